This design comes from an exercise in tuning for small area on the open sky130 flow, not from production work.
RTL that was checked went through simulation tests only; none was proved equivalent to the original.
Runs are listed by start time; runs that overlapped did not see each other's results, and the first one shown may already differ from the original design.
Some runs may be left out. An edit can pass the tests and still lose a function that they never use.
Function not checked in runs 3 and 4: the RTL went through the layout flow alone.
No activity file was given, so power comes from the tool's default toggle rates. The clock port is modelled as an ideal driver; clocking choices that lean on that would not hold on a real chip.

<file path="flow/run.sh">
#!/bin/bash
# synth_recipe.tcl (not shown) runs the flow's synth.tcl, then flattens the netlist and writes it again
# the make line also repeats each setting of config.mk as NAME=value (left out here)
make -C /OpenROAD-flow-scripts/flow DESIGN_CONFIG=/design/flow/config.mk WORK_HOME=/design/flow/orfs CLKGATE_MAP_FILE= SYNTH_SCRIPT=/design/flow/synth_recipe.tcl finish
</file>
<file path="flow/config.mk">
export PLATFORM = sky130hd
export DESIGN_NAME = TopModule
export DESIGN_NICKNAME = TopModule
export VERILOG_FILES = /design/flow/design.v
export SDC_FILE = /design/flow/constraint.sdc
export NUM_CORES = 4
export LEC_CHECK = 0
export CAP_MARGIN = 20
export CORE_MARGIN = 2
export CORE_UTILIZATION = 45
export PLACE_DENSITY = 0.6
export SLEW_MARGIN = 20
</file>
<file path="flow/constraint.sdc">
create_clock -name core_clock -period 10.0 [get_ports {axis_clk}]
set_input_delay 2.0000 -clock core_clock [delete_from_list [all_inputs] [get_ports {axis_clk}]]
set_output_delay 2.0000 -clock core_clock [all_outputs]
set_load 0.01 [all_outputs]
</file>
<file path="flow/design.v">
`timescale 1ns / 1ps
module LineBuffer
               #(parameter LINE_W = 64)  
               (input clk,
               input reset,  
               input [7:0] input_data,  
               input is_valid_data,  
               input read_data,  
               output [23:0] output_data);   
localparam AW = $clog2(LINE_W);
reg [7:0] mem [LINE_W-1:0];  
reg [AW-1:0] wraddr;  
reg [AW-1:0] rdaddr;  
wire [AW-1:0] rdaddr1 = rdaddr + 1'b1;
wire [AW-1:0] rdaddr2 = rdaddr + 2'd2;
always@(posedge clk) begin
if(is_valid_data)
mem[wraddr]<=input_data;
end
always@(posedge clk) begin
if(reset)
wraddr<=0;
else if(is_valid_data)
wraddr<=wraddr+1'b1;
end
assign output_data={mem[rdaddr],mem[rdaddr1],mem[rdaddr2]};
always@(posedge clk)begin
if(reset)
rdaddr<=0;
else if(read_data)
rdaddr<=rdaddr+1'b1;
end
endmodule
`timescale 1ns / 1ps
module MulAcc
               (input clk,
               input [71:0] pixel_data,  
               input is_valid_pdata,  
               output reg is_valid_odata,  
               output reg [7:0] pixel_odata );  
integer i;
localparam [71:0] KERNEL = {8'd0, 8'hFF, 8'd0, 8'hFF, 8'd5, 8'hFF, 8'd0, 8'hFF, 8'd0};
reg [15:0] o_data_mult [8:0];  
reg [15:0] o_data_sum;  
reg [15:0] o_data_sumf;  
reg multdatavalid;
reg sumdatavalid;
always@(posedge clk)
begin
for(i=0;i<9;i=i+1)
begin
o_data_mult[i]<=$signed(KERNEL[i*8+:8])*$signed({1'b0,pixel_data[i*8+:8]});
end
multdatavalid<=is_valid_pdata;
end
always@(*) begin
o_data_sum=0;
for(i=0;i<9;i=i+1)
begin
o_data_sum=$signed(o_data_sum)+$signed(o_data_mult[i]);
end
end
always @(posedge clk)
begin
    if(o_data_sum[15])
    begin
        o_data_sumf<=-o_data_sum;
    end
    else begin
        o_data_sumf<=o_data_sum;
    end
    sumdatavalid<=multdatavalid;
end
always@(posedge clk) begin
pixel_odata<= o_data_sumf[7:0];
is_valid_odata<=sumdatavalid;
end
endmodule
`timescale 1ns / 1ps
module CntrLogic
                #(parameter LINE_W = 64)  
                ( input clk,   
                input reset,  
                input [7:0] input_data,  
                input is_valid_input,  
                output is_valid_output ,  
                output reg [71:0] output_data, 
                output reg intr_signal 
);
localparam AW = $clog2(LINE_W);
reg [AW-1:0]counter_pixel;  
reg [AW-1:0]counter_read;   
reg [1:0] current_buffer_write; 
reg [1:0]current_buffer_read;   
reg [3:0] linebuffer_read;  
reg [3:0] linebuffer_valid; 
reg read_buffer;  
reg [11:0] total_pixel_counter;
reg read_state;
wire [23:0] datalb0;  
wire [23:0] datalb1;  
wire [23:0] datalb2;  
wire [23:0] datalb3;  
localparam IDLE='b0,
            reading_state='b1;
assign is_valid_output=read_buffer;
always@(posedge clk) begin
if(reset)
total_pixel_counter<=0;
else begin
if(is_valid_input & !read_buffer)  
total_pixel_counter<=total_pixel_counter+1;  
else if(!is_valid_input & read_buffer)  
total_pixel_counter<=total_pixel_counter-1;  
end
end
always@(posedge clk) begin
if(reset) begin
read_state<=IDLE;   
read_buffer<=0;
intr_signal<='b0;
end
else 
begin
case(read_state)  
IDLE: begin
       intr_signal<='b0; 
      if(total_pixel_counter>=3*LINE_W)  
      begin
      read_buffer<=1;  
      read_state<=reading_state;  
      intr_signal<='b0;
      end
      end
reading_state: begin
             if(counter_read==LINE_W-1)  
             begin
             read_state<=IDLE;
             read_buffer<=0;
             intr_signal<='b1;
             end
             end
endcase
end
end
always@(posedge clk) begin
if(reset)
counter_pixel<=0;
else if(is_valid_input)
counter_pixel<=counter_pixel+'b1;
end
always@(posedge clk) begin
if(reset)
current_buffer_write<=0;
else if(counter_pixel==LINE_W-1 & is_valid_input)  
current_buffer_write<=current_buffer_write+'b1;
end
always@(*) begin
linebuffer_valid=0;
linebuffer_valid[current_buffer_write]=is_valid_input;
end
always@(posedge clk) begin
if(reset)
counter_read<=0;
else if(read_buffer)
counter_read<=counter_read+'b1;
end
always@(posedge clk) begin
if(reset)
current_buffer_read<=0;
else if(counter_read==LINE_W-1 & read_buffer )  
current_buffer_read<=current_buffer_read+1;
end
always@(*) begin
case(current_buffer_read)
0: begin
   output_data={datalb2,datalb1,datalb0};  
   end
1: begin
    output_data={datalb3,datalb2,datalb1}; 
    end
2: begin
    output_data={datalb0,datalb3,datalb2}; 
    end
default: begin  
   output_data={datalb1,datalb0,datalb3}; 
    end
endcase
end
always@(*) begin
if(current_buffer_read==2'b00) begin
linebuffer_read[0]=read_buffer;
linebuffer_read[1]=read_buffer;
linebuffer_read[2]=read_buffer;
linebuffer_read[3]=0;
end
else if(current_buffer_read==2'b01) begin
linebuffer_read[0]=0;
linebuffer_read[1]=read_buffer;
linebuffer_read[2]=read_buffer;
linebuffer_read[3]=read_buffer;
end 
else if(current_buffer_read==2'b10) begin
linebuffer_read[0]=read_buffer;
linebuffer_read[1]=0;
linebuffer_read[2]=read_buffer;
linebuffer_read[3]=read_buffer;
end
else begin  
linebuffer_read[0]=read_buffer;
linebuffer_read[1]=read_buffer;
linebuffer_read[2]=0;
linebuffer_read[3]=read_buffer;
end
end
LineBuffer #(.LINE_W(LINE_W)) line_buffer0( .clk(clk), 
              .reset(reset), 
              .input_data(input_data), 
              .is_valid_data(linebuffer_valid[0]),    
              .read_data(linebuffer_read[0]), 
              . output_data(datalb0));  
LineBuffer #(.LINE_W(LINE_W)) line_buffer1( .clk(clk), 
              .reset(reset), 
              .input_data(input_data), 
              .is_valid_data(linebuffer_valid[1]),  
              .read_data(linebuffer_read[1]), 
              . output_data(datalb1));  
LineBuffer #(.LINE_W(LINE_W)) line_buffer2( .clk(clk), 
              .reset(reset), 
              .input_data(input_data), 
              .is_valid_data(linebuffer_valid[2]),  
              .read_data(linebuffer_read[2]), 
              . output_data(datalb2));  
LineBuffer #(.LINE_W(LINE_W)) line_buffer3( .clk(clk), 
              .reset(reset), 
              .input_data(input_data), 
              .is_valid_data(linebuffer_valid[3]),  
              .read_data(linebuffer_read[3]), 
              . output_data(datalb3));  
endmodule
`timescale 1ns / 1ps
module TopModule(
input axis_clk,   
input axis_resetn,  
input i_datavalid,  
input [7:0] idata,  
output s_axis_ready, 
output o_datavalid,  
output [7:0] odata, 
input m_axis_ready, 
output intr
    );
localparam LINE_W = 64;  
wire [7:0] conv_data;
wire conv_data_valid;
wire [71:0] pixeldata;
wire pixeldata_valid;
assign s_axis_ready=1'b1;
assign o_datavalid=conv_data_valid;
assign odata=conv_data;
 CntrLogic #(.LINE_W(LINE_W)) UUT1 (  .clk(axis_clk),
            .reset(!axis_resetn),
          .input_data(idata),
           .is_valid_input(i_datavalid),
           .is_valid_output(pixeldata_valid) ,
          .output_data (pixeldata),
          .intr_signal(intr)
);
MulAcc UUT2 (. clk(axis_clk),
        .pixel_data(pixeldata),
        .is_valid_pdata(pixeldata_valid),
        . is_valid_odata(conv_data_valid),
        . pixel_odata(conv_data) );
endmodule
</file>
==> results of run 1 <==
## per-layer routing
metal / vias to the layer above / share of wire
met1: 39300 / 0.37
met3: 787 / 0.11
met2: 4484 / 0.48
met4: 24 / 0.045
li1: 28000 / -
met5: - / 0.00041
## logic make-up (layout without fill, tap and decap cells)
kind of cell               count (synthesis)  after routing  synth area share
AOI/OAI and AO/OA                        332            332            0.0197
xor gates and xnor gates                 130            130           0.00939
adders and majority gates                113            113            0.0142
buffers and inverters                    663            826            0.0263
DFF                                     2241           2241             0.535
muxes                                   2003           2003             0.356
other                                      1              3         0.0000307
and+or+nand+nor                         1033           1033            0.0392
## stage by stage
stage	total power, W	utilization	cell area (um^2)
after floorplan	0.0199	-	122000
after global placement	0.0236	0.467	126000
after detailed placement	0.0237	0.467	126000
after CTS	0.0333	0.499	135000
after global routing	0.0344	0.499	135000
final	0.0332	0.499	135000
## synthesized netlist by cell type (11+ instances only)
master | instances | area share
xor2_1 | 41 | 0.0029
a211oi_1 | 17 | 0.0010
nand3_1 | 97 | 0.0040
o2111ai_1 | 11 | 0.00079
mux2_2 | 14 | 0.0013
o21ai_0 | 29 | 0.0012
buf_6 | 47 | 0.0043
buf_2 | 159 | 0.0065
a31oi_1 | 23 | 0.0012
mux4_2 | 1866 | 0.34
nor2_1 | 346 | 0.011
fa_1 | 42 | 0.0069
dfxtp_1 | 193 | 0.032
a22oi_1 | 18 | 0.0011
nor2b_1 | 32 | 0.0016
edfxtp_1 | 2048 | 0.50
and3_1 | 33 | 0.0017
buf_4 | 44 | 0.0027
nand2_1 | 314 | 0.0097
nand3b_1 | 14 | 0.00086
mux2i_1 | 120 | 0.0098
xnor2_1 | 88 | 0.0063
clkbuf_1 | 204 | 0.0063
ha_1 | 71 | 0.0073
and2_1 | 68 | 0.0035
o22ai_1 | 23 | 0.0012
or3_1 | 19 | 0.00097
buf_1 | 90 | 0.0028
a21oi_1 | 67 | 0.0027
a21boi_0 | 12 | 0.00074
nor3_1 | 15 | 0.00061
inv_1 | 114 | 0.0035
nand4_1 | 34 | 0.0017
## path summary, 6_finish.rpt
path,cells after the start,to,startpoint
worst max-delay path,17,UUT2.o_data_mult[4][9]$_DFF_P_,UUT1.line_buffer2.rdaddr[1]$_SDFFE_PN0P_
worst min-delay path,0,UUT2.is_valid_odata$_DFF_P_,UUT2.sumdatavalid$_DFF_P_
worst max register to register,17,UUT2.o_data_mult[4][9]$_DFF_P_,UUT1.line_buffer2.rdaddr[1]$_SDFFE_PN0P_
worst min register to register,0,UUT2.is_valid_odata$_DFF_P_,UUT2.sumdatavalid$_DFF_P_
## cell usage in the layout (no fill, tap or decap), types with 18 or more instances in the layout
| cell type | instances |
|---|---|
| clkbuf_1 | 52 |
| inv_1 | 113 |
| nand4_1 | 34 |
| nor2b_1 | 32 |
| buf_4 | 196 |
| nor2_2 | 44 |
| a21oi_1 | 67 |
| clkbuf_16 | 278 |
| nand3_1 | 97 |
| clkinv_1 | 43 |
| nor2_1 | 302 |
| and3_1 | 33 |
| mux2i_1 | 120 |
| o22ai_1 | 23 |
| nand2_1 | 314 |
| edfxtp_1 | 2048 |
| clkbuf_8 | 19 |
| bufinv_16 | 20 |
| xor2_1 | 30 |
| ha_1 | 62 |
| a31oi_1 | 23 |
| xnor2_1 | 81 |
| and2_1 | 68 |
| or3_1 | 19 |
| dfxtp_1 | 169 |
| o21ai_0 | 29 |
| clkinv_2 | 45 |
| fa_1 | 42 |
| mux4_2 | 1866 |
| a22oi_1 | 18 |
## power groups by stage
stage	Sequential [W]	Combinational [W]	Clock [W]
after floorplan	0.0107	0.00918	0
after global placement	0.0111	0.0125	0
after detailed placement	0.0111	0.0126	0
after CTS	0.0109	0.0126	0.00975
after global routing	0.0109	0.0134	0.0101
final	0.0109	0.0127	0.00966
## sequential cells by signal, summed over array words and instances, names as in the netlist, 8 cells and up, named ones only
| name | cells |
|---|---|
| UUT2.o_data_sumf | 8 |
| UUT1.line_buffer0.mem | 512 |
| UUT1.line_buffer1.mem | 512 |
| UUT1.total_pixel_counter | 12 |
| UUT2.pixel_odata | 8 |
| UUT1.line_buffer2.mem | 512 |
| UUT1.line_buffer3.mem | 512 |
| UUT2.o_data_mult | 71 |
## area by class of cell
class                           count  area (um^2)  share of cell area
Sequential cell                  2241        65400               0.485
Inverter                          116          435             0.00323
Clock buffer                      341         7300              0.0541
Antenna cell                        2         5.00           0.0000371
Timing Repair Buffer              236         2070              0.0153
Clock inverter                    133         1260             0.00934
Multi-Input combinational cell   3612        54000               0.400
Tap cell                         3570         4470              0.0331
==> out/qor.yml, run 1 <==
slowest_stage: "o31ai_1"
antenna_found_initial: 23
viasPerCell: 7.08
dieArea_um2: 276000
tightestPinTransition_ns: 1.30
die_w_um: 525
p_seq_frac: 0.328
numCtsBuffers: 267
hold_slack_ns: 0.312
hold_path.class: "reg -> reg"
hold_buffers: 0
p_int_w: 0.0220
routed_wl_um: 389000
dp_slack_ns: 3.47
finalClockSkew_ns: 0.0532
timing.final.crit_share: 0.661
reg2reg_slack_ns: 3.39
clock_path_buffers: 4
synth_cell_types: 98
cts_tree: "yes"
routedWlPerCell_um: 37.9
num_rows: 191
drc: 0
combPwrFrac: 0.381
fillers: 21600
cts_resized: 0
worstSetupPathType: "reg -> reg"
switching_power_w: 0.0112
grt_util_met2: 0.440
use_met1: 0.383
finalSetupTns_ns: 0
clkSinkCount: 2241
synth.cell_area_um2: 122000
switching_share: 0.337
fmax_mhz: 151
synthToLayoutAreaGrowth_pct: 10.5
use_met3: 0.0583
critPathCaptureType: "flop"
synth_cells: 6516
htree_levels: 5
grt_pass1_wl_um: 547000
cts_setup_buffers: 0
synth_area_per_cell_um2: 18.7
relSlewSlack: 0.126
crit_family: "compound AO/OA/AOI/OAI gates"
vias: 72500
startpoint_type: "flop"
hold_violations: 0
total_leakage_power_nw: 40.1
clk_latency_ns: 0.88
gp_congestion: 0.893
cp_num_buf_inv: 1
fin_crit_ns: 6.61
power_density_nw_per_um2: 246
status: "timing/DRC/antenna clean"
coreArea_um2: 270000
rsz0062_at_grt: "no"
synth_edf_count: 2048
max_cap_violations: 0
max_stage_delay_ns: 0.93
clock-root-buffer: "clkbuf_16"
die_h_um: 525
drt-initial-drc-count: 10100
p_clk_frac: 0.291
worst_ep_arrival_time_ns: 7.42
cp_cell_sequence: "ha_4 -> buf_4 -> mux4_2 -> mux2i_1 -> a21oi_1 -> o31ai_1 -> o22ai_1 -> a211oi_1 -> a21oi_1 -> ha_1 -> ha_1 -> fa_1 -> a21o_1 -> a21oi_1 -> o21bai_1 -> a21oi_1 -> xnor2_1"
drive_gt1_frac: 0.393
grt_pass1_vias: 71600
critPathRequiredTime_ns: 10.81
cp_max_fo: 39
grt_overflow: 0
hpwl_um: 253000
track_usage: 0.279
nets: 6599
ys.flop_type: "edfxtp_1"
setup_slack_ns: 3.39
placed_cells: 9764
finalNonFillerCells: 10300
syn_nets: 6641
synth_seq_cells: 2241
busiest_layer: "met2"
drv_slew: 0
ys_warn_count: 4
io_pins: 23
clk_pin_slew_ns: 0.06
ant_nets: 0
grt_max_degree: 129
crit_top_cell: "a21oi_1"
setup_violations: 0
peakVddDrop_uv: 584
portBuffers: 20
async_flop_share: 0
drt-pass1-iter-count: 8
start_util: 0.452
yosysSeqAreaShare: 0.535
==> run 2: changes to the inputs <==
==> flow/design.v (replaced) <==
`timescale 1ns / 1ps
module LineBuffer
               #(parameter LINE_W = 64)  
               (input clk,
               input [7:0] input_data,
               input shift,
               output [7:0] tap1,           
               output [7:0] tap_r,          
               output [7:0] tap_c,          
               output [7:0] tap_l,          
               output [7:0] tap_w,          
               output [7:0] tap_t);         
localparam N = 2*LINE_W;
reg [8*N-1:0] chain;
always @(posedge clk)
  if (shift)
    chain <= {chain[8*N-9:0], input_data};
assign tap1  = chain[8*1-1 -: 8];
assign tap_r = chain[8*(LINE_W-1)-1 -: 8];
assign tap_c = chain[8*LINE_W-1 -: 8];
assign tap_l = chain[8*(LINE_W+1)-1 -: 8];
assign tap_w = chain[8*(N-1)-1 -: 8];
assign tap_t = chain[8*N-1 -: 8];
endmodule
`timescale 1ns / 1ps
module MulAcc
               (input [7:0] c,  
               input [7:0] l,   
               input [7:0] r,   
               input [7:0] t,   
               input [7:0] b,   
               output [7:0] pixel_odata);
wire [10:0] pos = {1'b0, c, 2'b00} + {3'b000, c};
wire [9:0]  neg = ({2'b00, l} + {2'b00, r}) + ({2'b00, t} + {2'b00, b});
wire [11:0] s   = {1'b0, pos} - {2'b00, neg};
assign pixel_odata = s[11] ? -s[7:0] : s[7:0];
endmodule
`timescale 1ns / 1ps
module CntrLogic
                #(parameter LINE_W = 64)
                ( input clk,
                input reset,  
                input is_valid_input,
                output col_first,  
                output col_last,   
                output rows_ok     
);
localparam AW = $clog2(LINE_W);
reg [AW-1:0] col;
reg [1:0] rows;
assign col_first = (col == 0);
assign col_last  = (col == LINE_W-1);
assign rows_ok   = rows[1];
always @(posedge clk) begin
  if (reset) begin
    col <= 0;
    rows <= 0;
  end else if (is_valid_input) begin
    col <= col + 1'b1;
    if (col_last && !rows[1])
      rows <= rows + 1'b1;
  end
end
endmodule
`timescale 1ns / 1ps
module TopModule(
input axis_clk,
input axis_resetn,
input i_datavalid,
input [7:0] idata,
output s_axis_ready,
output o_datavalid,
output [7:0] odata,
input m_axis_ready,  
output intr
    );
localparam LINE_W = 64;
wire reset = !axis_resetn;
wire col_first, col_last, rows_ok;
wire [7:0] tap1, tap_r, tap_c, tap_l, tap_w, tap_t;
wire [7:0] result;
reg [7:0] odata_r;
reg       ovalid_r;
reg [7:0] last_px;   
reg       last_due;  
assign s_axis_ready = 1'b1;
assign o_datavalid = ovalid_r;
assign odata = odata_r;
assign intr = last_due;
CntrLogic #(.LINE_W(LINE_W)) ctrl (
  .clk(axis_clk), .reset(reset), .is_valid_input(i_datavalid),
  .col_first(col_first), .col_last(col_last), .rows_ok(rows_ok));
LineBuffer #(.LINE_W(LINE_W)) lines (
  .clk(axis_clk), .input_data(idata), .shift(i_datavalid),
  .tap1(tap1), .tap_r(tap_r), .tap_c(tap_c), .tap_l(tap_l),
  .tap_w(tap_w), .tap_t(tap_t));
MulAcc mac (
  .c(tap_c),
  .l(col_first ? tap1 : tap_l),
  .r(col_last ? tap_w : tap_r),
  .t(tap_t),
  .b(idata),
  .pixel_odata(result));
wire take = i_datavalid & rows_ok;
always @(posedge axis_clk) begin
  if (reset) begin
    ovalid_r <= 1'b0;
    last_due <= 1'b0;
  end else begin
    ovalid_r <= last_due | (take & !col_first);
    last_due <= take & col_last;
  end
end
always @(posedge axis_clk) begin
  if (take & col_first)
    last_px <= result;
  if (last_due)
    odata_r <= last_px;
  else
    odata_r <= result;
end
endmodule
==> out/qor.yml, run 2 <==
min_path_cells: 0
timing.final.crit_share: 0.672
p_clk_frac: 0.356
worst_ep_arrival_time_ns: 7.25
cts_tree: "yes"
clock_path_buffers: 3
fmax_mhz: 149
synth.cell_area_um2: 33500
clk_latency_ns: 0.64
fin_crit_ns: 6.72
portBuffers: 20
htree_levels: 3
synth_cell_types: 50
synth.top_cell.area_share: 0.924
synth_area_per_cell_um2: 25.0
p_seq_frac: 0.528
drv_slew: 0
use_met1: 0.179
yosysMostFrequentCell: "edfxtp_1"
cts_resized: 0
peakVddDrop_uv: 198
finalClockSkew_ns: 0.0293
worstReg2RegStart: "ctrl.col[0]$_SDFFE_PN0P_"
numCtsBuffers: 96
viasPerCell: 4.75
hold_end: "lines.chain[426]$_DFFE_PP_"
switching_share: 0.223
drive_gt1_frac: 0.110
hold_buffers: 0
cts_setup_buffers: 0
hold_path.class: "reg -> reg"
reg2reg_slack_ns: 3.28
hold_violations: 0
critPathRequiredTime_ns: 10.52
final_common_cell: "edfxtp_1"
io_pins: 23
use_met3: 0.0273
track_usage: 0.106
clock-root-buffer: "clkbuf_16"
routed_wl_um: 40400
grt_pass1_wl_um: 64000
routedWlPerCell_um: 16.1
antenna_found_initial: 2
die_h_um: 277
rsz0062_at_grt: "no"
yosys.area.top_type: "edfxtp_1"
finalSetupTns_ns: 0
setup_violations: 0
combPwrFrac: 0.116
final_util: 0.515
synthTopCellsByArea: "edfxtp_1, ha_1, dfxtp_1"
ys_warn_count: 3
drt-initial-drc-count: 1060
grt_util_met2: 0.128
relSlewSlack: 0.296
worstSetupPathType: "reg -> reg"
ys.flop_type: "edfxtp_1"
p_int_w: 0.00773
drc: 0
status: "timing/DRC/antenna clean"
clkSinkCount: 1050
grt_overflow: 0
yosysSeqAreaShare: 0.935
num_rows: 100
start_util: 0.453
switching_power_w: 0.00222
async_flop_share: 0
total_leakage_power_nw: 12.9
gp_congestion: 0.752
busiest_layer: "met1"
insertedDiodeCount: 0
synth_cells: 1342
grt_max_degree: 205
max_cap_violations: 0
final_cell_mix: "edfxtp_1, clkbuf_16, ha_1"
nets: 1524
r2r_end: "odata_r[7]$_DFF_P_"
power_density_nw_per_um2: 261
netlist_top_cells_count: "edfxtp_1, ha_1, nand2_1, inv_1, xnor2_1"
grt_pass1_vias: 11600
synthToLayoutAreaGrowth_pct: 13.8
coreArea_um2: 74100
synth_seq_cells: 1050
hpwl_um: 19400
drt-pass1-iter-count: 4
min_from: "lines.chain[418]$_DFFE_PP_"
largest-register: "lines.chain"
die_w_um: 277
cp_max_fo: 11
largest_reg_flops: 1024
critPathCaptureType: "flop"
syn_nets: 1405
synth_edf_count: 1032
dieArea_um2: 76700
ant_nets: 0
largestRegisters: "lines.chain: 1024 flops, last_px: 8 flops, odata_r: 8 flops"
clk_pin_slew_ns: 0.06
vias: 11900
tightestPinTransition_ns: 1.06
r2r_cells: 26
fillers: 5735
startpoint_type: "flop"
==> run 2: changes by cell type after synthesis, sizes merged, moves of 92 or more <==
cell and change:
edfxtp -1016, clkbuf -203, nand3 -92, nand2 -275, buf -339, dfxtp -175, nor2 -327, mux4 -1869
mux2i -119
==> run 2: layer usage <==
metal | wire [um] | vias to the layer above
li1 | - | 5539
met1 | 21900 | 6080
met2 | 15700 | 211
met3 | 1860 | 81
met4 | 938 | 0
met5 | 0 | -
==> run 2: through the flow <==
step	total power, W	instances	hold WS, ns	instance area [um^2]	setup WS (ns)
2_1_floorplan	0.00612	1342	0.400	33500	4.01
3_3_place_gp	0.00646	2332	0.404	35000	2.90
3_5_place_dp	0.00649	2332	0.405	35000	2.82
4_1_cts	0.0101	2507	0.410	38100	3.19
5_1_grt	0.0104	2507	0.412	38100	2.65
6_report	0.00995	2507	0.410	38100	3.28
==> run 2: kinds of logic (layout without fill, tap and decap cells) <==
group | after synthesis | count (layout) | share of synthesized area
other | 1 | 1 | 0.000112
buffers and inverters | 40 | 236 | 0.00459
AOI/OAI and AO/OA | 54 | 54 | 0.0115
and+or+nand+nor | 98 | 98 | 0.0137
muxes | 16 | 16 | 0.00534
xor gates and xnor gates | 32 | 32 | 0.00836
DFF | 1050 | 1050 | 0.935
adders and majority gates | 51 | 51 | 0.0215
==> run 2: worst max-delay path, cell delays in order (launching register included) <==
cell and delay, ns:
dfxtp_1 0.35, ha_1 0.25, and3_1 0.20, nand3_1 0.46, clkinv_1 0.57, nand2_1 0.19, nand2_1 0.07, ha_1 0.23
fa_1 0.41, a21o_1 0.18, a21oi_1 0.21, o21bai_1 0.10, a21oi_1 0.21, xnor2_1 0.16, ha_1 0.26, nor4_1 0.08
nor3_1 0.31, xor2_1 0.24, fa_1 0.45, inv_1 0.07, ha_1 0.14, a21oi_1 0.06, o31ai_1 0.65, inv_1 0.19
o311ai_2 0.12, xnor2_1 0.16, mux2_2 0.28
==> run 2: how the worst max path moves through the flow <==
stage | startpoint | endpoint | cells after the start
5_1_grt | ctrl.col[0]$_SDFFE_PN0P_ | odata_r[7]$_DFF_P_ | 25
2_1_floorplan | idata[0] | odata_r[7]$_DFF_P_ | 19
3_5_place_dp | idata[0] | odata_r[7]$_DFF_P_ | 20
4_1_cts | ctrl.col[0]$_SDFFE_PN0P_ | odata_r[7]$_DFF_P_ | 26
6_report | ctrl.col[0]$_SDFFE_PN0P_ | odata_r[7]$_DFF_P_ | 26
3_3_place_gp | idata[0] | odata_r[7]$_DFF_P_ | 20
==> run 2: layout make-up <==
cell class                 count  area (um^2)  area share
clock buffer                 122         2570      0.0675
clock inverter                53          541      0.0142
inverter                      35          131     0.00344
multi-input combinational    252         2030      0.0532
sequential                  1050        31400       0.822
tap                          969         1210      0.0318
timing repair buffer          26          313     0.00820
==> run 2: power groups by stage <==
| stage | clock network [W] | logic, W | registers, W |
|---|---|---|---|
| 2_1_floorplan | 0 | 0.000812 | 0.00531 |
| 3_3_place_gp | 0 | 0.00112 | 0.00534 |
| 3_5_place_dp | 0 | 0.00115 | 0.00534 |
| 4_1_cts | 0.00367 | 0.00116 | 0.00526 |
| 5_1_grt | 0.00383 | 0.00129 | 0.00528 |
| 6_report | 0.00354 | 0.00115 | 0.00525 |
==> run 3: changes to the inputs <==
--- a/flow/design.v
+++ b/flow/design.v
@@ -34,4 +34,5 @@
 wire [9:0]  neg = ({2'b00, l} + {2'b00, r}) + ({2'b00, t} + {2'b00, b});
-wire [11:0] s   = {1'b0, pos} - {2'b00, neg};
-assign pixel_odata = s[11] ? -s[7:0] : s[7:0];
+wire        sgn = pos < {1'b0, neg};
+wire [7:0]  low = pos[7:0] + ~neg[7:0] + {7'd0, ~sgn};
+assign pixel_odata = low ^ {8{sgn}};
 endmodule
==> flow/flow/run.sh (new file) <==
#!/bin/bash
# Standard ORFS layout; only the clock tree options differ (no dummy loads,
# larger sink clusters driven by clkbuf_16).
set -euo pipefail
export CTS_ARGS="-sink_clustering_enable -repair_clock_nets -sink_clustering_size 30 -sink_clustering_max_diameter 100 -dont_use_dummy_load -buf_list sky130_fd_sc_hd__clkbuf_16"
bash standard.sh > standard.log 2>&1
==> flow/standard.sh (new file) <==
#!/bin/bash
# synth_recipe.tcl (not shown) runs the flow's synth.tcl, then flattens the netlist and writes it again
# the make line also repeats each setting of config.mk as NAME=value (left out here)
make -C /OpenROAD-flow-scripts/flow DESIGN_CONFIG=/design/flow/config.mk WORK_HOME=/design/flow/orfs CLKGATE_MAP_FILE= SYNTH_SCRIPT=/design/flow/synth_recipe.tcl "${@:-finish}"
removed: flow/run.sh
==> out/qor.yml, run 3 <==
status: "timing/DRC/antenna clean"
final_cell_mix: "edfxtp_1, ha_1, clkbuf_16"
portBuffers: 20
grt_overflow: 0
antenna_found_initial: 1
peakVddDrop_uv: 129
ant_nets: 0
start_util: 0.452
cp_max_fo: 10
yosys.area.top_type: "edfxtp_1"
routedWlPerCell_um: 16.4
synth_area_per_cell_um2: 25.0
synth_seq_cells: 1050
ys_warn_count: 3
setup_violations: 0
async_flop_share: 0
clock-root-buffer: "clkbuf_16"
yosysMostFrequentCell: "edfxtp_1"
worst_ep_arrival_time_ns: 7.48
largest-register: "lines.chain"
reg2reg_slack_ns: 3.07
nets: 1471
power_density_nw_per_um2: 219
cts_setup_buffers: 0
drt-initial-drc-count: 1394
relSlewSlack: 0.249
numCtsBuffers: 40
yosysSeqAreaShare: 0.936
track_usage: 0.101
hold_buffers: 0
syn_nets: 1402
dieArea_um2: 76600
min_from: "lines.chain[869]$_DFFE_PP_"
drc: 0
largestRegisters: "lines.chain: 1024 flops, last_px: 8 flops, odata_r: 8 flops"
clock_path_buffers: 3
r2r_end: "odata_r[6]$_DFF_P_"
startpoint_type: "input pin"
rsz0062_at_grt: "no"
finalClockSkew_ns: 0.0165
netlist_top_cells_count: "edfxtp_1, ha_1, nand2_1, xnor2_1, inv_1"
final_common_cell: "edfxtp_1"
cts_tree: "yes"
clkSinkCount: 1050
coreArea_um2: 74100
worstReg2RegStart: "ctrl.col[0]$_SDFFE_PN0P_"
drive_gt1_frac: 0.0504
synthToLayoutAreaGrowth_pct: 7.51
routed_wl_um: 39000
synth.top_cell.area_share: 0.926
synth_edf_count: 1032
vias: 11500
timing.final.crit_share: 0.700
fin_crit_ns: 7.00
die_w_um: 277
synth.cell_area_um2: 33500
io_pins: 23
grt_pass1_vias: 11100
synth_cell_types: 39
total_leakage_power_nw: 11.9
cts_resized: 0
hold_violations: 0
largest_reg_flops: 1024
clk_latency_ns: 0.59
max_cap_violations: 0
gp_congestion: 0.749
hold_end: "lines.chain[877]$_DFFE_PP_"
r2r_cells: 35
critPathRequiredTime_ns: 10.49
grt_max_degree: 215
die_h_um: 277
drv_slew: 0
hold_slack_ns: 0.414
finalSetupTns_ns: 0
num_rows: 100
viasPerCell: 4.83
worstSetupPathType: "in -> reg"
critPathCaptureType: "flop"
drt-pass1-iter-count: 4
fmax_mhz: 143
grt_pass1_wl_um: 62100
hpwl_um: 19700
hold_path.class: "reg -> reg"
clk_pin_slew_ns: 0.11
tightestPinTransition_ns: 1.13
synthTopCellsByArea: "edfxtp_1, ha_1, dfxtp_1"
ys.flop_type: "edfxtp_1"
insertedDiodeCount: 0
htree_levels: 2
synth_cells: 1341
min_path_cells: 0
[run 3: cell count changes in the layout (fill, tap and decap cells not counted), moves of 9 or more]
cell       before  now
clkbuf_1       22    0
clkbuf_16      99   40
inv_1          33   23
clkinv_2       21    0
clkinv_1       16    1
bufinv_16       9    0
[run 3: layout make-up]
type	count	area (um^2)
Clock buffer	40	1000
Fill cell	5899	38100
Inverter	24	90.1
Multi-Input combinational cell	262	2010
Sequential cell	1050	31400
Tap cell	969	1210
Timing Repair Buffer	32	333
[run 3: how the worst max path moves through the flow]
stage	to	slack [ns]	cells past startpoint	startpoint
floorplan	odata_r[6]$_DFF_P_	3.48	27	idata[0]
global route	odata_r[6]$_DFF_P_	2.51	35	ctrl.col[0]$_SDFFE_PN0P_
finish	odata_r[6]$_DFF_P_	3.00	28	idata[0]
CTS	odata_r[6]$_DFF_P_	3.06	35	ctrl.col[0]$_SDFFE_PN0P_
global placement	odata_r[6]$_DFF_P_	2.48	28	idata[0]
detailed placement	odata_r[6]$_DFF_P_	2.49	28	idata[0]
[run 3: logic make-up after synthesis]
family,share of synthesized area
compound gates,0.0135
xor+xnor,0.00968
fa+ha+maj,0.0194
buf+inv,0.00359
flops,0.936
mux,0.00564
other cells,0.000112
simple gates,0.0117
[run 3: critical path: stages]
cell             delay [ns]
clkdlybuf4s50_1        0.45
ha_1                   0.26
fa_1                   0.41
a21o_1                 0.18
a21oi_1                0.23
o21bai_1               0.10
a21oi_1                0.23
xnor2_1                0.16
ha_1                   0.30
a21oi_1                0.16
o21ai_0                0.16
a21o_1                 0.21
a21oi_1                0.19
ha_1                   0.28
nand3_1                0.11
nor2_1                 0.06
a22oi_1                0.17
o2111ai_1              0.14
buf_4                  0.20
a21oi_1                0.18
fa_1                   0.23
nor2b_1                0.06
o21a_1                 0.18
o21a_1                 0.20
nand3_1                0.08
o211ai_1               0.10
xnor2_1                0.18
mux2_2                 0.27
[run 3: per-layer routing]
metal  up-vias  GRT usage  share of wire
met1      5920      0.176           0.55
li1       5364          -              -
met3        55     0.0218          0.047
met4         2     0.0319          0.022
met2       147      0.124           0.38
met5         -          0        0.00033
[run 3: metrics by stage]
step	cell area, um^2	utilization	worst slack, ns	cells	total power [W]
after floorplan	33500	-	3.48	1341	0.00584
after global placement	35000	0.472	2.48	2336	0.00609
after detailed placement	35000	0.472	2.49	2336	0.00612
after CTS	36000	0.486	3.06	2376	0.00800
after global routing	36000	0.486	2.51	2377	0.00827
final	36000	0.486	3.00	2377	0.00789
[run 3: power by group]
group	internal, W	switching, W	leakage [nW]
Combinational	0.000348	0.000440	1.17
Clock	0.000726	0.00114	0.493
Sequential	0.00515	0.0000767	10.2
==> run 4: changes to the inputs <==
--- a/flow/config.mk
+++ b/flow/config.mk
@@ -9,4 +9,4 @@
 export CORE_MARGIN = 2
-export CORE_UTILIZATION = 45
-export PLACE_DENSITY = 0.6
+export CORE_UTILIZATION = 60
+export PLACE_DENSITY = 0.75
 export SLEW_MARGIN = 20
==> out/qor.yml, run 4 <==
finalNonFillerCells: 2154
max_cap_violations: 0
synthToLayoutAreaGrowth_pct: 6.76
ys_warn_count: 3
setup_violations: 0
cts_setup_buffers: 0
cp_max_fo: 10
grt_pass1_wl_um: 60400
final_common_cell: "edfxtp_1"
synth_area_per_cell_um2: 25.0
insertedDiodeCount: 0
num_rows: 86
crit_top_cell: "ha_1"
gp_congestion: 0.744
viasPerCell: 5.38
worstSetupPathType: "reg -> reg"
vias: 11600
grt_pass1_vias: 11000
clk_latency_ns: 0.60
critPathCaptureType: "flop"
rsz0062_at_grt: "no"
post_dp_cell_area_um2: 34700
hpwl_um: 19400
drt-pass1-iter-count: 5
clk_pin_slew_ns: 0.11
slowest_stage: "o2111ai_1"
max_stage_delay_ns: 0.84
hold_buffers: 0
antenna_found_initial: 1
hold_violations: 0
hold_path.class: "reg -> reg"
worst_ep_arrival_time_ns: 7.94
drive_gt1_frac: 0.0491
die_w_um: 240
final_cell_mix: "edfxtp_1, ha_1, clkbuf_16"
largest-register: "lines.chain"
synth.top_cell.area_share: 0.926
coreArea_um2: 55100
clkSinkCount: 1050
start_util: 0.608
placed_cells: 2112
routed_wl_um: 39600
htree_levels: 2
synth_seq_cells: 1050
total_leakage_power_nw: 11.9
relSlewSlack: 0.327
setup_slack_ns: 2.53
largest_reg_flops: 1024
drv_slew: 0
startpoint_type: "flop"
yosysSeqAreaShare: 0.936
portBuffers: 20
synth_cell_types: 39
cts_resized: 0
routedWlPerCell_um: 18.4
track_usage: 0.137
clock_path_buffers: 3
yosys.area.top_type: "edfxtp_1"
peakVddDrop_uv: 187
synth_cells: 1341
finalSetupTns_ns: 0
async_flop_share: 0
timing.final.crit_share: 0.747
dp_slack_ns: 1.98
nets: 1469
ys.flop_type: "edfxtp_1"
status: "timing/DRC/antenna clean"
reg2reg_slack_ns: 2.53
yosysMostFrequentCell: "edfxtp_1"
netlist_top_cells_count: "edfxtp_1, ha_1, nand2_1, xnor2_1, inv_1"
fmax_mhz: 134
finalClockSkew_ns: 0.0235
fin_crit_ns: 7.47
io_pins: 23
postLayoutCellArea_um2: 35700
critPathRequiredTime_ns: 10.48
drc: 0
syn_nets: 1402
power_density_nw_per_um2: 220
grt_max_degree: 233
drt-initial-drc-count: 974
hold_slack_ns: 0.409
die_h_um: 240
synthTopCellsByArea: "edfxtp_1, ha_1, dfxtp_1"
synth.cell_area_um2: 33500
numCtsBuffers: 40
clock-root-buffer: "clkbuf_16"
synth_edf_count: 1032
largestRegisters: "lines.chain: 1024 flops, last_px: 8 flops, odata_r: 8 flops"
ant_nets: 0
dieArea_um2: 57700
cts_tree: "yes"
tightestPinTransition_ns: 1.01
grt_overflow: 0
## run 4: cell count changes in the layout (fill, tap and decap cells not counted)
cell and delta:
buf_4 -4, buf_16 +2
## run 4: cells by family (layout without fill, tap and decap cells)
kind of cell / after synthesis / after routing / synth area share
mux: 17 / 17 / 0.00564
fa+ha+maj: 49 / 49 / 0.0194
flops: 1050 / 1050 / 0.936
buf+inv: 29 / 94 / 0.00359
other cells: 1 / 1 / 0.000112
simple gates: 85 / 85 / 0.0117
compound gates: 73 / 73 / 0.0135
xor+xnor: 37 / 37 / 0.00968
## run 4: final cells by class
| type | count | area [um^2] |
|---|---|---|
| timing repair buffer | 30 | 358 |
| sequential | 1050 | 31400 |
| clock buffer | 40 | 1000 |
| multi-input combinational | 262 | 2010 |
| tap | 748 | 936 |
| inverter | 24 | 90.1 |
| fill | 3501 | 19300 |
## run 4: report_power, final
| part | switching [W] | internal [W] | leakage (nW) |
|---|---|---|---|
| Clock | 0.00113 | 0.000725 | 0.493 |
| Combinational | 0.000435 | 0.000344 | 1.18 |
| Sequential | 0.0000799 | 0.00515 | 10.2 |
| Total | 0.00164 | 0.00622 | 11.9 |
## run 4: stage by stage
stage                      util  power [W]
after floorplan               -    0.00584
after global placement    0.630    0.00607
after detailed placement  0.630    0.00610
after CTS                 0.648    0.00796
after global routing      0.649    0.00819
final                     0.649    0.00787
## run 4: per-layer routing
| layer | vias up | GRT usage | share of wire |
|---|---|---|---|
| met3 | 53 | 0.0207 | 0.039 |
| met4 | 0 | 0.0414 | 0.022 |
| met5 | - | 0 | 0 |
| li1 | 5347 | - | - |
| met1 | 6014 | 0.231 | 0.52 |
| met2 | 170 | 0.189 | 0.42 |
## run 4: path summary, 6_finish.rpt
check                                  start                         end  cells after the start
hold reg to reg   lines.chain[484]$_DFFE_PP_  lines.chain[492]$_DFFE_PP_                      0
setup / recovery    ctrl.col[0]$_SDFFE_PN0P_          odata_r[6]$_DFF_P_                     32
hold / removal    lines.chain[484]$_DFFE_PP_  lines.chain[492]$_DFFE_PP_                      0
setup reg to reg    ctrl.col[0]$_SDFFE_PN0P_          odata_r[6]$_DFF_P_                     32
## run 4: worst max-delay path: cells and delay by family, from the launching register on
family                   cells  cell delay [ns]
XOR/XNOR                     2             0.24
multiplexers                 1             0.31
AND/OR/NAND/NOR              9             1.31
flip-flops                   1             0.41
buffers and inverters        2             0.53
adder cells (fa/ha/maj)      6             1.76
AO/OA/AOI/OAI               12             2.79
==> run 5: changes to the inputs <==
--- a/flow/design.v
+++ b/flow/design.v
@@ -32,7 +32,113 @@
                output [7:0] pixel_odata);
-wire [10:0] pos = {1'b0, c, 2'b00} + {3'b000, c};
-wire [9:0]  neg = ({2'b00, l} + {2'b00, r}) + ({2'b00, t} + {2'b00, b});
-wire        sgn = pos < {1'b0, neg};
-wire [7:0]  low = pos[7:0] + ~neg[7:0] + {7'd0, ~sgn};
-assign pixel_odata = low ^ {8{sgn}};
+wire w1 = c[0] ^ c[2];
+wire w2 = c[0] & c[2];
+wire w3 = c[1] ^ c[3];
+wire w4 = c[1] & c[3];
+wire w5 = c[2] ^ c[4];
+wire w6 = c[2] & c[4];
+wire w7 = c[3] ^ c[5];
+wire w8 = c[3] & c[5];
+wire w9 = c[4] ^ c[6];
+wire w10 = c[4] & c[6];
+wire w11 = c[5] ^ c[7];
+wire w12 = c[5] & c[7];
+wire w13 = c[0] ^ ~l[0];
+wire w14 = c[0] & ~l[0];
+wire w15 = c[1] ^ ~l[1] ^ ~r[1];
+wire w16 = (c[1] & ~l[1]) | (~r[1] & (c[1] ^ ~l[1]));
+wire w17 = ~l[2] ^ ~r[2] ^ ~t[2];
+wire w18 = (~l[2] & ~r[2]) | (~t[2] & (~l[2] ^ ~r[2]));
+wire w19 = ~b[2] ^ 1'b1;
+wire w20 = ~b[2] & 1'b1;
+wire w21 = ~l[3] ^ ~r[3] ^ ~t[3];
+wire w22 = (~l[3] & ~r[3]) | (~t[3] & (~l[3] ^ ~r[3]));
+wire w23 = ~b[3] ^ w2 ^ w3;
+wire w24 = (~b[3] & w2) | (w3 & (~b[3] ^ w2));
+wire w25 = ~l[4] ^ ~r[4] ^ ~t[4];
+wire w26 = (~l[4] & ~r[4]) | (~t[4] & (~l[4] ^ ~r[4]));
+wire w27 = ~b[4] ^ w4 ^ w5;
+wire w28 = (~b[4] & w4) | (w5 & (~b[4] ^ w4));
+wire w29 = ~l[5] ^ ~r[5] ^ ~t[5];
+wire w30 = (~l[5] & ~r[5]) | (~t[5] & (~l[5] ^ ~r[5]));
+wire w31 = ~b[5] ^ w6 ^ w7;
+wire w32 = (~b[5] & w6) | (w7 & (~b[5] ^ w6));
+wire w33 = ~l[6] ^ ~r[6] ^ ~t[6];
+wire w34 = (~l[6] & ~r[6]) | (~t[6] & (~l[6] ^ ~r[6]));
+wire w35 = ~b[6] ^ w8 ^ w9;
+wire w36 = (~b[6] & w8) | (w9 & (~b[6] ^ w8));
+wire w37 = ~l[7] ^ ~r[7] ^ ~t[7];
+wire w38 = (~l[7] & ~r[7]) | (~t[7] & (~l[7] ^ ~r[7]));
+wire w39 = ~b[7] ^ w10 ^ w11;
+wire w40 = (~b[7] & w10) | (w11 & (~b[7] ^ w10));
+wire w41 = ~r[0] ^ ~t[0];
+wire w42 = ~r[0] & ~t[0];
+wire w43 = ~t[1] ^ ~b[1] ^ w14;
+wire w44 = (~t[1] & ~b[1]) | (w14 & (~t[1] ^ ~b[1]));
+wire w45 = w1 ^ w16 ^ w17;
+wire w46 = (w1 & w16) | (w17 & (w1 ^ w16));
+wire w47 = w18 ^ w20 ^ w21;
+wire w48 = (w18 & w20) | (w21 & (w18 ^ w20));
+wire w49 = w22 ^ w24 ^ w25;
+wire w50 = (w22 & w24) | (w25 & (w22 ^ w24));
+wire w51 = w26 ^ w28 ^ w29;
+wire w52 = (w26 & w28) | (w29 & (w26 ^ w28));
+wire w53 = w30 ^ w32 ^ w33;
+wire w54 = (w30 & w32) | (w33 & (w30 ^ w32));
+wire w55 = w34 ^ w36 ^ w37;
+wire w56 = (w34 & w36) | (w37 & (w34 ^ w36));
+wire w57 = c[6] ^ w12 ^ w38;
+wire w58 = (c[6] & w12) | (w38 & (c[6] ^ w12));
+wire w59 = ~b[0] ^ w13;
+wire w60 = ~b[0] & w13;
+wire w61 = w15 ^ w42 ^ w43;
+wire w62 = (w15 & w42) | (w43 & (w15 ^ w42));
+wire w63 = w19 ^ w44 ^ w45;
+wire w64 = (w19 & w44) | (w45 & (w19 ^ w44));
+wire w65 = w23 ^ w46 ^ w47;
+wire w66 = (w23 & w46) | (w47 & (w23 ^ w46));
+wire w67 = w27 ^ w48 ^ w49;
+wire w68 = (w27 & w48) | (w49 & (w27 ^ w48));
+wire w69 = w31 ^ w50 ^ w51;
+wire w70 = (w31 & w50) | (w51 & (w31 ^ w50));
+wire w71 = w35 ^ w52 ^ w53;
+wire w72 = (w35 & w52) | (w53 & (w35 ^ w52));
+wire w73 = w39 ^ w54 ^ w55;
+wire w74 = (w39 & w54) | (w55 & (w39 ^ w54));
+wire w75 = w40 ^ w56 ^ w57;
+wire w76 = (w40 & w56) | (w57 & (w40 ^ w56));
+wire w77 = c[7] ^ w58;
+wire w78 = c[7] & w58;
+wire w79 = w41 ^ w59;
+wire w80 = w41 & w59;
+wire w81 = w60 ^ w61 ^ w80;
+wire w82 = (w60 & w61) | (w80 & (w60 ^ w61));
+wire w83 = w62 ^ w63 ^ w82;
+wire w84 = (w62 & w63) | (w82 & (w62 ^ w63));
+wire w85 = w64 ^ w65 ^ w84;
+wire w86 = (w64 & w65) | (w84 & (w64 ^ w65));
+wire w87 = w66 ^ w67 ^ w86;
+wire w88 = (w66 & w67) | (w86 & (w66 ^ w67));
+wire w89 = w68 ^ w69 ^ w88;
+wire w90 = (w68 & w69) | (w88 & (w68 ^ w69));
+wire w91 = w70 ^ w71 ^ w90;
+wire w92 = (w70 & w71) | (w90 & (w70 ^ w71));
+wire w93 = w72 ^ w73 ^ w92;
+wire w94 = (w72 & w73) | (w92 & (w72 ^ w73));
+wire w95 = w74 ^ w75 ^ w94;
+wire w96 = (w74 & w75) | (w94 & (w74 ^ w75));
+wire w97 = w76 ^ w77 ^ w96;
+wire w98 = (w76 & w77) | (w96 & (w76 ^ w77));
+wire w99 = 1'b1 ^ w78 ^ w98;
+wire w100 = (1'b1 & w78) | (w98 & (1'b1 ^ w78));
+wire w101 = 1'b1 ^ w100;
+wire w102 = 1'b1 & w100;
+wire [7:0] s = {w93, w91, w89, w87, w85, w83, w81, w79};
+wire neg = w101;
+wire [7:0] below;
+assign below[0] = 1'b0;
+genvar i;
+generate for (i = 1; i < 8; i = i + 1) begin : g_neg
+  assign below[i] = below[i-1] | s[i-1];
+end endgenerate
+assign pixel_odata = s ^ ({8{neg}} & below);
 endmodule
--- a/flow/config.mk
+++ b/flow/config.mk
@@ -9,4 +9,4 @@
 export CORE_MARGIN = 2
-export CORE_UTILIZATION = 60
-export PLACE_DENSITY = 0.75
+export CORE_UTILIZATION = 45
+export PLACE_DENSITY = 0.6
 export SLEW_MARGIN = 20
==> out/qor.yml, run 5 <==
status: "timing/DRC/antenna clean"
antenna_found_initial: 0
hold_violations: 0
synth_edf_count: 1032
tightestPinTransition_ns: 1.08
crit_top_cell: "fa_1"
grt_pass1_vias: 10400
cp_num_buf_inv: 5
min_from: "lines.chain[689]$_DFFE_PP_"
critPathRequiredTime_ns: 10.47
final_cell_mix: "edfxtp_1, inv_1, clkbuf_16"
synth.cell_area_um2: 33100
clock-root-buffer: "clkbuf_16"
yosys.area.top_type: "edfxtp_1"
cp_cell_sequence: "clkdlybuf4s50_1 -> inv_1 -> fa_1 -> fa_1 -> inv_1 -> fa_1 -> fa_1 -> fa_1 -> fa_1 -> inv_1 -> fa_1 -> fa_1 -> inv_1 -> fa_1 -> nand3b_1 -> and2_1 -> and3_1 -> a221o_1"
cp_max_fo: 7
largestRegisters: "lines.chain: 1024 flops, last_px: 8 flops, odata_r: 8 flops"
netlist_top_cells_count: "edfxtp_1, inv_1, fa_1, dfxtp_1"
multi_input_area_um2: 1590
drt-initial-drc-count: 1112
startpoint: "idata[1]"
drive_gt1_frac: 0.0504
syn_nets: 1306
postLayoutCellArea_um2: 35600
largest_reg_flops: 1024
total_leakage_power_nw: 11.8
max_cap_violations: 0
post_dp_cell_area_um2: 34600
finalClockSkew_ns: 0.0394
max_stage_delay_ns: 0.49
clk_pin_slew_ns: 0.11
cts_setup_buffers: 0
synthToLayoutAreaGrowth_pct: 7.50
grt_overflow: 0
critPathCaptureType: "flop"
async_flop_share: 0
power.total_w: 0.00773
largest-register: "lines.chain"
hold_slack_ns: 0.405
hpwl_um: 19400
htree_levels: 2
ys_warn_count: 3
portBuffers: 20
yosysSeqAreaShare: 0.946
grt_max_degree: 214
final_util: 0.488
cts_tree: "yes"
yosysMostFrequentCell: "edfxtp_1"
nets: 1374
power_density_nw_per_um2: 217
rsz0062_at_grt: "no"
relSlewSlack: 0.279
fillers: 5668
numCtsBuffers: 40
finalSetupTns_ns: 0
fmax_mhz: 155
hold_buffers: 0
synth_cell_types: 40
clock_path_buffers: 3
drt-pass1-iter-count: 4
crit_family: "adder cells"
worstReg2RegStart: "ctrl.col[2]$_SDFFE_PN0P_"
peakVddDrop_uv: 116
ys.flop_type: "edfxtp_1"
final_common_cell: "edfxtp_1"
drc: 0
drv_slew: 0
start_util: 0.454
dieArea_um2: 75800
track_usage: 0.101
slowest_stage: "fa_1"
clk_latency_ns: 0.60
viasPerCell: 4.78
die_w_um: 275
hold_path.class: "reg -> reg"
setup_violations: 0
timing.final.crit_share: 0.646
vias: 10800
synth_area_per_cell_um2: 26.6
regArea_um2: 31400
ant_nets: 0
gp_congestion: 0.731
synthTopCellsByArea: "edfxtp_1, fa_1, dfxtp_1"
clkSinkCount: 1050
worst_ep_arrival_time_ns: 6.93
routed_wl_um: 38500
cts_resized: 0
num_rows: 99
io_pins: 23
synth_seq_cells: 1050
fin_crit_ns: 6.46
die_h_um: 275
startpoint_type: "input pin"
synth_cells: 1244
grt_pass1_wl_um: 59900
coreArea_um2: 73000
worstSetupPathType: "in -> reg"
synth.top_cell.area_share: 0.935
routedWlPerCell_um: 17.0
## run 5: cell count changes after synthesis, sizes merged, moves of 5 or more
cell,delta
mux2i,+13
o21ai,-19
mux2,-9
a21o,-8
inv,+23
ha,-29
a21oi,-22
fa,+30
o21a,-5
nor2,-7
nand2,-29
xnor2,-22
## run 5: per-stage QoR
| step | setup WS (ns) | instances |
|---|---|---|
| after floorplan | 3.65 | 1244 |
| after global placement | 2.91 | 2229 |
| after detailed placement | 2.91 | 2229 |
| after CTS | 3.55 | 2269 |
| after global routing | 3.33 | 2269 |
| final | 3.54 | 2270 |
## run 5: logic make-up after synthesis
logic type / share of synthesized area
flops: 0.946
buf+inv: 0.00612
fa+ha+maj: 0.0268
simple gates: 0.00831
mux: 0.00657
compound gates: 0.00317
xor+xnor: 0.00291
other cells: 0.000113
## run 5: layout make-up
| class | instances | share of cell area |
|---|---|---|
| inverters | 46 | 0.00485 |
| multi-input cells | 143 | 0.0445 |
| well taps | 959 | 0.0337 |
| diodes | 1 | 0.0000702 |
| flip-flops and latches | 1050 | 0.880 |
| clock buffers | 40 | 0.0281 |
| repair buffers | 31 | 0.00878 |
## run 5: worst paths after layout
path / to / slack (ns) / depth (start not counted)
max: odata_r[5]$_DFF_P_ / 3.54 / 18
min: lines.chain[697]$_DFFE_PP_ / 0.41 / 0
max reg2reg: odata_r[5]$_DFF_P_ / 3.73 / 20
min reg2reg: lines.chain[697]$_DFFE_PP_ / 0.41 / 0
## run 5: per-layer routing
metal	up-vias	global-route usage	share of wire
li1	4957	-	-
met1	5708	0.181	0.56
met2	133	0.122	0.39
met3	48	0.0181	0.036
met4	0	0.0303	0.020
met5	-	0	0
## run 5: report_power, final
group	total, W	switching (W)	internal, W
Combinational	0.000646	0.000366	0.000280
Clock	0.00186	0.00114	0.000725
Sequential	0.00522	0.0000763	0.00515
Total	0.00773	0.00158	0.00615
==> run 6: changes to the inputs <==
--- a/flow/flow/run.sh
+++ b/flow/flow/run.sh
@@ -5,2 +5,3 @@
 export CTS_ARGS="-sink_clustering_enable -repair_clock_nets -sink_clustering_size 30 -sink_clustering_max_diameter 100 -dont_use_dummy_load -buf_list sky130_fd_sc_hd__clkbuf_16"
+export BUFFER_PORTS_ARGS="-buffer_cell sky130_fd_sc_hd__buf_1"
 bash standard.sh > standard.log 2>&1
==> out/qor.yml, run 6 <==
status: "timing/DRC/antenna clean"
yosysMostFrequentCell: "edfxtp_1"
slowest_stage: "and2_1"
peakVddDrop_uv: 157
num_rows: 99
power_density_nw_per_um2: 218
cp_max_fo: 10
synth_area_per_cell_um2: 26.6
grt_overflow: 0
async_flop_share: 0
r2r_cells: 20
viasPerCell: 4.78
ys_warn_count: 3
cp_cell_sequence: "nor4_1 -> and2_1 -> mux2_2 -> fa_1 -> inv_1 -> fa_1 -> fa_1 -> inv_1 -> fa_1 -> fa_1 -> fa_1 -> inv_1 -> fa_1 -> fa_1 -> inv_1 -> fa_1 -> nand3b_1 -> and2_1 -> and3_1 -> a221o_1"
yosysSeqAreaShare: 0.946
nets: 1374
max_cap_violations: 0
critPathRequiredTime_ns: 10.47
largest-register: "lines.chain"
hold_end: "lines.chain[42]$_DFFE_PP_"
cts_setup_buffers: 0
die_h_um: 275
hold_buffers: 0
clk_latency_ns: 0.59
drc: 0
routed_wl_um: 37900
clkSinkCount: 1050
routedWlPerCell_um: 16.7
die_w_um: 275
total_leakage_power_nw: 11.7
worstSetupPathType: "reg -> reg"
synthTopCellsByArea: "edfxtp_1, fa_1, dfxtp_1"
synthToLayoutAreaGrowth_pct: 7.29
clock-root-buffer: "clkbuf_16"
cts_tree: "yes"
critPathCaptureType: "flop"
tightestPinTransition_ns: 0.959
rsz0062_at_grt: "no"
final_cell_mix: "edfxtp_1, inv_1, clkbuf_16"
timing.final.crit_share: 0.638
worstReg2RegStart: "ctrl.col[2]$_SDFFE_PN0P_"
min_path_cells: 0
track_usage: 0.0992
numCtsBuffers: 41
start_util: 0.454
clock_path_buffers: 3
startpoint_type: "flop"
synth_edf_count: 1032
finalClockSkew_ns: 0.0532
drt-pass1-iter-count: 4
setup_violations: 0
hold_violations: 0
crit_cells: 20
max_stage_delay_ns: 0.58
fillers: 5676
worst_ep_arrival_time_ns: 6.85
drv_slew: 0
antenna_found_initial: 0
clk_pin_slew_ns: 0.11
dieArea_um2: 75800
coreArea_um2: 73000
startpoint: "ctrl.col[2]$_SDFFE_PN0P_"
min_from: "lines.chain[34]$_DFFE_PP_"
crit_family: "adder cells"
synth.cell_area_um2: 33100
yosys.area.top_type: "edfxtp_1"
syn_nets: 1306
regArea_um2: 31400
relSlewSlack: 0.360
drt-initial-drc-count: 1258
netlist_top_cells_count: "edfxtp_1, inv_1, fa_1, dfxtp_1"
crit_top_cell: "fa_1"
io_pins: 23
finalSetupTns_ns: 0
synth.top_cell.area_share: 0.935
fin_crit_ns: 6.38
grt_max_degree: 216
largest_reg_flops: 1024
final_util: 0.487
largestRegisters: "lines.chain: 1024 flops, last_px: 8 flops, odata_r: 8 flops"
vias: 10900
hold_slack_ns: 0.357
ant_nets: 0
grt_pass1_vias: 10200
portBuffers: 20
synth_seq_cells: 1050
drive_gt1_frac: 0.0504
cp_num_buf_inv: 4
hold_path.class: "reg -> reg"
synth_cell_types: 40
htree_levels: 2
multi_input_area_um2: 1590
synth_cells: 1244
fmax_mhz: 157
grt_pass1_wl_um: 58900
reg2reg_slack_ns: 3.62
r2r_end: "odata_r[5]$_DFF_P_"
final_common_cell: "edfxtp_1"
ys.flop_type: "edfxtp_1"
hpwl_um: 19000
gp_congestion: 0.735
cts_resized: 0
==> run 6: changes by cell type in the layout (fill, tap and decap cells not counted), sizes merged <==
cell	previous run	this run
buf	12	29
clkbuf	40	42
clkdlybuf4s50	19	0
diode	1	2
==> run 6: per-layer routing <==
layer  global-route usage  share of wire  up-vias
met5                    0              0        -
met4               0.0296          0.020        0
met3               0.0182          0.039       49
met2                0.120           0.39      123
met1                0.177           0.55     5723
li1                     -              -     4961
==> run 6: where the power goes <==
part           internal [W]  switching (W)
Combinational      0.000260       0.000368
Clock              0.000742        0.00114
Sequential          0.00515      0.0000853
Total               0.00615        0.00160
==> run 6: how the worst max path moves through the flow <==
stage	end	slack (ns)
finish	odata_r[5]$_DFF_P_	3.62
global route	odata_r[5]$_DFF_P_	3.37
global placement	odata_r[5]$_DFF_P_	3.31
detailed placement	odata_r[5]$_DFF_P_	3.25
CTS	odata_r[5]$_DFF_P_	3.59
floorplan	odata_r[5]$_DFF_P_	3.65
==> run 6: layout make-up <==
type / instances / share of cell area
flip-flops and latches: 1050 / 0.882
multi-input cells: 143 / 0.0446
well taps: 959 / 0.0337
clock buffers: 41 / 0.0289
repair buffers: 30 / 0.00605
inverters: 46 / 0.00486
diodes: 2 / 0.000141
==> run 6: cell families after synthesis <==
kind of cell             Yosys count  synth area share
adder cells (fa/ha/maj)           50            0.0268
other                              1          0.000113
flip-flops                      1050             0.946
XOR/XNOR                          11           0.00291
multiplexers                      21           0.00657
AO/OA/AOI/OAI                     12           0.00317
buffers and inverters             51           0.00612
AND/OR/NAND/NOR                   48           0.00831
==> run 6: through the flow <==
stage | cells | power, W | worst slack [ns] | area (um^2)
2_1_floorplan | 1244 | 0.00571 | 3.65 | 33100
3_3_place_gp | 2227 | 0.00594 | 3.31 | 34500
3_5_place_dp | 2227 | 0.00597 | 3.25 | 34500
4_1_cts | 2268 | 0.00786 | 3.59 | 35500
5_1_grt | 2269 | 0.00808 | 3.37 | 35600
6_report | 2271 | 0.00775 | 3.62 | 35600
==> run 7: changes to the inputs <==
==> flow/flow/run.sh (replaced) <==
#!/bin/bash
# Standard ORFS layout; only the clock tree options differ (no dummy loads,
# larger sink clusters driven by clkbuf_16).
set -euo pipefail
export CTS_ARGS="-sink_clustering_enable -repair_clock_nets -sink_clustering_size 34 -sink_clustering_max_diameter 100 -dont_use_dummy_load -buf_list sky130_fd_sc_hd__clkbuf_16"
export BUFFER_PORTS_ARGS=""
bash standard.sh > standard.log 2>&1
==> out/qor.yml, run 7 <==
reg2reg_slack_ns: 3.75
die_h_um: 275
rsz0062_at_grt: "no"
io_pins: 23
critPathCaptureType: "flop"
finalClockSkew_ns: 0.0696
yosys.area.top_type: "edfxtp_1"
clk_pin_slew_ns: 0.12
min_from: "lines.chain[187]$_DFFE_PP_"
largest-register: "lines.chain"
cp_cell_sequence: "clkdlybuf4s50_1 -> inv_1 -> fa_1 -> fa_1 -> inv_1 -> fa_1 -> fa_1 -> fa_1 -> fa_1 -> inv_1 -> fa_1 -> fa_1 -> inv_1 -> fa_1 -> nand3b_1 -> and2_1 -> and3_1 -> a221o_1"
htree_levels: 2
yosysMostFrequentCell: "edfxtp_1"
routed_wl_um: 38400
synth_fa_ha_area_frac: 0.0268
synth_top_family_by_area: "adder cells"
synthSimpleGateAreaFrac: 0.00831
portBuffers: 20
p_clk_frac: 0.235
drc: 0
power_density_nw_per_um2: 216
hold_slack_ns: 0.354
drt-pass1-iter-count: 4
final_common_cell: "edfxtp_1"
peakVddDrop_uv: 157
fin_crit_ns: 6.45
worst_ep_arrival_time_ns: 6.93
hpwl_um: 19400
routedWlPerCell_um: 16.9
hold_end: "lines.chain[195]$_DFFE_PP_"
synth_compound_area_frac: 0.00317
min_path_cells: 0
synth.top_cell.area_share: 0.935
clkSinkCount: 1050
drv_slew: 0
hold_buffers: 0
cts_tree: "yes"
coreArea_um2: 73000
combPwrFrac: 0.084
max_stage_delay_ns: 0.49
drt-initial-drc-count: 1270
p_int_w: 0.00610
p_seq_frac: 0.681
drive_gt1_frac: 0.0482
grt_max_degree: 214
crit_top_cell: "fa_1"
grt_overflow: 0
fmax_mhz: 155
synthMuxAreaShare: 0.00657
track_usage: 0.101
antenna_found_initial: 1
numCtsBuffers: 37
setup_violations: 0
largestRegisters: "lines.chain: 1024 flops, last_px: 8 flops, odata_r: 8 flops"
final_util: 0.487
clock_path_buffers: 3
post_dp_cell_area_um2: 34600
async_flop_share: 0
cts_setup_buffers: 0
synth_seq_cells: 1050
max_cap_violations: 0
netlist_top_cells_count: "edfxtp_1, inv_1, fa_1, dfxtp_1"
timing.final.crit_share: 0.645
ant_nets: 0
tightestPinTransition_ns: 1.08
hold_path.class: "reg -> reg"
grt_pass1_vias: 10300
finalSetupTns_ns: 0
syn_nets: 1306
hold_violations: 0
r2r_end: "odata_r[5]$_DFF_P_"
r2r_cells: 20
synthToLayoutAreaGrowth_pct: 7.27
worstReg2RegStart: "ctrl.col[2]$_SDFFE_PN0P_"
nets: 1371
clk_latency_ns: 0.62
startpoint_type: "input pin"
synth_edf_count: 1032
synth_cells: 1244
synth_xor_area_frac: 0.00291
synthTopCellsByArea: "edfxtp_1, fa_1, dfxtp_1"
ys.flop_type: "edfxtp_1"
yosysSeqAreaShare: 0.946
total_leakage_power_nw: 11.7
gp_congestion: 0.731
synth.cell_area_um2: 33100
slowest_stage: "fa_1"
final_cell_mix: "edfxtp_1, inv_1, clkbuf_16"
num_rows: 99
start_util: 0.454
status: "timing/DRC/antenna clean"
synth_area_per_cell_um2: 26.6
largest_reg_flops: 1024
cts_resized: 0
viasPerCell: 4.81
insertedDiodeCount: 0
worstSetupPathType: "in -> reg"
switching_share: 0.204
critPathRequiredTime_ns: 10.48
dieArea_um2: 75800
ys_warn_count: 3
synth_cell_types: 40
die_w_um: 275
postLayoutCellArea_um2: 35500
switching_power_w: 0.00157
vias: 10900
cp_max_fo: 7
grt_pass1_wl_um: 59700
clock-root-buffer: "clkbuf_16"
relSlewSlack: 0.277
fillers: 5676
run 7: cell types whose count changed in the layout (fill, tap and decap cells not counted), moves of 2 or more:
cell             change
diode_2              -2
buf_4                +4
clkdlybuf4s50_1     +19
buf_1               -19
clkbuf_16            -4
run 7: kinds of logic (layout without fill, tap and decap cells):
group           count (synthesis)  after routing
buf+inv                        51            114
mux                            21             21
compound gates                 12             12
flops                        1050           1050
simple gates                   48             48
xor+xnor                       11             11
other cells                     1              1
fa+ha+maj                      50             50
run 7: power by group through the flow:
| stage | Sequential (W) | Combinational [W] | Clock [W] |
|---|---|---|---|
| 6_report | 0.00522 | 0.000645 | 0.00180 |
| 5_1_grt | 0.00525 | 0.000731 | 0.00203 |
| 4_1_cts | 0.00523 | 0.000659 | 0.00191 |
| 3_5_place_dp | 0.00532 | 0.000653 | 0 |
| 3_3_place_gp | 0.00532 | 0.000638 | 0 |
| 2_1_floorplan | 0.00529 | 0.000418 | 0 |
run 7: worst max-delay path by stage:
stage / endpoint / depth (start not counted) / start
finish: odata_r[5]$_DFF_P_ / 18 / idata[1]
CTS: odata_r[5]$_DFF_P_ / 18 / idata[1]
floorplan: odata_r[5]$_DFF_P_ / 18 / idata[1]
detailed placement: odata_r[5]$_DFF_P_ / 18 / idata[1]
global placement: odata_r[5]$_DFF_P_ / 18 / idata[1]
global route: odata_r[5]$_DFF_P_ / 18 / idata[1]
run 7: worst max-delay path: cells and delay by family:
family                   cells  cell delay, ns
adder cells (fa/ha/maj)      9            3.22
AO/OA/AOI/OAI                1            0.25
AND/OR/NAND/NOR              3            0.72
buffers and inverters        5            0.73
run 7: cell type report:
type,instances,area (um^2),share of cell area
Sequential cell,1050,31400,0.882
Tap cell,959,1200,0.0338
Clock buffer,37,926,0.0260
Timing Repair Buffer,31,313,0.00880
Multi-Input combinational cell,143,1590,0.0446
Inverter,46,173,0.00486
run 7: layer usage:
layer  vias up  wire, um  track usage
li1       4943         -            -
met1      5758     21100        0.180
met2       152     15000        0.123
met3        41      1490       0.0167
met4         0       729       0.0303
met5         -         0            0
run 7: per-stage QoR:
stage,total power [W],setup WS (ns),instances
after floorplan,0.00571,3.65,1244
after global placement,0.00596,2.91,2229
after detailed placement,0.00598,2.91,2229
after CTS,0.00780,3.57,2266
after global routing,0.00801,3.34,2266
final,0.00767,3.55,2266
==> run 8: changes to the inputs <==
==> flow/design.v (replaced) <==
`timescale 1ns / 1ps
module LineBuffer
               #(parameter LINE_W = 64)  
               (input clk,
               input [7:0] input_data,
               input shift,
               output [7:0] tap1,           
               output [7:0] tap_r,          
               output [7:0] tap_c,          
               output [7:0] tap_l,          
               output [7:0] tap_w,          
               output [7:0] tap_t);         
localparam N = 2*LINE_W;
reg [8*N-1:0] chain;
always @(posedge clk)
  if (shift)
    chain <= {chain[8*N-9:0], input_data};
assign tap1  = chain[8*1-1 -: 8];
assign tap_r = chain[8*(LINE_W-1)-1 -: 8];
assign tap_c = chain[8*LINE_W-1 -: 8];
assign tap_l = chain[8*(LINE_W+1)-1 -: 8];
assign tap_w = chain[8*(N-1)-1 -: 8];
assign tap_t = chain[8*N-1 -: 8];
endmodule
`timescale 1ns / 1ps
module MulAcc
               (input [7:0] c,  
               input [7:0] l,   
               input [7:0] r,   
               input [7:0] t,   
               input [7:0] b,   
               output [7:0] pixel_odata);
wire w1 = l[0] ^ r[0];
wire w2 = l[0] & r[0];
wire w3 = l[1] ^ r[1] ^ t[1];
wire w4 = (l[1] & r[1]) | (t[1] & (l[1] ^ r[1]));
wire w5 = l[2] ^ r[2] ^ t[2];
wire w6 = (l[2] & r[2]) | (t[2] & (l[2] ^ r[2]));
wire w7 = l[3] ^ r[3] ^ t[3];
wire w8 = (l[3] & r[3]) | (t[3] & (l[3] ^ r[3]));
wire w9 = l[4] ^ r[4] ^ t[4];
wire w10 = (l[4] & r[4]) | (t[4] & (l[4] ^ r[4]));
wire w11 = l[5] ^ r[5] ^ t[5];
wire w12 = (l[5] & r[5]) | (t[5] & (l[5] ^ r[5]));
wire w13 = l[6] ^ r[6] ^ t[6];
wire w14 = (l[6] & r[6]) | (t[6] & (l[6] ^ r[6]));
wire w15 = l[7] ^ r[7] ^ t[7];
wire w16 = (l[7] & r[7]) | (t[7] & (l[7] ^ r[7]));
wire w17 = t[0] ^ b[0];
wire w18 = t[0] & b[0];
wire w19 = b[1] ^ w2 ^ w3;
wire w20 = (b[1] & w2) | (w3 & (b[1] ^ w2));
wire w21 = b[2] ^ w4 ^ w5;
wire w22 = (b[2] & w4) | (w5 & (b[2] ^ w4));
wire w23 = b[3] ^ w6 ^ w7;
wire w24 = (b[3] & w6) | (w7 & (b[3] ^ w6));
wire w25 = b[4] ^ w8 ^ w9;
wire w26 = (b[4] & w8) | (w9 & (b[4] ^ w8));
wire w27 = b[5] ^ w10 ^ w11;
wire w28 = (b[5] & w10) | (w11 & (b[5] ^ w10));
wire w29 = b[6] ^ w12 ^ w13;
wire w30 = (b[6] & w12) | (w13 & (b[6] ^ w12));
wire w31 = b[7] ^ w14 ^ w15;
wire w32 = (b[7] & w14) | (w15 & (b[7] ^ w14));
wire w33 = w1 ^ w17;
wire w34 = w1 & w17;
wire w35 = w18 ^ w19 ^ w34;
wire w36 = (w18 & w19) | (w34 & (w18 ^ w19));
wire w37 = w20 ^ w21 ^ w36;
wire w38 = (w20 & w21) | (w36 & (w20 ^ w21));
wire w39 = w22 ^ w23 ^ w38;
wire w40 = (w22 & w23) | (w38 & (w22 ^ w23));
wire w41 = w24 ^ w25 ^ w40;
wire w42 = (w24 & w25) | (w40 & (w24 ^ w25));
wire w43 = w26 ^ w27 ^ w42;
wire w44 = (w26 & w27) | (w42 & (w26 ^ w27));
wire w45 = w28 ^ w29 ^ w44;
wire w46 = (w28 & w29) | (w44 & (w28 ^ w29));
wire w47 = w30 ^ w31 ^ w46;
wire w48 = (w30 & w31) | (w46 & (w30 ^ w31));
wire w49 = w16 ^ w32 ^ w48;
wire w50 = (w16 & w32) | (w48 & (w16 ^ w32));
wire w51 = c[0] ^ ~w33;
wire w52 = c[0] & ~w33;
wire w53 = c[1] ^ ~w35;
wire w54 = c[1] & ~w35;
wire w55 = c[0] ^ c[2] ^ ~w37;
wire w56 = (c[0] & c[2]) | (~w37 & (c[0] ^ c[2]));
wire w57 = c[1] ^ c[3] ^ ~w39;
wire w58 = (c[1] & c[3]) | (~w39 & (c[1] ^ c[3]));
wire w59 = c[2] ^ c[4] ^ ~w41;
wire w60 = (c[2] & c[4]) | (~w41 & (c[2] ^ c[4]));
wire w61 = c[3] ^ c[5] ^ ~w43;
wire w62 = (c[3] & c[5]) | (~w43 & (c[3] ^ c[5]));
wire w63 = c[4] ^ c[6] ^ ~w45;
wire w64 = (c[4] & c[6]) | (~w45 & (c[4] ^ c[6]));
wire w65 = c[5] ^ c[7] ^ ~w47;
wire w66 = (c[5] & c[7]) | (~w47 & (c[5] ^ c[7]));
wire w67 = c[6] ^ ~w49;
wire w68 = c[6] & ~w49;
wire w69 = c[7] ^ ~w50;
wire w70 = c[7] & ~w50;
wire w71 = 1'b1 ^ w51;
wire w72 = 1'b1 & w51;
wire w73 = w52 ^ w53 ^ w72;
wire w74 = (w52 & w53) | (w72 & (w52 ^ w53));
wire w75 = w54 ^ w55 ^ w74;
wire w76 = (w54 & w55) | (w74 & (w54 ^ w55));
wire w77 = w56 ^ w57 ^ w76;
wire w78 = (w56 & w57) | (w76 & (w56 ^ w57));
wire w79 = w58 ^ w59 ^ w78;
wire w80 = (w58 & w59) | (w78 & (w58 ^ w59));
wire w81 = w60 ^ w61 ^ w80;
wire w82 = (w60 & w61) | (w80 & (w60 ^ w61));
wire w83 = w62 ^ w63 ^ w82;
wire w84 = (w62 & w63) | (w82 & (w62 ^ w63));
wire w85 = w64 ^ w65 ^ w84;
wire w86 = (w64 & w65) | (w84 & (w64 ^ w65));
wire w87 = w66 ^ w67 ^ w86;
wire w88 = (w66 & w67) | (w86 & (w66 ^ w67));
wire w89 = w68 ^ w69 ^ w88;
wire w90 = (w68 & w69) | (w88 & (w68 ^ w69));
wire w91 = 1'b1 ^ w70 ^ w90;
wire w92 = (1'b1 & w70) | (w90 & (1'b1 ^ w70));
wire w93 = 1'b1 ^ w92;
wire w94 = 1'b1 & w92;
wire [7:0] s = {w85, w83, w81, w79, w77, w75, w73, w71};
wire neg = w93;
wire [7:0] below;
assign below[0] = 1'b0;
genvar i;
generate for (i = 1; i < 8; i = i + 1) begin : g_neg
  assign below[i] = below[i-1] | s[i-1];
end endgenerate
assign pixel_odata = s ^ ({8{neg}} & below);
endmodule
`timescale 1ns / 1ps
module CntrLogic
                ( input clk,
                input reset,  
                input is_valid_input,
                output col_first,  
                output col_last,   
                output rows_ok     
);
reg [5:0] col;
reg [1:0] rows;
wire fb = col[5] ^ col[4] ^ (col[4:0] == 5'd0);
assign col_first = (col == 6'b000000);
assign col_last  = (col == 6'b100000);
assign rows_ok   = rows[1];
always @(posedge clk) begin
  if (reset) begin
    col <= 0;
    rows <= 0;
  end else if (is_valid_input) begin
    col <= {col[4:0], fb};
    if (col_last && !rows[1])
      rows <= rows + 1'b1;
  end
end
endmodule
`timescale 1ns / 1ps
module TopModule(
input axis_clk,
input axis_resetn,
input i_datavalid,
input [7:0] idata,
output s_axis_ready,
output o_datavalid,
output [7:0] odata,
input m_axis_ready,  
output intr
    );
localparam LINE_W = 64;
wire reset = !axis_resetn;
wire col_first, col_last, rows_ok;
wire [7:0] tap1, tap_r, tap_c, tap_l, tap_w, tap_t;
wire [7:0] result;
reg [7:0] odata_r;
reg       ovalid_r;
reg [7:0] last_px;   
reg       last_due;  
assign s_axis_ready = 1'b1;
assign o_datavalid = ovalid_r;
assign odata = odata_r;
assign intr = last_due;
CntrLogic ctrl (
  .clk(axis_clk), .reset(reset), .is_valid_input(i_datavalid),
  .col_first(col_first), .col_last(col_last), .rows_ok(rows_ok));
LineBuffer #(.LINE_W(LINE_W)) lines (
  .clk(axis_clk), .input_data(idata), .shift(i_datavalid),
  .tap1(tap1), .tap_r(tap_r), .tap_c(tap_c), .tap_l(tap_l),
  .tap_w(tap_w), .tap_t(tap_t));
MulAcc mac (
  .c(tap_c),
  .l(col_first ? tap1 : tap_l),
  .r(col_last ? tap_w : tap_r),
  .t(tap_t),
  .b(idata),
  .pixel_odata(result));
wire take = i_datavalid & rows_ok;
always @(posedge axis_clk) begin
  if (reset) begin
    ovalid_r <= 1'b0;
    last_due <= 1'b0;
  end else begin
    ovalid_r <= last_due | (take & !col_first);
    last_due <= take & col_last;
  end
end
always @(posedge axis_clk) begin
  if (take & col_first)
    last_px <= result;
  if (last_due)
    odata_r <= last_px;
  else
    odata_r <= result;
end
endmodule
==> flow/flow/run.sh (replaced) <==
#!/bin/bash
# Standard ORFS layout with two changes: the clock tree uses clkbuf_16 only,
# with sink clusters of up to 32 flip-flops and no dummy loads, and the
# port buffers are buf_1.
set -euo pipefail
export CTS_ARGS="-sink_clustering_enable -repair_clock_nets -sink_clustering_size 32 -sink_clustering_max_diameter 100 -dont_use_dummy_load -buf_list sky130_fd_sc_hd__clkbuf_16"
export BUFFER_PORTS_ARGS="-buffer_cell sky130_fd_sc_hd__buf_1"
bash standard.sh > standard.log 2>&1
==> out/qor.yml, run 8 <==
status: "timing/DRC/antenna clean"
startpoint_type: "flop"
setup_slack_ns: 3.04
hold_buffers: 0
ys_warn_count: 3
start_util: 0.454
routed_wl_um: 37300
cts_setup_buffers: 0
synthToLayoutAreaGrowth_pct: 7.20
critPathCaptureType: "flop"
grt_max_degree: 201
htree_levels: 2
yosysSeqAreaShare: 0.948
largestRegisters: "lines.chain: 1024 flops, last_px: 8 flops, odata_r: 8 flops"
peakVddDrop_uv: 167
largest-register: "lines.chain"
synthTopCellsByArea: "edfxtp_1, fa_1, dfxtp_1"
synth.top_cell.area_share: 0.937
final_cell_mix: "edfxtp_1, inv_1, clkbuf_16"
ys.flop_type: "edfxtp_1"
die_w_um: 275
yosys.area.top_type: "edfxtp_1"
ant_nets: 0
coreArea_um2: 72800
drv_slew: 0
synth.cell_area_um2: 33100
total_leakage_power_nw: 11.7
rsz0062_at_grt: "no"
relSlewSlack: 0.310
fillers: 5735
finalSetupTns_ns: 0
viasPerCell: 4.75
drt-pass1-iter-count: 5
cp_max_fo: 9
max_cap_violations: 0
synth_edf_count: 1032
clkSinkCount: 1050
final_common_cell: "edfxtp_1"
max_stage_delay_ns: 0.53
worst_ep_arrival_time_ns: 7.48
drive_gt1_frac: 0.0547
vias: 10700
dp_slack_ns: 2.77
die_h_um: 275
hold_violations: 0
syn_nets: 1291
portBuffers: 20
tightestPinTransition_ns: 1.03
track_usage: 0.0984
synth_area_per_cell_um2: 26.9
critPathRequiredTime_ns: 10.52
synth_cell_types: 34
clk_pin_slew_ns: 0.11
gp_congestion: 0.692
crit_top_cell: "fa_1"
setup_violations: 0
grt_pass1_wl_um: 58500
io_pins: 23
drt-initial-drc-count: 1143
numCtsBuffers: 39
power_density_nw_per_um2: 221
timing.final.crit_share: 0.696
hpwl_um: 18000
antenna_found_initial: 2
synth_cells: 1231
cts_resized: 0
synth_seq_cells: 1050
routedWlPerCell_um: 16.5
clk_latency_ns: 0.58
finalClockSkew_ns: 0.0404
largest_reg_flops: 1024
drc: 0
fmax_mhz: 144
grt_overflow: 0
netlist_top_cells_count: "edfxtp_1, inv_1, fa_1, dfxtp_1, mux2_2"
grt_pass1_vias: 10100
clock_path_buffers: 3
yosysMostFrequentCell: "edfxtp_1"
slowest_stage: "fa_1"
cp_cell_sequence: "nor4_4 -> nand2_2 -> mux2_2 -> fa_1 -> inv_1 -> fa_1 -> fa_1 -> inv_1 -> fa_1 -> fa_1 -> inv_1 -> fa_1 -> fa_1 -> inv_1 -> fa_1 -> fa_1 -> fa_1 -> inv_1 -> ha_1 -> ha_1 -> a211oi_4 -> nand2_4 -> or4_1 -> o211ai_1"
async_flop_share: 0
dieArea_um2: 75600
cts_tree: "yes"
hold_path.class: "reg -> reg"
nets: 1359
clock-root-buffer: "clkbuf_16"
worstSetupPathType: "reg -> reg"
fin_crit_ns: 6.96
num_rows: 99
## run 8: cell types whose count changed in the layout (fill, tap and decap cells not counted), moves of 3 or more
cell             change
nor2b_1              +3
nand2_1              -4
and2_1               -5
buf_1               +19
clkdlybuf4s50_1     -19
mux2i_1              -4
mux2_2               +9
## run 8: worst paths after layout
check             slack (ns)                          to                       start  depth (start not counted)
setup / recovery        3.04          odata_r[6]$_DFF_P_    ctrl.col[0]$_SDFFE_PN0P_                         24
hold / removal          0.38  lines.chain[219]$_DFFE_PP_  lines.chain[211]$_DFFE_PP_                          0
setup reg to reg        3.04          odata_r[6]$_DFF_P_    ctrl.col[0]$_SDFFE_PN0P_                         24
hold reg to reg         0.38  lines.chain[219]$_DFFE_PP_  lines.chain[211]$_DFFE_PP_                          0
## run 8: cell families after synthesis
| kind of cell | Yosys count | share of synthesized area |
|---|---|---|
| AOI/OAI and AO/OA | 10 | 0.00238 |
| xor gates and xnor gates | 8 | 0.00212 |
| adders and majority gates | 48 | 0.0261 |
| buffers and inverters | 52 | 0.00602 |
| DFF | 1050 | 0.948 |
| muxes | 26 | 0.00844 |
| other | 1 | 0.000113 |
| and+or+nand+nor | 36 | 0.00647 |
## run 8: per-layer routing
layer	track usage	up-vias	wire length [um]
met5	0	-	13
met4	0.0290	2	794
met3	0.0189	52	1440
met2	0.120	130	14400
met1	0.174	5627	20700
li1	-	4902	-
## run 8: worst max-delay path: cells and delay by family, from the launching register on
family	cells	cell delay, ns
simple gates	4	1.35
compound gates	2	0.50
flops	1	0.36
mux	1	0.37
fa+ha+maj	12	4.06
buf+inv	5	0.26
## run 8: final cells by class
type | count | area [um^2] | share of cell area
Antenna cell | 1 | 2.50 | 0.0000706
Clock buffer | 39 | 976 | 0.0275
Inverter | 48 | 180 | 0.00508
Multi-Input combinational cell | 129 | 1510 | 0.0426
Sequential cell | 1050 | 31400 | 0.885
Tap cell | 959 | 1200 | 0.0339
Timing Repair Buffer | 31 | 219 | 0.00618
## run 8: metrics by stage
stage           util  power, W  hold WS, ns  std cells  cell area (um^2)
2_1_floorplan      -   0.00584        0.400       1231             33100
3_3_place_gp   0.473   0.00608        0.402       2216             34400
3_5_place_dp   0.473   0.00610        0.405       2216             34400
4_1_cts        0.486   0.00796        0.376       2255             35400
5_1_grt        0.486   0.00821        0.374       2256             35400
6_report       0.487   0.00783        0.377       2257             35400
## run 8: power by group
group	switching, W	leakage [nW]	total (W)	internal (W)
Clock	0.00114	0.481	0.00185	0.000709
Sequential	0.0000810	10.2	0.00524	0.00516
Combinational	0.000420	0.946	0.000739	0.000319
==> run 9: changes to the inputs <==
--- a/flow/config.mk
+++ b/flow/config.mk
@@ -9,4 +9,4 @@
 export CORE_MARGIN = 2
-export CORE_UTILIZATION = 45
-export PLACE_DENSITY = 0.6
+export CORE_UTILIZATION = 65
+export PLACE_DENSITY = 0.8
 export SLEW_MARGIN = 20
==> out/qor.yml, run 9 <==
status: "timing/DRC/antenna clean"
grt_overflow: 0
final_util: 0.698
ys_warn_count: 3
synthTopCellsByArea: "edfxtp_1, fa_1, dfxtp_1"
track_usage: 0.149
nets: 1356
clock-root-buffer: "clkbuf_16"
cts_setup_buffers: 0
power_density_nw_per_um2: 223
synth.cell_area_um2: 33100
hold_end: "lines.chain[794]$_DFFE_PP_"
synth_compound_area_frac: 0.00238
use_met3: 0.0210
critPathRequiredTime_ns: 10.51
ys.flop_type: "edfxtp_1"
total_leakage_power_nw: 11.6
yosysMostFrequentCell: "edfxtp_1"
grt_util_met2: 0.208
startpoint_type: "flop"
synth_seq_cells: 1050
routed_wl_um: 38800
clk_latency_ns: 0.59
insertedDiodeCount: 0
worst_ep_arrival_time_ns: 7.53
num_rows: 82
coreArea_um2: 50200
dieArea_um2: 52700
grt_pass1_vias: 10400
final_cell_mix: "edfxtp_1, inv_1, clkbuf_16"
gp_congestion: 0.722
busiest_layer: "met1"
relSlewSlack: 0.324
r2r_cells: 24
synth_area_per_cell_um2: 26.9
p_int_w: 0.00618
routedWlPerCell_um: 19.7
crit_top_cell: "fa_1"
worstReg2RegStart: "ctrl.col[0]$_SDFFE_PN0P_"
min_path_cells: 0
synthToLayoutAreaGrowth_pct: 5.94
yosys.area.top_type: "edfxtp_1"
synth_xor_area_frac: 0.00212
clock_path_buffers: 3
largestRegisters: "lines.chain: 1024 flops, last_px: 8 flops, odata_r: 8 flops"
die_w_um: 230
final_common_cell: "edfxtp_1"
synthSimpleGateAreaFrac: 0.00647
hold_violations: 0
hpwl_um: 19400
fin_crit_ns: 7.02
numCtsBuffers: 38
postLayoutCellArea_um2: 35000
slowest_stage: "fa_1"
finalClockSkew_ns: 0.0237
peakVddDrop_uv: 165
synth_cells: 1231
drive_gt1_frac: 0.0526
max_cap_violations: 0
clkSinkCount: 1050
finalSetupTns_ns: 0
cts_resized: 0
io_pins: 23
drt-initial-drc-count: 1026
cp_max_fo: 9
drc: 0
p_seq_frac: 0.672
synth.top_cell.area_share: 0.937
min_from: "lines.chain[786]$_DFFE_PP_"
synth_top_family_by_area: "adder cells"
combPwrFrac: 0.097
drt-pass1-iter-count: 5
switching_power_w: 0.00163
use_met1: 0.250
htree_levels: 2
synth_edf_count: 1032
clk_pin_slew_ns: 0.11
portBuffers: 20
largest-register: "lines.chain"
fillers: 2825
reg2reg_slack_ns: 2.98
regArea_um2: 31400
switching_share: 0.209
largest_reg_flops: 1024
p_clk_frac: 0.231
fmax_mhz: 142
drv_slew: 0
synth_fa_ha_area_frac: 0.0261
r2r_end: "odata_r[6]$_DFF_P_"
rsz0062_at_grt: "no"
hold_buffers: 0
vias: 10700
syn_nets: 1291
worstSetupPathType: "reg -> reg"
multi_input_area_um2: 1510
synthMuxAreaShare: 0.00844
netlist_top_cells_count: "edfxtp_1, inv_1, fa_1, dfxtp_1, mux2_2"
tightestPinTransition_ns: 1.01
critPathCaptureType: "flop"
die_h_um: 230
max_stage_delay_ns: 0.53
antenna_found_initial: 2
cts_tree: "yes"
yosysSeqAreaShare: 0.948
synth_cell_types: 34
viasPerCell: 5.44
start_util: 0.659
async_flop_share: 0
timing.final.crit_share: 0.702
cp_cell_sequence: "nor4_4 -> nand2_2 -> mux2_2 -> fa_1 -> inv_1 -> fa_1 -> fa_1 -> inv_1 -> fa_1 -> fa_1 -> inv_1 -> fa_1 -> fa_1 -> inv_1 -> fa_1 -> fa_1 -> fa_1 -> inv_1 -> ha_1 -> ha_1 -> a211oi_4 -> nand2_4 -> or4_1 -> o211ai_1"
hold_path.class: "reg -> reg"
post_dp_cell_area_um2: 34100
setup_violations: 0
grt_max_degree: 211
ant_nets: 0
grt_pass1_wl_um: 59200
## run 9: power groups by stage
stage                     clock [W]  sequential [W]  combinational (W)
after detailed placement          0         0.00534           0.000770
after floorplan                   0         0.00531           0.000535
after global routing        0.00200         0.00527           0.000865
after global placement            0         0.00533           0.000726
after CTS                   0.00188         0.00526           0.000771
final                       0.00180         0.00525           0.000756
## run 9: area by class of cell
cell class / count / area share
Inverter: 48 / 0.00514
Clock buffer: 38 / 0.0272
Tap cell: 672 / 0.0240
Sequential cell: 1050 / 0.895
Multi-Input combinational cell: 129 / 0.0431
Timing Repair Buffer: 29 / 0.00547
## run 9: worst max-delay path, delay by kind of cell, from the launching register on
kind                       cells  cell delay, ns
buffers and inverters          5            0.26
muxes                          1            0.37
AOI/OAI and AO/OA              2            0.50
DFF                            1            0.37
and+or+nand+nor                4            1.36
adders and majority gates     12            4.09
## run 9: cell families after synthesis
logic type / Yosys count
flip-flops: 1050
buffers and inverters: 52
adder cells (fa/ha/maj): 48
AND/OR/NAND/NOR: 36
multiplexers: 26
AO/OA/AOI/OAI: 10
XOR/XNOR: 8
other: 1
## run 9: routing by layer
metal  wire length [um]  part of all wire
met5                  0                 0
met4                834             0.021
met3               1680             0.043
met2              17000              0.44
met1              19300              0.50
## run 9: worst max path at each step
stage,startpoint,end,cells past startpoint
after floorplan,idata[1],odata_r[6]$_DFF_P_,20
after global placement,idata[1],odata_r[6]$_DFF_P_,21
after detailed placement,idata[1],odata_r[6]$_DFF_P_,21
after CTS,ctrl.col[0]$_SDFFE_PN0P_,odata_r[6]$_DFF_P_,24
after global routing,ctrl.col[0]$_SDFFE_PN0P_,odata_r[6]$_DFF_P_,24
final,ctrl.col[0]$_SDFFE_PN0P_,odata_r[6]$_DFF_P_,24
## run 9: through the flow
step	std cells	power, W	hold slack [ns]	setup slack, ns
final	1966	0.00781	0.407	2.98
after global placement	1928	0.00606	0.401	2.78
after global routing	1966	0.00814	0.422	2.63
after detailed placement	1928	0.00611	0.405	2.73
after floorplan	1231	0.00584	0.400	3.25
after CTS	1966	0.00791	0.406	2.96
==> run 10: changes to the inputs <==
==> flow/flow/run.sh (replaced) <==
#!/bin/bash
# Standard ORFS layout with two changes: the clock tree uses clkbuf_16 only,
# with sink clusters of up to 32 flip-flops and no dummy loads, and the
# port buffers are buf_1.
set -euo pipefail
export CTS_ARGS="-sink_clustering_enable -repair_clock_nets -sink_clustering_size 34 -sink_clustering_max_diameter 100 -dont_use_dummy_load -buf_list sky130_fd_sc_hd__clkbuf_16"
export BUFFER_PORTS_ARGS="-buffer_cell sky130_fd_sc_hd__buf_1"
bash standard.sh > standard.log 2>&1
==> out/qor.yml, run 10 <==
clk_latency_ns: 0.59
timing.final.crit_share: 0.698
tightestPinTransition_ns: 1.01
largest_reg_flops: 1024
io_pins: 23
hold_violations: 0
largest-register: "lines.chain"
synth_top_family_by_area: "adder cells"
power_density_nw_per_um2: 222
synth_seq_cells: 1050
hpwl_um: 19400
gp_congestion: 0.722
synth_cells: 1231
final_common_cell: "edfxtp_1"
grt_pass1_wl_um: 59100
min_from: "lines.chain[582]$_DFFE_PP_"
start_util: 0.659
synth_fa_ha_area_frac: 0.0261
die_w_um: 230
htree_levels: 2
track_usage: 0.149
numCtsBuffers: 36
nets: 1354
cts_setup_buffers: 0
r2r_cells: 24
dieArea_um2: 52700
switching_share: 0.209
synth_cell_types: 34
ys.flop_type: "edfxtp_1"
total_leakage_power_nw: 11.6
worstSetupPathType: "reg -> reg"
peakVddDrop_uv: 145
synthMuxAreaShare: 0.00844
viasPerCell: 5.45
max_cap_violations: 0
yosys.area.top_type: "edfxtp_1"
drt-initial-drc-count: 1195
startpoint_type: "flop"
hold_path.class: "reg -> reg"
synthSimpleGateAreaFrac: 0.00647
regArea_um2: 31400
synthTopCellsByArea: "edfxtp_1, fa_1, dfxtp_1"
routed_wl_um: 38900
async_flop_share: 0
drc: 0
coreArea_um2: 50200
hold_end: "lines.chain[590]$_DFFE_PP_"
final_cell_mix: "edfxtp_1, inv_1, clkbuf_16"
fillers: 2827
num_rows: 82
rsz0062_at_grt: "no"
cts_tree: "yes"
syn_nets: 1291
drt-pass1-iter-count: 5
switching_power_w: 0.00162
r2r_end: "odata_r[6]$_DFF_P_"
p_int_w: 0.00614
fmax_mhz: 143
antenna_found_initial: 3
critPathRequiredTime_ns: 10.51
yosysMostFrequentCell: "edfxtp_1"
clk_pin_slew_ns: 0.12
combPwrFrac: 0.098
netlist_top_cells_count: "edfxtp_1, inv_1, fa_1, dfxtp_1, mux2_2"
finalNonFillerCells: 1965
clkSinkCount: 1050
clock-root-buffer: "clkbuf_16"
placed_cells: 1928
grt_max_degree: 211
synth_compound_area_frac: 0.00238
drive_gt1_frac: 0.0511
finalClockSkew_ns: 0.0222
min_path_cells: 0
portBuffers: 20
synth_edf_count: 1032
drv_slew: 0
yosysSeqAreaShare: 0.948
synthToLayoutAreaGrowth_pct: 5.80
routedWlPerCell_um: 19.8
reg2reg_slack_ns: 3.02
vias: 10700
synth.cell_area_um2: 33100
setup_violations: 0
ant_nets: 0
grt_pass1_vias: 10300
worstReg2RegStart: "ctrl.col[0]$_SDFFE_PN0P_"
largestRegisters: "lines.chain: 1024 flops, last_px: 8 flops, odata_r: 8 flops"
hold_slack_ns: 0.418
synth.top_cell.area_share: 0.937
die_h_um: 230
clock_path_buffers: 3
synth_area_per_cell_um2: 26.9
worst_ep_arrival_time_ns: 7.50
p_clk_frac: 0.227
multi_input_area_um2: 1510
cp_max_fo: 9
finalSetupTns_ns: 0
status: "timing/DRC/antenna clean"
hold_buffers: 0
cts_resized: 0
grt_overflow: 0
relSlewSlack: 0.323
p_seq_frac: 0.676
synth_xor_area_frac: 0.00212
critPathCaptureType: "flop"
fin_crit_ns: 6.98
ys_warn_count: 3
==> run 10: cells by family (layout without fill, tap and decap cells) <==
family / count (synthesis) / after routing
other cells: 1 / 2
buf+inv: 52 / 113
fa+ha+maj: 48 / 48
compound gates: 10 / 10
xor+xnor: 8 / 8
flops: 1050 / 1050
simple gates: 36 / 36
mux: 26 / 26
==> run 10: metrics by stage <==
step	instance area (um^2)	worst slack [ns]	power [W]	util
2_1_floorplan	33100	3.25	0.00584	-
3_3_place_gp	34100	2.78	0.00606	0.679
3_5_place_dp	34100	2.73	0.00611	0.679
4_1_cts	35000	2.97	0.00786	0.697
5_1_grt	35000	2.64	0.00810	0.697
6_report	35000	3.02	0.00777	0.697
==> run 10: layout make-up <==
type,instances,area share
Antenna cell,1,0.0000715
Sequential cell,1050,0.896
Clock buffer,36,0.0258
Tap cell,672,0.0240
Multi-Input combinational cell,129,0.0431
Timing Repair Buffer,29,0.00547
Inverter,48,0.00515
==> run 10: critical path, stage by stage, from the launching register on <==
cell and delay, ns:
dfxtp_1 0.37, nor4_4 0.48, nand2_2 0.30, mux2_2 0.37, fa_1 0.53, inv_1 0.05, fa_1 0.50, fa_1 0.18
inv_1 0.05, fa_1 0.37, fa_1 0.37, inv_1 0.07, fa_1 0.18, fa_1 0.17, inv_1 0.05, fa_1 0.38
fa_1 0.39, fa_1 0.49, inv_1 0.04, ha_1 0.19, ha_1 0.34, a211oi_4 0.37, nand2_4 0.09, or4_1 0.47
o211ai_1 0.11
==> run 10: routing by layer <==
metal	vias to the layer above	global-route usage	share of wire
li1	4895	-	-
met1	5596	0.247	0.49
met2	184	0.212	0.45
met3	42	0.0265	0.042
met4	0	0.0381	0.018
met5	-	0	0
==> run 10: power groups by stage <==
stage	clock network (W)	logic (W)	registers [W]
6_report	0.00176	0.000758	0.00525
5_1_grt	0.00196	0.000866	0.00527
4_1_cts	0.00184	0.000771	0.00526
3_5_place_dp	0	0.000770	0.00534
3_3_place_gp	0	0.000726	0.00533
2_1_floorplan	0	0.000535	0.00531
==> run 10: worst max-delay path by stage <==
stage / start / cells past startpoint / slack (ns) / to
CTS: ctrl.col[0]$_SDFFE_PN0P_ / 24 / 2.97 / odata_r[6]$_DFF_P_
global route: ctrl.col[0]$_SDFFE_PN0P_ / 24 / 2.64 / odata_r[6]$_DFF_P_
finish: ctrl.col[0]$_SDFFE_PN0P_ / 24 / 3.02 / odata_r[6]$_DFF_P_
detailed placement: idata[1] / 21 / 2.73 / odata_r[6]$_DFF_P_
global placement: idata[1] / 21 / 2.78 / odata_r[6]$_DFF_P_
floorplan: idata[1] / 20 / 3.25 / odata_r[6]$_DFF_P_
==> run 11: changes to the inputs <==
--- a/flow/design.v
+++ b/flow/design.v
@@ -35,15 +35,15 @@
 wire w3 = l[1] ^ r[1] ^ t[1];
-wire w4 = (l[1] & r[1]) | (t[1] & (l[1] ^ r[1]));
+wire w4 = (l[1] & (r[1] | t[1])) | (r[1] & t[1]);
 wire w5 = l[2] ^ r[2] ^ t[2];
-wire w6 = (l[2] & r[2]) | (t[2] & (l[2] ^ r[2]));
+wire w6 = (l[2] & (r[2] | t[2])) | (r[2] & t[2]);
 wire w7 = l[3] ^ r[3] ^ t[3];
-wire w8 = (l[3] & r[3]) | (t[3] & (l[3] ^ r[3]));
+wire w8 = (l[3] & (r[3] | t[3])) | (r[3] & t[3]);
 wire w9 = l[4] ^ r[4] ^ t[4];
-wire w10 = (l[4] & r[4]) | (t[4] & (l[4] ^ r[4]));
+wire w10 = (l[4] & (r[4] | t[4])) | (r[4] & t[4]);
 wire w11 = l[5] ^ r[5] ^ t[5];
-wire w12 = (l[5] & r[5]) | (t[5] & (l[5] ^ r[5]));
+wire w12 = (l[5] & (r[5] | t[5])) | (r[5] & t[5]);
 wire w13 = l[6] ^ r[6] ^ t[6];
-wire w14 = (l[6] & r[6]) | (t[6] & (l[6] ^ r[6]));
+wire w14 = (l[6] & (r[6] | t[6])) | (r[6] & t[6]);
 wire w15 = l[7] ^ r[7] ^ t[7];
-wire w16 = (l[7] & r[7]) | (t[7] & (l[7] ^ r[7]));
+wire w16 = (l[7] & (r[7] | t[7])) | (r[7] & t[7]);
 wire w17 = t[0] ^ b[0];
@@ -51,15 +51,15 @@
 wire w19 = b[1] ^ w2 ^ w3;
-wire w20 = (b[1] & w2) | (w3 & (b[1] ^ w2));
+wire w20 = (b[1] & (w2 | w3)) | (w2 & w3);
 wire w21 = b[2] ^ w4 ^ w5;
-wire w22 = (b[2] & w4) | (w5 & (b[2] ^ w4));
+wire w22 = (b[2] & (w4 | w5)) | (w4 & w5);
 wire w23 = b[3] ^ w6 ^ w7;
-wire w24 = (b[3] & w6) | (w7 & (b[3] ^ w6));
+wire w24 = (b[3] & (w6 | w7)) | (w6 & w7);
 wire w25 = b[4] ^ w8 ^ w9;
-wire w26 = (b[4] & w8) | (w9 & (b[4] ^ w8));
+wire w26 = (b[4] & (w8 | w9)) | (w8 & w9);
 wire w27 = b[5] ^ w10 ^ w11;
-wire w28 = (b[5] & w10) | (w11 & (b[5] ^ w10));
+wire w28 = (b[5] & (w10 | w11)) | (w10 & w11);
 wire w29 = b[6] ^ w12 ^ w13;
-wire w30 = (b[6] & w12) | (w13 & (b[6] ^ w12));
+wire w30 = (b[6] & (w12 | w13)) | (w12 & w13);
 wire w31 = b[7] ^ w14 ^ w15;
-wire w32 = (b[7] & w14) | (w15 & (b[7] ^ w14));
+wire w32 = (b[7] & (w14 | w15)) | (w14 & w15);
 wire w33 = w1 ^ w17;
@@ -67,70 +67,66 @@
 wire w35 = w18 ^ w19 ^ w34;
-wire w36 = (w18 & w19) | (w34 & (w18 ^ w19));
+wire w36 = (w18 & (w19 | w34)) | (w19 & w34);
 wire w37 = w20 ^ w21 ^ w36;
-wire w38 = (w20 & w21) | (w36 & (w20 ^ w21));
+wire w38 = (w20 & (w21 | w36)) | (w21 & w36);
 wire w39 = w22 ^ w23 ^ w38;
-wire w40 = (w22 & w23) | (w38 & (w22 ^ w23));
+wire w40 = (w22 & (w23 | w38)) | (w23 & w38);
 wire w41 = w24 ^ w25 ^ w40;
-wire w42 = (w24 & w25) | (w40 & (w24 ^ w25));
+wire w42 = (w24 & (w25 | w40)) | (w25 & w40);
 wire w43 = w26 ^ w27 ^ w42;
-wire w44 = (w26 & w27) | (w42 & (w26 ^ w27));
+wire w44 = (w26 & (w27 | w42)) | (w27 & w42);
 wire w45 = w28 ^ w29 ^ w44;
-wire w46 = (w28 & w29) | (w44 & (w28 ^ w29));
+wire w46 = (w28 & (w29 | w44)) | (w29 & w44);
 wire w47 = w30 ^ w31 ^ w46;
-wire w48 = (w30 & w31) | (w46 & (w30 ^ w31));
+wire w48 = (w30 & (w31 | w46)) | (w31 & w46);
 wire w49 = w16 ^ w32 ^ w48;
-wire w50 = (w16 & w32) | (w48 & (w16 ^ w32));
-wire w51 = c[0] ^ ~w33;
-wire w52 = c[0] & ~w33;
-wire w53 = c[1] ^ ~w35;
-wire w54 = c[1] & ~w35;
-wire w55 = c[0] ^ c[2] ^ ~w37;
-wire w56 = (c[0] & c[2]) | (~w37 & (c[0] ^ c[2]));
-wire w57 = c[1] ^ c[3] ^ ~w39;
-wire w58 = (c[1] & c[3]) | (~w39 & (c[1] ^ c[3]));
-wire w59 = c[2] ^ c[4] ^ ~w41;
-wire w60 = (c[2] & c[4]) | (~w41 & (c[2] ^ c[4]));
-wire w61 = c[3] ^ c[5] ^ ~w43;
-wire w62 = (c[3] & c[5]) | (~w43 & (c[3] ^ c[5]));
-wire w63 = c[4] ^ c[6] ^ ~w45;
-wire w64 = (c[4] & c[6]) | (~w45 & (c[4] ^ c[6]));
-wire w65 = c[5] ^ c[7] ^ ~w47;
-wire w66 = (c[5] & c[7]) | (~w47 & (c[5] ^ c[7]));
-wire w67 = c[6] ^ ~w49;
-wire w68 = c[6] & ~w49;
-wire w69 = c[7] ^ ~w50;
-wire w70 = c[7] & ~w50;
-wire w71 = 1'b1 ^ w51;
-wire w72 = 1'b1 & w51;
-wire w73 = w52 ^ w53 ^ w72;
-wire w74 = (w52 & w53) | (w72 & (w52 ^ w53));
-wire w75 = w54 ^ w55 ^ w74;
-wire w76 = (w54 & w55) | (w74 & (w54 ^ w55));
-wire w77 = w56 ^ w57 ^ w76;
-wire w78 = (w56 & w57) | (w76 & (w56 ^ w57));
-wire w79 = w58 ^ w59 ^ w78;
-wire w80 = (w58 & w59) | (w78 & (w58 ^ w59));
-wire w81 = w60 ^ w61 ^ w80;
-wire w82 = (w60 & w61) | (w80 & (w60 ^ w61));
-wire w83 = w62 ^ w63 ^ w82;
-wire w84 = (w62 & w63) | (w82 & (w62 ^ w63));
-wire w85 = w64 ^ w65 ^ w84;
-wire w86 = (w64 & w65) | (w84 & (w64 ^ w65));
-wire w87 = w66 ^ w67 ^ w86;
-wire w88 = (w66 & w67) | (w86 & (w66 ^ w67));
-wire w89 = w68 ^ w69 ^ w88;
-wire w90 = (w68 & w69) | (w88 & (w68 ^ w69));
-wire w91 = 1'b1 ^ w70 ^ w90;
-wire w92 = (1'b1 & w70) | (w90 & (1'b1 ^ w70));
-wire w93 = 1'b1 ^ w92;
-wire w94 = 1'b1 & w92;
-wire [7:0] s = {w85, w83, w81, w79, w77, w75, w73, w71};
-wire neg = w93;
-wire [7:0] below;
-assign below[0] = 1'b0;
+wire w50 = (w16 & (w32 | w48)) | (w32 & w48);
+wire w51 = c[0] ^ c[2];
+wire w52 = c[0] & c[2];
+wire w53 = c[1] ^ c[3] ^ w52;
+wire w54 = (c[1] & (c[3] | w52)) | (c[3] & w52);
+wire w55 = c[2] ^ c[4] ^ w54;
+wire w56 = (c[2] & (c[4] | w54)) | (c[4] & w54);
+wire w57 = c[3] ^ c[5] ^ w56;
+wire w58 = (c[3] & (c[5] | w56)) | (c[5] & w56);
+wire w59 = c[4] ^ c[6] ^ w58;
+wire w60 = (c[4] & (c[6] | w58)) | (c[6] & w58);
+wire w61 = c[5] ^ c[7] ^ w60;
+wire w62 = (c[5] & (c[7] | w60)) | (c[7] & w60);
+wire w63 = c[6] ^ w62;
+wire w64 = c[6] & w62;
+wire w65 = c[7] ^ w64;
+wire w66 = c[7] & w64;
+wire w67 = w33 ^ ~c[0];
+wire w68 = w33 & ~c[0];
+wire w69 = w35 ^ ~c[1] ^ w68;
+wire w70 = (w35 & (~c[1] | w68)) | (~c[1] & w68);
+wire w71 = w37 ^ ~w51 ^ w70;
+wire w72 = (w37 & (~w51 | w70)) | (~w51 & w70);
+wire w73 = w39 ^ ~w53 ^ w72;
+wire w74 = (w39 & (~w53 | w72)) | (~w53 & w72);
+wire w75 = w41 ^ ~w55 ^ w74;
+wire w76 = (w41 & (~w55 | w74)) | (~w55 & w74);
+wire w77 = w43 ^ ~w57 ^ w76;
+wire w78 = (w43 & (~w57 | w76)) | (~w57 & w76);
+wire w79 = w45 ^ ~w59 ^ w78;
+wire w80 = (w45 & (~w59 | w78)) | (~w59 & w78);
+wire w81 = w47 ^ ~w61 ^ w80;
+wire w82 = (w47 & (~w61 | w80)) | (~w61 & w80);
+wire w83 = w49 ^ ~w63 ^ w82;
+wire w84 = (w49 & (~w63 | w82)) | (~w63 & w82);
+wire w85 = w50 ^ ~w65 ^ w84;
+wire w86 = (w50 & (~w65 | w84)) | (~w65 & w84);
+wire w87 = ~w66 ^ w86;
+wire w88 = ~w66 & w86;
+wire w89 = 1'b1 ^ w88;
+wire w90 = 1'b1 & w88;
+wire [7:0] u = {w81, w79, w77, w75, w73, w71, w69, w67};  
+wire pos = w89;  
+wire [7:0] ones;
+assign ones[0] = 1'b1;
 genvar i;
-generate for (i = 1; i < 8; i = i + 1) begin : g_neg
-  assign below[i] = below[i-1] | s[i-1];
+generate for (i = 1; i < 8; i = i + 1) begin : g_abs
+  assign ones[i] = ones[i-1] & u[i-1];
 end endgenerate
-assign pixel_odata = s ^ ({8{neg}} & below);
+assign pixel_odata = u ^ ({8{pos}} | ones);
 endmodule
--- a/flow/flow/run.sh
+++ b/flow/flow/run.sh
@@ -2,3 +2,3 @@
 # Standard ORFS layout with two changes: the clock tree uses clkbuf_16 only,
-# with sink clusters of up to 32 flip-flops and no dummy loads, and the
+# with sink clusters of up to 34 flip-flops and no dummy loads, and the
 # port buffers are buf_1.
==> out/qor.yml, run 11 <==
slowest_stage: "fa_1"
finalNonFillerCells: 1954
synth.top_cell.area_share: 0.941
grt_max_degree: 227
ys.flop_type: "edfxtp_1"
cp_num_buf_inv: 2
clock-root-buffer: "clkbuf_16"
grt_pass1_wl_um: 61300
drive_gt1_frac: 0.0515
synth.cell_area_um2: 32900
portBuffers: 20
synth_area_per_cell_um2: 27.0
regArea_um2: 31400
cp_max_fo: 10
gp_congestion: 0.748
synth_cell_types: 34
crit_top_cell: "fa_1"
die_w_um: 229
yosysSeqAreaShare: 0.952
switching_share: 0.203
critPathCaptureType: "flop"
netlist_top_cells_count: "edfxtp_1, inv_1, fa_1, dfxtp_1, mux2_2"
clock_path_buffers: 3
clkSinkCount: 1050
busiest_layer: "met1"
setup_violations: 0
hold_buffers: 0
io_pins: 23
worstSetupPathType: "reg -> reg"
numCtsBuffers: 36
fin_crit_ns: 6.56
largest-register: "lines.chain"
total_leakage_power_nw: 11.5
p_clk_frac: 0.234
start_util: 0.658
synthToLayoutAreaGrowth_pct: 5.88
startpoint_type: "flop"
grt_overflow: 0
grt_pass1_vias: 10400
final_util: 0.697
cts_resized: 0
dieArea_um2: 52500
rsz0062_at_grt: "no"
use_met3: 0.0240
tightestPinTransition_ns: 1.03
hold_slack_ns: 0.414
synth_cells: 1221
antenna_found_initial: 0
grt_util_met2: 0.227
crit_family: "adder cells"
synthTopCellsByArea: "edfxtp_1, fa_1, dfxtp_1"
reg2reg_slack_ns: 3.44
die_h_um: 229
placed_cells: 1917
num_rows: 82
coreArea_um2: 50100
ant_nets: 0
hold_violations: 0
largest_reg_flops: 1024
critPathRequiredTime_ns: 10.36
nets: 1339
viasPerCell: 5.46
drc: 0
yosys.area.top_type: "edfxtp_1"
drv_slew: 0
htree_levels: 2
synth_edf_count: 1032
switching_power_w: 0.00153
routed_wl_um: 40000
drt-initial-drc-count: 1060
routedWlPerCell_um: 20.5
syn_nets: 1276
max_stage_delay_ns: 0.54
cts_tree: "yes"
p_seq_frac: 0.695
status: "timing/DRC/antenna clean"
power_density_nw_per_um2: 216
use_met1: 0.253
vias: 10700
clk_latency_ns: 0.61
yosysMostFrequentCell: "edfxtp_1"
finalClockSkew_ns: 0.0303
combPwrFrac: 0.071
relSlewSlack: 0.315
clk_pin_slew_ns: 0.12
track_usage: 0.156
fillers: 2868
final_common_cell: "edfxtp_1"
finalSetupTns_ns: 0
multi_input_area_um2: 1440
async_flop_share: 0
final_cell_mix: "edfxtp_1, inv_1, clkbuf_16"
max_cap_violations: 0
ys_warn_count: 3
hpwl_um: 19800
drt-pass1-iter-count: 5
synth_seq_cells: 1050
worst_ep_arrival_time_ns: 6.92
hold_path.class: "reg -> reg"
peakVddDrop_uv: 207
p_int_w: 0.00601
largestRegisters: "lines.chain: 1024 flops, last_px: 8 flops, odata_r: 8 flops"
fmax_mhz: 152
cp_cell_sequence: "nor4_4 -> nand2_2 -> mux2i_1 -> fa_1 -> inv_1 -> fa_1 -> fa_1 -> fa_1 -> fa_1 -> fa_1 -> fa_1 -> fa_1 -> fa_1 -> inv_1 -> fa_1 -> a21oi_1 -> o21ai_2 -> o21a_1 -> nor2_1"
cts_setup_buffers: 0
insertedDiodeCount: 0
timing.final.crit_share: 0.656
==> run 11: area by class of cell <==
type	count	area share
inverter	36	0.00387
timing repair buffer	29	0.00617
sequential	1050	0.899
tap	672	0.0241
multi-input combinational	131	0.0414
clock buffer	36	0.0258
==> run 11: per-stage QoR <==
stage,total power [W],worst slack (ns),cell area (um^2)
floorplan,0.00563,3.59,32900
global placement,0.00584,3.29,33900
detailed placement,0.00587,3.21,33900
CTS,0.00763,3.42,34800
global route,0.00784,3.12,34900
finish,0.00754,3.44,34900
==> run 11: final timing paths <==
check,start,endpoint,cells after the start
max,ctrl.col[0]$_SDFFE_PN0P_,last_px[3]$_DFFE_PP_,19
min,lines.chain[108]$_DFFE_PP_,lines.chain[116]$_DFFE_PP_,0
max reg2reg,ctrl.col[0]$_SDFFE_PN0P_,last_px[3]$_DFFE_PP_,19
min reg2reg,lines.chain[108]$_DFFE_PP_,lines.chain[116]$_DFFE_PP_,0
==> run 11: cell families after synthesis <==
family / share of synthesized area
flip-flops: 0.952
XOR/XNOR: 0.00106
multiplexers: 0.00760
adder cells (fa/ha/maj): 0.0241
AO/OA/AOI/OAI: 0.00448
buffers and inverters: 0.00467
AND/OR/NAND/NOR: 0.00649
other: 0.000114
==> run 11: layer usage <==
layer / vias up / wire length, um / share of wire
met3: 42 / 1610 / 0.040
met2: 186 / 18200 / 0.45
li1: 4879 / - / -
met1: 5568 / 19500 / 0.49
met5: - / 0 / 0
met4: 0 / 717 / 0.018
==> run 11: power groups by stage <==
stage / clock network (W) / registers (W) / logic [W]
2_1_floorplan: 0 / 0.00529 / 0.000342
3_3_place_gp: 0 / 0.00533 / 0.000511
3_5_place_dp: 0 / 0.00534 / 0.000539
4_1_cts: 0.00184 / 0.00525 / 0.000539
5_1_grt: 0.00196 / 0.00527 / 0.000610
6_report: 0.00176 / 0.00524 / 0.000537
==> run 12: changes to the inputs <==
==> flow/flow/run.sh (replaced) <==
#!/bin/bash
# Standard ORFS layout with two changes: the clock tree uses clkbuf_16 only,
# with sink clusters of up to 32 flip-flops and no dummy loads, and the
# port buffers are buf_1.
set -euo pipefail
export CTS_ARGS="-sink_clustering_enable -repair_clock_nets -sink_clustering_size 32 -sink_clustering_max_diameter 100 -dont_use_dummy_load -buf_list sky130_fd_sc_hd__clkbuf_16"
export BUFFER_PORTS_ARGS="-buffer_cell sky130_fd_sc_hd__buf_1"
bash standard.sh > standard.log 2>&1
==> out/qor.yml, run 12 <==
ys.flop_type: "edfxtp_1"
total_leakage_power_nw: 11.5
fillers: 2856
slowest_stage: "fa_1"
syn_nets: 1276
routed_wl_um: 40400
gp_congestion: 0.748
synth.top_cell.area_share: 0.941
die_w_um: 229
grt_max_degree: 227
startpoint_type: "flop"
finalSetupTns_ns: 0
fin_crit_ns: 6.53
cp_max_fo: 10
post_dp_cell_area_um2: 33900
dp_slack_ns: 3.21
viasPerCell: 5.46
critPathRequiredTime_ns: 10.52
finalClockSkew_ns: 0.0209
clk_pin_slew_ns: 0.11
setup_violations: 0
synth_cells: 1221
portBuffers: 20
cts_resized: 0
final_util: 0.698
hold_path.class: "reg -> reg"
cp_cell_sequence: "nor4_4 -> nand2_2 -> mux2i_1 -> fa_1 -> inv_1 -> fa_1 -> fa_1 -> fa_1 -> fa_1 -> fa_1 -> inv_1 -> fa_1 -> fa_1 -> inv_1 -> fa_1 -> inv_1 -> fa_1 -> a21oi_1 -> o21ai_2 -> or3_1 -> a31oi_1"
power_density_nw_per_um2: 217
drv_slew: 0
hold_buffers: 0
max_stage_delay_ns: 0.54
synthTopCellsByArea: "edfxtp_1, fa_1, dfxtp_1"
synthToLayoutAreaGrowth_pct: 6.03
track_usage: 0.156
dieArea_um2: 52500
yosysSeqAreaShare: 0.952
final_common_cell: "edfxtp_1"
nets: 1341
io_pins: 23
vias: 10700
synth_cell_types: 34
timing.final.crit_share: 0.653
synth.cell_area_um2: 32900
drt-initial-drc-count: 1039
grt_overflow: 0
start_util: 0.658
hpwl_um: 19800
ys_warn_count: 3
routedWlPerCell_um: 20.6
cts_tree: "yes"
grt_pass1_wl_um: 61200
yosys.area.top_type: "edfxtp_1"
synth_seq_cells: 1050
num_rows: 82
fmax_mhz: 153
worst_ep_arrival_time_ns: 7.05
coreArea_um2: 50100
cp_num_buf_inv: 4
synth_area_per_cell_um2: 27.0
status: "timing/DRC/antenna clean"
peakVddDrop_uv: 159
critPathCaptureType: "flop"
final_cell_mix: "edfxtp_1, clkbuf_16, inv_1"
crit_top_cell: "fa_1"
antenna_found_initial: 0
numCtsBuffers: 38
relSlewSlack: 0.308
clk_latency_ns: 0.60
clock_path_buffers: 3
finalNonFillerCells: 1956
htree_levels: 2
largest-register: "lines.chain"
hold_violations: 0
yosysMostFrequentCell: "edfxtp_1"
rsz0062_at_grt: "no"
worstSetupPathType: "reg -> reg"
insertedDiodeCount: 0
largestRegisters: "lines.chain: 1024 flops, last_px: 8 flops, odata_r: 8 flops"
async_flop_share: 0
clkSinkCount: 1050
largest_reg_flops: 1024
drive_gt1_frac: 0.0530
setup_slack_ns: 3.47
cts_setup_buffers: 0
max_cap_violations: 0
tightestPinTransition_ns: 1.04
clock-root-buffer: "clkbuf_16"
crit_family: "adder cells"
placed_cells: 1917
ant_nets: 0
grt_pass1_vias: 10400
drt-pass1-iter-count: 4
postLayoutCellArea_um2: 34900
die_h_um: 229
synth_edf_count: 1032
drc: 0
netlist_top_cells_count: "edfxtp_1, inv_1, fa_1, dfxtp_1, mux2_2"
run 12: cell counts after synthesis:
No cell type changed its count.
run 12: worst reg2reg max path, delay by kind of cell (launching register included):
family,cells,cell delay (ns)
adder cells (fa/ha/maj),10,3.81
buffers and inverters,4,0.22
flip-flops,1,0.36
multiplexers,1,0.22
AO/OA/AOI/OAI,3,0.64
AND/OR/NAND/NOR,3,1.20
run 12: through the flow:
stage	total power (W)	hold slack, ns
floorplan	0.00563	0.400
global placement	0.00584	0.402
detailed placement	0.00587	0.405
CTS	0.00768	0.420
global route	0.00790	0.430
finish	0.00760	0.417
run 12: path summary, 6_finish.rpt:
| check | startpoint | to | depth (start not counted) | slack (ns) |
|---|---|---|---|---|
| hold reg to reg | lines.chain[108]$_DFFE_PP_ | lines.chain[116]$_DFFE_PP_ | 0 | 0.42 |
| hold / removal | lines.chain[108]$_DFFE_PP_ | lines.chain[116]$_DFFE_PP_ | 0 | 0.42 |
| setup / recovery | ctrl.col[0]$_SDFFE_PN0P_ | odata_r[7]$_DFF_P_ | 21 | 3.47 |
| setup reg to reg | ctrl.col[0]$_SDFFE_PN0P_ | odata_r[7]$_DFF_P_ | 21 | 3.47 |
run 12: routing by layer:
| metal | vias up | wire length (um) | GRT usage |
|---|---|---|---|
| met5 | - | 0 | 0 |
| met4 | 0 | 702 | 0.0371 |
| met3 | 48 | 1650 | 0.0288 |
| met2 | 174 | 18500 | 0.228 |
| met1 | 5579 | 19500 | 0.251 |
| li1 | 4883 | - | - |
run 12: cell families after synthesis:
group	synth area share
flip-flops	0.952
adder cells (fa/ha/maj)	0.0241
buffers and inverters	0.00467
AND/OR/NAND/NOR	0.00649
multiplexers	0.00760
AO/OA/AOI/OAI	0.00448
XOR/XNOR	0.00106
other	0.000114
run 12: report_power, final:
group | internal, W | total (W) | switching (W) | leakage, nW
Combinational | 0.000207 | 0.000541 | 0.000334 | 0.832
Sequential | 0.00515 | 0.00524 | 0.0000947 | 10.2
Clock | 0.000691 | 0.00182 | 0.00112 | 0.468
run 12: layout make-up:
class                   instances  area [um^2]  share of cell area
inverters                      36          135             0.00387
flip-flops and latches       1050        31400               0.897
repair buffers                 29          215             0.00616
well taps                     672          841              0.0241
clock buffers                  38          951              0.0272
multi-input cells             131         1440              0.0413
==> run 13: changes to the inputs <==
==> flow/flow/run.sh (replaced) <==
#!/bin/bash
# Standard ORFS layout with two changes: the clock tree uses clkbuf_16 only,
# with sink clusters of up to 32 flip-flops and no dummy loads, and the
# port buffers are buf_1.
set -euo pipefail
export CTS_ARGS="-sink_clustering_enable -repair_clock_nets -sink_clustering_size 36 -sink_clustering_max_diameter 100 -dont_use_dummy_load -buf_list sky130_fd_sc_hd__clkbuf_16"
export BUFFER_PORTS_ARGS="-buffer_cell sky130_fd_sc_hd__buf_1"
bash standard.sh > standard.log 2>&1
--- a/flow/config.mk
+++ b/flow/config.mk
@@ -9,4 +9,4 @@
 export CORE_MARGIN = 2
-export CORE_UTILIZATION = 65
-export PLACE_DENSITY = 0.8
+export CORE_UTILIZATION = 80
+export PLACE_DENSITY = 0.92
 export SLEW_MARGIN = 20
==> out/qor.yml, run 13 <==
start_util: 0.809
gp_congestion: 0.823
synth_seq_cells: 1050
synth_edf_count: 1032
portBuffers: 20
numCtsBuffers: 35
synthTopCellsByArea: "edfxtp_1, fa_1, dfxtp_1"
yosys.area.top_type: "edfxtp_1"
ys.flop_type: "edfxtp_1"
async_flop_share: 0
haltStage: "clock tree synthesis"
hold_buffers: 0
io_pins: 23
synth_cells: 1221
yosysMostFrequentCell: "edfxtp_1"
cts_setup_buffers: 0
htree_levels: 2
clock-root-buffer: "clkbuf_16"
synth_cell_types: 34
clock_path_buffers: 3
syn_nets: 1276
yosysSeqAreaShare: 0.952
clkSinkCount: 1050
cts_resized: 0
hpwl_um: 28100
synth.top_cell.area_share: 0.941
ys_warn_count: 3
netlist_top_cells_count: "edfxtp_1, inv_1, fa_1, dfxtp_1, mux2_2"
num_rows: 74
synth.cell_area_um2: 32900
error_line: "[ERROR DPL-0033] detailed placement checks failed during check placement."
status: "stopped before the end"
die_w_um: 207
die_h_um: 207
synth_area_per_cell_um2: 27.0
## run 13: cell counts after synthesis
No cell type changed its count.
## run 13: logic make-up after synthesis
family / after synthesis / synth area share
AO/OA/AOI/OAI: 22 / 0.00448
XOR/XNOR: 4 / 0.00106
adder cells (fa/ha/maj): 43 / 0.0241
buffers and inverters: 40 / 0.00467
flip-flops: 1050 / 0.952
multiplexers: 23 / 0.00760
other: 1 / 0.000114
AND/OR/NAND/NOR: 38 / 0.00649
## run 13: power groups by stage
stage	logic [W]	registers [W]	clock network [W]
3_3_place_gp	0.000509	0.00532	0
3_5_place_dp	0.000641	0.00534	0
2_1_floorplan	0.000342	0.00529	0
## run 13: stage by stage
step / hold slack [ns] / worst slack (ns) / power, W / std cells / instance area (um^2)
after floorplan: 0.400 / 3.59 / 0.00563 / 1221 / 32900
after global placement: 0.403 / 3.29 / 0.00582 / 1775 / 33800
after detailed placement: 0.405 / 2.80 / 0.00598 / 1775 / 33800
## run 13: how the worst max path moves through the flow
| stage | cells after the start | slack, ns | end | start |
|---|---|---|---|---|
| floorplan | 14 | 3.59 | last_px[7]$_DFFE_PP_ | idata[1] |
| global placement | 17 | 3.29 | odata_r[7]$_DFF_P_ | idata[1] |
| detailed placement | 15 | 2.80 | last_px[5]$_DFFE_PP_ | idata[1] |
==> run 14: changes to the inputs <==
==> flow/flow/run.sh (replaced) <==
#!/bin/bash
# Standard ORFS layout with two changes: the clock tree uses clkbuf_16 only,
# with sink clusters of up to 32 flip-flops and no dummy loads, and the
# port buffers are buf_1.
set -euo pipefail
export CTS_ARGS="-sink_clustering_enable -repair_clock_nets -sink_clustering_size 40 -sink_clustering_max_diameter 100 -dont_use_dummy_load -buf_list sky130_fd_sc_hd__clkbuf_16"
export BUFFER_PORTS_ARGS="-buffer_cell sky130_fd_sc_hd__buf_1"
bash standard.sh > standard.log 2>&1
==> out/qor.yml, run 14 <==
status: "stopped before the end"
haltStage: "clock tree synthesis"
error_line: "[ERROR DPL-0033] detailed placement checks failed during check placement."
async_flop_share: 0
hpwl_um: 28100
synthTopCellsByArea: "edfxtp_1, fa_1, dfxtp_1"
hold_buffers: 0
synth_area_per_cell_um2: 27.0
synth_cell_types: 34
netlist_top_cells_count: "edfxtp_1, inv_1, fa_1, dfxtp_1, mux2_2"
num_rows: 74
portBuffers: 20
ys.flop_type: "edfxtp_1"
placed_cells: 1775
clock_path_buffers: 3
ys_warn_count: 3
die_w_um: 207
gp_congestion: 0.823
start_util: 0.809
numCtsBuffers: 30
synth_edf_count: 1032
synth.cell_area_um2: 32900
yosys.area.top_type: "edfxtp_1"
synth.top_cell.area_share: 0.941
yosysMostFrequentCell: "edfxtp_1"
syn_nets: 1276
htree_levels: 1
synth_seq_cells: 1050
io_pins: 23
post_dp_cell_area_um2: 33800
clock-root-buffer: "clkbuf_16"
synth_cells: 1221
cts_resized: 0
yosysSeqAreaShare: 0.952
die_h_um: 207
clkSinkCount: 1050
cts_setup_buffers: 0
run 14: power groups by stage:
stage	Clock, W	Combinational [W]	Sequential (W)
after floorplan	0	0.000342	0.00529
after global placement	0	0.000509	0.00532
after detailed placement	0	0.000641	0.00534
run 14: how the worst max path moves through the flow:
stage	start	endpoint	slack, ns	depth (start not counted)
2_1_floorplan	idata[1]	last_px[7]$_DFFE_PP_	3.59	14
3_3_place_gp	idata[1]	odata_r[7]$_DFF_P_	3.29	17
3_5_place_dp	idata[1]	last_px[5]$_DFFE_PP_	2.80	15
run 14: through the flow:
step | utilization | setup slack (ns)
global placement | 0.829 | 3.29
detailed placement | 0.829 | 2.80
floorplan | - | 3.59
run 14: cells by family after synthesis:
kind of cell,synth area share
AOI/OAI and AO/OA,0.00448
adders and majority gates,0.0241
xor gates and xnor gates,0.00106
DFF,0.952
and+or+nand+nor,0.00649
other,0.000114
muxes,0.00760
buffers and inverters,0.00467
==> run 15: changes to the inputs <==
==> flow/run.sh (new file) <==
#!/bin/bash
# synth_recipe.tcl (not shown) runs the flow's synth.tcl, then flattens the netlist and writes it again
# the make line also repeats each setting of config.mk as NAME=value (left out here)
make -C /OpenROAD-flow-scripts/flow DESIGN_CONFIG=/design/flow/config.mk WORK_HOME=/design/flow/orfs CLKGATE_MAP_FILE= SYNTH_SCRIPT=/design/flow/synth_recipe.tcl finish
--- a/flow/config.mk
+++ b/flow/config.mk
@@ -9,4 +9,7 @@
 export CORE_MARGIN = 2
-export CORE_UTILIZATION = 80
-export PLACE_DENSITY = 0.92
+export CORE_UTILIZATION = 65
+export CTS_BUF_LIST = sky130_fd_sc_hd__clkbuf_16
+export CTS_CLUSTER_DIAMETER = 100
+export CTS_CLUSTER_SIZE = 30
+export PLACE_DENSITY = 0.8
 export SLEW_MARGIN = 20
removed: flow/flow/run.sh
removed: flow/standard.sh
==> out/qor.yml, run 15 <==
status: "timing/DRC/antenna clean"
hold_slack_ns: 0.405
dieArea_um2: 52500
max_stage_delay_ns: 0.59
track_usage: 0.157
yosys.area.top_type: "edfxtp_1"
synth_top_family_by_area: "adder cells"
combPwrFrac: 0.075
num_rows: 82
p_int_w: 0.00613
clock-root-buffer: "clkbuf_16"
worstReg2RegStart: "ctrl.col[0]$_SDFFE_PN0P_"
min_from: "lines.chain[968]$_DFFE_PP_"
hold_path.class: "reg -> reg"
drv_slew: 0
synth_cell_types: 34
io_pins: 23
drt-pass1-iter-count: 5
routed_wl_um: 40800
crit_family: "adder cells"
yosysSeqAreaShare: 0.952
clk_latency_ns: 0.61
final_cell_mix: "edfxtp_1, inv_1, clkbuf_16"
p_clk_frac: 0.247
startpoint_type: "input pin"
die_h_um: 229
fin_crit_ns: 6.60
fillers: 2811
synth_seq_cells: 1050
switching_power_w: 0.00160
clock_path_buffers: 3
antenna_found_initial: 0
p_seq_frac: 0.678
portBuffers: 20
routedWlPerCell_um: 20.6
grt_overflow: 0
start_util: 0.658
worstSetupPathType: "in -> reg"
worst_ep_arrival_time_ns: 7.09
clkSinkCount: 1050
power_density_nw_per_um2: 220
hold_violations: 0
hold_end: "lines.chain[976]$_DFFE_PP_"
timing.final.crit_share: 0.660
synthSimpleGateAreaFrac: 0.00649
synth_cells: 1221
ys.flop_type: "edfxtp_1"
vias: 10800
synthMuxAreaShare: 0.00760
netlist_top_cells_count: "edfxtp_1, inv_1, fa_1, dfxtp_1, mux2_2"
synth_compound_area_frac: 0.00448
ys_warn_count: 3
reg2reg_slack_ns: 3.40
hpwl_um: 19200
ant_nets: 0
largest-register: "lines.chain"
drt-initial-drc-count: 1158
switching_share: 0.207
synthToLayoutAreaGrowth_pct: 6.85
final_common_cell: "edfxtp_1"
drc: 0
critPathRequiredTime_ns: 10.49
grt_max_degree: 199
finalSetupTns_ns: 0
htree_levels: 2
syn_nets: 1276
synth_edf_count: 1032
nets: 1343
critPathCaptureType: "flop"
synthTopCellsByArea: "edfxtp_1, fa_1, dfxtp_1"
total_leakage_power_nw: 11.7
postLayoutCellArea_um2: 35200
die_w_um: 229
slowest_stage: "fa_1"
r2r_end: "odata_r[3]$_DFF_P_"
finalClockSkew_ns: 0.0323
post_dp_cell_area_um2: 34100
hold_buffers: 0
largestRegisters: "lines.chain: 1024 flops, last_px: 8 flops, odata_r: 8 flops"
peakVddDrop_uv: 188
synth_area_per_cell_um2: 27.0
r2r_cells: 19
drive_gt1_frac: 0.0559
cts_tree: "yes"
cp_max_fo: 10
cp_num_buf_inv: 2
gp_congestion: 0.749
max_cap_violations: 0
synth.cell_area_um2: 32900
synth_xor_area_frac: 0.00106
clk_pin_slew_ns: 0.12
cts_setup_buffers: 0
cp_cell_sequence: "clkdlybuf4s50_1 -> fa_1 -> fa_1 -> fa_1 -> fa_1 -> fa_1 -> fa_1 -> fa_1 -> fa_1 -> inv_1 -> fa_1 -> a21oi_1 -> o21ai_2 -> nor3_1 -> o31ai_1"
viasPerCell: 5.45
largest_reg_flops: 1024
yosysMostFrequentCell: "edfxtp_1"
final_util: 0.703
grt_pass1_wl_um: 62000
grt_pass1_vias: 10700
min_path_cells: 0
async_flop_share: 0
numCtsBuffers: 40
setup_violations: 0
fmax_mhz: 151
tightestPinTransition_ns: 1.01
rsz0062_at_grt: "no"
synth_fa_ha_area_frac: 0.0241
crit_top_cell: "fa_1"
cts_resized: 0
coreArea_um2: 50100
synth.top_cell.area_share: 0.941
relSlewSlack: 0.328
==> run 15: cell counts after synthesis <==
Identical to the previous run, type by type.
==> run 15: routing by layer <==
layer  up-vias  routed length [um]  part of all wire  track usage
li1       4912                   -                 -            -
met1      5645               19600              0.48        0.252
met2       170               18900              0.46        0.234
met3        50                1560             0.038       0.0261
met5         -                   0                 0            0
met4         0                 685             0.017       0.0398
==> run 15: worst max-delay path by stage <==
stage / startpoint / cells after the start / slack, ns / endpoint
2_1_floorplan: idata[1] / 14 / 3.59 / last_px[7]$_DFFE_PP_
3_3_place_gp: idata[1] / 17 / 2.93 / odata_r[7]$_DFF_P_
3_5_place_dp: idata[1] / 15 / 2.82 / last_px[5]$_DFFE_PP_
4_1_cts: ctrl.col[0]$_SDFFE_PN0P_ / 19 / 3.42 / last_px[5]$_DFFE_PP_
5_1_grt: ctrl.col[0]$_SDFFE_PN0P_ / 21 / 3.09 / odata_r[7]$_DFF_P_
6_report: idata[1] / 15 / 3.40 / odata_r[3]$_DFF_P_
==> run 15: kinds of logic after synthesis <==
| family | count (synthesis) |
|---|---|
| AO/OA/AOI/OAI | 22 |
| XOR/XNOR | 4 |
| adder cells (fa/ha/maj) | 43 |
| buffers and inverters | 40 |
| flip-flops | 1050 |
| multiplexers | 23 |
| other | 1 |
| AND/OR/NAND/NOR | 38 |
==> run 15: area by class of cell <==
class	instances	area [um^2]	area share
diodes	1	2.50	0.0000711
clock buffers	41	1030	0.0291
clock inverters	19	81.3	0.00231
inverters	36	135	0.00384
multi-input cells	131	1440	0.0410
flip-flops and latches	1050	31400	0.890
well taps	672	841	0.0239
repair buffers	29	327	0.00928
==> run 15: stage by stage <==
stage                     setup slack, ns  std cells  power, W
after floorplan                      3.59       1221   0.00563
after global placement               2.93       1917   0.00586
after detailed placement             2.82       1917   0.00591
after CTS                            3.42       1977   0.00782
after global routing                 3.09       1978   0.00803
final                                3.40       1979   0.00773
==> run 15: power groups by stage <==
stage	clock network [W]	logic, W	registers [W]
floorplan	0	0.000342	0.00529
global placement	0	0.000535	0.00533
detailed placement	0	0.000578	0.00533
CTS	0.00198	0.000582	0.00525
global route	0.00211	0.000645	0.00527
finish	0.00191	0.000583	0.00524
==> run 16: changes to the inputs <==
==> flow/flow/run.sh (new file) <==
#!/bin/bash
# Standard ORFS layout with two changes: the clock tree uses clkbuf_16 only,
# with sink clusters of up to 34 flip-flops and no dummy loads, and the
# port buffers are buf_1.
set -euo pipefail
export CTS_ARGS="-sink_clustering_enable -repair_clock_nets -sink_clustering_size 34 -sink_clustering_max_diameter 100 -dont_use_dummy_load -buf_list sky130_fd_sc_hd__clkbuf_16"
export BUFFER_PORTS_ARGS="-buffer_cell sky130_fd_sc_hd__buf_1"
bash standard.sh > standard.log 2>&1
==> flow/standard.sh (new file) <==
#!/bin/bash
# synth_recipe.tcl (not shown) runs the flow's synth.tcl, then flattens the netlist and writes it again
# the make line also repeats each setting of config.mk as NAME=value (left out here)
make -C /OpenROAD-flow-scripts/flow DESIGN_CONFIG=/design/flow/config.mk WORK_HOME=/design/flow/orfs CLKGATE_MAP_FILE= SYNTH_SCRIPT=/design/flow/synth_recipe.tcl "${@:-finish}"
==> flow/config.mk (replaced) <==
export PLATFORM = sky130hd
export DESIGN_NAME = TopModule
export DESIGN_NICKNAME = TopModule
export VERILOG_FILES = /design/flow/design.v
export SDC_FILE = /design/flow/constraint.sdc
export NUM_CORES = 4
export LEC_CHECK = 0
export CAP_MARGIN = 5
export CORE_MARGIN = 2
export CORE_UTILIZATION = 65
export PLACE_DENSITY = 0.8
export SLEW_MARGIN = 5
removed: flow/run.sh
==> out/qor.yml, run 16 <==
rsz0062_at_grt: "no"
largest-register: "lines.chain"
synth_area_per_cell_um2: 27.0
portBuffers: 20
max_stage_delay_ns: 0.54
drc: 0
routed_wl_um: 40100
coreArea_um2: 50100
finalClockSkew_ns: 0.0288
grt_util_met2: 0.227
drt-initial-drc-count: 1070
synth_seq_cells: 1050
endpoint: "last_px[3]$_DFFE_PP_"
yosys.area.top_type: "edfxtp_1"
antenna_found_initial: 0
peakVddDrop_uv: 207
setup_violations: 0
hpwl_um: 19800
drive_gt1_frac: 0.0507
finalSetupTns_ns: 0
ys_warn_count: 3
synthToLayoutAreaGrowth_pct: 5.76
multi_input_area_um2: 1440
cp_max_fo: 10
clk_pin_slew_ns: 0.12
synth.cell_area_um2: 32900
num_rows: 82
timing.final.crit_share: 0.656
synth_cells: 1221
critPathCaptureType: "flop"
fin_crit_ns: 6.56
viasPerCell: 5.44
routedWlPerCell_um: 20.5
use_met3: 0.0240
largest_reg_flops: 1024
async_flop_share: 0
io_pins: 23
busiest_layer: "met1"
cts_tree: "yes"
r2r_end: "last_px[3]$_DFFE_PP_"
grt_pass1_vias: 10400
track_usage: 0.156
clock_path_buffers: 3
clock-root-buffer: "clkbuf_16"
worstReg2RegStart: "ctrl.col[0]$_SDFFE_PN0P_"
fillers: 2872
r2r_cells: 19
drv_slew: 0
hold_violations: 0
htree_levels: 2
clkSinkCount: 1050
yosysSeqAreaShare: 0.952
start_util: 0.658
hold_path.class: "reg -> reg"
hold_buffers: 0
total_leakage_power_nw: 11.5
crit_top_cell: "fa_1"
startpoint_type: "flop"
reg2reg_slack_ns: 3.44
fmax_mhz: 152
setup_slack_ns: 3.44
startpoint: "ctrl.col[0]$_SDFFE_PN0P_"
cts_resized: 0
dieArea_um2: 52500
die_h_um: 229
insertedDiodeCount: 0
yosysMostFrequentCell: "edfxtp_1"
gp_congestion: 0.748
status: "timing/DRC/antenna clean"
grt_max_degree: 227
grt_overflow: 0
dp_slack_ns: 3.21
power_density_nw_per_um2: 216
synthTopCellsByArea: "edfxtp_1, fa_1, dfxtp_1"
worst_ep_arrival_time_ns: 6.92
synth.top_cell.area_share: 0.941
ys.flop_type: "edfxtp_1"
drt-pass1-iter-count: 4
clk_latency_ns: 0.61
max_cap_violations: 0
die_w_um: 229
final_cell_mix: "edfxtp_1, inv_1, clkbuf_16"
syn_nets: 1276
vias: 10600
min_path_cells: 0
grt_pass1_wl_um: 61300
synth_edf_count: 1032
relSlewSlack: 0.222
ant_nets: 0
final_util: 0.696
worstSetupPathType: "reg -> reg"
synth_cell_types: 34
netlist_top_cells_count: "edfxtp_1, inv_1, fa_1, dfxtp_1, mux2_2"
regArea_um2: 31400
use_met1: 0.253
numCtsBuffers: 36
cts_setup_buffers: 0
critPathRequiredTime_ns: 10.36
final_common_cell: "edfxtp_1"
slowest_stage: "fa_1"
cp_cell_sequence: "nor4_4 -> nand2_2 -> mux2i_1 -> fa_1 -> inv_1 -> fa_1 -> fa_1 -> fa_1 -> fa_1 -> fa_1 -> fa_1 -> fa_1 -> fa_1 -> inv_1 -> fa_1 -> a21oi_1 -> o21ai_2 -> o21a_1 -> nor2_1"
nets: 1338
tightestPinTransition_ns: 1.17
largestRegisters: "lines.chain: 1024 flops, last_px: 8 flops, odata_r: 8 flops"
-- run 16: cell counts after synthesis --
No cell type changed its count.
-- run 16: kinds of logic (layout without fill, tap and decap cells) --
| group | count (synthesis) | in the layout | share of synthesized area |
|---|---|---|---|
| XOR/XNOR | 4 | 4 | 0.00106 |
| AND/OR/NAND/NOR | 38 | 38 | 0.00649 |
| AO/OA/AOI/OAI | 22 | 22 | 0.00448 |
| other | 1 | 1 | 0.000114 |
| adder cells (fa/ha/maj) | 43 | 43 | 0.0241 |
| multiplexers | 23 | 23 | 0.00760 |
| buffers and inverters | 40 | 100 | 0.00467 |
| flip-flops | 1050 | 1050 | 0.952 |
-- run 16: worst min path at each step --
stage / start / endpoint / slack, ns
2_1_floorplan: lines.chain[992]$_DFFE_PP_ / lines.chain[1000]$_DFFE_PP_ / 0.40
3_3_place_gp: lines.chain[740]$_DFFE_PP_ / lines.chain[748]$_DFFE_PP_ / 0.40
3_5_place_dp: lines.chain[1005]$_DFFE_PP_ / lines.chain[1013]$_DFFE_PP_ / 0.40
4_1_cts: lines.chain[1005]$_DFFE_PP_ / lines.chain[1013]$_DFFE_PP_ / 0.41
5_1_grt: lines.chain[611]$_DFFE_PP_ / lines.chain[619]$_DFFE_PP_ / 0.43
6_report: lines.chain[1005]$_DFFE_PP_ / lines.chain[1013]$_DFFE_PP_ / 0.40
-- run 16: cell type report --
class,count,share of cell area
flip-flops and latches,1050,0.900
clock buffers,36,0.0259
well taps,672,0.0241
repair buffers,28,0.00506
inverters,36,0.00388
multi-input cells,131,0.0414
-- run 16: worst max-delay path: cells and delay by family (launching register included) --
family | cells | cell delay, ns
adders and majority gates | 10 | 4.05
AOI/OAI and AO/OA | 3 | 0.67
DFF | 1 | 0.37
and+or+nand+nor | 3 | 0.87
muxes | 1 | 0.22
buffers and inverters | 2 | 0.11
-- run 16: power by group --
part	internal (W)	total, W	switching [W]
Clock	0.000658	0.00176	0.00111
Sequential	0.00515	0.00524	0.0000939
Combinational	0.000205	0.000536	0.000331
-- run 16: routing by layer --
metal | part of all wire | vias to the layer above
met5 | 0 | -
met3 | 0.037 | 42
li1 | - | 4876
met4 | 0.018 | 0
met2 | 0.45 | 160
met1 | 0.49 | 5551
-- run 16: through the flow --
step / instance area [um^2] / power (W) / cells / hold WS (ns)
final: 34800 / 0.00754 / 1953 / 0.403
after global routing: 34800 / 0.00784 / 1953 / 0.425
after CTS: 34800 / 0.00763 / 1953 / 0.409
after detailed placement: 33900 / 0.00587 / 1917 / 0.405
after global placement: 33900 / 0.00584 / 1917 / 0.402
after floorplan: 32900 / 0.00563 / 1221 / 0.400
==> run 17: changes to the inputs <==
==> flow/flow/run.sh (replaced) <==
#!/bin/bash
# Standard ORFS layout with two changes: the clock tree uses clkbuf_16 only,
# with sink clusters of up to 34 flip-flops and no dummy loads, and the
# port buffers are buf_1.
set -euo pipefail
export CTS_ARGS="-sink_clustering_enable -repair_clock_nets -sink_clustering_size 35 -sink_clustering_max_diameter 100 -dont_use_dummy_load -buf_list sky130_fd_sc_hd__clkbuf_16"
export BUFFER_PORTS_ARGS="-buffer_cell sky130_fd_sc_hd__buf_1"
bash standard.sh > standard.log 2>&1
==> out/qor.yml, run 17 <==
clkSinkCount: 1050
yosysMostFrequentCell: "edfxtp_1"
num_rows: 82
yosysSeqAreaShare: 0.952
total_leakage_power_nw: 11.5
final_common_cell: "edfxtp_1"
r2r_cells: 19
synthToLayoutAreaGrowth_pct: 5.69
finalSetupTns_ns: 0
numCtsBuffers: 35
max_cap_violations: 0
critPathRequiredTime_ns: 10.47
ys.flop_type: "edfxtp_1"
finalNonFillerCells: 1952
coreArea_um2: 50100
drive_gt1_frac: 0.0500
drt-initial-drc-count: 1169
worstSetupPathType: "reg -> reg"
async_flop_share: 0
fin_crit_ns: 6.54
r2r_end: "odata_r[3]$_DFF_P_"
start_util: 0.658
power_density_nw_per_um2: 216
hold_violations: 0
synth_cell_types: 34
synthTopCellsByArea: "edfxtp_1, fa_1, dfxtp_1"
largest-register: "lines.chain"
startpoint_type: "flop"
htree_levels: 2
netlist_top_cells_count: "edfxtp_1, inv_1, fa_1, dfxtp_1, mux2_2"
track_usage: 0.154
drt-pass1-iter-count: 5
io_pins: 23
clk_pin_slew_ns: 0.12
clock-root-buffer: "clkbuf_16"
synth_area_per_cell_um2: 27.0
yosys.area.top_type: "edfxtp_1"
worst_ep_arrival_time_ns: 7.01
peakVddDrop_uv: 190
timing.final.crit_share: 0.654
hpwl_um: 19800
min_path_cells: 0
synth_cells: 1221
synth.cell_area_um2: 32900
cts_tree: "yes"
gp_congestion: 0.748
syn_nets: 1276
hold_buffers: 0
finalClockSkew_ns: 0.0319
final_cell_mix: "edfxtp_1, inv_1, clkbuf_16"
rsz0062_at_grt: "no"
clock_path_buffers: 3
die_h_um: 229
largest_reg_flops: 1024
hold_path.class: "reg -> reg"
antenna_found_initial: 1
synth_seq_cells: 1050
routed_wl_um: 39600
routedWlPerCell_um: 20.3
fillers: 2870
cts_setup_buffers: 0
ant_nets: 0
vias: 10700
placed_cells: 1917
die_w_um: 229
drv_slew: 0
largestRegisters: "lines.chain: 1024 flops, last_px: 8 flops, odata_r: 8 flops"
reg2reg_slack_ns: 3.46
cp_max_fo: 10
dieArea_um2: 52500
grt_pass1_wl_um: 60700
ys_warn_count: 3
insertedDiodeCount: 0
grt_pass1_vias: 10400
worstReg2RegStart: "ctrl.col[0]$_SDFFE_PN0P_"
portBuffers: 20
grt_max_degree: 227
grt_overflow: 0
endpoint: "odata_r[3]$_DFF_P_"
synth_edf_count: 1032
clk_latency_ns: 0.60
fmax_mhz: 153
critPathCaptureType: "flop"
synth.top_cell.area_share: 0.941
setup_violations: 0
startpoint: "ctrl.col[0]$_SDFFE_PN0P_"
cts_resized: 0
status: "timing/DRC/antenna clean"
viasPerCell: 5.47
nets: 1337
tightestPinTransition_ns: 1.16
relSlewSlack: 0.225
drc: 0
[run 17: cell counts after synthesis]
Identical to the previous run, type by type.
[run 17: power by group]
group | switching (W) | total [W] | internal (W)
clock network | 0.00109 | 0.00174 | 0.000641
registers | 0.0000943 | 0.00524 | 0.00515
logic | 0.000333 | 0.000538 | 0.000205
total | 0.00152 | 0.00751 | 0.00599
[run 17: metrics by stage]
step	utilization	total power, W	setup slack [ns]	area (um^2)	hold slack, ns
floorplan	-	0.00563	3.59	32900	0.400
global placement	0.678	0.00584	3.29	33900	0.402
detailed placement	0.678	0.00587	3.21	33900	0.405
CTS	0.695	0.00760	3.40	34800	0.405
global route	0.695	0.00780	3.06	34800	0.422
finish	0.695	0.00751	3.46	34800	0.418
[run 17: layout make-up]
type                            instances  area (um^2)  area share
Clock buffer                           35          876      0.0252
Inverter                               36          135     0.00388
Multi-Input combinational cell        131         1440      0.0415
Sequential cell                      1050        31400       0.900
Tap cell                              672          841      0.0241
Timing Repair Buffer                   28          176     0.00507
[run 17: how the worst min path moves through the flow]
stage,start,endpoint,slack (ns)
after floorplan,lines.chain[992]$_DFFE_PP_,lines.chain[1000]$_DFFE_PP_,0.40
after global placement,lines.chain[740]$_DFFE_PP_,lines.chain[748]$_DFFE_PP_,0.40
after detailed placement,lines.chain[1005]$_DFFE_PP_,lines.chain[1013]$_DFFE_PP_,0.40
after CTS,lines.chain[494]$_DFFE_PP_,lines.chain[502]$_DFFE_PP_,0.41
after global routing,lines.chain[265]$_DFFE_PP_,lines.chain[273]$_DFFE_PP_,0.42
final,lines.chain[494]$_DFFE_PP_,lines.chain[502]$_DFFE_PP_,0.42
[run 17: worst max-delay path: stages, from the launching register on]
cell and delay, ns:
dfxtp_1 0.37, nor4_4 0.48, nand2_2 0.31, mux2i_1 0.21, fa_1 0.54, inv_1 0.05, fa_1 0.45, fa_1 0.44
fa_1 0.39, fa_1 0.48, fa_1 0.44, fa_1 0.39, fa_1 0.39, fa_1 0.36, inv_1 0.07, fa_1 0.19
a21oi_1 0.11, o21ai_2 0.36, nor3_1 0.12, o31ai_1 0.28
[run 17: kinds of logic after synthesis]
group                    after synthesis  synth area share
other                                  1          0.000114
AND/OR/NAND/NOR                       38           0.00649
flip-flops                          1050             0.952
buffers and inverters                 40           0.00467
AO/OA/AOI/OAI                         22           0.00448
adder cells (fa/ha/maj)               43            0.0241
XOR/XNOR                               4           0.00106
multiplexers                          23           0.00760
[run 17: routing by layer]
| metal | part of all wire | vias up | track usage |
|---|---|---|---|
| met2 | 0.46 | 179 | 0.228 |
| met1 | 0.49 | 5583 | 0.247 |
| met5 | 0 | - | 0 |
| li1 | - | 4869 | - |
| met4 | 0.021 | 0 | 0.0453 |
| met3 | 0.035 | 46 | 0.0210 |
==> run 18: changes to the inputs <==
==> flow/flow/run.sh (replaced) <==
#!/bin/bash
# Standard ORFS layout with two changes: the clock tree uses clkbuf_16 only,
# with sink clusters of up to 34 flip-flops and no dummy loads, and the
# port buffers are buf_1.
set -euo pipefail
export CTS_ARGS="-sink_clustering_enable -repair_clock_nets -sink_clustering_size 17 -sink_clustering_max_diameter 100 -dont_use_dummy_load -buf_list sky130_fd_sc_hd__clkbuf_8"
export BUFFER_PORTS_ARGS="-buffer_cell sky130_fd_sc_hd__buf_1"
bash standard.sh > standard.log 2>&1
==> out/qor.yml, run 18 <==
insertedDiodeCount: 0
nets: 1373
max_cap_violations: 0
power_density_nw_per_um2: 216
timing.final.crit_share: 0.654
ant_nets: 0
rsz0062_at_grt: "no"
worst_ep_arrival_time_ns: 6.92
synth_compound_area_frac: 0.00448
critPathCaptureType: "flop"
hpwl_um: 19800
synth_top_family_by_area: "adder cells"
grt_pass1_wl_um: 60200
die_h_um: 229
routed_wl_um: 38800
largest_reg_flops: 1024
io_pins: 23
finalSetupTns_ns: 0
cts_setup_buffers: 0
finalNonFillerCells: 1988
largestRegisters: "lines.chain: 1024 flops, last_px: 8 flops, odata_r: 8 flops"
clkSinkCount: 1050
synth_cells: 1221
synth_fa_ha_area_frac: 0.0241
grt_overflow: 0
ys_warn_count: 3
fmax_mhz: 153
antenna_found_initial: 0
start_util: 0.658
cts_resized: 0
track_usage: 0.152
synthTopCellsByArea: "edfxtp_1, fa_1, dfxtp_1"
drive_gt1_frac: 0.0760
syn_nets: 1276
cts_tree: "yes"
numCtsBuffers: 71
placed_cells: 1917
viasPerCell: 5.44
num_rows: 82
postLayoutCellArea_um2: 34900
portBuffers: 20
fillers: 2783
synth_edf_count: 1032
startpoint_type: "flop"
relSlewSlack: 0.223
status: "timing/DRC/antenna clean"
synth_seq_cells: 1050
hold_buffers: 0
clk_latency_ns: 0.66
setup_slack_ns: 3.46
synthMuxAreaShare: 0.00760
ys.flop_type: "edfxtp_1"
drv_slew: 0
async_flop_share: 0
clock-root-buffer: "clkbuf_8"
coreArea_um2: 50100
final_cell_mix: "edfxtp_1, clkbuf_8, inv_1"
cp_max_fo: 10
critPathRequiredTime_ns: 10.38
netlist_top_cells_count: "edfxtp_1, inv_1, fa_1, dfxtp_1, mux2_2"
finalClockSkew_ns: 0.0322
yosys.area.top_type: "edfxtp_1"
setup_violations: 0
hold_violations: 0
largest-register: "lines.chain"
gp_congestion: 0.748
routedWlPerCell_um: 19.5
total_leakage_power_nw: 11.6
peakVddDrop_uv: 147
drt-initial-drc-count: 1073
htree_levels: 3
fin_crit_ns: 6.54
dieArea_um2: 52500
drc: 0
hold_slack_ns: 0.402
grt_pass1_vias: 10600
synthToLayoutAreaGrowth_pct: 6.00
drt-pass1-iter-count: 4
dp_slack_ns: 3.21
synth.top_cell.area_share: 0.941
synth_area_per_cell_um2: 27.0
hold_path.class: "reg -> reg"
grt_max_degree: 227
final_common_cell: "edfxtp_1"
yosysSeqAreaShare: 0.952
worstSetupPathType: "reg -> reg"
synth_cell_types: 34
synthSimpleGateAreaFrac: 0.00649
clk_pin_slew_ns: 0.10
clock_path_buffers: 3
tightestPinTransition_ns: 1.17
vias: 10800
yosysMostFrequentCell: "edfxtp_1"
synth.cell_area_um2: 32900
die_w_um: 229
post_dp_cell_area_um2: 33900
synth_xor_area_frac: 0.00106
run 18: cell count changes in the layout (fill, tap and decap cells not counted):
cell,before,now
clkbuf_16,35,0
clkbuf_8,0,71
run 18: stage by stage:
| stage | utilization | total power, W |
|---|---|---|
| 2_1_floorplan | - | 0.00563 |
| 3_3_place_gp | 0.678 | 0.00584 |
| 3_5_place_dp | 0.678 | 0.00587 |
| 4_1_cts | 0.698 | 0.00764 |
| 5_1_grt | 0.698 | 0.00787 |
| 6_report | 0.698 | 0.00754 |
run 18: worst max-delay path, stage by stage, from the launching register on:
cell     delay, ns
dfxtp_1       0.36
nor4_4        0.47
nand2_2       0.32
mux2i_1       0.22
fa_1          0.54
inv_1         0.05
fa_1          0.45
fa_1          0.43
fa_1          0.39
fa_1          0.48
fa_1          0.44
fa_1          0.38
fa_1          0.39
fa_1          0.36
inv_1         0.07
fa_1          0.19
a21oi_1       0.11
o21ai_2       0.37
o21a_1        0.20
nor2_1        0.05
run 18: cells by family after synthesis:
logic type	count (synthesis)
flops	1050
fa+ha+maj	43
buf+inv	40
simple gates	38
mux	23
compound gates	22
xor+xnor	4
other cells	1
run 18: path summary, 6_finish.rpt:
path,start,to,slack [ns],cells after the start
worst max-delay path,ctrl.col[0]$_SDFFE_PN0P_,last_px[3]$_DFFE_PP_,3.46,19
worst min-delay path,lines.chain[743]$_DFFE_PP_,lines.chain[751]$_DFFE_PP_,0.40,0
worst max register to register,ctrl.col[0]$_SDFFE_PN0P_,last_px[3]$_DFFE_PP_,3.46,19
worst min register to register,lines.chain[743]$_DFFE_PP_,lines.chain[751]$_DFFE_PP_,0.40,0
run 18: area by class of cell:
| class | instances | area [um^2] | area share |
|---|---|---|---|
| clock buffers | 71 | 977 | 0.0280 |
| inverters | 36 | 135 | 0.00387 |
| multi-input cells | 131 | 1440 | 0.0413 |
| flip-flops and latches | 1050 | 31400 | 0.898 |
| well taps | 672 | 841 | 0.0241 |
| repair buffers | 28 | 176 | 0.00505 |
run 18: routing by layer:
layer	global-route usage	routed length (um)
met1	0.252	19600
met2	0.206	16900
met3	0.0340	1620
met4	0.0469	763
met5	0	0
run 18: power by group:
part | internal (W) | switching, W | leakage, nW
clock | 0.000641 | 0.00112 | 0.510
combinational | 0.000204 | 0.000329 | 0.816
sequential | 0.00515 | 0.0000914 | 10.2
==> run 19: changes to the inputs <==
==> flow/flow/run.sh (replaced) <==
#!/bin/bash
# Standard ORFS layout with two changes: the clock tree uses clkbuf_16 only,
# with sink clusters of up to 34 flip-flops and no dummy loads, and the
# port buffers are buf_1.
set -euo pipefail
export CTS_ARGS="-sink_clustering_enable -repair_clock_nets -sink_clustering_size 20 -sink_clustering_max_diameter 100 -dont_use_dummy_load -buf_list sky130_fd_sc_hd__clkbuf_8"
export BUFFER_PORTS_ARGS="-buffer_cell sky130_fd_sc_hd__buf_1"
bash standard.sh > standard.log 2>&1
==> out/qor.yml, run 19 <==
worstSetupPathType: "reg -> reg"
drv_slew: 0
power_density_nw_per_um2: 213
finalClockSkew_ns: 0.0551
synth_cells: 1221
clock_path_buffers: 3
synthTopCellsByArea: "edfxtp_1, fa_1, dfxtp_1"
total_leakage_power_nw: 11.5
drive_gt1_frac: 0.0668
cts_tree: "yes"
die_h_um: 229
grt_pass1_wl_um: 59600
fin_crit_ns: 6.52
regArea_um2: 31400
synth_edf_count: 1032
hold_violations: 0
ant_nets: 0
ys.flop_type: "edfxtp_1"
hold_buffers: 0
synth_seq_cells: 1050
cts_setup_buffers: 0
reg2reg_slack_ns: 3.48
ys_warn_count: 3
grt_overflow: 0
relSlewSlack: 0.214
htree_levels: 2
start_util: 0.658
drc: 0
netlist_top_cells_count: "edfxtp_1, inv_1, fa_1, dfxtp_1, mux2_2"
nets: 1360
coreArea_um2: 50100
routed_wl_um: 38700
cp_max_fo: 10
largest_reg_flops: 1024
yosysMostFrequentCell: "edfxtp_1"
clkSinkCount: 1050
max_cap_violations: 0
io_pins: 23
multi_input_area_um2: 1440
routedWlPerCell_um: 19.6
max_stage_delay_ns: 0.54
status: "timing/DRC/antenna clean"
vias: 10700
fmax_mhz: 153
synth_area_per_cell_um2: 27.0
slowest_stage: "fa_1"
drt-pass1-iter-count: 5
largestRegisters: "lines.chain: 1024 flops, last_px: 8 flops, odata_r: 8 flops"
setup_violations: 0
synth.cell_area_um2: 32900
yosys.area.top_type: "edfxtp_1"
track_usage: 0.149
grt_pass1_vias: 10400
finalSetupTns_ns: 0
startpoint_type: "flop"
setup_slack_ns: 3.48
insertedDiodeCount: 0
hold_slack_ns: 0.385
worst_ep_arrival_time_ns: 7.11
yosysSeqAreaShare: 0.952
tightestPinTransition_ns: 1.18
crit_top_cell: "fa_1"
hold_path.class: "reg -> reg"
peakVddDrop_uv: 140
die_w_um: 229
dp_slack_ns: 3.21
antenna_found_initial: 0
clk_latency_ns: 0.70
syn_nets: 1276
dieArea_um2: 52500
synth_cell_types: 34
critPathRequiredTime_ns: 10.59
largest-register: "lines.chain"
clk_pin_slew_ns: 0.11
rsz0062_at_grt: "no"
timing.final.crit_share: 0.652
drt-initial-drc-count: 1035
cts_resized: 0
portBuffers: 20
fillers: 2824
final_common_cell: "edfxtp_1"
num_rows: 82
gp_congestion: 0.748
cp_cell_sequence: "nor4_4 -> nand2_2 -> mux2i_1 -> fa_1 -> inv_1 -> fa_1 -> fa_1 -> fa_1 -> fa_1 -> fa_1 -> inv_1 -> fa_1 -> fa_1 -> inv_1 -> fa_1 -> inv_1 -> fa_1 -> a21oi_1 -> o21ai_2 -> or3_1 -> a31oi_1"
final_cell_mix: "edfxtp_1, clkbuf_8, inv_1"
synth.top_cell.area_share: 0.941
hpwl_um: 19800
critPathCaptureType: "flop"
clock-root-buffer: "clkbuf_8"
async_flop_share: 0
synthToLayoutAreaGrowth_pct: 5.45
grt_max_degree: 227
numCtsBuffers: 58
viasPerCell: 5.42
[run 19: cell count changes in the layout (fill, tap and decap cells not counted), sizes merged]
cell,delta
clkbuf,-13
[run 19: cell families after synthesis]
kind of cell	after synthesis	synth area share
flip-flops	1050	0.952
adder cells (fa/ha/maj)	43	0.0241
buffers and inverters	40	0.00467
AND/OR/NAND/NOR	38	0.00649
multiplexers	23	0.00760
AO/OA/AOI/OAI	22	0.00448
XOR/XNOR	4	0.00106
other	1	0.000114
[run 19: final cells by class]
type	instances	share of cell area
clock buffers	58	0.0230
well taps	672	0.0242
repair buffers	28	0.00508
flip-flops and latches	1050	0.902
inverters	36	0.00389
multi-input cells	131	0.0416
[run 19: routing by layer]
layer / share of wire / vias to the layer above / track usage
met3: 0.044 / 51 / 0.0317
met2: 0.43 / 187 / 0.205
met4: 0.017 / 0 / 0.0373
met5: 0 / - / 0
met1: 0.51 / 5547 / 0.251
li1: - / 4913 / -
[run 19: worst paths after layout]
check / from / end / cells after the start
max: ctrl.col[0]$_SDFFE_PN0P_ / odata_r[7]$_DFF_P_ / 21
min: lines.chain[172]$_DFFE_PP_ / lines.chain[180]$_DFFE_PP_ / 0
max reg2reg: ctrl.col[0]$_SDFFE_PN0P_ / odata_r[7]$_DFF_P_ / 21
min reg2reg: lines.chain[172]$_DFFE_PP_ / lines.chain[180]$_DFFE_PP_ / 0
[run 19: metrics by stage]
stage	total power (W)	area, um^2	utilization	std cells
floorplan	0.00563	32900	-	1221
finish	0.00740	34700	0.694	1975
global route	0.00771	34700	0.694	1975
global placement	0.00584	33900	0.678	1917
detailed placement	0.00587	33900	0.678	1917
CTS	0.00748	34700	0.694	1975
[run 19: worst max-delay path: cells and delay by family, from the launching register on]
family | cells | cell delay [ns]
muxes | 1 | 0.21
DFF | 1 | 0.36
and+or+nand+nor | 3 | 1.19
adders and majority gates | 10 | 3.82
buffers and inverters | 4 | 0.22
AOI/OAI and AO/OA | 3 | 0.63
[run 19: where the power goes]
part | total (W) | internal [W] | switching (W)
Sequential | 0.00524 | 0.00515 | 0.0000914
Clock | 0.00162 | 0.000522 | 0.00110
Combinational | 0.000537 | 0.000205 | 0.000332
==> run 20: changes to the inputs <==
==> flow/flow/run.sh (replaced) <==
#!/bin/bash
# Standard ORFS layout with two changes: the clock tree uses clkbuf_16 only,
# with sink clusters of up to 34 flip-flops and no dummy loads, and the
# port buffers are buf_1.
set -euo pipefail
export CTS_ARGS="-sink_clustering_enable -repair_clock_nets -sink_clustering_size 19 -sink_clustering_max_diameter 100 -dont_use_dummy_load -buf_list sky130_fd_sc_hd__clkbuf_8"
export BUFFER_PORTS_ARGS="-buffer_cell sky130_fd_sc_hd__buf_1"
bash standard.sh > standard.log 2>&1
==> out/qor.yml, run 20 <==
status: "timing/DRC/antenna clean"
crit_family: "adder cells"
r2r_end: "last_px[3]$_DFFE_PP_"
nets: 1363
hold_path.class: "reg -> reg"
top_layer_used: "met4"
largestRegisters: "lines.chain: 1024 flops, last_px: 8 flops, odata_r: 8 flops"
min_path_cells: 0
ys_warn_count: 3
vias: 10800
die_w_um: 229
synth.top_cell.area_share: 0.941
post_dp_cell_area_um2: 33900
final_cell_mix: "edfxtp_1, clkbuf_8, inv_1"
tightestPinTransition_ns: 1.18
p_seq_frac: 0.705
viasPerCell: 5.44
drive_gt1_frac: 0.0689
final_util: 0.695
synth_seq_cells: 1050
drv_slew: 0
htree_levels: 2
ys.flop_type: "edfxtp_1"
synth_cell_types: 34
drt-initial-drc-count: 1025
finalClockSkew_ns: 0.0508
critPathRequiredTime_ns: 10.43
grt_overflow: 0
postLayoutCellArea_um2: 34800
clock-root-buffer: "clkbuf_8"
async_flop_share: 0
io_pins: 23
netlist_top_cells_count: "edfxtp_1, inv_1, fa_1, dfxtp_1, mux2_2"
routed_wl_um: 38500
relSlewSlack: 0.216
wl_met1_um: 19500
yosys.area.top_type: "edfxtp_1"
cp_cell_sequence: "nor4_4 -> nand2_2 -> mux2i_1 -> fa_1 -> inv_1 -> fa_1 -> fa_1 -> fa_1 -> fa_1 -> fa_1 -> fa_1 -> fa_1 -> fa_1 -> inv_1 -> fa_1 -> a21oi_1 -> o21ai_2 -> o21a_1 -> nor2_1"
gp_congestion: 0.748
worstReg2RegStart: "ctrl.col[0]$_SDFFE_PN0P_"
die_h_um: 229
cts_tree: "yes"
crit_top_cell: "fa_1"
rsz0062_at_grt: "no"
hold_buffers: 0
p_int_w: 0.00590
clk_pin_slew_ns: 0.12
cts_setup_buffers: 0
fillers: 2811
final_common_cell: "edfxtp_1"
insertedDiodeCount: 0
finalNonFillerCells: 1978
synthTopCellsByArea: "edfxtp_1, fa_1, dfxtp_1"
numCtsBuffers: 61
hold_violations: 0
fmax_mhz: 153
critPathCaptureType: "flop"
cts_resized: 0
r2r_cells: 19
synth_cells: 1221
drt-pass1-iter-count: 5
num_rows: 82
yosysSeqAreaShare: 0.952
start_util: 0.658
syn_nets: 1276
yosysMostFrequentCell: "edfxtp_1"
cp_num_buf_inv: 2
grt_pass1_wl_um: 59700
hold_slack_ns: 0.358
combPwrFrac: 0.072
synthToLayoutAreaGrowth_pct: 5.58
dieArea_um2: 52500
portBuffers: 20
synth_edf_count: 1032
worstSetupPathType: "reg -> reg"
clk_latency_ns: 0.68
reg2reg_slack_ns: 3.46
grt_max_degree: 227
max_cap_violations: 0
clkSinkCount: 1050
fin_crit_ns: 6.54
power_density_nw_per_um2: 213
slowest_stage: "fa_1"
routedWlPerCell_um: 19.4
min_from: "lines.chain[244]$_DFFE_PP_"
wl_met3_um: 1520
ant_nets: 0
largest_reg_flops: 1024
switching_power_w: 0.00153
synth_area_per_cell_um2: 27.0
wl_met2_um: 16700
p_clk_frac: 0.223
max_stage_delay_ns: 0.54
clock_path_buffers: 3
placed_cells: 1917
largest-register: "lines.chain"
antenna_found_initial: 0
track_usage: 0.150
setup_violations: 0
switching_share: 0.206
total_leakage_power_nw: 11.5
peakVddDrop_uv: 149
cp_max_fo: 10
coreArea_um2: 50100
hpwl_um: 19800
synth.cell_area_um2: 32900
grt_pass1_vias: 10500
timing.final.crit_share: 0.654
worst_ep_arrival_time_ns: 6.97
hold_end: "lines.chain[252]$_DFFE_PP_"
drc: 0
startpoint_type: "flop"
finalSetupTns_ns: 0
-- run 20: cell count changes in the layout (fill, tap and decap cells not counted), sizes merged --
cell,before,now
clkbuf,59,62
-- run 20: per-stage QoR --
stage | total power, W | worst slack [ns]
3_5_place_dp | 0.00587 | 3.21
2_1_floorplan | 0.00563 | 3.59
3_3_place_gp | 0.00584 | 3.29
4_1_cts | 0.00751 | 3.43
5_1_grt | 0.00774 | 3.12
6_report | 0.00743 | 3.46
-- run 20: power by group through the flow --
stage	registers, W	logic, W	clock network [W]
CTS	0.00525	0.000539	0.00173
finish	0.00524	0.000535	0.00165
global placement	0.00533	0.000511	0
floorplan	0.00529	0.000342	0
detailed placement	0.00534	0.000539	0
global route	0.00526	0.000607	0.00187
-- run 20: how the worst max path moves through the flow --
stage,startpoint,end,cells after the start
after detailed placement,idata[1],last_px[7]$_DFFE_PP_,15
after floorplan,idata[1],last_px[7]$_DFFE_PP_,14
final,ctrl.col[0]$_SDFFE_PN0P_,last_px[3]$_DFFE_PP_,19
after global routing,ctrl.col[0]$_SDFFE_PN0P_,last_px[3]$_DFFE_PP_,21
after CTS,ctrl.col[0]$_SDFFE_PN0P_,odata_r[7]$_DFF_P_,21
after global placement,idata[1],last_px[7]$_DFFE_PP_,15
-- run 20: area by class of cell --
| type | count | area, um^2 | share of cell area |
|---|---|---|---|
| inverters | 36 | 135 | 0.00388 |
| well taps | 672 | 841 | 0.0242 |
| repair buffers | 28 | 176 | 0.00507 |
| flip-flops and latches | 1050 | 31400 | 0.901 |
| multi-input cells | 131 | 1440 | 0.0415 |
| clock buffers | 61 | 840 | 0.0241 |
-- run 20: kinds of logic after synthesis --
family / after synthesis / share of synthesized area
mux: 23 / 0.00760
buf+inv: 40 / 0.00467
fa+ha+maj: 43 / 0.0241
simple gates: 38 / 0.00649
other cells: 1 / 0.000114
compound gates: 22 / 0.00448
flops: 1050 / 0.952
xor+xnor: 4 / 0.00106
-- run 20: routing by layer --
metal	global-route usage	vias to the layer above
met3	0.0319	57
met2	0.206	176
met5	0	-
met4	0.0396	0
li1	-	4921
met1	0.250	5611
==> run 21: changes to the inputs <==
--- a/flow/flow/run.sh
+++ b/flow/flow/run.sh
@@ -1,4 +1,4 @@
 #!/bin/bash
-# Standard ORFS layout with two changes: the clock tree uses clkbuf_16 only,
-# with sink clusters of up to 34 flip-flops and no dummy loads, and the
+# Standard ORFS layout with two changes: the clock tree uses clkbuf_8 only,
+# with sink clusters of up to 19 flip-flops and no dummy loads, and the
 # port buffers are buf_1.
==> out/qor.yml, run 21 <==
fillers: 2811
coreArea_um2: 50100
crit_top_cell: "fa_1"
numCtsBuffers: 61
synth_edf_count: 1032
fin_crit_ns: 6.54
viasPerCell: 5.44
routed_wl_um: 38500
finalSetupTns_ns: 0
ys.flop_type: "edfxtp_1"
portBuffers: 20
max_stage_delay_ns: 0.54
gp_congestion: 0.748
worstReg2RegStart: "ctrl.col[0]$_SDFFE_PN0P_"
clk_latency_ns: 0.68
yosys.area.top_type: "edfxtp_1"
die_w_um: 229
worstSetupPathType: "reg -> reg"
netlist_top_cells_count: "edfxtp_1, inv_1, fa_1, dfxtp_1, mux2_2"
cts_tree: "yes"
die_h_um: 229
cts_resized: 0
nets: 1363
drt-initial-drc-count: 1025
synth_seq_cells: 1050
clock_path_buffers: 3
final_cell_mix: "edfxtp_1, clkbuf_8, inv_1"
timing.final.crit_share: 0.654
synthTopCellsByArea: "edfxtp_1, fa_1, dfxtp_1"
finalClockSkew_ns: 0.0508
routedWlPerCell_um: 19.4
insertedDiodeCount: 0
slowest_stage: "fa_1"
drv_slew: 0
hpwl_um: 19800
fmax_mhz: 153
critPathRequiredTime_ns: 10.43
drc: 0
io_pins: 23
grt_overflow: 0
antenna_found_initial: 0
dieArea_um2: 52500
total_leakage_power_nw: 11.5
relSlewSlack: 0.216
startpoint: "ctrl.col[0]$_SDFFE_PN0P_"
drive_gt1_frac: 0.0689
critPathCaptureType: "flop"
tightestPinTransition_ns: 1.18
ys_warn_count: 3
peakVddDrop_uv: 149
drt-pass1-iter-count: 5
synth_cell_types: 34
hold_buffers: 0
rsz0062_at_grt: "no"
vias: 10800
max_cap_violations: 0
hold_path.class: "reg -> reg"
largestRegisters: "lines.chain: 1024 flops, last_px: 8 flops, odata_r: 8 flops"
worst_ep_arrival_time_ns: 6.97
num_rows: 82
grt_pass1_vias: 10500
synth.cell_area_um2: 32900
min_from: "lines.chain[244]$_DFFE_PP_"
status: "timing/DRC/antenna clean"
hold_violations: 0
synth_area_per_cell_um2: 27.0
cts_setup_buffers: 0
power_density_nw_per_um2: 213
final_common_cell: "edfxtp_1"
final_util: 0.695
ant_nets: 0
cp_cell_sequence: "nor4_4 -> nand2_2 -> mux2i_1 -> fa_1 -> inv_1 -> fa_1 -> fa_1 -> fa_1 -> fa_1 -> fa_1 -> fa_1 -> fa_1 -> fa_1 -> inv_1 -> fa_1 -> a21oi_1 -> o21ai_2 -> o21a_1 -> nor2_1"
largest_reg_flops: 1024
cp_max_fo: 10
clkSinkCount: 1050
grt_pass1_wl_um: 59700
htree_levels: 2
clock-root-buffer: "clkbuf_8"
track_usage: 0.150
setup_violations: 0
largest-register: "lines.chain"
syn_nets: 1276
start_util: 0.658
synth_cells: 1221
yosysSeqAreaShare: 0.952
startpoint_type: "flop"
clk_pin_slew_ns: 0.12
grt_max_degree: 227
synthToLayoutAreaGrowth_pct: 5.58
async_flop_share: 0
yosysMostFrequentCell: "edfxtp_1"
synth.top_cell.area_share: 0.941
[run 21: cell counts in the layout (fill, tap and decap cells not counted)]
No cell type changed its count.
[run 21: power by group]
group | total [W] | internal (W) | switching [W]
clock | 0.00165 | 0.000547 | 0.00111
combinational | 0.000535 | 0.000205 | 0.000331
sequential | 0.00524 | 0.00515 | 0.0000910
[run 21: cells by family after synthesis]
kind of cell / share of synthesized area
flip-flops: 0.952
adder cells (fa/ha/maj): 0.0241
buffers and inverters: 0.00467
AND/OR/NAND/NOR: 0.00649
multiplexers: 0.00760
AO/OA/AOI/OAI: 0.00448
XOR/XNOR: 0.00106
other: 0.000114
[run 21: routing by layer]
layer,share of wire,routed length (um),track usage,vias up
li1,-,-,-,4921
met3,0.039,1520,0.0319,57
met2,0.43,16700,0.206,176
met4,0.018,711,0.0396,0
met5,0,0,0,-
met1,0.51,19500,0.250,5611
[run 21: final cells by class]
class	instances	area, um^2	share of cell area
flip-flops and latches	1050	31400	0.901
multi-input cells	131	1440	0.0415
well taps	672	841	0.0242
clock buffers	61	840	0.0241
repair buffers	28	176	0.00507
inverters	36	135	0.00388
[run 21: per-stage QoR]
| step | std cells | power [W] | hold slack, ns | instance area (um^2) | worst slack [ns] |
|---|---|---|---|---|---|
| after detailed placement | 1917 | 0.00587 | 0.405 | 33900 | 3.21 |
| after global routing | 1978 | 0.00774 | 0.371 | 34800 | 3.12 |
| after floorplan | 1221 | 0.00563 | 0.400 | 32900 | 3.59 |
| after CTS | 1978 | 0.00751 | 0.359 | 34800 | 3.43 |
| final | 1978 | 0.00743 | 0.358 | 34800 | 3.46 |
| after global placement | 1917 | 0.00584 | 0.402 | 33900 | 3.29 |
[run 21: final timing paths]
path | endpoint | slack [ns] | depth (start not counted)
setup / recovery | last_px[3]$_DFFE_PP_ | 3.46 | 19
hold / removal | lines.chain[252]$_DFFE_PP_ | 0.36 | 0
setup reg to reg | last_px[3]$_DFFE_PP_ | 3.46 | 19
hold reg to reg | lines.chain[252]$_DFFE_PP_ | 0.36 | 0
[run 21: critical path: cells and delay by family, from the launching register on]
family	cells	cell delay, ns
fa+ha+maj	10	4.05
buf+inv	2	0.11
compound gates	3	0.67
simple gates	3	0.84
flops	1	0.36
mux	1	0.22
==> run 22: changes to the inputs <==
--- a/flow/config.mk
+++ b/flow/config.mk
@@ -10,3 +10,3 @@
 export CORE_UTILIZATION = 65
-export PLACE_DENSITY = 0.8
+export PLACE_DENSITY = 0.9
 export SLEW_MARGIN = 5
==> out/qor.yml, run 22 <==
status: "timing/DRC/antenna clean"
tightestPinTransition_ns: 1.23
hold_buffers: 0
ys_warn_count: 3
switching_power_w: 0.00160
viasPerCell: 5.52
hold_end: "lines.chain[724]$_DFFE_PP_"
syn_nets: 1276
worstReg2RegStart: "ctrl.col[0]$_SDFFE_PN0P_"
largest_reg_flops: 1024
fillers: 2726
relSlewSlack: 0.183
drc: 0
total_leakage_power_nw: 11.5
switching_share: 0.213
die_h_um: 229
finalSetupTns_ns: 0
clock-root-buffer: "clkbuf_8"
synthToLayoutAreaGrowth_pct: 5.56
numCtsBuffers: 61
grt_pass1_vias: 10900
cp_max_fo: 10
async_flop_share: 0
routedWlPerCell_um: 21.3
critPathCaptureType: "flop"
cts_setup_buffers: 0
multi_input_area_um2: 1440
num_rows: 82
hpwl_um: 23200
timing.final.crit_share: 0.684
track_usage: 0.160
grt_pass1_wl_um: 62700
antenna_found_initial: 1
clk_pin_slew_ns: 0.12
coreArea_um2: 50100
synth_edf_count: 1032
netlist_top_cells_count: "edfxtp_1, inv_1, fa_1, dfxtp_1, mux2_2"
power_density_nw_per_um2: 216
htree_levels: 2
yosys.area.top_type: "edfxtp_1"
regArea_um2: 31400
fin_crit_ns: 6.84
hold_slack_ns: 0.377
postLayoutCellArea_um2: 34800
routed_wl_um: 42100
dieArea_um2: 52500
clkSinkCount: 1050
final_common_cell: "edfxtp_1"
reg2reg_slack_ns: 3.16
vias: 10900
die_w_um: 229
io_pins: 23
synthTopCellsByArea: "edfxtp_1, fa_1, dfxtp_1"
hold_violations: 0
portBuffers: 20
dp_slack_ns: 3.02
nets: 1362
finalClockSkew_ns: 0.0499
r2r_end: "last_px[6]$_DFFE_PP_"
start_util: 0.658
grt_max_degree: 233
worst_ep_arrival_time_ns: 7.30
max_cap_violations: 0
synth_cell_types: 34
p_clk_frac: 0.221
peakVddDrop_uv: 138
gp_congestion: 0.780
combPwrFrac: 0.081
yosysSeqAreaShare: 0.952
setup_slack_ns: 3.16
post_dp_cell_area_um2: 33900
yosysMostFrequentCell: "edfxtp_1"
setup_violations: 0
ant_nets: 0
synth_seq_cells: 1050
largestRegisters: "lines.chain: 1024 flops, last_px: 8 flops, odata_r: 8 flops"
min_from: "lines.chain[716]$_DFFE_PP_"
drive_gt1_frac: 0.0682
fmax_mhz: 146
worstSetupPathType: "reg -> reg"
p_seq_frac: 0.698
grt_overflow: 0
largest-register: "lines.chain"
min_path_cells: 0
cts_resized: 0
drt-initial-drc-count: 1312
startpoint_type: "flop"
final_cell_mix: "edfxtp_1, clkbuf_8, inv_1"
synth_area_per_cell_um2: 27.0
p_int_w: 0.00591
clock_path_buffers: 3
hold_path.class: "reg -> reg"
synth_cells: 1221
synth.top_cell.area_share: 0.941
ys.flop_type: "edfxtp_1"
clk_latency_ns: 0.68
cts_tree: "yes"
drt-pass1-iter-count: 6
rsz0062_at_grt: "no"
critPathRequiredTime_ns: 10.46
drv_slew: 0
synth.cell_area_um2: 32900
r2r_cells: 21
run 22: cell counts after synthesis:
No cell type changed its count.
run 22: per-layer routing:
layer	vias up	track usage	part of all wire
met5	-	0	0.00019
met4	2	0.0568	0.027
met3	95	0.0284	0.050
met2	298	0.240	0.46
met1	5593	0.247	0.46
li1	4923	-	-
run 22: worst max-delay path, stage by stage (launching register included):
cell	delay [ns]
dfxtp_1	0.36
nor4_4	0.45
nand2_2	0.32
mux2i_1	0.32
fa_1	0.46
inv_1	0.08
fa_1	0.43
fa_1	0.42
fa_1	0.40
fa_1	0.39
fa_1	0.37
inv_1	0.09
fa_1	0.20
fa_1	0.18
inv_1	0.05
fa_1	0.48
inv_1	0.06
fa_1	0.44
o22ai_1	0.35
o21ai_2	0.23
nor3_1	0.41
nor2_1	0.11
run 22: logic make-up (layout without fill, tap and decap cells):
group / after synthesis / after routing / synth area share
fa+ha+maj: 43 / 43 / 0.0241
other cells: 1 / 2 / 0.000114
compound gates: 22 / 22 / 0.00448
simple gates: 38 / 38 / 0.00649
xor+xnor: 4 / 4 / 0.00106
mux: 23 / 23 / 0.00760
buf+inv: 40 / 124 / 0.00467
flops: 1050 / 1050 / 0.952
run 22: power groups by stage:
stage	combinational, W	sequential [W]	clock [W]
global placement	0.000513	0.00532	0
finish	0.000607	0.00524	0.00166
CTS	0.000600	0.00525	0.00173
floorplan	0.000342	0.00529	0
global route	0.000658	0.00527	0.00186
detailed placement	0.000599	0.00534	0
run 22: how the worst max path moves through the flow:
stage,slack [ns],cells after the start,to,from
floorplan,3.59,14,last_px[7]$_DFFE_PP_,idata[1]
global placement,3.28,15,last_px[7]$_DFFE_PP_,idata[1]
detailed placement,3.02,15,last_px[7]$_DFFE_PP_,idata[1]
CTS,3.22,21,last_px[6]$_DFFE_PP_,ctrl.col[0]$_SDFFE_PN0P_
global route,2.90,21,last_px[6]$_DFFE_PP_,ctrl.col[0]$_SDFFE_PN0P_
finish,3.16,21,last_px[6]$_DFFE_PP_,ctrl.col[0]$_SDFFE_PN0P_
run 22: per-stage QoR:
stage,power [W],util,instances
finish,0.00751,0.695,1978
global route,0.00779,0.695,1977
CTS,0.00758,0.695,1977
detailed placement,0.00594,0.678,1916
global placement,0.00584,0.678,1916
floorplan,0.00563,-,1221
run 22: layout make-up:
type | count | share of cell area
inverters | 36 | 0.00389
diodes | 1 | 0.0000719
flip-flops and latches | 1050 | 0.901
well taps | 672 | 0.0242
clock buffers | 61 | 0.0241
multi-input cells | 131 | 0.0415
repair buffers | 27 | 0.00486
==> run 23: changes to the inputs <==
==> flow/flow/run.sh (replaced) <==
#!/bin/bash
# Standard ORFS layout with two changes: the clock tree uses clkbuf_8 only,
# with sink clusters of up to 19 flip-flops and no dummy loads, and the
# port buffers are buf_1.
set -euo pipefail
export CTS_ARGS="-sink_clustering_enable -repair_clock_nets -sink_clustering_size 19 -sink_clustering_max_diameter 100 -dont_use_dummy_load -buf_list {sky130_fd_sc_hd__clkbuf_8 sky130_fd_sc_hd__clkbuf_16}"
export BUFFER_PORTS_ARGS="-buffer_cell sky130_fd_sc_hd__buf_1"
bash standard.sh > standard.log 2>&1
--- a/flow/config.mk
+++ b/flow/config.mk
@@ -10,3 +10,3 @@
 export CORE_UTILIZATION = 65
-export PLACE_DENSITY = 0.9
+export PLACE_DENSITY = 0.8
 export SLEW_MARGIN = 5
==> out/qor.yml, run 23 <==
status: "timing/DRC/antenna clean"
dieArea_um2: 52500
synth.top_cell.area_share: 0.941
io_pins: 23
insertedDiodeCount: 0
die_h_um: 229
synth_seq_cells: 1050
grt_pass1_wl_um: 64100
syn_nets: 1276
worst_ep_arrival_time_ns: 6.88
synth_cells: 1221
clk_latency_ns: 0.61
max_stage_delay_ns: 0.54
async_flop_share: 0
ys_warn_count: 3
drt-initial-drc-count: 1179
drc: 0
yosys.area.top_type: "edfxtp_1"
max_cap_violations: 0
portBuffers: 20
drive_gt1_frac: 0.0689
grt_overflow: 0
final_common_cell: "edfxtp_1"
netlist_top_cells_count: "edfxtp_1, inv_1, fa_1, dfxtp_1, mux2_2"
viasPerCell: 5.49
worstSetupPathType: "reg -> reg"
hold_violations: 0
dp_slack_ns: 3.21
hold_buffers: 0
yosysSeqAreaShare: 0.952
grt_max_degree: 227
synthTopCellsByArea: "edfxtp_1, fa_1, dfxtp_1"
hpwl_um: 19800
tightestPinTransition_ns: 1.19
critPathCaptureType: "flop"
start_util: 0.658
coreArea_um2: 50100
die_w_um: 229
finalClockSkew_ns: 0.0317
rsz0062_at_grt: "no"
synth_cell_types: 34
clock_path_buffers: 3
startpoint_type: "flop"
yosysMostFrequentCell: "edfxtp_1"
finalSetupTns_ns: 0
fin_crit_ns: 6.52
nets: 1363
synth.cell_area_um2: 32900
total_leakage_power_nw: 11.8
cp_cell_sequence: "nor4_4 -> nand2_2 -> mux2i_1 -> fa_1 -> inv_1 -> fa_1 -> fa_1 -> fa_1 -> fa_1 -> fa_1 -> fa_1 -> fa_1 -> fa_1 -> inv_1 -> fa_1 -> a21oi_1 -> o21ai_2 -> o21a_1 -> nor2_1"
setup_violations: 0
critPathRequiredTime_ns: 10.35
num_rows: 82
timing.final.crit_share: 0.652
drv_slew: 0
routed_wl_um: 42000
final_cell_mix: "edfxtp_1, clkbuf_16, inv_1"
power_density_nw_per_um2: 228
hold_path.class: "reg -> reg"
ant_nets: 0
grt_pass1_vias: 10700
relSlewSlack: 0.208
track_usage: 0.163
synth_area_per_cell_um2: 27.0
cp_max_fo: 10
cts_setup_buffers: 0
numCtsBuffers: 61
cts_tree: "yes"
largestRegisters: "lines.chain: 1024 flops, last_px: 8 flops, odata_r: 8 flops"
gp_congestion: 0.748
htree_levels: 2
crit_top_cell: "fa_1"
routedWlPerCell_um: 21.2
synthToLayoutAreaGrowth_pct: 7.66
largest_reg_flops: 1024
antenna_found_initial: 0
ys.flop_type: "edfxtp_1"
cts_resized: 0
fmax_mhz: 153
drt-pass1-iter-count: 5
clk_pin_slew_ns: 0.08
vias: 10900
peakVddDrop_uv: 203
synth_edf_count: 1032
largest-register: "lines.chain"
setup_slack_ns: 3.48
clkSinkCount: 1050
clock-root-buffer: "clkbuf_16"
slowest_stage: "fa_1"
-- run 23: cell counts after synthesis --
Identical to the previous run, type by type.
-- run 23: kinds of logic (layout without fill, tap and decap cells) --
family / after synthesis / in the layout / synth area share
and+or+nand+nor: 38 / 38 / 0.00649
muxes: 23 / 23 / 0.00760
buffers and inverters: 40 / 125 / 0.00467
AOI/OAI and AO/OA: 22 / 22 / 0.00448
other: 1 / 1 / 0.000114
adders and majority gates: 43 / 43 / 0.0241
DFF: 1050 / 1050 / 0.952
xor gates and xnor gates: 4 / 4 / 0.00106
-- run 23: worst max-delay path, delay by kind of cell, from the launching register on --
family	cells	cell delay, ns
fa+ha+maj	10	4.08
simple gates	3	0.82
compound gates	3	0.68
flops	1	0.35
mux	1	0.21
buf+inv	2	0.11
-- run 23: routing by layer --
metal | global-route usage | vias up | wire (um)
li1 | - | 4930 | -
met1 | 0.260 | 5669 | 20000
met2 | 0.242 | 213 | 19500
met3 | 0.0324 | 52 | 1810
met4 | 0.0381 | 0 | 685
met5 | 0 | - | 0
-- run 23: cell type report --
type                    count  area, um^2
flip-flops and latches   1050       31400
fillers                  2797       14600
clock buffers              61        1530
multi-input cells         131        1440
well taps                 672         841
repair buffers             28         176
inverters                  36         135
-- run 23: path summary, 6_finish.rpt --
kind | slack (ns) | from | cells after the start | to
worst max-delay path | 3.48 | ctrl.col[0]$_SDFFE_PN0P_ | 19 | last_px[3]$_DFFE_PP_
worst max register to register | 3.48 | ctrl.col[0]$_SDFFE_PN0P_ | 19 | last_px[3]$_DFFE_PP_
worst min-delay path | 0.38 | lines.chain[244]$_DFFE_PP_ | 0 | lines.chain[252]$_DFFE_PP_
worst min register to register | 0.38 | lines.chain[244]$_DFFE_PP_ | 0 | lines.chain[252]$_DFFE_PP_
-- run 23: stage by stage --
stage / utilization / hold WS (ns) / cell area, um^2 / cells / power [W]
6_report: 0.708 / 0.378 / 35500 / 1978 / 0.00808
3_5_place_dp: 0.678 / 0.405 / 33900 / 1917 / 0.00587
3_3_place_gp: 0.678 / 0.402 / 33900 / 1917 / 0.00584
5_1_grt: 0.708 / 0.391 / 35500 / 1978 / 0.00841
4_1_cts: 0.708 / 0.376 / 35500 / 1978 / 0.00818
2_1_floorplan: - / 0.400 / 32900 / 1221 / 0.00563
-- run 23: report_power, final --
part / internal (W) / total, W / switching [W]
combinational: 0.000205 / 0.000536 / 0.000331
sequential: 0.00515 / 0.00524 / 0.0000961
clock: 0.00108 / 0.00230 / 0.00123

-- what the ideal ports hide --
No port has a modelled driver above. Below, the same layouts with a new extraction and two added sets of constraints. Step 1, drivers: a clkbuf_16 drives axis_clk and a buf_2 each remaining input, both assumed. Step 2 times the ports against the registers' clock, not the clock port: input delays grow and output delays shrink by t, the midpoint of the rising clock arrivals with the driver on. a / b / c = ideal ports / drivers / drivers and shift; a / b = the first two.
| run | t (ns) | slack for setup (ns) | latest minus earliest clock arrival (ns) | slew at the worst register clock pin (ns) |
|---|---|---|---|---|
| run 1 | 0.942 | 3.389 / 3.389 / 3.389 | 0.053 / 0.053 | 0.07 / 0.07 |
| run 2 | 0.682 | 3.277 / 3.277 / 2.877 | 0.032 / 0.031 | 0.06 / 0.06 |
| run 3 | 0.641 | 3.002 / 3.017 / 2.376 | 0.020 / 0.020 | 0.11 / 0.11 |
| run 4 | 0.636 | 2.534 / 2.534 / 1.926 | 0.032 / 0.032 | 0.11 / 0.11 |
| run 5 | 0.635 | 3.536 / 3.532 / 2.896 | 0.047 / 0.047 | 0.11 / 0.11 |
| run 6 | 0.627 | 3.619 / 3.619 / 3.235 | 0.059 / 0.059 | 0.11 / 0.11 |
| run 7 | 0.637 | 3.546 / 3.544 / 2.906 | 0.084 / 0.083 | 0.12 / 0.12 |
| run 8 | 0.631 | 3.044 / 3.044 / 2.775 | 0.050 / 0.051 | 0.12 / 0.12 |
| run 9 | 0.635 | 2.979 / 2.979 / 2.704 | 0.032 / 0.031 | 0.12 / 0.12 |
| run 10 | 0.641 | 3.017 / 3.017 / 2.702 | 0.035 / 0.035 | 0.12 / 0.12 |
| run 11 | 0.647 | 3.441 / 3.441 / 3.241 | 0.043 / 0.043 | 0.12 / 0.12 |
| run 12 | 0.641 | 3.469 / 3.469 / 3.218 | 0.026 / 0.026 | 0.12 / 0.12 |
| run 15 | 0.646 | 3.398 / 3.399 / 2.753 | 0.044 / 0.044 | 0.12 / 0.12 |
| run 16 | 0.646 | 3.440 / 3.440 / 3.236 | 0.042 / 0.042 | 0.12 / 0.12 |
| run 17 | 0.633 | 3.463 / 3.463 / 3.217 | 0.045 / 0.045 | 0.12 / 0.12 |
| run 18 | 0.694 | 3.464 / 3.464 / 3.212 | 0.040 / 0.041 | 0.10 / 0.10 |
| run 19 | 0.726 | 3.477 / 3.477 / 3.202 | 0.062 / 0.063 | 0.12 / 0.12 |
| run 20 | 0.714 | 3.457 / 3.457 / 3.243 | 0.062 / 0.062 | 0.12 / 0.12 |
| run 21 | 0.714 | 3.457 / 3.457 / 3.243 | 0.062 / 0.062 | 0.12 / 0.12 |
| run 22 | 0.721 | 3.157 / 3.157 / 2.935 | 0.084 / 0.084 | 0.12 / 0.12 |
| run 23 | 0.655 | 3.478 / 3.478 / 3.191 | 0.042 / 0.042 | 0.09 / 0.09 |
After both steps every run listed still meets setup and hold. For run 15, which loses most, drivers alone change the setup slack by +0.001 ns; drivers and shift together by -0.645 ns.
